Source: an optimization exercise on an open RTL-to-GDS flow (aim: small area). Production flows keep margins and buffers that such runs may drop. Where RTL was checked, it was by simulation tests only, not by an equivalence proof against the original. The runs stand in the order in which they began. Some may have run side by side, so a run need not build on the results above it, and the first need not be the original design. Some runs may be left out. An edit can pass the tests and still lose a function that they never use. For runs 6 and 15, only the layout was checked, not whether the RTL still works. The clock port is modelled as an ideal driver; clocking choices that lean on that would not hold on a real chip.

[flow/design.v]
`timescale 1ns / 1ps
module hexto7segment (
    input [3:0] x,
    output reg [6:0] r
);
always @(*) begin
    case (x)
        4'b0000: r = 7'b1000000;  
        4'b0001: r = 7'b1111001;  
        4'b0010: r = 7'b0100100;  
        4'b0011: r = 7'b0110000;  
        4'b0100: r = 7'b0011001;  
        4'b0101: r = 7'b0010010;  
        4'b0110: r = 7'b0000010;  
        4'b0111: r = 7'b1111000;  
        4'b1000: r = 7'b0000000;  
        4'b1001: r = 7'b0010000;  
        default: r = 7'b1111111;  
    endcase
end
endmodule
`timescale 1ns / 1ps
module clk_div_disp(
    input clk,
    input reset,
    output clk_en
);
    reg [3:0] COUNT;
    assign clk_en = (COUNT == 4'd7);
    always @(posedge clk) begin
        if (reset)
            COUNT <= 0;
        else
            COUNT <= COUNT + 1;
    end
endmodule
`timescale 1ns / 1ps
module time_mux_state_machine(
    input clk,
    input clk_en,
    input reset,
    input [6:0] in0,
    input [6:0] in1,
    input [6:0] in2,
    input [6:0] in3,
    output reg [3:0] an,
    output reg [6:0] sseg
);
    reg [1:0] state;
    always @(posedge clk) begin
        if (reset)
            state <= 2'b00;
        else if (clk_en)
            state <= state + 1'b1;
    end
    always @(*) begin
        case (state)
            2'b00: begin
                sseg = in0;
                an   = 4'b1110;  
            end
            2'b01: begin
                sseg = in1;
                an   = 4'b1101;  
            end
            2'b10: begin
                sseg = in2;
                an   = 4'b1011;  
            end
            2'b11: begin
                sseg = in3;
                an   = 4'b0111;  
            end
            default: begin
                sseg = 7'b1111111;
                an   = 4'b1111;
            end
        endcase
    end
endmodule
`timescale 1ns / 1ps
module time_multiplexing_main(
    input clk,
    input reset,
    input [15:0] sw,
    output [3:0] an,
    output [6:0] sseg
);
    wire [6:0] in0, in1, in2, in3;
    wire slow_clk_en;
    hexto7segment c1 (.x(sw[3:0]),   .r(in0));
    hexto7segment c2 (.x(sw[7:4]),   .r(in1));
    hexto7segment c3 (.x(sw[11:8]),  .r(in2));
    hexto7segment c4 (.x(sw[15:12]), .r(in3));
    clk_div_disp c5 (.clk(clk), .reset(reset), .clk_en(slow_clk_en));
    time_mux_state_machine c6(
        .clk(clk),
        .clk_en(slow_clk_en),
        .reset(reset),
        .in0(in0),
        .in1(in1),
        .in2(in2),
        .in3(in3),
        .an(an),
        .sseg(sseg)
    );
endmodule
`timescale 1ns / 1ps
module button_debouncer (
    input clk,                  
    input reset,
    input buttonU, buttonL, buttonR, buttonD, 
    input switch0, switch1,     
    output reg [3:0] step_option, 
    output reg [2:0] hold_option  
);
    reg buttonU_state, buttonL_state, buttonR_state, buttonD_state;
    reg switch0_state, switch1_state;
    parameter DEBOUNCE_LIMIT = 200;
    reg [$clog2(DEBOUNCE_LIMIT+1)-1:0] counterU, counterL, counterR, counterD, counterS0, counterS1;
    always @(posedge clk) begin
        if (reset) begin
            counterU <= 0; counterL <= 0; counterR <= 0; counterD <= 0;
            counterS0 <= 0; counterS1 <= 0;
            buttonU_state <= 0; buttonL_state <= 0; buttonR_state <= 0; buttonD_state <= 0;
            switch0_state <= 0; switch1_state <= 0;
        end else begin
        if (buttonU == buttonU_state)
            counterU <= 0;
        else if (counterU < DEBOUNCE_LIMIT)
            counterU <= counterU + 1;
        else begin
            counterU <= 0;
            buttonU_state <= buttonU;
        end
        if (buttonL == buttonL_state)
            counterL <= 0;
        else if (counterL < DEBOUNCE_LIMIT)
            counterL <= counterL + 1;
        else begin
            counterL <= 0;
            buttonL_state <= buttonL;
        end
        if (buttonR == buttonR_state)
            counterR <= 0;
        else if (counterR < DEBOUNCE_LIMIT)
            counterR <= counterR + 1;
        else begin
            counterR <= 0;
            buttonR_state <= buttonR;
        end
        if (buttonD == buttonD_state)
            counterD <= 0;
        else if (counterD < DEBOUNCE_LIMIT)
            counterD <= counterD + 1;
        else begin
            counterD <= 0;
            buttonD_state <= buttonD;
        end
        if (switch0 == switch0_state)
            counterS0 <= 0;
        else if (counterS0 < DEBOUNCE_LIMIT)
            counterS0 <= counterS0 + 1;
        else begin
            counterS0 <= 0;
            switch0_state <= switch0;
        end
        if (switch1 == switch1_state)
            counterS1 <= 0;
        else if (counterS1 < DEBOUNCE_LIMIT)
            counterS1 <= counterS1 + 1;
        else begin
            counterS1 <= 0;
            switch1_state <= switch1;
        end
        end
    end
    always @(*) begin
        step_option = 4'b0000;
        if (buttonU_state) step_option = 4'b0001; 
        if (buttonL_state) step_option = 4'b0010; 
        if (buttonR_state) step_option = 4'b0100; 
        if (buttonD_state) step_option = 4'b1000; 
    end
    always @(*) begin
        hold_option = 3'b000;
        if (switch0_state) hold_option = 3'b001; 
        if (switch1_state) hold_option = 3'b010; 
    end
endmodule
`timescale 1ns / 1ps
module counter_bcd(
    input [3:0] step_option,
    input [2:0] hold_option,
    input clk,
    input reset,
    output reg [15:0] bcd_value,
    output reg flash_slow,
    output reg flash_fast
);
    parameter TICK_CYCLES = 12800;
    parameter FAST_CYCLES = 6400;
    reg [$clog2(TICK_CYCLES)-1:0] clock_divisor;
    reg clk_out_enable;
    parameter MAX_COUNT = 9999;
    reg [13:0] count;
    reg [$clog2(FAST_CYCLES)-1:0] flash_fast_divisor;
    reg [3:0] step_option_prev;
    reg [3:0] step_pulse;
    always @(posedge clk) begin
        if (reset) begin
            clock_divisor <= 0;
            clk_out_enable <= 0;
            count <= 0;
            step_option_prev <= 0;
            step_pulse <= 0;
        end else begin
            if (clock_divisor == TICK_CYCLES - 1) begin
                clock_divisor <= 0;
                clk_out_enable <= 1;
            end else begin
                clock_divisor <= clock_divisor + 1;
                clk_out_enable <= 0;
            end
            if (clk_out_enable) begin
                step_pulse <= step_option & ~step_option_prev;
                step_option_prev <= step_option;
                if (hold_option == 3'b001)
                    count <= 10;
                else if (hold_option == 3'b010)
                    count <= 205;
                else if (step_pulse != 4'b0000) begin
                    case (step_pulse)
                        4'b0001: count <= (count + 10  > MAX_COUNT) ? MAX_COUNT : count + 10;
                        4'b0010: count <= (count + 180 > MAX_COUNT) ? MAX_COUNT : count + 180;
                        4'b0100: count <= (count + 200 > MAX_COUNT) ? MAX_COUNT : count + 200;
                        4'b1000: count <= (count + 550 > MAX_COUNT) ? MAX_COUNT : count + 550;
                        default: count <= count;
                    endcase
                end 
                else if (count > 0)
                    count <= count - 1;
            end
        end
    end
    always @(posedge clk) begin
        if (reset)
            flash_slow <= 0;
        else if (clk_out_enable) begin
            if (count < 200 && count != 0)
                flash_slow <= ~flash_slow;
            else
                flash_slow <= 0;
        end
    end
    always @(posedge clk) begin
        if (reset) begin
            flash_fast_divisor <= 0;
            flash_fast <= 0;
        end else begin
            if (flash_fast_divisor == FAST_CYCLES - 1) begin
                flash_fast_divisor <= 0;
                if (count == 0)
                    flash_fast <= ~flash_fast;
                else
                    flash_fast <= 0;
            end else begin
                flash_fast_divisor <= flash_fast_divisor + 1;
            end
        end
    end
    reg [29:0] conv_data;
    reg [2:0] conv_state;
    reg conv_rdy;
    reg [3:0] conv_sh_counter;
    reg [1:0] conv_add_counter;
    reg conv_start;
    localparam IDLE   = 3'b000;
    localparam SETUP  = 3'b001;
    localparam ADD    = 3'b010;
    localparam SHIFT  = 3'b011;
    localparam DONE   = 3'b100;
    always @(posedge clk) begin
        if (reset)
            conv_start <= 0;
        else if (clk_out_enable)
            conv_start <= 1;
        else if (conv_state == IDLE && conv_rdy)
            conv_start <= 0;
    end
    always @(posedge clk) begin
        if (reset) begin
            conv_state <= IDLE;
            conv_rdy <= 0;
            conv_sh_counter <= 0;
            conv_add_counter <= 0;
            conv_data <= 0;
        end else begin
            if (conv_start && conv_state == IDLE) begin
                conv_data <= {16'b0, count};
                conv_state <= SETUP;
                conv_rdy <= 0;
                conv_sh_counter <= 0;
                conv_add_counter <= 0;
            end else begin
                case(conv_state)
                    IDLE: conv_rdy <= 0;
                    SETUP: conv_state <= ADD;
                    ADD: begin
                        case(conv_add_counter)
                            2'b00: begin
                                if(conv_data[17:14] > 4)
                                    conv_data[29:14] <= conv_data[29:14] + 3;
                                conv_add_counter <= conv_add_counter + 1;
                            end
                            2'b01: begin
                                if(conv_data[21:18] > 4)
                                    conv_data[29:18] <= conv_data[29:18] + 3;
                                conv_add_counter <= conv_add_counter + 1;
                            end
                            2'b10: begin
                                if(conv_data[25:22] > 4)
                                    conv_data[29:22] <= conv_data[29:22] + 3;
                                conv_add_counter <= conv_add_counter + 1;
                            end
                            2'b11: begin
                                if(conv_data[29:26] > 4)
                                    conv_data[29:26] <= conv_data[29:26] + 3;
                                conv_add_counter <= 0;
                                conv_state <= SHIFT;
                            end
                        endcase
                    end
                    SHIFT: begin
                        conv_sh_counter <= conv_sh_counter + 1;
                        conv_data <= conv_data << 1;
                        if(conv_sh_counter == 13) begin
                            conv_sh_counter <= 0;
                            conv_state <= DONE;
                        end else begin
                            conv_state <= ADD;
                        end
                    end
                    DONE: begin
                        conv_rdy <= 1;
                        conv_state <= IDLE;
                    end
                    default: conv_state <= IDLE;
                endcase
            end
        end
    end
    always @(posedge clk) begin
        if (reset)
            bcd_value <= 0;
        else if (conv_rdy)
            bcd_value <= conv_data[29:14];
    end
endmodule
`timescale 1ns / 1ps
module parking_meter_top(
    input clk,
    input reset,
    input buttonU, buttonL, buttonR, buttonD,
    input switch0, switch1,
    output [3:0] an,
    output [6:0] sseg
);
    wire [3:0] step_option;
    wire [2:0] hold_option;
    wire [15:0] bcd_value;
    wire flash_slow, flash_fast;
    button_debouncer db(
        .clk(clk),
        .reset(reset),
        .buttonU(buttonU),
        .buttonL(buttonL),
        .buttonR(buttonR),
        .buttonD(buttonD),
        .switch0(switch0),
        .switch1(switch1),
        .step_option(step_option),
        .hold_option(hold_option)
    );
    counter_bcd counter(
        .step_option(step_option),
        .hold_option(hold_option),
        .clk(clk),
        .reset(reset),
        .bcd_value(bcd_value),
        .flash_slow(flash_slow),
        .flash_fast(flash_fast)
    );
    time_multiplexing_main display(
        .clk(clk),
        .reset(reset),
        .sw(flash_fast ? 16'hFFFF : (flash_slow ? 16'hFFFF : bcd_value)),
        .an(an),
        .sseg(sseg)
    );
endmodule
[flow/run.sh]
#!/bin/bash
# synth_recipe.tcl (not shown) runs the flow's synth.tcl, then flattens the netlist and writes it again
# the make line also repeats each setting of config.mk as NAME=value (left out here)
make -C /OpenROAD-flow-scripts/flow DESIGN_CONFIG=/design/flow/config.mk WORK_HOME=/design/flow/orfs CLKGATE_MAP_FILE= SYNTH_SCRIPT=/design/flow/synth_recipe.tcl finish
[flow/config.mk]
export PLATFORM = sky130hd
export DESIGN_NAME = parking_meter_top
export DESIGN_NICKNAME = parking_meter_top
export VERILOG_FILES = /design/flow/design.v
export SDC_FILE = /design/flow/constraint.sdc
export NUM_CORES = 4
export LEC_CHECK = 0
export CAP_MARGIN = 20
export CORE_MARGIN = 2
export CORE_UTILIZATION = 40
export SLEW_MARGIN = 20
[flow/constraint.sdc]
create_clock -name core_clock -period 10.0 [get_ports {clk}]
set_input_delay 2.0000 -clock core_clock [delete_from_list [all_inputs] [get_ports {clk}]]
set_output_delay 2.0000 -clock core_clock [all_outputs]
set_load 0.01 [all_outputs]
==> results of run 1 <==
[layer usage]
| metal | up-vias | routed length, um |
|---|---|---|
| met3 | 50 | 1600 |
| met2 | 321 | 12900 |
| met1 | 4758 | 13700 |
| met5 | - | 0 |
| met4 | 0 | 577 |
| li1 | 5157 | - |
[synth_stat cells, types with 6 or more instances]
master and number:
nand2b_1 16, buf_2 9, or3_1 25, ha_1 73, a211oi_1 20, nand4_1 11, a21oi_1 89, a31oi_1 27
mux2i_1 35, o22ai_1 16, o21a_1 8, inv_1 61, nand2_1 125, buf_1 7, dfxtp_1 169, nand3_1 62
nand3b_1 10, a221o_1 6, xor2_1 36, o21ai_0 58, clkbuf_1 75, nor2_1 227, or2_2 7, o211ai_1 10
o221ai_1 7, nor2b_1 10, a21o_1 9, a311oi_1 16, o311a_1 8, and3_1 25, o31ai_1 7, o2111ai_1 8
nor4_1 13, and2_1 11, xnor2_1 70, a22oi_1 7, nor3_1 30
[cells by family (layout without fill, tap and decap cells)]
family	after synthesis	after routing
fa+ha+maj	73	73
compound gates	350	350
mux	35	35
flops	169	169
simple gates	590	590
buf+inv	158	124
xor+xnor	106	106
[cell type report]
| cell class | count | area, um2 | share of cell area, % |
|---|---|---|---|
| multi-input combinational | 1154 | 7330 | 59.6 |
| sequential | 169 | 3380 | 27.5 |
| tap | 378 | 473 | 3.84 |
| clock buffer | 18 | 439 | 3.57 |
| timing repair buffer | 29 | 258 | 2.09 |
| inverter | 64 | 240 | 1.95 |
| clock inverter | 13 | 181 | 1.47 |
[worst min-delay path by stage]
stage / end / slack, ns / cells past startpoint
after floorplan: db.counterD[0]$_SDFF_PP0_ / 0.41 / 1
after global placement: display.c5.COUNT[0]$_SDFF_PP0_ / 0.43 / 1
after detailed placement: db.counterS0[0]$_SDFF_PP0_ / 0.44 / 1
after CTS: db.counterD[0]$_SDFF_PP0_ / 0.45 / 1
after global routing: display.c5.COUNT[0]$_SDFF_PP0_ / 0.47 / 1
final: db.counterD[0]$_SDFF_PP0_ / 0.45 / 1
[flip-flops by register name (all words and copies together), names as in the netlist, 13 cells and up]
register and count:
counter.bcd_value 16, counter.flash_fast_divisor 13, counter.count 14, counter.clock_divisor 14, counter.conv_data 30
[placed cells by master (no fill, tap or decap), drive strengths merged, types with 7 or more instances in the layout]
cell type      netlist  final
a311oi              18     18
nor4                14     14
buf                 19     12
nand3b              10     10
o21a                 8      8
a31oi               28     28
ha                  73     73
nand3               62     62
nand2b              16     16
o21ai               63     63
nor2               227    227
clkbuf              75     18
xnor2               70     70
a211oi              21     21
o311a                8      8
o211ai              10     10
nand4               11     11
nand2              125    125
o221ai               8      8
a22oi                7      7
a21oi               89     89
and2                11     11
o22ai               16     16
nor3                30     30
inv                 62     68
or2                  8      8
xor2                36     36
a21o                 9      9
or3                 25     25
mux2i               35     35
dfxtp              169    169
nor2b               10     10
o31ai                7      7
and3                25     25
o2111ai              8      8
clkdlybuf4s50        0     17
[through the flow]
step                utilization, %  hold slack, ns
floorplan                        -           0.413
global placement              41.9           0.430
detailed placement            41.9           0.436
CTS                           44.2           0.449
global route                  44.2           0.467
finish                        44.2           0.447
==> results.py, run 1 <==
metrics = {
    "outcome": {
        "outcome": "finished clean",
    },
    "clock_tree": {
        "clock_path_buffers": 2,
        "cts_resized": 0,
        "cts.clk_slew.worst_paths_ns": 0.07,
        "clockRootBuffer": "clkbuf_16",
        "postCtsSetupRepairBufs": 0,
        "ctsHoldBuffers": 0,
        "numCtsBuffers": 17,
        "h-tree-depth": 4,
        "clock-sinks": 169,
        "cts_tree": "yes",
        "clock_latency_ns": 0.43,
    },
    "routing": {
        "drt_iter0_drc": 1058,
        "routed_wirelength_um": 28800,
        "dr_total_vias": 10286,
        "post_drt_wl_per_cell_um": 15.8,
        "dr.pass1.iters": 6,
        "via_per_inst": 5.64,
        "ant_nets": 0,
        "post-route-drc-count": 0,
    },
    "hold_path": {
        "hold_class": "reg2reg",
        "hold_start": "db.counterD[0]$_SDFF_PP0_",
    },
    "sta": {
        "hold_violations": 0,
        "fin_setup_tns_ns": 0,
        "timing.final.crit_share_pct": 51.3,
        "finalSetupViolations": 0,
        "tightest_slew_ns": 1.06,
        "slew_viol_final": 0,
        "slew_headroom_pct": 29.1,
        "skew_ns": 0.0107,
        "rsz0062_at_grt": "no",
        "post-route-min-period_ns": 5.13,
        "fin_ws_ns": 4.87,
        "fmax_ghz": 0.195,
    },
    "place": {
        "place.gp.congestion": 0.886,
        "dpl.hpwl_um": 20100,
        "io_buffers": 18,
        "pre_cts_ws_ns": 5.38,
        "placedCellCount": 1794,
        "placed_area_mm2": 0.0117,
    },
    "die": {
        "die_h_um": 172,
        "initial_core_util_pct": 40.7,
        "pin_count": 19,
        "die-area_mm2": 0.0297,
        "coreArea_mm2": 0.0279,
        "die_width_um": 172,
        "fp-row-count": 61,
    },
    "finish": {
        "fillCellCount": 2775,
        "final_nets": 1516,
        "fin_cells": 1825,
        "synthToLayoutAreaGrowth_pct": 8.60,
        "drive_above_1_share_pct": 4.35,
        "final_area_mm2": 0.0123,
        "antenna_cells": 0,
    },
    "global_routing": {
        "grt_pass1_vias": 9290,
        "grt_remaining_overflow": 0,
        "met1_usage_pct": 26.8,
        "grt_antenna_before_repair": 0,
        "use_met2_pct": 30.9,
        "top_usage_layer": "met2",
        "grt_start_max_net_pins": 70,
        "grt_use_total_pct": 19.6,
        "grt_util_met3_pct": 3.20,
        "grt_pass1_wl_um": 47100,
    },
    "yosys": {
        "syn_inst": 1481,
        "async_reset_ff_share_pct": 0,
        "yosysTopAreaCell": "dfxtp_1",
        "seq_area_frac_synth_pct": 29.9,
        "synth_area_mm2": 0.0113,
        "synth_xor_area_share_pct": 8.19,
        "syn_nets": 1562,
        "synth_edf_count": 0,
        "synth_top_area_share_pct": 29.9,
        "muxShareOfSynthArea_pct": 3.09,
        "synth_simple_gate_area_share_pct": 24.2,
        "ys_dominant_reg_cell": "dfxtp_1",
        "synth_top_family_by_area": "simple AND/OR/NAND/NOR gates",
        "avgSynthCellArea_um2": 7.65,
        "ys_types": 76,
        "yosys-top-cells-area": "dfxtp_1, ha_1, nor2_1, xnor2_1, nand2_1",
        "synth_fa_ha_area_share_pct": 8.06,
        "yosys_warnings": 5,
        "synth_compound_area_share_pct": 21.1,
        "ys_seq_elements": 169,
    },
    "worst_setup_path": {
        "path_max_fanout": 10,
        "crit_buf_inv": 2,
        "ff2ff_path_depth": 9,
        "rr_startpoint": "counter.count[3]$_SDFFE_PP0P_",
        "arrival_ns": 3.13,
        "crit_chain": "nor2_1 -> nand2_1 -> inv_1 -> ha_1 -> a21oi_1 -> o21ai_0 -> nand2_1 -> a221oi_1 -> a22oi_1 -> nor2_1 -> a21oi_1 -> clkdlybuf4s50_1",
        "crit_slowest_cell": "clkdlybuf4s50_1",
        "r2r_slack_ns": 5.96,
        "critPathCaptureType": "primary output",
        "critPathMaxStageDelay_ns": 0.49,
        "worstSetupStartpoint": "counter.flash_fast$_SDFFE_PP0P_",
        "crit_family": "compound AO/OA/AOI/OAI gates",
        "cp.depth": 12,
        "start_kind": "flop",
        "worstPathRequired_ns": 8.00,
        "crit_path_end": "sseg[4]",
        "r2r_end": "counter.count[9]$_SDFFE_PP0P_",
        "crit_type": "reg2out",
    },
    "flow_run": {
        "cap_violations": 0,
    },
}
Power of run 1 is not shown: the default activity estimate is doubtful for this run.
==> inputs of run 2 (changes only) <==
==> flow/design.v (replaced) <==
`timescale 1ns / 1ps
module button_debouncer (
    input  clk,
    input  reset,
    input  in,
    output reg state
);
    localparam [7:0] POL = 8'b1010_1010;
    reg  [7:0] r;                        
    wire [7:0] c = r ^ POL;              
    wire diff = in ^ state;
    wire term = (c & 8'hF5) == 8'h00;
    wire run  = ~reset & diff & ~term;
    wire [7:0] nc = run ? {c[6:0], c[2] ^ c[7]} : 8'h04;
    always @(posedge clk) begin
        r <= nc ^ POL;
        if (reset)
            state <= 1'b0;
        else if (diff && term)
            state <= in;
    end
endmodule
`timescale 1ns / 1ps
module parking_meter_top(
    input clk,
    input reset,
    input buttonU, buttonL, buttonR, buttonD,
    input switch0, switch1,
    output [3:0] an,
    output [6:0] sseg
);
    wire dU, dL, dR, dD, dS0, dS1;
    button_debouncer db0 (.clk(clk), .reset(reset), .in(buttonU), .state(dU));
    button_debouncer db1 (.clk(clk), .reset(reset), .in(buttonL), .state(dL));
    button_debouncer db2 (.clk(clk), .reset(reset), .in(buttonR), .state(dR));
    button_debouncer db3 (.clk(clk), .reset(reset), .in(buttonD), .state(dD));
    button_debouncer db4 (.clk(clk), .reset(reset), .in(switch0), .state(dS0));
    button_debouncer db5 (.clk(clk), .reset(reset), .in(switch1), .state(dS1));
    reg [13:0] E;
    wire wrap     = (E == 14'd12799);
    wire tick     = (E == 14'd8);       
    wire fast_ev  = (E == 14'd7) || (E == 14'd6407);
    wire apply    = (E == 14'd82);      
    always @(posedge clk) begin
        if (reset)
            E <= 14'd8;
        else if (wrap)
            E <= 14'd0;
        else
            E <= E + 1'b1;
    end
    wire       nz  = dU | dL | dR | dD;
    wire [1:0] idx = dD ? 2'd3 : dR ? 2'd2 : dL ? 2'd1 : 2'd0;
    reg  [1:0] prev_idx;
    reg        prev_nz;
    reg        pend;
    reg  [2:0] op;    
    always @(posedge clk) begin
        if (reset)
            pend <= 1'b0;
        else if (tick)
            pend <= nz & (~prev_nz | (idx != prev_idx));
        if (tick) begin
            prev_nz  <= nz;
            prev_idx <= idx;
            if (dS1)        op <= 3'b010;
            else if (dS0)   op <= 3'b001;
            else if (pend)  op <= {1'b1, prev_idx};
            else            op <= 3'b000;
        end
    end
    reg [3:0] d0, d1, d2, d3;
    wire zero = ~|{d3, d2, d1, d0};
    wire b1 = (d0 == 0);
    wire b2 = b1 & (d1 == 0);
    wire b3 = b2 & (d2 == 0);
    wire [3:0] m0 = b1 ? 4'd9 : d0 - 1'b1;
    wire [3:0] m1 = b1 ? ((d1 == 0) ? 4'd9 : d1 - 1'b1) : d1;
    wire [3:0] m2 = b2 ? ((d2 == 0) ? 4'd9 : d2 - 1'b1) : d2;
    wire [3:0] m3 = b3 ? d3 - 1'b1 : d3;
    reg [3:0] at, ah;
    always @(*) begin
        case (op[1:0])
            2'd0: begin at = 4'd1; ah = 4'd0; end    
            2'd1: begin at = 4'd8; ah = 4'd1; end    
            2'd2: begin at = 4'd0; ah = 4'd2; end    
            default: begin at = 4'd5; ah = 4'd5; end  
        endcase
    end
    wire [4:0] st  = d1 + at;
    wire       c1  = st > 9;
    wire [3:0] s1  = c1 ? st - 5'd10 : st[3:0];
    wire [4:0] sh  = d2 + ah + c1;
    wire       c2  = sh > 9;
    wire [3:0] s2  = c2 ? sh - 5'd10 : sh[3:0];
    wire [4:0] sk  = d3 + c2;
    wire       c3  = sk > 9;
    wire [3:0] s3  = sk[3:0];
    always @(posedge clk) begin
        if (reset) begin
            {d3, d2, d1, d0} <= 16'h0000;
        end else if (apply) begin
            case (op)
                3'b000: if (!zero) {d3, d2, d1, d0} <= {m3, m2, m1, m0};
                3'b001: {d3, d2, d1, d0} <= 16'h0010;
                3'b010: {d3, d2, d1, d0} <= 16'h0205;
                3'b100, 3'b101, 3'b110, 3'b111:
                    {d3, d2, d1, d0} <= c3 ? 16'h9999 : {s3, s2, s1, d0};
                default: ;
            endcase
        end
    end
    reg flash_slow, flash_fast;
    always @(posedge clk) begin
        if (reset)
            flash_slow <= 1'b0;
        else if (tick)
            flash_slow <= (d3 == 0 && d2 < 2 && !zero) ? ~flash_slow : 1'b0;
        if (reset)
            flash_fast <= 1'b0;
        else if (fast_ev)
            flash_fast <= zero ? ~flash_fast : 1'b0;
    end
    wire [1:0] sel = E[5:4];
    reg  [3:0] dig;
    always @(*) begin
        case (sel)
            2'd0: dig = d0;
            2'd1: dig = d1;
            2'd2: dig = d2;
            default: dig = d3;
        endcase
    end
    reg [6:0] seg;
    always @(*) begin
        case (dig)
            4'd0: seg = 7'b1000000;
            4'd1: seg = 7'b1111001;
            4'd2: seg = 7'b0100100;
            4'd3: seg = 7'b0110000;
            4'd4: seg = 7'b0011001;
            4'd5: seg = 7'b0010010;
            4'd6: seg = 7'b0000010;
            4'd7: seg = 7'b1111000;
            4'd8: seg = 7'b0000000;
            4'd9: seg = 7'b0010000;
            default: seg = 7'b1111111;
        endcase
    end
    assign sseg = (flash_fast | flash_slow) ? 7'b1111111 : seg;
    assign an   = ~(4'b0001 << sel);
endmodule
==> run 2 against run 1 <==
  * Setup slack got worse by 1.5 ns
  * Critical path depth rose by 16
  * Area after synthesis fell by 57%
  * Via count fell by 61%
  * Critical endpoint is now d0[1]$_SDFFE_PP0P_
==> results.py, run 2 <==
metrics = {
    "die": {
        "die_width_um": 115,
        "coreArea_mm2": 0.0120,
        "initial_core_util_pct": 41.0,
        "die-area_mm2": 0.0132,
        "pin_count": 19,
        "die_h_um": 115,
        "fp-row-count": 40,
    },
    "finish": {
        "antenna_cells": 0,
        "top_register": "E",
        "drive_above_1_share_pct": 7.03,
        "final_nets": 600,
        "synthToLayoutAreaGrowth_pct": 12.4,
        "mostFrequentLayoutCells": "dfxtp_1, nand2_1, nor2_1",
        "final_common_cell": "dfxtp_1",
        "largest_reg_flops": 14,
        "fillCellCount": 1137,
    },
    "routing": {
        "post_drt_wl_per_cell_um": 14.9,
        "drt_iter0_drc": 337,
        "ant_nets": 0,
        "routed_wirelength_um": 10700,
        "dr_total_vias": 3962,
        "post-route-drc-count": 0,
        "via_per_inst": 5.53,
        "dr.pass1.iters": 5,
    },
    "yosys": {
        "async_reset_ff_share_pct": 0,
        "synth_top_area_share_pct": 35.5,
        "syn_inst": 549,
        "synth_common_cells": "dfxtp_1, nand2_1, nor2_1",
        "ys_seq_elements": 93,
        "syn_nets": 585,
        "ys_dominant_reg_cell": "dfxtp_1",
        "yosysTopAreaCell": "dfxtp_1",
        "seq_area_frac_synth_pct": 39.2,
        "ys_types": 64,
        "yosys_warnings": 2,
        "synth.most_common_cell": "dfxtp_1",
        "synth_edf_count": 6,
        "synth_area_mm2": 0.00490,
        "yosys-top-cells-area": "dfxtp_1, ha_1, nand2_1, nor2_1, edfxtp_1",
        "avgSynthCellArea_um2": 8.93,
    },
    "flow_run": {
        "cap_violations": 0,
    },
    "clock_tree": {
        "clock_path_buffers": 2,
        "cts_tree": "yes",
        "cts_resized": 0,
        "ctsHoldBuffers": 0,
        "clock-sinks": 93,
        "clockRootBuffer": "clkbuf_16",
        "numCtsBuffers": 9,
        "cts.clk_slew.worst_paths_ns": 0.07,
        "h-tree-depth": 3,
        "clock_latency_ns": 0.34,
        "postCtsSetupRepairBufs": 0,
    },
    "worst_setup_path": {
        "crit_type": "reg2reg",
        "start_kind": "flop",
        "critPathCaptureType": "flop",
        "crit_slowest_cell": "o31ai_1",
        "crit_path_frequent_cell": "ha_1",
        "path_max_fanout": 6,
        "arrival_ns": 6.92,
        "worstPathRequired_ns": 10.27,
        "critPathMaxStageDelay_ns": 0.77,
    },
    "sta": {
        "skew_ns": 0.0117,
        "finalSetupViolations": 0,
        "rsz0062_at_grt": "no",
        "fin_setup_tns_ns": 0,
        "fmax_ghz": 0.150,
        "slew_viol_final": 0,
        "slew_headroom_pct": 35.3,
        "hold_violations": 0,
        "tightest_slew_ns": 0.960,
        "timing.final.crit_share_pct": 66.5,
        "post-route-min-period_ns": 6.65,
    },
    "global_routing": {
        "grt_pass1_wl_um": 18200,
        "grt_use_total_pct": 17.2,
        "grt_antenna_before_repair": 0,
        "grt_remaining_overflow": 0,
        "grt_pass1_vias": 3774,
        "grt_start_max_net_pins": 37,
    },
    "place": {
        "place.gp.congestion": 0.883,
        "io_buffers": 18,
        "dpl.hpwl_um": 7880,
    },
    "outcome": {
        "outcome": "finished clean",
    },
    "hold_path": {
        "hold_class": "reg2reg",
    },
}
==> run 2: cell count changes after synthesis, sizes merged, moves of 58 or more <==
| cell | delta |
|---|---|
| nand2 | -63 |
| a21oi | -71 |
| clkbuf | -63 |
| nor2 | -171 |
| dfxtp | -82 |
| xnor2 | -58 |
==> run 2: logic make-up (layout without fill, tap and decap cells) <==
| logic type | Yosys count | after routing | synth area share [%] |
|---|---|---|---|
| DFF | 93 | 93 | 39.2 |
| and+or+nand+nor | 237 | 237 | 25.1 |
| buffers and inverters | 39 | 59 | 3.01 |
| AOI/OAI and AO/OA | 103 | 103 | 14.8 |
| muxes | 16 | 16 | 4.31 |
| adders and majority gates | 28 | 28 | 7.45 |
| xor gates and xnor gates | 33 | 33 | 6.18 |
==> run 2: path summary, 6_finish.rpt <==
check,from,endpoint,slack [ns],depth (start not counted)
worst min register to register,db5.r[1]$_DFF_P_,db5.r[2]$_SDFF_PN1_,0.36,1
worst max-delay path,op[1]$_SDFFCE_PP1N_,d0[1]$_SDFFE_PP0P_,3.35,28
worst min-delay path,db5.r[1]$_DFF_P_,db5.r[2]$_SDFF_PN1_,0.36,1
worst max register to register,op[1]$_SDFFCE_PP1N_,d0[1]$_SDFFE_PP0P_,3.35,28
==> run 2: per-layer routing <==
layer  vias up  GRT usage, %  part of all wire (%)
met5         -             0                     0
li1       1973             -                     -
met4         0          6.10                   1.6
met1      1856          23.2                    48
met3        18          3.44                   5.1
met2       115          27.6                    45
==> run 2: final cells by class <==
cell class	count	area, um2	share of cell area (%)
Inverter	24	90.1	1.64
Multi-Input combinational cell	417	2840	51.5
Timing Repair Buffer	19	188	3.41
Clock buffer	11	243	4.41
Tap cell	147	184	3.34
Sequential cell	93	1920	34.9
Clock inverter	5	42.5	0.772
==> run 2: through the flow <==
step / setup slack, ns / util [%] / cells / hold slack, ns / instance area (um2)
after detailed placement: 3.45 / 43.7 / 700 / 0.350 / 5220
after floorplan: 4.28 / - / 549 / 0.343 / 4900
after CTS: 3.42 / 46.0 / 716 / 0.365 / 5510
after global routing: 2.80 / 46.0 / 716 / 0.382 / 5510
final: 3.35 / 46.0 / 716 / 0.363 / 5510
after global placement: 3.79 / 43.7 / 700 / 0.346 / 5220
==> run 2: worst max-delay path, delay by kind of cell, from the launching register on <==
kind                     cells  cell delay (ns)
adder cells (fa/ha/maj)      8             2.12
AO/OA/AOI/OAI                7             1.53
AND/OR/NAND/NOR              7             1.42
XOR/XNOR                     3             0.86
flip-flops                   1             0.43
buffers and inverters        3             0.22
Power of run 2 is not shown: the default activity estimate is doubtful for this run.
==> inputs of run 3 (changes only) <==
==> flow/design.v (replaced) <==
`timescale 1ns / 1ps
module button_debouncer (
    input  clk,
    input  reset,
    input  in,
    output reg state
);
    localparam [7:0] POL = 8'b1010_1010;
    reg  [7:0] r;                        
    wire [7:0] c = r ^ POL;              
    wire diff = in ^ state;
    wire term = (c & 8'hF5) == 8'h00;
    wire run  = ~reset & diff & ~term;
    wire [7:0] nc = run ? {c[6:0], c[2] ^ c[7]} : 8'h04;
    always @(posedge clk) begin
        r <= nc ^ POL;
        if (reset)
            state <= 1'b0;
        else if (diff && term)
            state <= in;
    end
endmodule
`timescale 1ns / 1ps
module parking_meter_top(
    input clk,
    input reset,
    input buttonU, buttonL, buttonR, buttonD,
    input switch0, switch1,
    output [3:0] an,
    output [6:0] sseg
);
    wire dU, dL, dR, dD, dS0, dS1;
    button_debouncer db0 (.clk(clk), .reset(reset), .in(buttonU), .state(dU));
    button_debouncer db1 (.clk(clk), .reset(reset), .in(buttonL), .state(dL));
    button_debouncer db2 (.clk(clk), .reset(reset), .in(buttonR), .state(dR));
    button_debouncer db3 (.clk(clk), .reset(reset), .in(buttonD), .state(dD));
    button_debouncer db4 (.clk(clk), .reset(reset), .in(switch0), .state(dS0));
    button_debouncer db5 (.clk(clk), .reset(reset), .in(switch1), .state(dS1));
    reg [13:0] E;
    wire wrap    = (E == 14'd12799);
    wire tick    = (E == 14'd8);
    wire fast_ev = (E == 14'd7) || (E == 14'd6407);
    wire go      = (E == 14'd82);
    wire stop    = (E == 14'd143);
    wire rot     = (E[3:0] == 4'd15);
    wire [1:0] sel = E[5:4];
    always @(posedge clk) begin
        if (reset)
            E <= 14'd8;
        else if (wrap)
            E <= 14'd0;
        else
            E <= E + 1'b1;
    end
    reg [15:0] R;
    wire [3:0] r0 = R[3:0], r1 = R[7:4], r2 = R[11:8], r3 = R[15:12];
    wire zero = ~|R;
    wire       nz  = dU | dL | dR | dD;
    wire [1:0] idx = dD ? 2'd3 : dR ? 2'd2 : dL ? 2'd1 : 2'd0;
    reg  [1:0] prev_idx;
    reg        prev_nz;
    reg        pend;
    localparam M_ZERO = 3'd0, M_9999 = 3'd1, M_0010 = 3'd2, M_0180 = 3'd3,
               M_0200 = 3'd4, M_0550 = 3'd5, M_0205 = 3'd6;
    reg  [3:0] op;
    reg        carry;
    reg        active;
    wire n9_3 = r3[3] & r3[0];
    wire n9_2 = r2[3] & r2[0];
    wire n9_1 = r1[3] & r1[0];
    reg  sat;
    always @(*) begin
        case (prev_idx)
            2'd0: sat = n9_3 & n9_2 & n9_1;                                    
            2'd1: sat = n9_3 & (n9_2 | (r2[3] & (r1[3] | r1[2] | r1[1])));     
            2'd2: sat = n9_3 & r2[3];                                          
            default: sat = n9_3 & (r2[3] | (r2[2] & (r2[1] | r2[0])) |
                                   (r2 == 4'd4 & (r1[3] | (r1[2] & (r1[1] | r1[0])))));  
        endcase
    end
    reg [3:0] op_next;
    always @(*) begin
        if (dS1)        op_next = {1'b1, M_0205};
        else if (dS0)   op_next = {1'b1, M_0010};
        else if (pend)  op_next = sat ? {1'b1, M_9999} : {1'b0, 3'd2 + {1'b0, prev_idx}};
        else if (zero)  op_next = {1'b0, M_ZERO};
        else            op_next = {1'b0, M_9999};
    end
    always @(posedge clk) begin
        if (reset)
            pend <= 1'b0;
        else if (tick)
            pend <= nz & (~prev_nz | (idx != prev_idx));
        if (tick) begin
            prev_nz  <= nz;
            prev_idx <= idx;
            op       <= op_next;
        end
    end
    reg [3:0] a;
    always @(*) begin
        case (op[2:0])
            M_9999: a = 4'd9;
            M_0010: a = (sel == 2'd1) ? 4'd1 : 4'd0;
            M_0180: a = (sel == 2'd1) ? 4'd8 : (sel == 2'd2) ? 4'd1 : 4'd0;
            M_0200: a = (sel == 2'd2) ? 4'd2 : 4'd0;
            M_0550: a = (sel == 2'd1 || sel == 2'd2) ? 4'd5 : 4'd0;
            M_0205: a = (sel == 2'd0) ? 4'd5 : (sel == 2'd2) ? 4'd2 : 4'd0;
            default: a = 4'd0;
        endcase
    end
    wire [3:0] x    = op[3] ? 4'd0 : r0;
    wire       cin  = carry & (sel != 2'd0);
    wire [4:0] sum  = x + a + cin;
    wire       cout = (sum > 5'd9);
    wire [3:0] sumd = cout ? sum[3:0] + 4'd6 : sum[3:0];
    wire [3:0] dig  = active ? sumd : r0;
    always @(posedge clk) begin
        if (reset) begin
            R <= 16'h0000;
        end else if (rot) begin
            R <= {dig, R[15:4]};
        end
        if (reset)
            active <= 1'b0;
        else if (go)
            active <= 1'b1;
        else if (stop)
            active <= 1'b0;
        if (tick)
            carry <= ~dS1 & ~dS0 & ~pend & (r0 != 4'd0);
        else if (rot & active)
            carry <= cout;
    end
    reg flash_slow, flash_fast;
    always @(posedge clk) begin
        if (reset)
            flash_slow <= 1'b0;
        else if (tick)
            flash_slow <= (r3 == 0 && r2 < 2 && !zero) ? ~flash_slow : 1'b0;
        if (reset)
            flash_fast <= 1'b0;
        else if (fast_ev)
            flash_fast <= zero ? ~flash_fast : 1'b0;
    end
    reg [6:0] seg;
    always @(*) begin
        case (dig)
            4'd0: seg = 7'b1000000;
            4'd1: seg = 7'b1111001;
            4'd2: seg = 7'b0100100;
            4'd3: seg = 7'b0110000;
            4'd4: seg = 7'b0011001;
            4'd5: seg = 7'b0010010;
            4'd6: seg = 7'b0000010;
            4'd7: seg = 7'b1111000;
            4'd8: seg = 7'b0000000;
            4'd9: seg = 7'b0010000;
            default: seg = 7'b1111111;
        endcase
    end
    assign sseg = (flash_fast | flash_slow) ? 7'b1111111 : seg;
    assign an   = ~(4'b0001 << sel);
endmodule
==> run 3 against run 2 <==
  * Still clean
  * Maximum frequency is 5.7% lower
  * Sequential cell count is 3 higher
  * Register-to-register slack better by 2.8 ns
  * Synthesized cell count is 13% lower
  * Routed wire length is 26% lower
  * First-iteration DRC count is 42% lower
  * Via count is 19% lower
  * Utilization is 0.33 points lower
  * Global-route usage is 2.5 points lower
  * Count of clock-buffer cells in the layout stayed put
==> results.py, run 3 <==
metrics = {
    "routing": {
        "post-route-drc-count": 0,
        "routed_wirelength_um": 7940,
        "via_per_inst": 5.00,
        "dr_total_vias": 3197,
        "post_drt_wl_per_cell_um": 12.4,
        "drt_iter0_drc": 195,
        "dr.pass1.iters": 4,
        "ant_nets": 0,
    },
    "place": {
        "io_buffers": 18,
        "place.gp.congestion": 0.823,
        "placed_area_mm2": 0.00466,
        "dpl.hpwl_um": 5860,
    },
    "yosys": {
        "async_reset_ff_share_pct": 0,
        "ys_types": 55,
        "seq_area_frac_synth_pct": 46.1,
        "yosys_warnings": 2,
        "synth_top_area_share_pct": 40.6,
        "yosys-top-cells-area": "dfxtp_1, nand2_1, edfxtp_1, ha_1, nor2_1",
        "avgSynthCellArea_um2": 9.10,
        "synth_common_cells": "dfxtp_1, nand2_1, nor2_1",
        "synth_edf_count": 8,
        "syn_nets": 506,
        "synth.most_common_cell": "dfxtp_1",
        "yosysTopAreaCell": "dfxtp_1",
        "syn_inst": 477,
        "synth_area_mm2": 0.00434,
        "ys_dominant_reg_cell": "dfxtp_1",
        "ys_seq_elements": 96,
    },
    "worst_setup_path": {
        "critPathCaptureType": "primary output",
        "path_max_fanout": 8,
        "worstPathRequired_ns": 8.00,
        "crit_type": "reg2out",
        "crit_chain": "inv_1 -> ha_1 -> nand3b_1 -> o21ai_0 -> and2_1 -> nor2_1 -> fa_1 -> inv_1 -> fa_1 -> inv_1 -> ha_1 -> a22o_1 -> or4_1 -> nand3_1 -> inv_2 -> ha_1 -> a2111oi_4 -> a21oi_1 -> clkdlybuf4s50_1",
        "arrival_ns": 5.05,
        "start_kind": "flop",
        "critPathMaxStageDelay_ns": 0.61,
        "crit_slowest_cell": "fa_1",
    },
    "global_routing": {
        "grt_pass1_vias": 3136,
        "grt_use_total_pct": 14.8,
        "grt_antenna_before_repair": 0,
        "grt_remaining_overflow": 0,
        "grt_start_max_net_pins": 40,
        "grt_pass1_wl_um": 14000,
    },
    "hold_path": {
        "hold_class": "reg2reg",
    },
    "finish": {
        "antenna_cells": 0,
        "largest_reg_flops": 16,
        "final_area_mm2": 0.00489,
        "final_common_cell": "dfxtp_1",
        "reg_top3": "R (16), E (14)",
        "top_register": "R",
        "fillCellCount": 1047,
        "drive_above_1_share_pct": 5.60,
        "mostFrequentLayoutCells": "dfxtp_1, nand2_1, nor2_1",
        "final_nets": 524,
        "synthToLayoutAreaGrowth_pct": 12.7,
    },
    "sta": {
        "hold_violations": 0,
        "skew_ns": 0.00509,
        "finalSetupViolations": 0,
        "post-route-min-period_ns": 7.05,
        "fmax_ghz": 0.142,
        "rsz0062_at_grt": "no",
        "fin_setup_tns_ns": 0,
        "slew_headroom_pct": 50.3,
        "slew_viol_final": 0,
        "timing.final.crit_share_pct": 70.5,
        "tightest_slew_ns": 0.746,
    },
    "die": {
        "initial_core_util_pct": 40.6,
        "pin_count": 19,
        "fp-row-count": 38,
        "coreArea_mm2": 0.0107,
        "die_width_um": 108,
        "die_h_um": 108,
        "die-area_mm2": 0.0117,
    },
    "clock_tree": {
        "clock_latency_ns": 0.36,
        "cts_resized": 0,
        "clock_path_buffers": 2,
        "clock-sinks": 96,
        "ctsHoldBuffers": 0,
        "cts.clk_slew.worst_paths_ns": 0.09,
        "numCtsBuffers": 9,
        "cts_tree": "yes",
        "clockRootBuffer": "clkbuf_8",
        "postCtsSetupRepairBufs": 0,
        "h-tree-depth": 3,
    },
    "flow_run": {
        "cap_violations": 0,
    },
    "outcome": {
        "outcome": "finished clean",
    },
}
[run 3: cell types whose count changed after synthesis, sizes merged, moves of 5 or more]
| cell | previous run | this run |
|---|---|---|
| nand2 | 62 | 76 |
| o21ai | 25 | 11 |
| nor2b | 21 | 16 |
| nor2 | 56 | 51 |
| ha | 26 | 19 |
| nor3b | 5 | 0 |
| and2 | 9 | 4 |
| o211ai | 6 | 0 |
| a21oi | 18 | 30 |
| or3 | 9 | 3 |
[run 3: cell families (layout without fill, tap and decap cells)]
family	Yosys count	after routing	share of synthesized area, %
AO/OA/AOI/OAI	73	73	11.9
flip-flops	96	96	46.1
multiplexers	9	9	2.45
AND/OR/NAND/NOR	212	212	23.8
adder cells (fa/ha/maj)	21	21	6.40
XOR/XNOR	30	30	6.22
buffers and inverters	36	59	3.11
[run 3: layout make-up]
cell class | instances | area [um2] | area share [%]
tap | 140 | 175 | 3.58
timing repair buffer | 19 | 188 | 3.84
clock buffer | 11 | 174 | 3.56
multi-input combinational | 345 | 2200 | 45.1
clock inverter | 5 | 57.6 | 1.18
inverter | 24 | 90.1 | 1.84
sequential | 96 | 2000 | 40.9
[run 3: worst max-delay path, delay by kind of cell, from the launching register on]
| kind | cells | cell delay (ns) |
|---|---|---|
| buffers and inverters | 5 | 0.86 |
| flip-flops | 1 | 0.45 |
| AO/OA/AOI/OAI | 4 | 0.77 |
| adder cells (fa/ha/maj) | 5 | 1.59 |
| AND/OR/NAND/NOR | 5 | 1.03 |
[run 3: stage by stage]
stage	utilization (%)	std cells	hold WS, ns	setup WS (ns)
finish	45.7	640	0.370	2.95
global route	45.7	640	0.395	2.62
CTS	45.7	640	0.375	2.93
detailed placement	43.6	624	0.353	3.37
global placement	43.6	624	0.347	3.49
floorplan	-	477	0.343	4.09
[run 3: worst paths after layout]
kind | from | end | slack [ns] | depth (start not counted)
max | E[5]$_SDFF_PP0_ | sseg[3] | 2.95 | 19
min | db1.r[1]$_DFF_P_ | db1.r[2]$_SDFF_PN1_ | 0.37 | 1
max reg2reg | E[5]$_SDFF_PP0_ | R[13]$_SDFFE_PP0P_ | 6.14 | 16
min reg2reg | db1.r[1]$_DFF_P_ | db1.r[2]$_SDFF_PN1_ | 0.37 | 1
[run 3: metal layers]
layer	track usage (%)	wire length [um]
met4	5.77	116
met5	0	0
met3	2.71	194
met1	19.0	3970
met2	24.6	3660
Power of run 3 is not shown: the default activity estimate is doubtful for this run.
==> inputs of run 4 (changes only) <==
--- a/flow/design.v
+++ b/flow/design.v
@@ -1,3 +1,29 @@
+`timescale 1ns / 1ps
+module hexto7segment (
+    input  [3:0] x,
+    output reg [6:0] r
+);
+    always @(*) begin
+        case (x)
+            4'd0:  r = 7'b1000000;
+            4'd1:  r = 7'b1111001;
+            4'd2:  r = 7'b0100100;
+            4'd3:  r = 7'b0110000;
+            4'd4:  r = 7'b0011001;
+            4'd5:  r = 7'b0010010;
+            4'd6:  r = 7'b0000010;
+            4'd7:  r = 7'b1111000;
+            4'd8:  r = 7'b0000000;
+            4'd9:  r = 7'b0010000;
+            4'd10: r = 7'b0100100;
+            4'd11: r = 7'b0110000;
+            4'd12: r = 7'b0011001;
+            4'd13: r = 7'b0010010;
+            4'd14: r = 7'b0000010;
+            default: r = 7'b1111000;
+        endcase
+    end
+endmodule
 `timescale 1ns / 1ps
 module button_debouncer (
     input  clk,
@@ -36,21 +62,24 @@
     button_debouncer db3 (.clk(clk), .reset(reset), .in(buttonD), .state(dD));
     button_debouncer db4 (.clk(clk), .reset(reset), .in(switch0), .state(dS0));
     button_debouncer db5 (.clk(clk), .reset(reset), .in(switch1), .state(dS1));
-    reg [13:0] E;
-    wire wrap    = (E == 14'd12799);
-    wire tick    = (E == 14'd8);
-    wire fast_ev = (E == 14'd7) || (E == 14'd6407);
-    wire go      = (E == 14'd82);
-    wire stop    = (E == 14'd143);
-    wire rot     = (E[3:0] == 4'd15);
-    wire [1:0] sel = E[5:4];
-    always @(posedge clk) begin
-        if (reset)
-            E <= 14'd8;
-        else if (wrap)
-            E <= 14'd0;
-        else
-            E <= E + 1'b1;
+    reg [8:0] A;
+    reg [4:0] B;
+    wire b24 = B[4] & B[3];                     
+    wire b23 = B[4] & B[2] & B[1] & B[0];       
+    wire tick    = (A == 9'd8) & b24;                        
+    wire fast_ev = (A[7:0] == 8'd7) & b23;                   
+    wire go      = (A == 9'd82) & b23;                       
+    wire stop    = (A[5:0] == 6'd15);
+    wire rot     = (A[3:0] == 4'd15);
+    wire [1:0] sel = A[5:4];
+    always @(posedge clk) begin
+        if (reset) begin
+            A <= 9'd8;
+            B <= 5'd24;
+        end else begin
+            A <= A + 1'b1;
+            B <= b24 ? 5'd0 : B + 1'b1;
+        end
     end
     reg [15:0] R;
     wire [3:0] r0 = R[3:0], r1 = R[7:4], r2 = R[11:8], r3 = R[15:12];
@@ -97,6 +126,53 @@
             op       <= op_next;
         end
     end
+    wire       cout;
+    wire [3:0] sumd;
+    digit_alu alu (.op(op), .sel(sel), .x_in(r0), .carry(carry), .cout(cout), .sumd(sumd));
+    wire [3:0] dig  = active ? sumd : r0;
+    always @(posedge clk) begin
+        if (reset) begin
+            R <= 16'h0000;
+        end else if (rot) begin
+            R <= {dig, R[15:4]};
+        end
+        if (reset)
+            active <= 1'b0;
+        else if (go)
+            active <= 1'b1;
+        else if (stop)
+            active <= 1'b0;
+        if (tick)
+            carry <= ~dS1 & ~dS0 & ~pend & (r0 != 4'd0);
+        else if (rot & active)
+            carry <= cout;
+    end
+    reg flash_slow, flash_fast;
+    always @(posedge clk) begin
+        if (reset)
+            flash_slow <= 1'b0;
+        else if (tick)
+            flash_slow <= (r3 == 0 && r2 < 2 && !zero) ? ~flash_slow : 1'b0;
+        if (reset)
+            flash_fast <= 1'b0;
+        else if (fast_ev)
+            flash_fast <= zero ? ~flash_fast : 1'b0;
+    end
+    wire [6:0] seg;
+    hexto7segment dec (.x(dig), .r(seg));
+    assign sseg = (flash_fast | flash_slow) ? 7'b1111111 : seg;
+    assign an   = ~(4'b0001 << sel);
+endmodule
+module digit_alu (
+    input  [3:0] op,
+    input  [1:0] sel,
+    input  [3:0] x_in,
+    input        carry,
+    output       cout,
+    output [3:0] sumd
+);
+    localparam M_ZERO = 3'd0, M_9999 = 3'd1, M_0010 = 3'd2, M_0180 = 3'd3,
+               M_0200 = 3'd4, M_0550 = 3'd5, M_0205 = 3'd6;
     reg [3:0] a;
     always @(*) begin
         case (op[2:0])
@@ -109,56 +185,16 @@
             default: a = 4'd0;
         endcase
     end
-    wire [3:0] x    = op[3] ? 4'd0 : r0;
+    wire [3:0] x    = op[3] ? 4'd0 : x_in;
     wire       cin  = carry & (sel != 2'd0);
-    wire [4:0] sum  = x + a + cin;
-    wire       cout = (sum > 5'd9);
-    wire [3:0] sumd = cout ? sum[3:0] + 4'd6 : sum[3:0];
-    wire [3:0] dig  = active ? sumd : r0;
-    always @(posedge clk) begin
-        if (reset) begin
-            R <= 16'h0000;
-        end else if (rot) begin
-            R <= {dig, R[15:4]};
-        end
-        if (reset)
-            active <= 1'b0;
-        else if (go)
-            active <= 1'b1;
-        else if (stop)
-            active <= 1'b0;
-        if (tick)
-            carry <= ~dS1 & ~dS0 & ~pend & (r0 != 4'd0);
-        else if (rot & active)
-            carry <= cout;
-    end
-    reg flash_slow, flash_fast;
-    always @(posedge clk) begin
-        if (reset)
-            flash_slow <= 1'b0;
-        else if (tick)
-            flash_slow <= (r3 == 0 && r2 < 2 && !zero) ? ~flash_slow : 1'b0;
-        if (reset)
-            flash_fast <= 1'b0;
-        else if (fast_ev)
-            flash_fast <= zero ? ~flash_fast : 1'b0;
-    end
-    reg [6:0] seg;
-    always @(*) begin
-        case (dig)
-            4'd0: seg = 7'b1000000;
-            4'd1: seg = 7'b1111001;
-            4'd2: seg = 7'b0100100;
-            4'd3: seg = 7'b0110000;
-            4'd4: seg = 7'b0011001;
-            4'd5: seg = 7'b0010010;
-            4'd6: seg = 7'b0000010;
-            4'd7: seg = 7'b1111000;
-            4'd8: seg = 7'b0000000;
-            4'd9: seg = 7'b0010000;
-            default: seg = 7'b1111111;
-        endcase
-    end
-    assign sseg = (flash_fast | flash_slow) ? 7'b1111111 : seg;
-    assign an   = ~(4'b0001 << sel);
-endmodule
+    wire c1 = (x[0] & a[0]) | (cin & (x[0] ^ a[0]));
+    wire s0 = x[0] ^ a[0] ^ cin;
+    wire c2 = (x[1] & a[1]) | (c1 & (x[1] ^ a[1]));
+    wire s1 = x[1] ^ a[1] ^ c1;
+    wire c3 = (x[2] & a[2]) | (c2 & (x[2] ^ a[2]));
+    wire s2 = x[2] ^ a[2] ^ c2;
+    wire s4 = (x[3] & a[3]) | (c3 & (x[3] ^ a[3]));
+    wire s3 = x[3] ^ a[3] ^ c3;
+    assign cout = s4 | (s3 & (s2 | s1));
+    assign sumd = cout ? {s3 ^ (s2 | s1), ~(s2 ^ s1), ~s1, s0} : {s3, s2, s1, s0};
+endmodule
==> flow/flow/run.sh (new file) <==
#!/bin/bash
# Layout: the standard flow (standard synthesis unchanged), with two changes:
#  - port buffers are the smallest buffer, sky130_fd_sc_hd__buf_1;
#  - clock tree synthesis uses clkbuf_8 and inserts no dummy loads.
# The output of each run goes to a log file here; ORFS keeps per-step logs in orfs/logs/.
set -euo pipefail
export BUFFER_PORTS_ARGS="-buffer_cell sky130_fd_sc_hd__buf_1"
export CTS_ARGS="-sink_clustering_enable -repair_clock_nets -dont_use_dummy_load -sink_clustering_size 30 -buf_list sky130_fd_sc_hd__clkbuf_8"
bash standard.sh synth > synth.log 2>&1
bash standard.sh > layout.log 2>&1
==> flow/standard.sh (new file) <==
#!/bin/bash
# synth_recipe.tcl (not shown) runs the flow's synth.tcl, then flattens the netlist and writes it again
# the make line also repeats each setting of config.mk as NAME=value (left out here)
make -C /OpenROAD-flow-scripts/flow DESIGN_CONFIG=/design/flow/config.mk WORK_HOME=/design/flow/orfs CLKGATE_MAP_FILE= SYNTH_SCRIPT=/design/flow/synth_recipe.tcl "${@:-finish}"
--- a/flow/config.mk
+++ b/flow/config.mk
@@ -7,5 +7,5 @@
 export LEC_CHECK = 0
 export CAP_MARGIN = 20
 export CORE_MARGIN = 2
-export CORE_UTILIZATION = 40
+export CORE_UTILIZATION = 60
 export SLEW_MARGIN = 20
removed: flow/run.sh
==> run 4 against run 3 <==
  * Final cell count shrank 17%
  * Die area shrank 37%
  * Critical endpoint is now sseg[5]
  * Area after synthesis shrank 6.8%
  * First-iteration DRC count shrank 13%
  * Utilization grew 21 points
  * Register-to-register slack lost 0.24 ns
  * Still clean
  * Via count shrank 9.8%
  * Synthesized cell count shrank 8.0%
  * Setup slack gained 0.18 ns
==> results.py, run 4 <==
metrics = {
    "clock_tree": {
        "h-tree-depth": 3,
        "cts_resized": 0,
        "postCtsSetupRepairBufs": 0,
        "clock_path_buffers": 2,
        "cts_tree": "yes",
        "cts.clk_slew.worst_paths_ns": 0.09,
        "clock-sinks": 96,
        "numCtsBuffers": 9,
        "ctsHoldBuffers": 0,
        "clock_latency_ns": 0.35,
        "clockRootBuffer": "clkbuf_8",
    },
    "yosys": {
        "synth_top_family_by_area": "simple AND/OR/NAND/NOR gates",
        "synth_common_cells": "dfxtp_1, nand2_1, nor2_1",
        "synth_area_mm2": 0.00405,
        "ys_seq_elements": 96,
        "synth_simple_gate_area_share_pct": 24.6,
        "synth_xor_area_share_pct": 4.98,
        "synth_compound_area_share_pct": 8.32,
        "synth_fa_ha_area_share_pct": 8.17,
        "avgSynthCellArea_um2": 9.21,
        "yosysTopAreaCell": "dfxtp_1",
        "syn_inst": 439,
        "ys_types": 45,
        "seq_area_frac_synth_pct": 49.5,
        "synth_top_area_share_pct": 43.6,
        "yosys-top-cells-area": "dfxtp_1, nand2_1, ha_1, edfxtp_1, nor2_1",
        "yosys_warnings": 4,
        "synth_edf_count": 8,
        "muxShareOfSynthArea_pct": 1.48,
        "ys_dominant_reg_cell": "dfxtp_1",
        "synth.most_common_cell": "dfxtp_1",
        "async_reset_ff_share_pct": 0,
        "syn_nets": 471,
    },
    "worst_setup_path": {
        "crit_type": "reg2out",
        "worstPathRequired_ns": 8.00,
        "r2r_end": "R[13]$_SDFFE_PP0P_",
        "arrival_ns": 4.86,
        "path_max_fanout": 6,
        "worstSetupStartpoint": "A[5]$_SDFF_PP0_",
        "ff2ff_path_depth": 20,
        "crit_path_end": "sseg[5]",
        "rr_startpoint": "A[5]$_SDFF_PP0_",
        "critPathCaptureType": "primary output",
        "start_kind": "flop",
        "r2r_slack_ns": 5.90,
    },
    "sta": {
        "skew_ns": 0.0228,
        "tightest_slew_ns": 0.895,
        "rsz0062_at_grt": "no",
        "post-route-min-period_ns": 6.86,
        "fmax_ghz": 0.146,
        "holdWs_ns": 0.342,
        "slew_viol_final": 0,
        "timing.final.crit_share_pct": 68.6,
        "fin_setup_tns_ns": 0,
        "finalSetupViolations": 0,
        "slew_headroom_pct": 40.3,
        "hold_violations": 0,
    },
    "finish": {
        "antenna_cells": 0,
        "final_area_mm2": 0.00430,
        "mostFrequentLayoutCells": "dfxtp_1, nand2_1, nor2_1",
        "final-seq-area_mm2": 0.00200,
        "final_common_cell": "dfxtp_1",
        "synthToLayoutAreaGrowth_pct": 6.28,
        "largest_reg_flops": 16,
        "drive_above_1_share_pct": 2.84,
        "top_register": "R",
        "reg_top3": "R (16), A (9)",
        "fillCellCount": 539,
        "final_nets": 491,
        "multi_input_area_mm2": 0.00192,
        "fin_util_pct": 66.9,
    },
    "place": {
        "dpl.hpwl_um": 5000,
        "io_buffers": 18,
        "placed_area_mm2": 0.00418,
        "place.gp.congestion": 0.791,
    },
    "die": {
        "fp-row-count": 29,
        "die_width_um": 86.1,
        "initial_core_util_pct": 63.0,
        "pin_count": 19,
        "coreArea_mm2": 0.00642,
        "die_h_um": 86.1,
        "die-area_mm2": 0.00741,
    },
    "global_routing": {
        "grt_remaining_overflow": 0,
        "grt_antenna_before_repair": 0,
        "grt_pass1_vias": 2829,
        "grt_use_total_pct": 21.1,
        "grt_pass1_wl_um": 12500,
        "grt_start_max_net_pins": 47,
    },
    "routing": {
        "dr_total_vias": 2884,
        "post_drt_wl_per_cell_um": 13.0,
        "post-route-drc-count": 0,
        "routed_wirelength_um": 6930,
        "ant_nets": 0,
        "drt_iter0_drc": 170,
        "via_per_inst": 5.40,
        "dr.pass1.iters": 4,
    },
    "hold_path": {
        "hold_start": "db4.r[1]$_DFF_P_",
        "hold_class": "reg2reg",
    },
    "flow_run": {
        "cap_violations": 0,
    },
    "outcome": {
        "outcome": "finished clean",
    },
}
run 4: cell type report:
type                    count  area share (%)
clock buffers               9            2.88
inverters                  23            2.01
multi-input cells         311            44.7
flip-flops and latches     96            46.6
well taps                  77            2.24
repair buffers             18            1.60
run 4: kinds of logic (layout without fill, tap and decap cells):
| family | Yosys count | in the layout |
|---|---|---|
| and+or+nand+nor | 204 | 204 |
| muxes | 6 | 6 |
| DFF | 96 | 96 |
| xor gates and xnor gates | 23 | 23 |
| adders and majority gates | 24 | 24 |
| AOI/OAI and AO/OA | 54 | 54 |
| buffers and inverters | 32 | 50 |
run 4: worst max-delay path: stages, from the launching register on:
cell	delay [ns]
dfxtp_1	0.45
inv_1	0.10
ha_1	0.28
nand3b_1	0.06
o21ai_0	0.06
and2_1	0.18
nor2_1	0.07
fa_1	0.42
fa_1	0.39
inv_1	0.08
fa_1	0.16
inv_1	0.05
fa_1	0.52
inv_1	0.06
ha_1	0.22
nor2b_1	0.23
xnor2_1	0.15
a21o_1	0.23
inv_2	0.09
ha_1	0.21
nor4_1	0.29
a31oi_1	0.08
buf_1	0.14
run 4: worst min-delay path by stage:
stage,slack (ns),to,depth (start not counted)
after CTS,0.35,db4.r[2]$_SDFF_PN1_,1
after global placement,0.35,db3.r[2]$_SDFF_PN1_,1
final,0.34,db4.r[2]$_SDFF_PN1_,1
after floorplan,0.34,db0.r[2]$_SDFF_PN1_,1
after detailed placement,0.35,db4.r[2]$_SDFF_PN1_,1
after global routing,0.37,db4.r[2]$_SDFF_PN1_,1
run 4: metal layers:
layer | GRT usage [%] | wire (um)
met1 | 27.6 | 3490
met2 | 34.3 | 3140
met4 | 6.93 | 89
met3 | 5.10 | 202
met5 | 0 | 0
run 4: through the flow:
stage,worst slack (ns),instances
2_1_floorplan,3.99,439
3_3_place_gp,3.77,525
3_5_place_dp,3.52,525
4_1_cts,3.13,534
5_1_grt,2.81,534
6_report,3.14,534
Power of run 4 is not shown: the default activity estimate is doubtful for this run.
==> inputs of run 5 (changes only) <==
==> flow/run.sh (new file) <==
#!/bin/bash
# synth_recipe.tcl (not shown) runs the flow's synth.tcl, then flattens the netlist and writes it again
# the make line also repeats each setting of config.mk as NAME=value (left out here)
make -C /OpenROAD-flow-scripts/flow DESIGN_CONFIG=/design/flow/config.mk WORK_HOME=/design/flow/orfs CLKGATE_MAP_FILE= SYNTH_SCRIPT=/design/flow/synth_recipe.tcl finish
--- a/flow/config.mk
+++ b/flow/config.mk
@@ -8,4 +8,6 @@
 export CAP_MARGIN = 20
 export CORE_MARGIN = 2
 export CORE_UTILIZATION = 60
+export CTS_BUF_LIST = sky130_fd_sc_hd__clkbuf_8
+export CTS_CLUSTER_SIZE = 30
 export SLEW_MARGIN = 20
removed: flow/flow/run.sh
removed: flow/standard.sh
==> run 5 against run 4 <==
  * Still clean on timing, DRC and antenna
  * Setup slack got worse by 0.28 ns
  * Register-to-register slack improved by 0.06 ns
  * Design area increased by 4.9%
  * Area after synthesis unchanged
  * Synthesized cell count unchanged
  * Count of clock-buffer cells in the layout unchanged
  * Largest cell class unchanged
==> results.py, run 5 <==
metrics = {
    "outcome": {
        "outcome": "finished clean",
    },
    "global_routing": {
        "grt_pass1_wl_um": 12500,
        "grt_start_max_net_pins": 47,
        "grt_pass1_vias": 2779,
        "grt_remaining_overflow": 0,
        "grt_use_total_pct": 20.9,
        "grt_antenna_before_repair": 0,
    },
    "worst_setup_path": {
        "path_max_fanout": 5,
        "start_kind": "flop",
        "crit_chain": "inv_1 -> ha_1 -> nand3b_1 -> o21ai_0 -> and2_1 -> nor2_1 -> fa_1 -> fa_1 -> inv_1 -> fa_1 -> inv_1 -> fa_1 -> inv_1 -> ha_1 -> nor2b_1 -> xnor2_1 -> a21o_1 -> inv_2 -> ha_1 -> o211ai_1 -> clkdlybuf4s50_1",
        "crit_family": "adder cells",
        "crit_buf_inv": 6,
        "crit_slowest_cell": "clkdlybuf4s50_1",
        "worstPathRequired_ns": 8.00,
        "crit_type": "reg2out",
        "arrival_ns": 5.14,
        "critPathMaxStageDelay_ns": 0.56,
        "critPathCaptureType": "primary output",
    },
    "place": {
        "dpl.hpwl_um": 5060,
        "io_buffers": 18,
        "pre_cts_ws_ns": 3.26,
        "place.gp.congestion": 0.812,
    },
    "clock_tree": {
        "numCtsBuffers": 9,
        "ctsHoldBuffers": 0,
        "clockRootBuffer": "clkbuf_8",
        "clock-sinks": 96,
        "cts_resized": 0,
        "cts_tree": "yes",
        "cts.clk_slew.worst_paths_ns": 0.09,
        "clock_path_buffers": 2,
        "postCtsSetupRepairBufs": 0,
        "clock_latency_ns": 0.35,
        "h-tree-depth": 3,
    },
    "yosys": {
        "synth_edf_count": 8,
        "seq_area_frac_synth_pct": 49.5,
        "synth_xor_area_share_pct": 4.98,
        "synth_compound_area_share_pct": 8.32,
        "synth_common_cells": "dfxtp_1, nand2_1, nor2_1",
        "synth_area_mm2": 0.00405,
        "synth_simple_gate_area_share_pct": 24.6,
        "async_reset_ff_share_pct": 0,
        "yosysTopAreaCell": "dfxtp_1",
        "synth.most_common_cell": "dfxtp_1",
        "ys_types": 45,
        "ys_dominant_reg_cell": "dfxtp_1",
        "synth_top_area_share_pct": 43.6,
        "syn_nets": 471,
        "yosys-top-cells-area": "dfxtp_1, nand2_1, ha_1, edfxtp_1, nor2_1",
        "synth_top_family_by_area": "simple AND/OR/NAND/NOR gates",
        "yosys_warnings": 4,
        "muxShareOfSynthArea_pct": 1.48,
        "synth_fa_ha_area_share_pct": 8.17,
        "avgSynthCellArea_um2": 9.21,
        "ys_seq_elements": 96,
        "syn_inst": 439,
    },
    "finish": {
        "mostFrequentLayoutCells": "dfxtp_1, nand2_1, nor2_1",
        "antenna_cells": 0,
        "fillCellCount": 499,
        "final_common_cell": "dfxtp_1",
        "fin_util_pct": 70.2,
        "synthToLayoutAreaGrowth_pct": 11.5,
        "reg_top3": "R (16), A (9)",
        "final-seq-area_mm2": 0.00200,
        "top_register": "R",
        "drive_above_1_share_pct": 4.09,
        "multi_input_area_mm2": 0.00192,
        "largest_reg_flops": 16,
        "final_nets": 492,
    },
    "die": {
        "die-area_mm2": 0.00741,
        "die_h_um": 86.1,
        "coreArea_mm2": 0.00642,
        "pin_count": 19,
        "initial_core_util_pct": 63.0,
        "fp-row-count": 29,
        "die_width_um": 86.1,
    },
    "sta": {
        "fmax_ghz": 0.140,
        "finalSetupViolations": 0,
        "skew_ns": 0.0126,
        "post-route-min-period_ns": 7.14,
        "timing.final.crit_share_pct": 71.4,
        "rsz0062_at_grt": "no",
        "fin_setup_tns_ns": 0,
        "holdWs_ns": 0.369,
        "slew_viol_final": 0,
        "hold_violations": 0,
        "slew_headroom_pct": 51.7,
        "tightest_slew_ns": 0.725,
        "fin_ws_ns": 2.86,
    },
    "routing": {
        "drt_iter0_drc": 163,
        "post_drt_wl_per_cell_um": 12.9,
        "via_per_inst": 5.35,
        "post-route-drc-count": 0,
        "dr_total_vias": 2897,
        "ant_nets": 0,
        "dr.pass1.iters": 4,
        "routed_wirelength_um": 7000,
    },
    "hold_path": {
        "hold_class": "reg2reg",
    },
    "flow_run": {
        "cap_violations": 0,
    },
}
-- run 5: cell type report --
cell class | count | area share (%)
Clock buffer | 9 | 2.75
Timing Repair Buffer | 19 | 4.16
Clock inverter | 7 | 2.05
Tap cell | 77 | 2.14
Inverter | 23 | 1.91
Sequential cell | 96 | 44.4
Multi-Input combinational cell | 311 | 42.6
-- run 5: logic make-up (layout without fill, tap and decap cells) --
family | after synthesis | in the layout
AOI/OAI and AO/OA | 54 | 54
xor gates and xnor gates | 23 | 23
adders and majority gates | 24 | 24
and+or+nand+nor | 204 | 204
muxes | 6 | 6
DFF | 96 | 96
buffers and inverters | 32 | 58
-- run 5: stage by stage --
step	cell area, um2	std cells
final	4510	542
after global routing	4510	542
after CTS	4510	542
after detailed placement	4290	526
after global placement	4290	526
after floorplan	4050	439
-- run 5: final timing paths --
kind / start / end / slack, ns / depth (start not counted)
max: A[4]$_SDFF_PP0_ / sseg[3] / 2.86 / 21
min reg2reg: db3.r[1]$_DFF_P_ / db3.r[2]$_SDFF_PN1_ / 0.37 / 1
min: db3.r[1]$_DFF_P_ / db3.r[2]$_SDFF_PN1_ / 0.37 / 1
max reg2reg: A[4]$_SDFF_PP0_ / R[13]$_SDFFE_PP0P_ / 5.96 / 20
-- run 5: layer usage --
metal / global-route usage (%) / up-vias / wire [um]
met5: 0 / - / 0
met4: 7.94 / 0 / 118
met3: 3.18 / 12 / 148
met2: 33.8 / 28 / 3200
met1: 28.4 / 1334 / 3530
li1: - / 1523 / -
Power of run 5 is not shown: the default activity estimate is doubtful for this run.
==> inputs of run 6 (changes only) <==
--- a/flow/design.v
+++ b/flow/design.v
@@ -128,8 +128,9 @@
     end
     wire       cout;
     wire [3:0] sumd;
-    digit_alu alu (.op(op), .sel(sel), .x_in(r0), .carry(carry), .cout(cout), .sumd(sumd));
-    wire [3:0] dig  = active ? sumd : r0;
+    wire [3:0] dig;
+    digit_alu alu (.op(op & {4{active}}), .sel(sel), .x_in(r0), .carry(carry & active),
+                   .cout(cout), .sumd(dig));
     always @(posedge clk) begin
         if (reset) begin
             R <= 16'h0000;
==> flow/flow/run.sh (new file) <==
#!/bin/bash
# Layout: the standard flow (standard synthesis unchanged), with two changes:
#  - port buffers are the smallest buffer, sky130_fd_sc_hd__buf_1;
#  - clock tree synthesis uses clkbuf_8 and inserts no dummy loads.
# The output of each run goes to a log file here; ORFS keeps per-step logs in orfs/logs/.
set -euo pipefail
export BUFFER_PORTS_ARGS="-buffer_cell sky130_fd_sc_hd__buf_1"
export CTS_ARGS="-sink_clustering_enable -repair_clock_nets -dont_use_dummy_load -sink_clustering_size 60 -sink_clustering_max_diameter 300 -buf_list sky130_fd_sc_hd__clkbuf_16"
bash standard.sh synth > synth.log 2>&1
bash standard.sh > layout.log 2>&1
==> flow/standard.sh (new file) <==
#!/bin/bash
# synth_recipe.tcl (not shown) runs the flow's synth.tcl, then flattens the netlist and writes it again
# the make line also repeats each setting of config.mk as NAME=value (left out here)
make -C /OpenROAD-flow-scripts/flow DESIGN_CONFIG=/design/flow/config.mk WORK_HOME=/design/flow/orfs CLKGATE_MAP_FILE= SYNTH_SCRIPT=/design/flow/synth_recipe.tcl "${@:-finish}"
--- a/flow/config.mk
+++ b/flow/config.mk
@@ -8,6 +8,4 @@
 export CAP_MARGIN = 20
 export CORE_MARGIN = 2
 export CORE_UTILIZATION = 60
-export CTS_BUF_LIST = sky130_fd_sc_hd__clkbuf_8
-export CTS_CLUSTER_SIZE = 30
 export SLEW_MARGIN = 20
removed: flow/run.sh
==> run 6 against run 5 <==
  * Sequential share of layout area rose by 1.5 points
  * Worst hold slack got worse by 0.0028 ns
  * Critical path type unchanged
  * Register-to-register slack lost 0.13 ns
  * Final cell count fell by 3.3%
  * Setup slack improved by 0.19 ns
  * Critical path depth is 1 lower
  * Design area is 3.3% lower
==> results.py, run 6 <==
metrics = {
    "sta": {
        "slew_headroom_pct": 45.0,
        "holdWs_ns": 0.366,
        "hold_violations": 0,
        "finalSetupViolations": 0,
        "rsz0062_at_grt": "no",
        "skew_ns": 0.0112,
        "post-route-min-period_ns": 6.95,
        "slew_viol_final": 0,
        "tightest_slew_ns": 0.825,
        "timing.final.crit_share_pct": 69.5,
        "fmax_ghz": 0.144,
        "fin_setup_tns_ns": 0,
    },
    "clock_tree": {
        "postCtsSetupRepairBufs": 0,
        "numCtsBuffers": 9,
        "clock-sinks": 96,
        "cts_resized": 0,
        "clock_path_buffers": 2,
        "clockRootBuffer": "clkbuf_16",
        "cts_tree": "yes",
        "clock_latency_ns": 0.33,
        "h-tree-depth": 3,
        "ctsHoldBuffers": 0,
        "cts.clk_slew.worst_paths_ns": 0.06,
    },
    "die": {
        "coreArea_mm2": 0.00642,
        "die_width_um": 85.8,
        "die-area_mm2": 0.00737,
        "fp-row-count": 29,
        "pin_count": 19,
        "initial_core_util_pct": 62.6,
        "die_h_um": 85.8,
    },
    "yosys": {
        "synth_edf_count": 8,
        "synth_xor_area_share_pct": 4.14,
        "ys_seq_elements": 96,
        "ys_types": 50,
        "synth_simple_gate_area_share_pct": 23.9,
        "synth_common_cells": "nand2_1, dfxtp_1, nor2_1",
        "async_reset_ff_share_pct": 0,
        "synth_top_area_share_pct": 43.8,
        "ys_dominant_reg_cell": "dfxtp_1",
        "yosys-top-cells-area": "dfxtp_1, nand2_1, ha_1, edfxtp_1, nor2_1",
        "synth_top_family_by_area": "simple AND/OR/NAND/NOR gates",
        "seq_area_frac_synth_pct": 49.8,
        "yosysTopAreaCell": "dfxtp_1",
        "synth_fa_ha_area_share_pct": 8.22,
        "muxShareOfSynthArea_pct": 3.21,
        "yosys_warnings": 4,
        "synth_area_mm2": 0.00402,
        "synth.most_common_cell": "nand2_1",
        "syn_inst": 431,
        "avgSynthCellArea_um2": 9.32,
        "synth_compound_area_share_pct": 7.32,
        "syn_nets": 463,
    },
    "worst_setup_path": {
        "worstPathRequired_ns": 8.00,
        "critPathCaptureType": "primary output",
        "crit_path_frequent_cell": "inv_1",
        "rr_startpoint": "A[4]$_SDFF_PP0_",
        "path_max_fanout": 6,
        "arrival_ns": 4.95,
        "worstSetupStartpoint": "A[4]$_SDFF_PP0_",
        "crit_family": "adder cells",
        "critPathMaxStageDelay_ns": 0.47,
        "crit_chain": "inv_1 -> ha_1 -> nand3b_1 -> a21oi_1 -> a21oi_1 -> fa_1 -> fa_1 -> inv_1 -> fa_1 -> inv_1 -> fa_1 -> inv_1 -> ha_1 -> nor2b_1 -> xnor2_1 -> inv_1 -> ha_1 -> a21boi_0 -> o31ai_1 -> buf_1",
        "crit_type": "reg2out",
        "crit_buf_inv": 6,
        "start_kind": "flop",
        "crit_slowest_cell": "fa_1",
    },
    "routing": {
        "via_per_inst": 5.38,
        "drt_iter0_drc": 134,
        "routed_wirelength_um": 6950,
        "dr_total_vias": 2819,
        "post-route-drc-count": 0,
        "post_drt_wl_per_cell_um": 13.3,
        "dr.pass1.iters": 19,
        "ant_nets": 0,
    },
    "hold_path": {
        "hold_start": "db3.r[1]$_DFF_P_",
        "hold_class": "reg2reg",
    },
    "finish": {
        "final-seq-area_mm2": 0.00200,
        "drive_above_1_share_pct": 4.92,
        "synthToLayoutAreaGrowth_pct": 8.60,
        "antenna_cells": 0,
        "fin_cells": 524,
        "top_register": "R",
        "fin_util_pct": 67.9,
        "multi_input_area_mm2": 0.00188,
        "largest_reg_flops": 16,
        "mostFrequentLayoutCells": "nand2_1, dfxtp_1, nor2_1",
        "fillCellCount": 527,
        "final_nets": 481,
        "final_common_cell": "nand2_1",
        "reg_top3": "R (16), A (9)",
    },
    "flow_run": {
        "cap_violations": 0,
    },
    "global_routing": {
        "grt_pass1_wl_um": 12000,
        "grt_remaining_overflow": 0,
        "grt_use_total_pct": 20.8,
        "grt_antenna_before_repair": 0,
        "grt_start_max_net_pins": 39,
        "grt_pass1_vias": 2657,
    },
    "place": {
        "io_buffers": 18,
        "place.gp.congestion": 0.824,
        "dpl.hpwl_um": 4970,
        "placedCellCount": 515,
    },
    "outcome": {
        "outcome": "finished clean",
    },
}
run 6: cell count changes after synthesis, sizes merged, moves of 4 or more:
cell    before  now
nand2b      11    1
nand2       83   89
and3         6    2
mux2         0    4
xnor2       10    6
run 6: cell families after synthesis:
| kind of cell | after synthesis |
|---|---|
| AO/OA/AOI/OAI | 49 |
| XOR/XNOR | 19 |
| adder cells (fa/ha/maj) | 24 |
| buffers and inverters | 34 |
| flip-flops | 96 |
| multiplexers | 12 |
| AND/OR/NAND/NOR | 197 |
run 6: routing by layer:
metal	global-route usage [%]	part of all wire, %	up-vias
met3	4.72	2.9	7
li1	-	-	1468
met5	0	0	-
met1	27.4	50	1310
met2	33.3	46	34
met4	8.23	1.3	0
run 6: area by class of cell:
type	count	area share [%]
inverter	22	1.89
multi-input combinational	301	43.1
clock buffer	9	5.16
tap	77	2.21
sequential	96	45.9
timing repair buffer	19	1.72
run 6: path summary, 6_finish.rpt:
kind | end | slack (ns) | cells after the start
setup reg to reg | R[14]$_SDFFE_PP0P_ | 5.83 | 16
hold / removal | db3.r[2]$_SDFF_PN1_ | 0.37 | 1
hold reg to reg | db3.r[2]$_SDFF_PN1_ | 0.37 | 1
setup / recovery | sseg[6] | 3.05 | 20
run 6: metrics by stage:
step / setup WS (ns) / cell area, um2
finish: 3.05 / 4360
global route: 2.64 / 4360
CTS: 3.04 / 4360
detailed placement: 3.41 / 4140
global placement: 3.60 / 4140
floorplan: 3.93 / 4020
Power of run 6 is not shown: the default activity estimate is doubtful for this run.
==> inputs of run 7 (changes only) <==
--- a/flow/design.v
+++ b/flow/design.v
@@ -64,21 +64,22 @@
     button_debouncer db5 (.clk(clk), .reset(reset), .in(switch1), .state(dS1));
     reg [8:0] A;
     reg [4:0] B;
-    wire b24 = B[4] & B[3];                     
-    wire b23 = B[4] & B[2] & B[1] & B[0];       
-    wire tick    = (A == 9'd8) & b24;                        
-    wire fast_ev = (A[7:0] == 8'd7) & b23;                   
-    wire go      = (A == 9'd82) & b23;                       
+    wire bz  = ~B[0] &  B[1] & ~B[2] & ~B[3];    
+    wire bm1 =  B[0] & ~B[1] & ~B[3] & ~B[4];    
+    wire bfb = B[4] ? ~B[2] : (B[2] | (B[0] & B[3]));
+    wire tick    = (A == 9'd8) & bz;                         
+    wire fast_ev = (A[7:0] == 8'd7) & bm1;                   
+    wire go      = (A == 9'd82) & bm1;                       
     wire stop    = (A[5:0] == 6'd15);
     wire rot     = (A[3:0] == 4'd15);
     wire [1:0] sel = A[5:4];
     always @(posedge clk) begin
         if (reset) begin
             A <= 9'd8;
-            B <= 5'd24;
+            B <= 5'b00010;
         end else begin
             A <= A + 1'b1;
-            B <= b24 ? 5'd0 : B + 1'b1;
+            B <= {B[3:0], bfb};
         end
     end
     reg [15:0] R;
==> flow/flow/run.sh (replaced) <==
#!/bin/bash
# Layout: the standard flow (standard synthesis unchanged), with two changes:
#  - port buffers are the smallest buffer, sky130_fd_sc_hd__buf_1;
#  - clock tree synthesis uses clkbuf_8 and inserts no dummy loads.
# The output of each run goes to a log file here; ORFS keeps per-step logs in orfs/logs/.
set -euo pipefail
export BUFFER_PORTS_ARGS="-buffer_cell sky130_fd_sc_hd__buf_1"
export CTS_ARGS="-sink_clustering_enable -repair_clock_nets -dont_use_dummy_load -sink_clustering_size 30 -buf_list sky130_fd_sc_hd__clkbuf_8"
bash standard.sh synth > synth.log 2>&1
bash standard.sh > layout.log 2>&1
==> run 7 against run 6 <==
  * Sequential share of layout area rose by 1.3 points
  * Sequential cell count unchanged
  * Die area shrank 0.72%
  * Final cell count decreased by 1.7%
  * Global-route usage increased by 0.15 points
  * Critical path type unchanged
  * Utilization shrank 1.5 points
  * Highest routed layer unchanged
  * Area after synthesis is 0.75% lower
  * Worst hold slack gained 0.0026 ns
  * Largest cell class unchanged
  * Setup slack about the same
  * Routed wire length decreased by 0.60%
  * Register-to-register slack improved by 0.05 ns
==> results.py, run 7 <==
metrics = {
    "sta": {
        "post-route-min-period_ns": 6.95,
        "fin_setup_tns_ns": 0,
        "tightest_slew_ns": 0.784,
        "slew_viol_final": 0,
        "holdWs_ns": 0.368,
        "slew_headroom_pct": 47.7,
        "timing.final.crit_share_pct": 69.5,
        "finalSetupViolations": 0,
        "skew_ns": 0.0172,
        "rsz0062_at_grt": "no",
        "hold_violations": 0,
        "fmax_ghz": 0.144,
    },
    "flow_run": {
        "cap_violations": 0,
    },
    "clock_tree": {
        "h-tree-depth": 3,
        "postCtsSetupRepairBufs": 0,
        "cts.clk_slew.worst_paths_ns": 0.08,
        "clockRootBuffer": "clkbuf_8",
        "clock_latency_ns": 0.35,
        "cts_tree": "yes",
        "clock_path_buffers": 2,
        "clock-sinks": 96,
        "ctsHoldBuffers": 0,
        "numCtsBuffers": 9,
        "cts_resized": 0,
    },
    "die": {
        "pin_count": 19,
        "die_h_um": 85.5,
        "fp-row-count": 29,
        "die_width_um": 85.5,
        "coreArea_mm2": 0.00639,
        "die-area_mm2": 0.00731,
        "initial_core_util_pct": 62.4,
    },
    "routing": {
        "dr_total_vias": 2823,
        "drt_iter0_drc": 186,
        "ant_nets": 0,
        "routed_wirelength_um": 6910,
        "dr_wl_met3_um": 186,
        "dr.pass1.iters": 4,
        "post_drt_wl_per_cell_um": 13.4,
        "via_per_inst": 5.48,
        "maxUsedRoutingLayer": "met4",
        "met1Wirelength_um": 3470,
        "post-route-drc-count": 0,
        "wl_met2_um": 3160,
    },
    "finish": {
        "final_common_cell": "dfxtp_1",
        "largest_reg_flops": 16,
        "final_nets": 471,
        "synthToLayoutAreaGrowth_pct": 6.46,
        "drive_above_1_share_pct": 5.02,
        "antenna_cells": 0,
        "top_register": "R",
        "reg_top3": "R (16), A (9)",
        "mostFrequentLayoutCells": "dfxtp_1, nand2_1, nor2_1",
        "fin_util_pct": 66.5,
    },
    "yosys": {
        "avgSynthCellArea_um2": 9.49,
        "synth_top_area_share_pct": 44.2,
        "ys_dominant_reg_cell": "dfxtp_1",
        "yosys_warnings": 4,
        "syn_inst": 420,
        "async_reset_ff_share_pct": 0,
        "synth_common_cells": "dfxtp_1, nand2_1, nor2_1",
        "yosysTopAreaCell": "dfxtp_1",
        "ys_seq_elements": 96,
        "seq_area_frac_synth_pct": 50.2,
        "synth.most_common_cell": "dfxtp_1",
        "synth_edf_count": 8,
        "yosys-top-cells-area": "dfxtp_1, nand2_1, edfxtp_1, ha_1, nor2b_1",
        "synth_area_mm2": 0.00399,
        "ys_types": 48,
        "syn_nets": 451,
    },
    "hold_path": {
        "worstHoldPathCells": 1,
        "hold_class": "reg2reg",
    },
    "worst_setup_path": {
        "worstPathRequired_ns": 8.00,
        "crit_buf_inv": 6,
        "crit_slowest_cell": "dfxtp_1",
        "cp.depth": 20,
        "critPathMaxStageDelay_ns": 0.43,
        "rr_startpoint": "A[5]$_SDFF_PP0_",
        "crit_chain": "inv_1 -> ha_1 -> nand3b_1 -> a21o_1 -> a21boi_0 -> fa_1 -> inv_1 -> fa_1 -> inv_1 -> fa_1 -> inv_1 -> fa_1 -> ha_1 -> nor2_1 -> xnor2_1 -> inv_1 -> ha_1 -> nor4_1 -> a31oi_1 -> buf_1",
        "start_kind": "flop",
        "crit_path_end": "sseg[5]",
        "path_max_fanout": 7,
        "ff2ff_path_depth": 18,
        "crit_type": "reg2out",
        "r2r_end": "R[13]$_SDFFE_PP0P_",
        "crit_path_frequent_cell": "inv_1",
        "crit_family": "adder cells",
        "arrival_ns": 4.95,
        "r2r_slack_ns": 5.88,
        "critPathCaptureType": "primary output",
        "worstSetupStartpoint": "A[5]$_SDFF_PP0_",
    },
    "outcome": {
        "outcome": "finished clean",
    },
    "global_routing": {
        "grt_antenna_before_repair": 0,
        "grt_pass1_vias": 2786,
        "grt_pass1_wl_um": 12400,
        "grt_remaining_overflow": 0,
        "grt_use_total_pct": 20.9,
        "grt_start_max_net_pins": 44,
    },
    "place": {
        "dpl.hpwl_um": 4920,
        "place.gp.congestion": 0.851,
        "io_buffers": 18,
    },
}
run 7: cell types whose count changed after synthesis, sizes merged, moves of 3 or more:
cell   before  now
nor3        4    7
nor2b      15   18
and2        2    5
nor2       38   28
nor4        6    3
or4         0    5
nor4b       5    8
o31ai       4    1
inv        22   19
nand2      89   85
run 7: metrics by stage:
step                      worst slack (ns)  area (um2)  std cells
after CTS                             3.00        4250        515
after detailed placement              3.42        4120        506
after floorplan                       3.90        3990        420
after global routing                  2.67        4250        515
after global placement                3.70        4120        506
final                                 3.05        4250        515
run 7: worst min path at each step:
| stage | end | from |
|---|---|---|
| after floorplan | db0.r[2]$_SDFF_PN1_ | db0.r[1]$_DFF_P_ |
| after global placement | db0.r[2]$_SDFF_PN1_ | db0.r[1]$_DFF_P_ |
| after detailed placement | db0.r[2]$_SDFF_PN1_ | db0.r[1]$_DFF_P_ |
| after CTS | db5.r[2]$_SDFF_PN1_ | db5.r[1]$_DFF_P_ |
| after global routing | db3.r[2]$_SDFF_PN1_ | db3.r[1]$_DFF_P_ |
| final | db5.r[2]$_SDFF_PN1_ | db5.r[1]$_DFF_P_ |
run 7: final cells by class:
class	instances	area, um2
inverters	20	75.1
clock buffers	9	124
well taps	77	96.3
fillers	530	2140
flip-flops and latches	96	2000
repair buffers	19	76.3
multi-input cells	294	1870
run 7: logic make-up (layout without fill, tap and decap cells):
group / Yosys count / in the layout / share of synthesized area, %
buffers and inverters: 30 / 48 / 2.86
XOR/XNOR: 18 / 18 / 3.95
adder cells (fa/ha/maj): 23 / 23 / 7.97
AND/OR/NAND/NOR: 193 / 193 / 24.3
multiplexers: 13 / 13 / 3.36
AO/OA/AOI/OAI: 47 / 47 / 7.34
flip-flops: 96 / 96 / 50.2
run 7: routing by layer:
layer,vias up,GRT usage [%]
met1,1327,28.1
met2,33,33.6
met4,0,8.51
met3,9,3.85
li1,1454,-
met5,-,0
Power of run 7 is not shown: the default activity estimate is doubtful for this run.
==> inputs of run 8 (changes only) <==
--- a/flow/design.v
+++ b/flow/design.v
@@ -1,28 +1,15 @@
 `timescale 1ns / 1ps
 module hexto7segment (
     input  [3:0] x,
-    output reg [6:0] r
+    output [6:0] r
 );
-    always @(*) begin
-        case (x)
-            4'd0:  r = 7'b1000000;
-            4'd1:  r = 7'b1111001;
-            4'd2:  r = 7'b0100100;
-            4'd3:  r = 7'b0110000;
-            4'd4:  r = 7'b0011001;
-            4'd5:  r = 7'b0010010;
-            4'd6:  r = 7'b0000010;
-            4'd7:  r = 7'b1111000;
-            4'd8:  r = 7'b0000000;
-            4'd9:  r = 7'b0010000;
-            4'd10: r = 7'b0100100;
-            4'd11: r = 7'b0110000;
-            4'd12: r = 7'b0011001;
-            4'd13: r = 7'b0010010;
-            4'd14: r = 7'b0000010;
-            default: r = 7'b1111000;
-        endcase
-    end
+    assign r[0] = (~x[0] & ~x[1] & x[2]) | (x[0] & ~x[1] & ~x[2] & ~x[3]);
+    assign r[1] = (~x[0] & x[1] & x[2]) | (x[0] & ~x[1] & x[2]);
+    assign r[2] = ~x[0] & x[1] & ~x[2];
+    assign r[3] = (~x[0] & ~x[1] & x[2]) | (x[0] & ~x[1] & ~x[2] & ~x[3]) | (x[0] & x[1] & x[2]);
+    assign r[4] = x[0] | (~x[1] & x[2]);
+    assign r[5] = (x[0] & x[1]) | (x[0] & ~x[2] & ~x[3]) | (x[1] & ~x[2]);
+    assign r[6] = (x[0] & x[1] & x[2]) | (~x[1] & ~x[2] & ~x[3]);
 endmodule
 `timescale 1ns / 1ps
 module button_debouncer (
==> run 8 against run 7 <==
  * Final cell count is 0.78% lower
  * Clock skew is 0.0096 ns higher
  * First-iteration DRC count decreased by 44%
  * Synthesized cell count unchanged
  * Sequential share of layout area grew 0.95 points
  * Maximum frequency is 1.1% higher
  * Via count shrank 0.39%
  * Count of clock-buffer cells in the layout stayed put
  * Routed wire length down 1.8%
  * Worst hold slack got worse by 0.00095 ns
  * Design area down 2.0%
  * Still clean
  * Die area decreased by 1.2%
==> results.py, run 8 <==
metrics = {
    "finish": {
        "final_nets": 461,
        "antenna_cells": 0,
        "mostFrequentLayoutCells": "dfxtp_1, nand2_1, nor2_1",
        "fillCellCount": 537,
        "largest_reg_flops": 16,
        "top_register": "R",
        "reg_top3": "R (16), A (9)",
        "drive_above_1_share_pct": 4.38,
        "fin_cells": 511,
        "synthToLayoutAreaGrowth_pct": 5.69,
        "final_common_cell": "dfxtp_1",
    },
    "die": {
        "pin_count": 19,
        "die-area_mm2": 0.00723,
        "coreArea_mm2": 0.00635,
        "die_h_um": 85.0,
        "die_width_um": 85.0,
        "initial_core_util_pct": 62.0,
        "fp-row-count": 29,
    },
    "global_routing": {
        "grt_pass1_vias": 2568,
        "grt_antenna_before_repair": 0,
        "grt_start_max_net_pins": 46,
        "grt_remaining_overflow": 0,
        "grt_use_total_pct": 19.9,
        "grt_pass1_wl_um": 11600,
    },
    "clock_tree": {
        "cts.clk_slew.worst_paths_ns": 0.09,
        "ctsHoldBuffers": 0,
        "cts_tree": "yes",
        "h-tree-depth": 3,
        "postCtsSetupRepairBufs": 0,
        "cts_resized": 0,
        "clock_latency_ns": 0.35,
        "clockRootBuffer": "clkbuf_8",
        "clock_path_buffers": 2,
        "clock-sinks": 96,
        "numCtsBuffers": 9,
    },
    "routing": {
        "via_per_inst": 5.50,
        "dr.pass1.iters": 4,
        "post-route-drc-count": 0,
        "drt_iter0_drc": 104,
        "dr_total_vias": 2812,
        "post_drt_wl_per_cell_um": 13.3,
        "ant_nets": 0,
        "routed_wirelength_um": 6790,
    },
    "worst_setup_path": {
        "path_max_fanout": 8,
        "critPathMaxStageDelay_ns": 0.52,
        "crit_chain": "inv_1 -> ha_1 -> nand3b_1 -> a21oi_1 -> nor2_1 -> fa_1 -> fa_1 -> inv_1 -> fa_1 -> inv_1 -> fa_1 -> inv_1 -> ha_1 -> nor2b_1 -> mux2_2 -> o21a_1 -> o21ai_0 -> buf_1",
        "crit_slowest_cell": "fa_1",
        "crit_family": "adder cells",
        "arrival_ns": 4.87,
        "crit_buf_inv": 5,
        "worstPathRequired_ns": 8.00,
        "critPathCaptureType": "primary output",
        "crit_type": "reg2out",
        "start_kind": "flop",
    },
    "yosys": {
        "seq_area_frac_synth_pct": 50.8,
        "ys_dominant_reg_cell": "dfxtp_1",
        "yosys_warnings": 3,
        "synth_common_cells": "dfxtp_1, nand2_1, nor2_1",
        "synth_edf_count": 8,
        "synth_area_mm2": 0.00394,
        "avgSynthCellArea_um2": 9.38,
        "ys_seq_elements": 96,
        "async_reset_ff_share_pct": 0,
        "syn_nets": 445,
        "yosys-top-cells-area": "dfxtp_1, nand2_1, edfxtp_1, ha_1, nor2b_1",
        "syn_inst": 420,
        "yosysTopAreaCell": "dfxtp_1",
        "synth_top_area_share_pct": 44.7,
        "ys_types": 44,
        "synth.most_common_cell": "dfxtp_1",
    },
    "sta": {
        "slew_viol_final": 0,
        "fin_setup_tns_ns": 0,
        "rsz0062_at_grt": "no",
        "hold_violations": 0,
        "skew_ns": 0.0268,
        "finalSetupViolations": 0,
        "tightest_slew_ns": 0.898,
        "fmax_ghz": 0.145,
        "post-route-min-period_ns": 6.87,
        "slew_headroom_pct": 40.1,
        "timing.final.crit_share_pct": 68.7,
    },
    "place": {
        "dpl.hpwl_um": 4880,
        "io_buffers": 18,
        "place.gp.congestion": 0.778,
        "placedCellCount": 502,
    },
    "flow_run": {
        "cap_violations": 0,
    },
    "hold_path": {
        "hold_class": "reg2reg",
    },
    "outcome": {
        "outcome": "finished clean",
    },
}
[run 8: cell types whose count changed after synthesis, moves of 4 or more]
cell     change
o21ai_0      +5
ha_1         -6
nor4_1       +4
nand2_1      -5
[run 8: cells by family after synthesis]
kind of cell / count (synthesis) / share of synthesized area, %
and+or+nand+nor: 193 / 24.6
buffers and inverters: 31 / 3.37
AOI/OAI and AO/OA: 54 / 8.29
DFF: 96 / 50.8
muxes: 8 / 2.07
xor gates and xnor gates: 21 / 4.67
adders and majority gates: 17 / 6.16
[run 8: layout make-up]
cell class,count,area [um2],share of cell area [%]
Clock buffer,9,124,2.98
Inverter,18,67.6,1.62
Multi-Input combinational cell,293,1800,43.3
Sequential cell,96,2000,48.1
Tap cell,77,96.3,2.32
Timing Repair Buffer,18,68.8,1.65
[run 8: metrics by stage]
stage	hold slack, ns	cell area, um2	setup slack, ns	utilization (%)
after floorplan	0.343	3940	3.93	-
after global placement	0.345	4040	3.70	63.6
after detailed placement	0.348	4040	3.51	63.6
after CTS	0.370	4160	3.12	65.5
after global routing	0.374	4160	2.68	65.5
final	0.368	4160	3.13	65.5
[run 8: metal layers]
layer | vias up | share of wire [%] | global-route usage, %
li1 | 1436 | - | -
met1 | 1313 | 50 | 27.4
met2 | 55 | 45 | 31.0
met3 | 8 | 3.6 | 4.38
met4 | 0 | 1.2 | 6.93
met5 | - | 0 | 0
[run 8: final timing paths]
check	start	end	slack, ns	cells past startpoint
setup / recovery	A[4]$_SDFF_PP0_	sseg[6]	3.13	18
hold / removal	db3.r[1]$_DFF_P_	db3.r[2]$_SDFF_PN1_	0.37	1
hold reg to reg	db3.r[1]$_DFF_P_	db3.r[2]$_SDFF_PN1_	0.37	1
setup reg to reg	A[4]$_SDFF_PP0_	R[14]$_SDFFE_PP0P_	5.61	16
Power of run 8 is not shown: the default activity estimate is doubtful for this run.
==> inputs of run 9 (changes only) <==
--- a/flow/design.v
+++ b/flow/design.v
@@ -57,8 +57,7 @@
     wire tick    = (A == 9'd8) & bz;                         
     wire fast_ev = (A[7:0] == 8'd7) & bm1;                   
     wire go      = (A == 9'd82) & bm1;                       
-    wire stop    = (A[5:0] == 6'd15);
-    wire rot     = (A[3:0] == 4'd15);
+    wire stop    = (A[2:0] == 3'd5);                         
     wire [1:0] sel = A[5:4];
     always @(posedge clk) begin
         if (reset) begin
@@ -70,7 +69,8 @@
         end
     end
     reg [15:0] R;
-    wire [3:0] r0 = R[3:0], r1 = R[7:4], r2 = R[11:8], r3 = R[15:12];
+    wire [1:0] p = A[1:0] - 2'd1;
+    wire [3:0] r0 = R[7:4], r1 = R[11:8], r2 = R[15:12], r3 = R[3:0];    
     wire zero = ~|R;
     wire       nz  = dU | dL | dR | dD;
     wire [1:0] idx = dD ? 2'd3 : dR ? 2'd2 : dL ? 2'd1 : 2'd0;
@@ -115,15 +115,15 @@
         end
     end
     wire       cout;
-    wire [3:0] sumd;
-    wire [3:0] dig;
-    digit_alu alu (.op(op & {4{active}}), .sel(sel), .x_in(r0), .carry(carry & active),
-                   .cout(cout), .sumd(dig));
+    wire [3:0] alu_out;
+    wire       upd = go | active;
+    digit_alu alu (.op(op & {4{upd}}), .sel(p), .x_in(R[3:0]), .carry(carry & upd),
+                   .cout(cout), .sumd(alu_out));
     always @(posedge clk) begin
         if (reset) begin
             R <= 16'h0000;
-        end else if (rot) begin
-            R <= {dig, R[15:4]};
+        end else begin
+            R <= {alu_out, R[15:4]};
         end
         if (reset)
             active <= 1'b0;
@@ -133,7 +133,7 @@
             active <= 1'b0;
         if (tick)
             carry <= ~dS1 & ~dS0 & ~pend & (r0 != 4'd0);
-        else if (rot & active)
+        else if (upd)
             carry <= cout;
     end
     reg flash_slow, flash_fast;
@@ -148,6 +148,16 @@
             flash_fast <= zero ? ~flash_fast : 1'b0;
     end
     wire [6:0] seg;
+    wire [1:0] j = sel - p;
+    reg  [3:0] dig;
+    always @(*) begin
+        case (j)
+            2'd0: dig = R[3:0];
+            2'd1: dig = R[7:4];
+            2'd2: dig = R[11:8];
+            default: dig = R[15:12];
+        endcase
+    end
     hexto7segment dec (.x(dig), .r(seg));
     assign sseg = (flash_fast | flash_slow) ? 7'b1111111 : seg;
     assign an   = ~(4'b0001 << sel);
==> run 9 against run 8 <==
  * Design area up 0.36%
  * Critical path depth is 10 lower
  * Area after synthesis shrank 0.60%
  * Worst hold slack worse by 0.00098 ns
  * Setup slack better by 1.9 ns
  * Via count is 6.2% lower
  * Non-clock buffer count is 1 higher
  * Clock skew down 0.0035 ns
  * Maximum frequency rose by 39%
  * Utilization increased by 0.61 points
  * Synthesized cell count decreased by 7.4%
  * Highest routed layer unchanged
==> results.py, run 9 <==
metrics = {
    "clock_tree": {
        "clock_path_buffers": 2,
        "cts_resized": 0,
        "cts_tree": "yes",
        "ctsHoldBuffers": 0,
        "clockRootBuffer": "clkbuf_8",
        "numCtsBuffers": 9,
        "h-tree-depth": 3,
        "clock_latency_ns": 0.36,
        "postCtsSetupRepairBufs": 0,
        "cts.clk_slew.worst_paths_ns": 0.08,
        "clock-sinks": 96,
    },
    "worst_setup_path": {
        "worstPathRequired_ns": 8.00,
        "path_max_fanout": 8,
        "arrival_ns": 2.96,
        "critPathCaptureType": "primary output",
        "rr_startpoint": "B[1]$_SDFF_PP1_",
        "crit_slowest_cell": "dfxtp_1",
        "start_kind": "flop",
        "crit_type": "reg2out",
        "worstSetupStartpoint": "A[0]$_SDFF_PP0_",
        "critPathMaxStageDelay_ns": 0.45,
        "crit_chain": "inv_1 -> ha_1 -> xnor3_2 -> mux4_2 -> or3_1 -> and3_1 -> o21ai_2 -> buf_1",
    },
    "place": {
        "place.gp.congestion": 0.846,
        "dpl.hpwl_um": 4770,
        "io_buffers": 18,
        "pre_cts_ws_ns": 5.39,
    },
    "die": {
        "die-area_mm2": 0.00719,
        "die_width_um": 84.8,
        "initial_core_util_pct": 62.0,
        "coreArea_mm2": 0.00631,
        "fp-row-count": 29,
        "pin_count": 19,
        "die_h_um": 84.8,
    },
    "finish": {
        "mostFrequentLayoutCells": "dfxtp_1, nand2_1, nor2_1",
        "synthToLayoutAreaGrowth_pct": 6.71,
        "largest_reg_flops": 16,
        "final_common_cell": "dfxtp_1",
        "antenna_cells": 0,
        "reg_top3": "R (16), A (9)",
        "top_register": "R",
        "drive_above_1_share_pct": 6.34,
        "final_nets": 437,
    },
    "sta": {
        "fin_setup_tns_ns": 0,
        "post-route-min-period_ns": 4.96,
        "fin_ws_ns": 5.04,
        "hold_violations": 0,
        "finalSetupViolations": 0,
        "rsz0062_at_grt": "no",
        "slew_viol_final": 0,
        "skew_ns": 0.0233,
        "fmax_ghz": 0.202,
        "timing.final.crit_share_pct": 49.6,
        "slew_headroom_pct": 40.4,
        "tightest_slew_ns": 0.894,
    },
    "yosys": {
        "avgSynthCellArea_um2": 10.1,
        "syn_nets": 414,
        "ys_dominant_reg_cell": "dfxtp_1",
        "yosysTopAreaCell": "dfxtp_1",
        "synth_edf_count": 8,
        "synth.most_common_cell": "dfxtp_1",
        "synth_common_cells": "dfxtp_1, nand2_1, nor2_1",
        "ys_seq_elements": 96,
        "yosys_warnings": 3,
        "synth_area_mm2": 0.00391,
        "synth_top_area_share_pct": 45.0,
        "seq_area_frac_synth_pct": 51.2,
        "syn_inst": 389,
        "ys_types": 48,
        "async_reset_ff_share_pct": 0,
        "yosys-top-cells-area": "dfxtp_1, edfxtp_1, nor2b_1, nand2_1, ha_1",
    },
    "routing": {
        "dr.pass1.iters": 4,
        "drt_iter0_drc": 175,
        "post-route-drc-count": 0,
        "ant_nets": 0,
        "routed_wirelength_um": 6550,
        "dr_total_vias": 2639,
        "post_drt_wl_per_cell_um": 13.5,
        "via_per_inst": 5.42,
    },
    "global_routing": {
        "grt_remaining_overflow": 0,
        "grt_use_total_pct": 20.6,
        "grt_pass1_wl_um": 11800,
        "grt_pass1_vias": 2601,
        "grt_start_max_net_pins": 48,
        "grt_antenna_before_repair": 0,
    },
    "flow_run": {
        "cap_violations": 0,
    },
    "outcome": {
        "outcome": "finished clean",
    },
    "hold_path": {
        "hold_class": "reg2reg",
        "hold_start": "db5.r[1]$_DFF_P_",
    },
}
[run 9: worst max-delay path, delay by kind of cell, from the launching register on]
kind / cells / cell delay (ns)
muxes: 1 / 0.39
adders and majority gates: 1 / 0.34
and+or+nand+nor: 2 / 0.59
xor gates and xnor gates: 1 / 0.45
buffers and inverters: 2 / 0.30
DFF: 1 / 0.45
AOI/OAI and AO/OA: 1 / 0.10
[run 9: final cells by class]
class | instances | area [um2]
Inverter | 15 | 56.3
Clock buffer | 9 | 124
Timing Repair Buffer | 19 | 76.3
Tap cell | 77 | 96.3
Multi-Input combinational cell | 271 | 1820
Fill cell | 515 | 2140
Sequential cell | 96 | 2000
[run 9: worst paths after layout]
path | to | slack [ns] | cells past startpoint
worst min-delay path | db5.r[2]$_SDFF_PN1_ | 0.37 | 1
worst max-delay path | sseg[3] | 5.04 | 8
worst max register to register | R[14]$_SDFF_PP0_ | 5.79 | 14
worst min register to register | db5.r[2]$_SDFF_PN1_ | 0.37 | 1
[run 9: routing by layer]
layer	track usage, %	wire (um)	part of all wire (%)	vias to the layer above
met5	0	0	0	-
met4	9.09	135	2.1	0
met3	4.03	174	2.7	12
met2	33.4	3090	47	36
met1	26.8	3150	48	1234
li1	-	-	-	1357
[run 9: metrics by stage]
| step | std cells | hold slack, ns | utilization, % | area (um2) |
|---|---|---|---|---|
| 3_5_place_dp | 478 | 0.352 | 64.2 | 4050 |
| 3_3_place_gp | 478 | 0.344 | 64.2 | 4050 |
| 5_1_grt | 487 | 0.376 | 66.2 | 4180 |
| 6_report | 487 | 0.367 | 66.2 | 4180 |
| 2_1_floorplan | 389 | 0.343 | - | 3910 |
| 4_1_cts | 487 | 0.370 | 66.2 | 4180 |
[run 9: cells by family after synthesis]
logic type	share of synthesized area [%]
compound gates	5.95
xor+xnor	5.08
fa+ha+maj	6.20
buf+inv	2.30
flops	51.2
mux	4.83
simple gates	24.5
Power of run 9 is not shown: the default activity estimate is doubtful for this run.
==> inputs of run 10 (changes only) <==
==> flow/flow/run.sh (replaced) <==
#!/bin/bash
# Layout: the standard flow (standard synthesis unchanged), with these changes:
#  - port buffers are the smallest buffer, sky130_fd_sc_hd__buf_1;
#  - the clock tree is built by flow/clock_tree.tcl just before the CTS step
#    (which then adds nothing): 6 leaf clock buffers (clkbuf_8), one per group
#    of nearby clock sinks, driven by one root clock buffer (clkbuf_2).
# Each run's full output goes to a log file here; ORFS keeps per-step logs in orfs/logs/.
set -euo pipefail
here=$(pwd)
export BUFFER_PORTS_ARGS="-buffer_cell sky130_fd_sc_hd__buf_1"
export PRE_CTS_TCL="$here/flow/clock_tree.tcl"
export CLOCK_NX=3
export CLOCK_NY=2
export CLOCK_LEAF_BUFFER=sky130_fd_sc_hd__clkbuf_8
export CLOCK_ROOT_BUFFER=sky130_fd_sc_hd__clkbuf_2
export CTS_ARGS="-sink_clustering_enable -dont_use_dummy_load"
bash standard.sh synth > synth.log 2>&1
bash standard.sh > layout.log 2>&1
==> flow/flow/clock_tree.tcl (new file) <==
set block [ord::get_db_block]
set dbu [$block getDbUnitsPerMicron]
set nx $::env(CLOCK_NX)
set ny $::env(CLOCK_NY)
set sinks {}
foreach pin [get_pins -of_objects [get_nets clk]] {
  if {[get_property $pin direction] ne "input"} { continue }
  set loc [[sta::sta_to_db_inst [$pin instance]] getLocation]
  lappend sinks [list [lindex $loc 0] [lindex $loc 1] $pin]
}
set sinks [lsort -integer -index 0 $sinks]
set n [llength $sinks]
set groups {}
for {set c 0} {$c < $nx} {incr c} {
  set col [lsort -integer -index 1 [lrange $sinks [expr {$c * $n / $nx}] [expr {($c + 1) * $n / $nx - 1}]]]
  set m [llength $col]
  for {set r 0} {$r < $ny} {incr r} {
    lappend groups [lrange $col [expr {$r * $m / $ny}] [expr {($r + 1) * $m / $ny - 1}]]
  }
}
set nets [list clk]
set leaves {}
set i 0
set lx 0.0
set ly 0.0
foreach g $groups {
  if {[llength $g] == 0} { continue }
  set sx 0.0
  set sy 0.0
  set pins {}
  foreach s $g {
    set sx [expr {$sx + [lindex $s 0]}]
    set sy [expr {$sy + [lindex $s 1]}]
    lappend pins [lindex $s 2]
  }
  set cx [expr {$sx / [llength $g] / $dbu}]
  set cy [expr {$sy / [llength $g] / $dbu}]
  set lx [expr {$lx + $cx}]
  set ly [expr {$ly + $cy}]
  insert_buffer -buffer_cell $::env(CLOCK_LEAF_BUFFER) -net clk -load_pins $pins \
    -location [list $cx $cy] -buffer_name clkleaf$i -net_name clkleaf${i}_net
  puts "clock group $i: [llength $g] sinks, buffer at ($cx, $cy)"
  incr i
}
set_propagated_clock [all_clocks]
foreach pin [get_pins -of_objects [get_nets clk]] {
  if {[get_property $pin direction] eq "output"} { continue }
  lappend leaves $pin
  lappend nets [get_full_name [get_nets -of_objects [get_pins [get_full_name [$pin instance]]/X]]]
}
if {[info exists ::env(CLOCK_ROOT_BUFFER)] && $::env(CLOCK_ROOT_BUFFER) ne ""} {
  insert_buffer -buffer_cell $::env(CLOCK_ROOT_BUFFER) -net clk -load_pins $leaves \
    -location [list [expr {$lx / $i}] [expr {$ly / $i}]] -buffer_name clkroot -net_name clkroot_net
  foreach pin [get_pins -of_objects [get_nets clk]] {
    if {[get_property $pin direction] eq "output"} { continue }
    lappend nets [get_full_name [get_nets -of_objects [get_pins [get_full_name [$pin instance]]/X]]]
  }
}
puts "clock nets: $nets"
set_cts_config -skip_nets $nets
==> run 10 against run 9 <==
  * Utilization decreased by 0.57 points
  * Critical path depth unchanged
  * Critical path type unchanged
  * Sequential cell count is the same
  * Worst hold slack got worse by 0.0012 ns
  * Clock skew is 0.011 ns lower
  * Largest cell class unchanged
  * Final cell count down 0.41%
  * Critical endpoint unchanged
  * First-iteration DRC count shrank 34%
  * Setup slack got worse by 0.16 ns
  * Highest routed layer unchanged
  * Die area unchanged
  * Via count fell by 0.99%
  * Design area shrank 0.87%
==> results.py, run 10 <==
metrics = {
    "place": {
        "place.gp.congestion": 0.846,
        "placed_area_mm2": 0.00405,
        "dpl.hpwl_um": 4770,
        "pre_cts_ws_ns": 5.39,
        "io_buffers": 18,
    },
    "global_routing": {
        "grt_antenna_before_repair": 0,
        "grt_start_max_net_pins": 48,
        "grt_use_total_pct": 19.1,
        "grt_pass1_wl_um": 11700,
        "grt_pass1_vias": 2573,
        "grt_remaining_overflow": 0,
    },
    "worst_setup_path": {
        "critPathMaxStageDelay_ns": 0.46,
        "worstPathRequired_ns": 8.00,
        "crit_slowest_cell": "dfxtp_1",
        "arrival_ns": 3.12,
        "start_kind": "flop",
        "critPathCaptureType": "primary output",
        "crit_type": "reg2out",
        "crit_chain": "inv_1 -> ha_1 -> xnor3_2 -> mux4_2 -> or3_1 -> and3_1 -> o21ai_2 -> buf_1",
        "path_max_fanout": 8,
    },
    "die": {
        "coreArea_mm2": 0.00631,
        "fp-row-count": 29,
        "die_width_um": 84.8,
        "die-area_mm2": 0.00719,
        "die_h_um": 84.8,
        "initial_core_util_pct": 62.0,
        "pin_count": 19,
    },
    "yosys": {
        "yosys_warnings": 3,
        "ys_types": 48,
        "synth_area_mm2": 0.00391,
        "seq_area_frac_synth_pct": 51.2,
        "synth_common_cells": "dfxtp_1, nand2_1, nor2_1",
        "synth_edf_count": 8,
        "ys_seq_elements": 96,
        "syn_inst": 389,
        "async_reset_ff_share_pct": 0,
        "avgSynthCellArea_um2": 10.1,
        "synth_top_area_share_pct": 45.0,
        "yosysTopAreaCell": "dfxtp_1",
        "synth.most_common_cell": "dfxtp_1",
        "ys_dominant_reg_cell": "dfxtp_1",
        "syn_nets": 414,
        "yosys-top-cells-area": "dfxtp_1, edfxtp_1, nor2b_1, nand2_1, ha_1",
    },
    "sta": {
        "fin_ws_ns": 4.88,
        "skew_ns": 0.0124,
        "slew_viol_final": 0,
        "fmax_ghz": 0.195,
        "timing.final.crit_share_pct": 51.2,
        "finalSetupViolations": 0,
        "hold_violations": 0,
        "rsz0062_at_grt": "no",
        "slew_headroom_pct": 39.5,
        "fin_setup_tns_ns": 0,
        "tightest_slew_ns": 0.907,
        "post-route-min-period_ns": 5.12,
    },
    "routing": {
        "post-route-drc-count": 0,
        "ant_nets": 0,
        "post_drt_wl_per_cell_um": 13.4,
        "dr.pass1.iters": 4,
        "drt_iter0_drc": 115,
        "via_per_inst": 5.39,
        "dr_total_vias": 2613,
        "routed_wirelength_um": 6480,
    },
    "finish": {
        "top_register": "R",
        "mostFrequentLayoutCells": "dfxtp_1, nand2_1, nor2_1",
        "fillCellCount": 520,
        "final_common_cell": "dfxtp_1",
        "reg_top3": "R (16), A (9)",
        "synthToLayoutAreaGrowth_pct": 5.79,
        "antenna_cells": 0,
        "largest_reg_flops": 16,
        "drive_above_1_share_pct": 5.88,
        "final_area_mm2": 0.00414,
        "final_nets": 435,
    },
    "clock_tree": {
        "postCtsSetupRepairBufs": 0,
        "cts.clk_slew.worst_paths_ns": 0.10,
        "ctsHoldBuffers": 0,
        "clock_latency_ns": 0.50,
        "cts_resized": 0,
    },
    "outcome": {
        "outcome": "finished clean",
    },
    "flow_run": {
        "cap_violations": 0,
    },
    "hold_path": {
        "hold_class": "reg2reg",
    },
}
[run 10: cell counts after synthesis]
Identical to the previous run, type by type.
[run 10: logic make-up after synthesis]
logic type / after synthesis / synth area share [%]
AND/OR/NAND/NOR: 180 / 24.5
XOR/XNOR: 21 / 5.08
adder cells (fa/ha/maj): 17 / 6.20
buffers and inverters: 22 / 2.30
flip-flops: 96 / 51.2
multiplexers: 15 / 4.83
AO/OA/AOI/OAI: 38 / 5.95
[run 10: path summary, 6_finish.rpt]
check | startpoint | endpoint | slack [ns] | depth (start not counted)
max | A[0]$_SDFF_PP0_ | sseg[3] | 4.88 | 8
min | db5.r[1]$_DFF_P_ | db5.r[2]$_SDFF_PN1_ | 0.37 | 1
max reg2reg | B[1]$_SDFF_PP1_ | R[14]$_SDFF_PP0_ | 5.83 | 14
min reg2reg | db5.r[1]$_DFF_P_ | db5.r[2]$_SDFF_PN1_ | 0.37 | 1
[run 10: stage by stage]
step | utilization [%] | instances | hold slack, ns
6_report | 65.6 | 485 | 0.365
5_1_grt | 65.6 | 485 | 0.383
4_1_cts | 65.6 | 485 | 0.370
3_5_place_dp | 64.2 | 478 | 0.352
3_3_place_gp | 64.2 | 478 | 0.344
2_1_floorplan | - | 389 | 0.343
[run 10: cell type report, without the clock buffers]
type	count	area, um2	area share, %
timing repair buffer	19	76.3	1.84
multi-input combinational	271	1820	44.0
inverter	15	56.3	1.36
tap	77	96.3	2.33
sequential	96	2000	48.4
[run 10: worst max-delay path: cells and delay by family (launching register included)]
| family | cells | cell delay, ns |
|---|---|---|
| simple gates | 2 | 0.59 |
| flops | 1 | 0.46 |
| xor+xnor | 1 | 0.45 |
| mux | 1 | 0.39 |
| fa+ha+maj | 1 | 0.35 |
| buf+inv | 2 | 0.30 |
| compound gates | 1 | 0.10 |
[run 10: layer usage]
metal	vias up	share of wire (%)	track usage [%]
met5	-	0	0
met4	0	1.0	1.88
met2	37	47	33.9
li1	1352	-	-
met3	5	3.5	1.87
met1	1219	48	26.3
Power of run 10 is not shown: the default activity estimate is doubtful for this run.
==> inputs of run 11 (changes only) <==
--- a/flow/design.v
+++ b/flow/design.v
@@ -57,7 +57,8 @@
     wire tick    = (A == 9'd8) & bz;                         
     wire fast_ev = (A[7:0] == 8'd7) & bm1;                   
     wire go      = (A == 9'd82) & bm1;                       
-    wire stop    = (A[2:0] == 3'd5);                         
+    wire stop    = (A[5:0] == 6'd15);
+    wire rot     = (A[3:0] == 4'd15);
     wire [1:0] sel = A[5:4];
     always @(posedge clk) begin
         if (reset) begin
@@ -69,8 +70,7 @@
         end
     end
     reg [15:0] R;
-    wire [1:0] p = A[1:0] - 2'd1;
-    wire [3:0] r0 = R[7:4], r1 = R[11:8], r2 = R[15:12], r3 = R[3:0];    
+    wire [3:0] r0 = R[3:0], r1 = R[7:4], r2 = R[11:8], r3 = R[15:12];
     wire zero = ~|R;
     wire       nz  = dU | dL | dR | dD;
     wire [1:0] idx = dD ? 2'd3 : dR ? 2'd2 : dL ? 2'd1 : 2'd0;
@@ -115,15 +115,15 @@
         end
     end
     wire       cout;
-    wire [3:0] alu_out;
-    wire       upd = go | active;
-    digit_alu alu (.op(op & {4{upd}}), .sel(p), .x_in(R[3:0]), .carry(carry & upd),
-                   .cout(cout), .sumd(alu_out));
+    wire [3:0] sumd;
+    wire [3:0] dig;
+    digit_alu alu (.op(op & {4{active}}), .sel(sel), .x_in(r0), .carry(carry & active),
+                   .cout(cout), .sumd(dig));
     always @(posedge clk) begin
         if (reset) begin
             R <= 16'h0000;
-        end else begin
-            R <= {alu_out, R[15:4]};
+        end else if (rot) begin
+            R <= {dig, R[15:4]};
         end
         if (reset)
             active <= 1'b0;
@@ -133,7 +133,7 @@
             active <= 1'b0;
         if (tick)
             carry <= ~dS1 & ~dS0 & ~pend & (r0 != 4'd0);
-        else if (upd)
+        else if (rot & active)
             carry <= cout;
     end
     reg flash_slow, flash_fast;
@@ -148,16 +148,6 @@
             flash_fast <= zero ? ~flash_fast : 1'b0;
     end
     wire [6:0] seg;
-    wire [1:0] j = sel - p;
-    reg  [3:0] dig;
-    always @(*) begin
-        case (j)
-            2'd0: dig = R[3:0];
-            2'd1: dig = R[7:4];
-            2'd2: dig = R[11:8];
-            default: dig = R[15:12];
-        endcase
-    end
     hexto7segment dec (.x(dig), .r(seg));
     assign sseg = (flash_fast | flash_slow) ? 7'b1111111 : seg;
     assign an   = ~(4'b0001 << sel);
==> run 11 against run 10 <==
  * Still clean on timing, DRC and antenna
  * Routed wire length is 3.1% higher
  * Final cell count is 4.9% higher
  * Sequential share of layout area is 0.18 points higher
  * First-iteration DRC count is 30% lower
  * Global-route usage is 0.59 points lower
  * Clock skew is 0.0030 ns lower
  * Worst hold slack better by 0.0025 ns
  * Via count is 6.8% higher
  * Register-to-register slack worse by 0.21 ns
  * Area after synthesis is 0.61% higher
  * Highest routed layer unchanged
==> results.py, run 11 <==
metrics = {
    "die": {
        "die_width_um": 85.0,
        "die-area_mm2": 0.00723,
        "die_h_um": 85.0,
        "coreArea_mm2": 0.00635,
        "initial_core_util_pct": 62.0,
        "fp-row-count": 29,
        "pin_count": 19,
    },
    "worst_setup_path": {
        "ff2ff_path_depth": 16,
        "r2r_slack_ns": 5.62,
        "rr_startpoint": "A[4]$_SDFF_PP0_",
        "critPathCaptureType": "primary output",
        "r2r_end": "R[14]$_SDFFE_PP0P_",
        "crit_type": "reg2out",
        "worstPathRequired_ns": 8.00,
        "path_max_fanout": 8,
        "arrival_ns": 5.03,
        "start_kind": "flop",
    },
    "sta": {
        "post-route-min-period_ns": 7.03,
        "hold_violations": 0,
        "finalSetupViolations": 0,
        "fin_setup_tns_ns": 0,
        "fmax_ghz": 0.142,
        "rsz0062_at_grt": "no",
        "holdWs_ns": 0.368,
        "skew_ns": 0.00942,
        "slew_viol_final": 0,
        "fin_ws_ns": 2.97,
        "tightest_slew_ns": 0.902,
        "timing.final.crit_share_pct": 70.3,
        "slew_headroom_pct": 39.9,
    },
    "hold_path": {
        "min_to": "db3.r[2]$_SDFF_PN1_",
        "worstHoldPathCells": 1,
        "hold_start": "db3.r[1]$_DFF_P_",
        "hold_class": "reg2reg",
    },
    "yosys": {
        "yosys_warnings": 3,
        "ys_seq_elements": 96,
        "seq_area_frac_synth_pct": 50.8,
        "yosysTopAreaCell": "dfxtp_1",
        "yosys-top-cells-area": "dfxtp_1, nand2_1, edfxtp_1, ha_1, nor2b_1",
        "avgSynthCellArea_um2": 9.38,
        "synth_edf_count": 8,
        "syn_inst": 420,
        "syn_nets": 445,
        "synth_common_cells": "dfxtp_1, nand2_1, nor2_1",
        "synth.most_common_cell": "dfxtp_1",
        "ys_types": 44,
        "synth_top_area_share_pct": 44.7,
        "synth_area_mm2": 0.00394,
        "ys_dominant_reg_cell": "dfxtp_1",
        "async_reset_ff_share_pct": 0,
    },
    "clock_tree": {
        "cts.clk_slew.worst_paths_ns": 0.10,
        "ctsHoldBuffers": 0,
        "clock_latency_ns": 0.49,
        "postCtsSetupRepairBufs": 0,
        "cts_resized": 0,
    },
    "global_routing": {
        "grt_antenna_before_repair": 0,
        "grt_start_max_net_pins": 46,
        "grt_use_total_pct": 18.5,
        "grt_pass1_wl_um": 11500,
        "grt_remaining_overflow": 0,
        "grt_pass1_vias": 2573,
    },
    "routing": {
        "via_per_inst": 5.48,
        "post-route-drc-count": 0,
        "dr_total_vias": 2790,
        "dr.pass1.iters": 4,
        "drt_iter0_drc": 81,
        "ant_nets": 0,
        "routed_wirelength_um": 6680,
        "post_drt_wl_per_cell_um": 13.1,
    },
    "finish": {
        "drive_above_1_share_pct": 3.94,
        "synthToLayoutAreaGrowth_pct": 4.77,
        "reg_top3": "R (16), A (9)",
        "final_nets": 459,
        "antenna_cells": 0,
        "mostFrequentLayoutCells": "dfxtp_1, nand2_1, nor2_1",
        "final_common_cell": "dfxtp_1",
        "largest_reg_flops": 16,
        "top_register": "R",
    },
    "place": {
        "pre_cts_ws_ns": 3.51,
        "dpl.hpwl_um": 4880,
        "place.gp.congestion": 0.778,
        "io_buffers": 18,
    },
    "flow_run": {
        "cap_violations": 0,
    },
    "outcome": {
        "outcome": "finished clean",
    },
}
## run 11: cell types whose count changed after synthesis, moves of 5 or more
cell      before  now
nor2b_1       31   20
nand2_1       50   80
nand2b_1       8    3
nor2_1        35   30
a21oi_1       11   22
## run 11: critical path, stage by stage (launching register included)
cell and delay [ns]:
dfxtp_1 0.41, inv_1 0.12, ha_1 0.29, nand3b_1 0.07, a21oi_1 0.28, nor2_1 0.11, fa_1 0.41, fa_1 0.37
inv_1 0.08, fa_1 0.16, inv_1 0.05, fa_1 0.52, inv_1 0.05, ha_1 0.19, nor2b_1 0.45, mux2_2 0.47
o21a_1 0.18, o21ai_0 0.15, buf_1 0.17
## run 11: logic make-up (layout without fill, tap and decap cells)
kind of cell / count (synthesis) / in the layout / share of synthesized area [%]
AO/OA/AOI/OAI: 54 / 54 / 8.29
XOR/XNOR: 21 / 21 / 4.67
multiplexers: 8 / 8 / 2.07
AND/OR/NAND/NOR: 193 / 193 / 24.6
flip-flops: 96 / 96 / 50.8
adder cells (fa/ha/maj): 17 / 17 / 6.16
buffers and inverters: 31 / 43 / 3.37
## run 11: per-stage QoR
stage | cell area (um2) | instances | utilization [%]
after floorplan | 3940 | 420 | -
after global placement | 4040 | 502 | 63.6
after detailed placement | 4040 | 502 | 63.6
after CTS | 4130 | 509 | 65.0
after global routing | 4130 | 509 | 65.0
final | 4130 | 509 | 65.0
## run 11: how the worst max path moves through the flow
stage                               start       to  slack [ns]  depth (start not counted)
after global placement    A[4]$_SDFF_PP0_  sseg[0]        3.70                         18
after floorplan           A[4]$_SDFF_PP0_  sseg[0]        3.93                         18
final                     A[4]$_SDFF_PP0_  sseg[6]        2.97                         18
after global routing      A[5]$_SDFF_PP0_  sseg[5]        2.50                         18
after detailed placement  A[5]$_SDFF_PP0_  sseg[6]        3.51                         18
after CTS                 A[4]$_SDFF_PP0_  sseg[5]        2.94                         18
## run 11: metal layers
metal,vias up,GRT usage (%),part of all wire [%]
li1,1433,-,-
met5,-,0,0
met4,0,1.59,0.76
met3,4,1.75,4.0
met1,1305,26.5,49
met2,48,31.8,46
## run 11: layout make-up, without the clock buffers
type,instances,area [um2]
fill,545,2220
inverter,18,67.6
multi-input combinational,293,1800
timing repair buffer,18,68.8
sequential,96,2000
tap,77,96.3
Power of run 11 is not shown: the default activity estimate is doubtful for this run.
==> inputs of run 12 (changes only) <==
--- a/flow/config.mk
+++ b/flow/config.mk
@@ -7,5 +7,5 @@
 export LEC_CHECK = 0
 export CAP_MARGIN = 20
 export CORE_MARGIN = 2
-export CORE_UTILIZATION = 60
+export CORE_UTILIZATION = 75
 export SLEW_MARGIN = 20
==> run 12 against run 11 <==
  * Global-route usage rose by 5.9 points
  * Die area is 19% lower
  * Maximum frequency up 1.1%
  * Still clean on timing, DRC and antenna
==> results.py, run 12 <==
metrics = {
    "global_routing": {
        "grt_pass1_wl_um": 12200,
        "grt_antenna_before_repair": 0,
        "grt_start_max_net_pins": 46,
        "use_met2_pct": 42.9,
        "top_usage_layer": "met2",
        "met1_usage_pct": 33.7,
        "grt_util_met3_pct": 1.54,
        "grt_pass1_vias": 2723,
        "grt_use_total_pct": 24.4,
        "grt_remaining_overflow": 0,
    },
    "hold_path": {
        "worstHoldPathCells": 1,
        "hold_class": "reg2reg",
    },
    "yosys": {
        "synth_edf_count": 8,
        "yosys_warnings": 3,
        "ys_seq_elements": 96,
        "synth.most_common_cell": "dfxtp_1",
        "async_reset_ff_share_pct": 0,
        "synth_top_area_share_pct": 44.7,
        "avgSynthCellArea_um2": 9.38,
        "ys_types": 44,
        "ys_dominant_reg_cell": "dfxtp_1",
        "syn_nets": 445,
        "yosys-top-cells-area": "dfxtp_1, nand2_1, edfxtp_1, ha_1, nor2b_1",
        "synth_common_cells": "dfxtp_1, nand2_1, nor2_1",
        "synth_area_mm2": 0.00394,
        "seq_area_frac_synth_pct": 50.8,
        "yosysTopAreaCell": "dfxtp_1",
        "syn_inst": 420,
    },
    "finish": {
        "final_nets": 459,
        "synthToLayoutAreaGrowth_pct": 4.54,
        "final_common_cell": "dfxtp_1",
        "fillCellCount": 335,
        "fin_cells": 502,
        "drive_above_1_share_pct": 3.94,
        "multi_input_area_mm2": 0.00180,
        "top_register": "R",
        "mostFrequentLayoutCells": "dfxtp_1, nand2_1, nor2_1",
        "antenna_cells": 0,
        "reg_top3": "R (16), A (9)",
        "largest_reg_flops": 16,
        "final-seq-area_mm2": 0.00200,
    },
    "die": {
        "die_h_um": 76.5,
        "initial_core_util_pct": 77.6,
        "coreArea_mm2": 0.00507,
        "fp-row-count": 26,
        "pin_count": 19,
        "die_width_um": 76.5,
        "die-area_mm2": 0.00585,
    },
    "clock_tree": {
        "ctsHoldBuffers": 0,
        "cts.clk_slew.worst_paths_ns": 0.10,
        "clock_latency_ns": 0.48,
        "postCtsSetupRepairBufs": 0,
        "cts_resized": 0,
    },
    "sta": {
        "fin_setup_tns_ns": 0,
        "slew_viol_final": 0,
        "fin_ws_ns": 3.04,
        "skew_ns": 0.00597,
        "fmax_ghz": 0.144,
        "finalSetupViolations": 0,
        "timing.final.crit_share_pct": 69.6,
        "rsz0062_at_grt": "no",
        "post-route-min-period_ns": 6.96,
        "hold_violations": 0,
        "tightest_slew_ns": 0.904,
        "slew_headroom_pct": 39.7,
    },
    "routing": {
        "routed_wirelength_um": 7040,
        "ant_nets": 0,
        "post-route-drc-count": 0,
        "drt_iter0_drc": 182,
        "via_per_inst": 5.70,
        "dr.pass1.iters": 5,
        "post_drt_wl_per_cell_um": 14.0,
        "dr_total_vias": 2863,
    },
    "worst_setup_path": {
        "path_max_fanout": 8,
        "arrival_ns": 4.96,
        "crit_type": "reg2out",
        "start_kind": "flop",
        "critPathCaptureType": "primary output",
        "crit_chain": "inv_1 -> ha_1 -> nand3b_1 -> a21oi_1 -> nor2_1 -> fa_1 -> fa_1 -> inv_1 -> fa_1 -> inv_1 -> fa_1 -> inv_1 -> ha_1 -> nor2b_1 -> mux2_2 -> o21a_1 -> o21ai_0 -> buf_1",
        "crit_slowest_cell": "fa_1",
        "r2r_slack_ns": 5.71,
        "critPathMaxStageDelay_ns": 0.52,
        "ff2ff_path_depth": 16,
        "worstPathRequired_ns": 8.00,
    },
    "place": {
        "place.gp.congestion": 0.798,
        "pre_cts_ws_ns": 3.58,
        "io_buffers": 18,
        "dpl.hpwl_um": 4980,
        "placedCellCount": 495,
    },
    "flow_run": {
        "cap_violations": 0,
    },
    "outcome": {
        "outcome": "finished clean",
    },
}
## run 12: layout make-up, without the clock buffers
type	count	share of cell area (%)
Multi-Input combinational cell	293	43.8
Tap cell	70	2.13
Timing Repair Buffer	18	1.67
Sequential cell	96	48.6
Inverter	18	1.64
## run 12: cell families after synthesis
kind of cell             count (synthesis)  synth area share (%)
AND/OR/NAND/NOR                        193                  24.6
flip-flops                              96                  50.8
AO/OA/AOI/OAI                           54                  8.29
buffers and inverters                   31                  3.37
XOR/XNOR                                21                  4.67
adder cells (fa/ha/maj)                 17                  6.16
multiplexers                             8                  2.07
## run 12: stage by stage
stage                     area, um2  utilization, %  hold WS (ns)
after global placement         4030            79.4         0.345
after floorplan                3940               -         0.343
after global routing           4120            81.1         0.376
after detailed placement       4030            79.4         0.349
after CTS                      4120            81.1         0.375
final                          4120            81.1         0.373
## run 12: path summary, 6_finish.rpt
check                                 startpoint             endpoint
worst min register to register  db3.r[1]$_DFF_P_  db3.r[2]$_SDFF_PN1_
worst max register to register   A[5]$_SDFF_PP0_   R[14]$_SDFFE_PP0P_
worst min-delay path            db3.r[1]$_DFF_P_  db3.r[2]$_SDFF_PN1_
worst max-delay path             A[5]$_SDFF_PP0_              sseg[6]
## run 12: critical path: cells and delay by family (launching register included)
family | cells | cell delay [ns]
AND/OR/NAND/NOR | 3 | 0.59
buffers and inverters | 5 | 0.46
multiplexers | 1 | 0.46
adder cells (fa/ha/maj) | 6 | 1.95
AO/OA/AOI/OAI | 3 | 0.58
flip-flops | 1 | 0.44
## run 12: layer usage
layer  share of wire [%]  vias to the layer above
met3                 3.6                       11
li1                    -                     1435
met1                  46                     1350
met2                  48                       67
met5                   0                        -
met4                 1.7                        0
Power of run 12 is not shown: the default activity estimate is doubtful for this run.
==> inputs of run 13 (changes only) <==
--- a/flow/flow/run.sh
+++ b/flow/flow/run.sh
@@ -9,10 +9,10 @@
 here=$(pwd)
 export BUFFER_PORTS_ARGS="-buffer_cell sky130_fd_sc_hd__buf_1"
 export PRE_CTS_TCL="$here/flow/clock_tree.tcl"
-export CLOCK_NX=3
+export CLOCK_NX=4
 export CLOCK_NY=2
-export CLOCK_LEAF_BUFFER=sky130_fd_sc_hd__clkbuf_8
-export CLOCK_ROOT_BUFFER=sky130_fd_sc_hd__clkbuf_2
+export CLOCK_LEAF_BUFFER=sky130_fd_sc_hd__clkbuf_4
+export CLOCK_ROOT_BUFFER=sky130_fd_sc_hd__clkbuf_4
 export CTS_ARGS="-sink_clustering_enable -dont_use_dummy_load"
 bash standard.sh synth > synth.log 2>&1
 bash standard.sh > layout.log 2>&1
==> run 13 against run 12 <==
  * Setup slack gained 0.021 ns
  * Global-route usage is 0.43 points lower
  * Maximum frequency is 0.30% higher
  * First-iteration DRC count is 24% lower
  * Sequential cell count did not move
  * Final cell count is 0.40% higher
==> results.py, run 13 <==
metrics = {
    "finish": {
        "largest_reg_flops": 16,
        "synthToLayoutAreaGrowth_pct": 4.04,
        "final_nets": 461,
        "fillCellCount": 337,
        "antenna_cells": 0,
        "reg_top3": "R (16), A (9)",
        "drive_above_1_share_pct": 4.38,
        "top_register": "R",
        "mostFrequentLayoutCells": "dfxtp_1, nand2_1, nor2_1",
        "final_common_cell": "dfxtp_1",
    },
    "yosys": {
        "synth_xor_area_share_pct": 4.67,
        "seq_area_frac_synth_pct": 50.8,
        "ys_seq_elements": 96,
        "avgSynthCellArea_um2": 9.38,
        "async_reset_ff_share_pct": 0,
        "muxShareOfSynthArea_pct": 2.07,
        "yosys_warnings": 3,
        "synth_compound_area_share_pct": 8.29,
        "synth_simple_gate_area_share_pct": 24.6,
        "synth.most_common_cell": "dfxtp_1",
        "synth_fa_ha_area_share_pct": 6.16,
        "ys_types": 44,
        "syn_nets": 445,
        "synth_area_mm2": 0.00394,
        "synth_edf_count": 8,
        "synth_top_area_share_pct": 44.7,
        "syn_inst": 420,
        "yosysTopAreaCell": "dfxtp_1",
        "synth_top_family_by_area": "simple AND/OR/NAND/NOR gates",
        "ys_dominant_reg_cell": "dfxtp_1",
        "yosys-top-cells-area": "dfxtp_1, nand2_1, edfxtp_1, ha_1, nor2b_1",
        "synth_common_cells": "dfxtp_1, nand2_1, nor2_1",
    },
    "worst_setup_path": {
        "crit_chain": "inv_1 -> ha_1 -> nand3b_1 -> a21oi_1 -> nor2_1 -> fa_1 -> fa_1 -> inv_1 -> fa_1 -> inv_1 -> fa_1 -> inv_1 -> ha_1 -> nor2b_1 -> mux2_2 -> o21a_1 -> o21ai_0 -> buf_1",
        "worstSetupStartpoint": "A[5]$_SDFF_PP0_",
        "rr_startpoint": "A[5]$_SDFF_PP0_",
        "critPathCaptureType": "primary output",
        "start_kind": "flop",
        "crit_buf_inv": 5,
        "arrival_ns": 4.93,
        "path_max_fanout": 8,
        "critPathMaxStageDelay_ns": 0.51,
        "crit_family": "adder cells",
        "crit_type": "reg2out",
        "crit_slowest_cell": "fa_1",
        "worstPathRequired_ns": 8.00,
    },
    "die": {
        "die-area_mm2": 0.00585,
        "initial_core_util_pct": 77.6,
        "die_width_um": 76.5,
        "coreArea_mm2": 0.00507,
        "pin_count": 19,
        "die_h_um": 76.5,
        "fp-row-count": 26,
    },
    "sta": {
        "slew_viol_final": 0,
        "post-route-min-period_ns": 6.93,
        "rsz0062_at_grt": "no",
        "tightest_slew_ns": 0.891,
        "hold_violations": 0,
        "fmax_ghz": 0.144,
        "fin_setup_tns_ns": 0,
        "finalSetupViolations": 0,
        "timing.final.crit_share_pct": 69.3,
        "slew_headroom_pct": 40.6,
        "holdWs_ns": 0.367,
        "skew_ns": 0.0129,
    },
    "routing": {
        "post-route-drc-count": 0,
        "drt_iter0_drc": 138,
        "dr.pass1.iters": 4,
        "via_per_inst": 5.63,
        "post_drt_wl_per_cell_um": 13.6,
        "routed_wirelength_um": 6870,
        "ant_nets": 0,
        "dr_total_vias": 2838,
    },
    "global_routing": {
        "grt_use_total_pct": 23.9,
        "grt_start_max_net_pins": 46,
        "grt_remaining_overflow": 0,
        "grt_pass1_vias": 2735,
        "grt_pass1_wl_um": 12000,
        "grt_antenna_before_repair": 0,
    },
    "clock_tree": {
        "ctsHoldBuffers": 0,
        "clock_latency_ns": 0.42,
        "cts.clk_slew.worst_paths_ns": 0.12,
        "cts_resized": 0,
        "postCtsSetupRepairBufs": 0,
    },
    "place": {
        "io_buffers": 18,
        "dpl.hpwl_um": 4980,
        "place.gp.congestion": 0.798,
    },
    "hold_path": {
        "hold_start": "db5.r[1]$_DFF_P_",
        "hold_class": "reg2reg",
    },
    "outcome": {
        "outcome": "finished clean",
    },
    "flow_run": {
        "cap_violations": 0,
    },
}
run 13: cell types whose count changed in the layout (fill, tap and decap cells not counted), sizes merged:
cell | previous run | this run
clkbuf | 8 | 10
run 13: routing by layer:
metal	vias to the layer above	global-route usage (%)	wire length [um]
met3	15	2.25	274
met2	61	41.7	3260
li1	1443	-	-
met4	0	5.82	167
met5	-	0	0
met1	1319	32.4	3160
run 13: cell type report, without the clock buffers:
| cell class | count | area (um2) | area share [%] |
|---|---|---|---|
| Multi-Input combinational cell | 293 | 1800 | 44.0 |
| Sequential cell | 96 | 2000 | 48.9 |
| Tap cell | 70 | 87.6 | 2.14 |
| Inverter | 18 | 67.6 | 1.65 |
| Timing Repair Buffer | 18 | 68.8 | 1.68 |
run 13: stage by stage:
stage,setup slack [ns],util (%),instances,cell area (um2)
after detailed placement,3.58,79.4,495,4030
after global routing,2.65,80.7,504,4100
after floorplan,3.93,-,420,3940
after CTS,3.09,80.7,504,4100
after global placement,3.75,79.4,495,4030
final,3.07,80.7,504,4100
run 13: cell families (layout without fill, tap and decap cells):
family	after synthesis	after routing
buffers and inverters	31	45
AOI/OAI and AO/OA	54	54
DFF	96	96
and+or+nand+nor	193	193
xor gates and xnor gates	21	21
adders and majority gates	17	17
muxes	8	8
run 13: worst paths after layout:
path / cells past startpoint / endpoint / slack (ns)
worst max-delay path: 18 / sseg[6] / 3.07
worst min-delay path: 1 / db5.r[2]$_SDFF_PN1_ / 0.37
worst max register to register: 16 / R[14]$_SDFFE_PP0P_ / 5.68
worst min register to register: 1 / db5.r[2]$_SDFF_PN1_ / 0.37
run 13: worst reg2reg max path: stages (launching register included):
cell      delay [ns]
dfxtp_1         0.45
inv_1           0.11
ha_1            0.28
nand3b_1        0.07
a21oi_1         0.26
nor2_1          0.11
fa_1            0.41
fa_1            0.37
inv_1           0.08
fa_1            0.17
inv_1           0.05
fa_1            0.51
inv_1           0.05
ha_1            0.20
nor2b_1         0.42
mux2_2          0.47
a211oi_1        0.22
Power of run 13 is not shown: the default activity estimate is doubtful for this run.
==> inputs of run 14 (changes only) <==
--- a/flow/flow/run.sh
+++ b/flow/flow/run.sh
@@ -9,7 +9,7 @@
 here=$(pwd)
 export BUFFER_PORTS_ARGS="-buffer_cell sky130_fd_sc_hd__buf_1"
 export PRE_CTS_TCL="$here/flow/clock_tree.tcl"
-export CLOCK_NX=4
+export CLOCK_NX=5
 export CLOCK_NY=2
 export CLOCK_LEAF_BUFFER=sky130_fd_sc_hd__clkbuf_4
 export CLOCK_ROOT_BUFFER=sky130_fd_sc_hd__clkbuf_4
--- a/flow/config.mk
+++ b/flow/config.mk
@@ -7,5 +7,5 @@
 export LEC_CHECK = 0
 export CAP_MARGIN = 20
 export CORE_MARGIN = 2
-export CORE_UTILIZATION = 75
+export CORE_UTILIZATION = 60
 export SLEW_MARGIN = 20
==> run 14 against run 13 <==
  * Still clean on timing, DRC and antenna
  * Design area rose by 0.58%
  * Die area rose by 24%
  * Register-to-register slack got worse by 0.07 ns
  * Sequential cell count did not move
  * Worst hold slack improved by 0.0037 ns
  * Setup slack got worse by 0.061 ns
  * Synthesized cell count did not move
  * Maximum frequency fell by 0.87%
  * Global-route usage fell by 5.2 points
  * Sequential share of layout area fell by 0.28 points
  * Largest cell class unchanged
==> results.py, run 14 <==
metrics = {
    "yosys": {
        "synth_top_area_share_pct": 44.7,
        "yosysTopAreaCell": "dfxtp_1",
        "avgSynthCellArea_um2": 9.38,
        "yosys-top-cells-area": "dfxtp_1, nand2_1, edfxtp_1, ha_1, nor2b_1",
        "synth.most_common_cell": "dfxtp_1",
        "ys_seq_elements": 96,
        "synth_edf_count": 8,
        "yosys_warnings": 3,
        "syn_inst": 420,
        "syn_nets": 445,
        "ys_types": 44,
        "synth_area_mm2": 0.00394,
        "ys_dominant_reg_cell": "dfxtp_1",
        "seq_area_frac_synth_pct": 50.8,
        "async_reset_ff_share_pct": 0,
        "synth_common_cells": "dfxtp_1, nand2_1, nor2_1",
    },
    "die": {
        "fp-row-count": 29,
        "pin_count": 19,
        "die_width_um": 85.0,
        "initial_core_util_pct": 62.0,
        "die-area_mm2": 0.00723,
        "die_h_um": 85.0,
        "coreArea_mm2": 0.00635,
    },
    "routing": {
        "post_drt_wl_per_cell_um": 13.1,
        "drt_iter0_drc": 96,
        "ant_nets": 0,
        "dr.pass1.iters": 4,
        "post-route-drc-count": 0,
        "routed_wirelength_um": 6730,
        "dr_total_vias": 2836,
        "via_per_inst": 5.53,
    },
    "finish": {
        "top_register": "R",
        "final_nets": 463,
        "synthToLayoutAreaGrowth_pct": 4.64,
        "final_common_cell": "dfxtp_1",
        "largest_reg_flops": 16,
        "drive_above_1_share_pct": 4.82,
        "antenna_cells": 0,
        "reg_top3": "R (16), A (9)",
        "mostFrequentLayoutCells": "dfxtp_1, nand2_1, nor2_1",
    },
    "worst_setup_path": {
        "worstPathRequired_ns": 8.00,
        "critPathMaxStageDelay_ns": 0.52,
        "crit_buf_inv": 5,
        "critPathCaptureType": "primary output",
        "crit_chain": "inv_1 -> ha_1 -> nand3b_1 -> a21oi_1 -> nor2_1 -> fa_1 -> fa_1 -> inv_1 -> fa_1 -> inv_1 -> fa_1 -> inv_1 -> ha_1 -> nor2b_1 -> mux2_2 -> o21a_1 -> o21ai_0 -> buf_1",
        "arrival_ns": 5.00,
        "crit_family": "adder cells",
        "crit_slowest_cell": "fa_1",
        "crit_type": "reg2out",
        "path_max_fanout": 8,
        "start_kind": "flop",
    },
    "sta": {
        "fmax_ghz": 0.143,
        "tightest_slew_ns": 0.888,
        "post-route-min-period_ns": 7.00,
        "slew_viol_final": 0,
        "fin_setup_tns_ns": 0,
        "finalSetupViolations": 0,
        "slew_headroom_pct": 40.8,
        "hold_violations": 0,
        "timing.final.crit_share_pct": 70.0,
        "rsz0062_at_grt": "no",
        "skew_ns": 0.0172,
    },
    "global_routing": {
        "grt_remaining_overflow": 0,
        "grt_pass1_vias": 2604,
        "grt_pass1_wl_um": 11600,
        "grt_use_total_pct": 18.7,
        "grt_start_max_net_pins": 46,
        "grt_antenna_before_repair": 0,
    },
    "clock_tree": {
        "cts.clk_slew.worst_paths_ns": 0.11,
        "cts_resized": 0,
        "postCtsSetupRepairBufs": 0,
        "clock_latency_ns": 0.44,
        "ctsHoldBuffers": 0,
    },
    "outcome": {
        "outcome": "finished clean",
    },
    "place": {
        "dpl.hpwl_um": 4880,
        "io_buffers": 18,
        "place.gp.congestion": 0.778,
    },
    "hold_path": {
        "hold_class": "reg2reg",
    },
    "flow_run": {
        "cap_violations": 0,
    },
}
run 14: cell counts after synthesis:
Identical to the previous run, type by type.
run 14: worst register-to-register path: stages (launching register included):
cell and delay [ns]:
dfxtp_1 0.42, inv_1 0.12, ha_1 0.30, nand3b_1 0.07, a21oi_1 0.29, nor2_1 0.11, fa_1 0.41, fa_1 0.37
inv_1 0.08, fa_1 0.16, inv_1 0.05, fa_1 0.52, inv_1 0.05, ha_1 0.19, nor2b_1 0.45, mux2_2 0.47
a211oi_1 0.23
run 14: area by class of cell, without the clock buffers:
type                    count  area, um2
fillers                   541       2230
inverters                  18       67.6
multi-input cells         293       1800
flip-flops and latches     96       2000
well taps                  77       96.3
repair buffers             18       68.8
run 14: metal layers:
layer	global-route usage (%)	routed length, um
met2	32.4	3150
met5	0	0
met1	26.3	3250
met4	2.02	77
met3	2.24	256
run 14: cells by family (layout without fill, tap and decap cells):
| kind of cell | after synthesis | after routing | share of synthesized area, % |
|---|---|---|---|
| AOI/OAI and AO/OA | 54 | 54 | 8.29 |
| xor gates and xnor gates | 21 | 21 | 4.67 |
| adders and majority gates | 17 | 17 | 6.16 |
| buffers and inverters | 31 | 47 | 3.37 |
| DFF | 96 | 96 | 50.8 |
| muxes | 8 | 8 | 2.07 |
| and+or+nand+nor | 193 | 193 | 24.6 |
run 14: final timing paths:
kind	depth (start not counted)	start	endpoint	slack, ns
max	18	A[4]$_SDFF_PP0_	sseg[6]	3.00
min	1	db3.r[1]$_DFF_P_	db3.r[2]$_SDFF_PN1_	0.37
max reg2reg	16	A[4]$_SDFF_PP0_	R[14]$_SDFFE_PP0P_	5.61
min reg2reg	1	db3.r[1]$_DFF_P_	db3.r[2]$_SDFF_PN1_	0.37
run 14: stage by stage:
| step | setup slack (ns) | instances | cell area (um2) | hold WS, ns | util, % |
|---|---|---|---|---|---|
| after floorplan | 3.93 | 420 | 3940 | 0.343 | - |
| after CTS | 2.99 | 513 | 4120 | 0.373 | 64.9 |
| after global routing | 2.55 | 513 | 4120 | 0.377 | 64.9 |
| final | 3.00 | 513 | 4120 | 0.371 | 64.9 |
| after global placement | 3.70 | 502 | 4040 | 0.345 | 63.6 |
| after detailed placement | 3.51 | 502 | 4040 | 0.348 | 63.6 |
Power of run 14 is not shown: the default activity estimate is doubtful for this run.
==> inputs of run 15 (changes only) <==
--- a/flow/design.v
+++ b/flow/design.v
@@ -77,9 +77,9 @@
     reg  [1:0] prev_idx;
     reg        prev_nz;
     reg        pend;
-    localparam M_ZERO = 3'd0, M_9999 = 3'd1, M_0010 = 3'd2, M_0180 = 3'd3,
-               M_0200 = 3'd4, M_0550 = 3'd5, M_0205 = 3'd6;
-    reg  [3:0] op;
+    localparam OP_DEC = 3'b000, OP_ADD10 = 3'b001, OP_ADD200 = 3'b010, OP_ADD180 = 3'b011,
+               OP_SAT = 3'b100, OP_SET10 = 3'b101, OP_SET205 = 3'b110, OP_ADD550 = 3'b111;
+    reg  [2:0] op;
     reg        carry;
     reg        active;
     wire n9_3 = r3[3] & r3[0];
@@ -95,13 +95,19 @@
                                    (r2 == 4'd4 & (r1[3] | (r1[2] & (r1[1] | r1[0])))));  
         endcase
     end
-    reg [3:0] op_next;
+    reg [2:0] op_next;
     always @(*) begin
-        if (dS1)        op_next = {1'b1, M_0205};
-        else if (dS0)   op_next = {1'b1, M_0010};
-        else if (pend)  op_next = sat ? {1'b1, M_9999} : {1'b0, 3'd2 + {1'b0, prev_idx}};
-        else if (zero)  op_next = {1'b0, M_ZERO};
-        else            op_next = {1'b0, M_9999};
+        if (dS1)        op_next = OP_SET205;
+        else if (dS0)   op_next = OP_SET10;
+        else if (pend) begin
+            if (sat)    op_next = OP_SAT;
+            else case (prev_idx)
+                2'd0:    op_next = OP_ADD10;
+                2'd1:    op_next = OP_ADD180;
+                2'd2:    op_next = OP_ADD200;
+                default: op_next = OP_ADD550;
+            endcase
+        end else        op_next = OP_DEC;
     end
     always @(posedge clk) begin
         if (reset)
@@ -117,7 +123,7 @@
     wire       cout;
     wire [3:0] sumd;
     wire [3:0] dig;
-    digit_alu alu (.op(op & {4{active}}), .sel(sel), .x_in(r0), .carry(carry & active),
+    digit_alu alu (.op(op), .en(active), .sel(sel), .x_in(r0), .carry(carry & active),
                    .cout(cout), .sumd(dig));
     always @(posedge clk) begin
         if (reset) begin
@@ -128,7 +134,7 @@
         if (reset)
             active <= 1'b0;
         else if (go)
-            active <= 1'b1;
+            active <= ~(op == OP_DEC && zero);
         else if (stop)
             active <= 1'b0;
         if (tick)
@@ -153,28 +159,28 @@
     assign an   = ~(4'b0001 << sel);
 endmodule
 module digit_alu (
-    input  [3:0] op,
+    input  [2:0] op,
+    input        en,
     input  [1:0] sel,
     input  [3:0] x_in,
     input        carry,
     output       cout,
     output [3:0] sumd
 );
-    localparam M_ZERO = 3'd0, M_9999 = 3'd1, M_0010 = 3'd2, M_0180 = 3'd3,
-               M_0200 = 3'd4, M_0550 = 3'd5, M_0205 = 3'd6;
     reg [3:0] a;
     always @(*) begin
-        case (op[2:0])
-            M_9999: a = 4'd9;
-            M_0010: a = (sel == 2'd1) ? 4'd1 : 4'd0;
-            M_0180: a = (sel == 2'd1) ? 4'd8 : (sel == 2'd2) ? 4'd1 : 4'd0;
-            M_0200: a = (sel == 2'd2) ? 4'd2 : 4'd0;
-            M_0550: a = (sel == 2'd1 || sel == 2'd2) ? 4'd5 : 4'd0;
-            M_0205: a = (sel == 2'd0) ? 4'd5 : (sel == 2'd2) ? 4'd2 : 4'd0;
-            default: a = 4'd0;
+        case (op[1:0])
+            2'b00: a = 4'd9;
+            2'b01: a = (sel == 2'd1) ? 4'd1 : 4'd0;
+            2'b10: a = (sel == 2'd2) ? 4'd2 : (sel == 2'd0 && op[2]) ? 4'd5 : 4'd0;
+            default: a = op[2] ? ((sel == 2'd1 || sel == 2'd2) ? 4'd5 : 4'd0)
+                               : ((sel == 2'd1) ? 4'd8 : (sel == 2'd2) ? 4'd1 : 4'd0);
         endcase
+        if (!en)
+            a = 4'd0;
     end
-    wire [3:0] x    = op[3] ? 4'd0 : x_in;
+    wire       clr  = en & op[2] & ~(op[1] & op[0]);
+    wire [3:0] x    = clr ? 4'd0 : x_in;
     wire       cin  = carry & (sel != 2'd0);
     wire c1 = (x[0] & a[0]) | (cin & (x[0] ^ a[0]));
     wire s0 = x[0] ^ a[0] ^ cin;
--- a/flow/flow/run.sh
+++ b/flow/flow/run.sh
@@ -9,10 +9,10 @@
 here=$(pwd)
 export BUFFER_PORTS_ARGS="-buffer_cell sky130_fd_sc_hd__buf_1"
 export PRE_CTS_TCL="$here/flow/clock_tree.tcl"
-export CLOCK_NX=5
+export CLOCK_NX=3
 export CLOCK_NY=2
-export CLOCK_LEAF_BUFFER=sky130_fd_sc_hd__clkbuf_4
-export CLOCK_ROOT_BUFFER=sky130_fd_sc_hd__clkbuf_4
+export CLOCK_LEAF_BUFFER=sky130_fd_sc_hd__clkbuf_8
+export CLOCK_ROOT_BUFFER=sky130_fd_sc_hd__clkbuf_2
 export CTS_ARGS="-sink_clustering_enable -dont_use_dummy_load"
 bash standard.sh synth > synth.log 2>&1
 bash standard.sh > layout.log 2>&1
==> run 15 against run 14 <==
  * Setup slack improved by 0.27 ns
  * Utilization increased by 0.40 points
  * Routed wire length increased by 4.3%
  * Register-to-register slack gained 0.49 ns
  * Largest cell class unchanged
  * Highest routed layer unchanged
==> results.py, run 15 <==
metrics = {
    "routing": {
        "maxUsedRoutingLayer": "met4",
        "routed_wirelength_um": 7020,
        "post-route-drc-count": 0,
        "wl_met2_um": 3070,
        "via_per_inst": 5.44,
        "dr_wl_met3_um": 289,
        "met1Wirelength_um": 3600,
        "post_drt_wl_per_cell_um": 13.6,
        "ant_nets": 0,
        "drt_iter0_drc": 143,
        "dr.pass1.iters": 4,
        "dr_total_vias": 2803,
    },
    "die": {
        "die-area_mm2": 0.00728,
        "coreArea_mm2": 0.00639,
        "die_h_um": 85.3,
        "fp-row-count": 29,
        "pin_count": 19,
        "die_width_um": 85.3,
        "initial_core_util_pct": 62.1,
    },
    "yosys": {
        "synth_common_cells": "dfxtp_1, nand2_1, nor2_1",
        "synth.most_common_cell": "dfxtp_1",
        "syn_nets": 451,
        "yosysTopAreaCell": "dfxtp_1",
        "yosys-top-cells-area": "dfxtp_1, nand2_1, edfxtp_1, ha_1, nor2_1",
        "ys_seq_elements": 95,
        "synth_edf_count": 7,
        "avgSynthCellArea_um2": 9.33,
        "synth_top_area_share_pct": 44.4,
        "async_reset_ff_share_pct": 0,
        "seq_area_frac_synth_pct": 49.7,
        "synth_area_mm2": 0.00397,
        "ys_dominant_reg_cell": "dfxtp_1",
        "ys_types": 57,
        "yosys_warnings": 3,
        "syn_inst": 425,
    },
    "finish": {
        "antenna_cells": 0,
        "mostFrequentLayoutCells": "dfxtp_1, nand2_1, nor2_1",
        "final_common_cell": "dfxtp_1",
        "final_nets": 466,
        "drive_above_1_share_pct": 5.02,
        "reg_top3": "R (16), A (9)",
        "final_area_mm2": 0.00417,
        "largest_reg_flops": 16,
        "fin_util_pct": 65.3,
        "fillCellCount": 572,
        "top_register": "R",
        "synthToLayoutAreaGrowth_pct": 5.11,
    },
    "sta": {
        "fin_setup_tns_ns": 0,
        "tightest_slew_ns": 0.799,
        "slew_viol_final": 0,
        "finalSetupViolations": 0,
        "slew_headroom_pct": 46.7,
        "timing.final.crit_share_pct": 67.2,
        "post-route-min-period_ns": 6.72,
        "skew_ns": 0.0171,
        "hold_violations": 0,
        "fmax_ghz": 0.149,
        "rsz0062_at_grt": "no",
        "holdWs_ns": 0.371,
    },
    "worst_setup_path": {
        "crit_buf_inv": 5,
        "critPathCaptureType": "primary output",
        "start_kind": "flop",
        "path_max_fanout": 7,
        "crit_family": "adder cells",
        "crit_type": "reg2out",
        "cp.depth": 18,
        "r2r_slack_ns": 6.10,
        "worstPathRequired_ns": 8.00,
        "crit_slowest_cell": "mux2i_1",
        "ff2ff_path_depth": 17,
        "critPathMaxStageDelay_ns": 0.48,
        "crit_chain": "inv_1 -> ha_1 -> nand3_1 -> a21oi_1 -> o21ai_0 -> fa_1 -> inv_1 -> fa_1 -> fa_1 -> inv_1 -> fa_1 -> inv_1 -> ha_1 -> nand2b_4 -> mux2i_1 -> nor4_1 -> a2111o_1 -> buf_1",
        "arrival_ns": 4.72,
    },
    "global_routing": {
        "grt_antenna_before_repair": 0,
        "grt_start_max_net_pins": 47,
        "grt_use_total_pct": 20.2,
        "grt_pass1_vias": 2688,
        "grt_pass1_wl_um": 12400,
        "grt_remaining_overflow": 0,
    },
    "clock_tree": {
        "cts.clk_slew.worst_paths_ns": 0.10,
        "ctsHoldBuffers": 0,
        "clock_latency_ns": 0.50,
        "postCtsSetupRepairBufs": 0,
        "cts_resized": 0,
    },
    "place": {
        "dpl.hpwl_um": 5110,
        "io_buffers": 18,
        "place.gp.congestion": 0.882,
        "placed_area_mm2": 0.00408,
    },
    "flow_run": {
        "cap_violations": 0,
    },
    "hold_path": {
        "worstHoldPathCells": 1,
        "hold_class": "reg2reg",
    },
    "outcome": {
        "outcome": "finished clean",
    },
}
run 15: changes by cell type in the layout (fill, tap and decap cells not counted), moves of 2 or more:
| cell | before | now |
|---|---|---|
| a211oi_1 | 5 | 3 |
| nand2_1 | 80 | 83 |
| clkbuf_4 | 11 | 0 |
| nand2b_1 | 3 | 0 |
| clkbuf_8 | 0 | 6 |
| a31o_2 | 2 | 0 |
| nand3b_1 | 9 | 6 |
| xnor2_1 | 9 | 7 |
| nor4b_1 | 7 | 5 |
| nor2b_1 | 20 | 16 |
| nand4bb_1 | 2 | 0 |
| nor3_1 | 7 | 13 |
| nor3b_1 | 0 | 2 |
run 15: area by class of cell, without the clock buffers:
cell class              instances  area [um2]  area share [%]
multi-input cells             298        1870            44.7
well taps                      77        96.3            2.31
inverters                      19        71.3            1.71
flip-flops and latches         95        1970            47.3
repair buffers                 19        76.3            1.83
run 15: layer usage:
layer	track usage (%)	vias up
met2	32.5	37
met4	2.16	0
met1	30.9	1296
met3	1.85	6
met5	0	-
li1	-	1464
run 15: logic make-up after synthesis:
family                     synth area share (%)
adders and majority gates                  6.44
DFF                                        49.7
xor gates and xnor gates                   4.61
buffers and inverters                      3.25
AOI/OAI and AO/OA                          8.39
and+or+nand+nor                            25.6
muxes                                      2.05
run 15: worst paths after layout:
| path | startpoint | endpoint |
|---|---|---|
| worst max-delay path | A[4]$_SDFF_PP0_ | sseg[3] |
| worst min-delay path | db4.r[1]$_DFF_P_ | db4.r[2]$_SDFF_PN1_ |
| worst max register to register | A[4]$_SDFF_PP0_ | R[14]$_SDFFE_PP0P_ |
| worst min register to register | db4.r[1]$_DFF_P_ | db4.r[2]$_SDFF_PN1_ |
run 15: through the flow:
| step | cells | setup WS, ns |
|---|---|---|
| after detailed placement | 508 | 3.83 |
| after global placement | 508 | 3.99 |
| after global routing | 515 | 2.82 |
| final | 515 | 3.28 |
| after floorplan | 425 | 4.18 |
| after CTS | 515 | 3.23 |
Power of run 15 is not shown: the default activity estimate is doubtful for this run.
==> inputs of run 16 (changes only) <==
==> flow/design.v: back to that of run 8 <==
==> flow/flow/run.sh (replaced) <==
#!/bin/bash
# Layout: the standard flow (standard synthesis unchanged), with these changes:
#  - port buffers are the smallest buffer, sky130_fd_sc_hd__buf_1;
#  - the clock tree is built by flow/clock_tree.tcl just before the CTS step
#    (which then adds nothing): 10 leaf clock buffers (clkbuf_4), one per group
#    of nearby clock sinks, driven by one root clock buffer (clkbuf_4).
# Each run's full output goes to a log file here; ORFS keeps per-step logs in orfs/logs/.
set -euo pipefail
here=$(pwd)
export BUFFER_PORTS_ARGS="-buffer_cell sky130_fd_sc_hd__buf_1"
export PRE_CTS_TCL="$here/flow/clock_tree.tcl"
export CLOCK_NX=5
export CLOCK_NY=2
export CLOCK_LEAF_BUFFER=sky130_fd_sc_hd__clkbuf_4
export CLOCK_ROOT_BUFFER=sky130_fd_sc_hd__clkbuf_4
export CTS_ARGS="-sink_clustering_enable -dont_use_dummy_load"
bash standard.sh synth > synth.log 2>&1
bash standard.sh > layout.log 2>&1
==> run 16 against run 15 <==
  * Worst hold slack about the same
  * Still clean on timing, DRC and antenna
  * Critical path depth did not move
  * Via count rose by 1.2%
  * Sequential share of layout area up 1.3 points
  * Final cell count is 0.39% lower
  * Register-to-register slack got worse by 0.49 ns
  * Die area shrank 0.69%
  * Routed wire length down 4.1%
  * Clock skew about the same
  * Global-route usage decreased by 1.5 points
  * Largest cell class unchanged
==> results.py, run 16 <==
metrics = {
    "outcome": {
        "outcome": "finished clean",
    },
    "yosys": {
        "ys_dominant_reg_cell": "dfxtp_1",
        "synth.most_common_cell": "dfxtp_1",
        "ys_seq_elements": 96,
        "synth_area_mm2": 0.00394,
        "synth_common_cells": "dfxtp_1, nand2_1, nor2_1",
        "synth_top_area_share_pct": 44.7,
        "yosys_warnings": 3,
        "seq_area_frac_synth_pct": 50.8,
        "ys_types": 44,
        "syn_inst": 420,
        "syn_nets": 445,
        "avgSynthCellArea_um2": 9.38,
        "synth_edf_count": 8,
        "yosys-top-cells-area": "dfxtp_1, nand2_1, edfxtp_1, ha_1, nor2b_1",
        "async_reset_ff_share_pct": 0,
        "yosysTopAreaCell": "dfxtp_1",
    },
    "sta": {
        "skew_ns": 0.0172,
        "slew_headroom_pct": 40.8,
        "finalSetupViolations": 0,
        "post-route-min-period_ns": 7.00,
        "timing.final.crit_share_pct": 70.0,
        "fin_setup_tns_ns": 0,
        "rsz0062_at_grt": "no",
        "fmax_ghz": 0.143,
        "tightest_slew_ns": 0.888,
        "hold_violations": 0,
        "slew_viol_final": 0,
    },
    "finish": {
        "fillCellCount": 541,
        "synthToLayoutAreaGrowth_pct": 4.64,
        "final_area_mm2": 0.00412,
        "multi_input_area_mm2": 0.00180,
        "final_nets": 463,
        "top_register": "R",
        "antenna_cells": 0,
        "mostFrequentLayoutCells": "dfxtp_1, nand2_1, nor2_1",
        "reg_top3": "R (16), A (9)",
        "final-seq-area_mm2": 0.00200,
        "largest_reg_flops": 16,
        "drive_above_1_share_pct": 4.82,
        "final_common_cell": "dfxtp_1",
    },
    "worst_setup_path": {
        "start_kind": "flop",
        "worstPathRequired_ns": 8.00,
        "crit_slowest_cell": "fa_1",
        "path_max_fanout": 8,
        "crit_chain": "inv_1 -> ha_1 -> nand3b_1 -> a21oi_1 -> nor2_1 -> fa_1 -> fa_1 -> inv_1 -> fa_1 -> inv_1 -> fa_1 -> inv_1 -> ha_1 -> nor2b_1 -> mux2_2 -> o21a_1 -> o21ai_0 -> buf_1",
        "crit_type": "reg2out",
        "arrival_ns": 5.00,
        "critPathCaptureType": "primary output",
        "crit_buf_inv": 5,
        "crit_family": "adder cells",
        "critPathMaxStageDelay_ns": 0.52,
    },
    "die": {
        "coreArea_mm2": 0.00635,
        "fp-row-count": 29,
        "pin_count": 19,
        "die_h_um": 85.0,
        "die-area_mm2": 0.00723,
        "initial_core_util_pct": 62.0,
        "die_width_um": 85.0,
    },
    "place": {
        "dpl.hpwl_um": 4880,
        "place.gp.congestion": 0.778,
        "io_buffers": 18,
        "placed_area_mm2": 0.00404,
    },
    "global_routing": {
        "grt_antenna_before_repair": 0,
        "grt_start_max_net_pins": 46,
        "grt_pass1_vias": 2604,
        "grt_remaining_overflow": 0,
        "grt_use_total_pct": 18.7,
        "grt_pass1_wl_um": 11600,
    },
    "hold_path": {
        "hold_class": "reg2reg",
    },
    "clock_tree": {
        "cts.clk_slew.worst_paths_ns": 0.11,
        "ctsHoldBuffers": 0,
        "postCtsSetupRepairBufs": 0,
        "clock_latency_ns": 0.44,
        "cts_resized": 0,
    },
    "routing": {
        "via_per_inst": 5.53,
        "routed_wirelength_um": 6730,
        "dr.pass1.iters": 4,
        "dr_total_vias": 2836,
        "post-route-drc-count": 0,
        "drt_iter0_drc": 96,
        "post_drt_wl_per_cell_um": 13.1,
        "ant_nets": 0,
    },
    "flow_run": {
        "cap_violations": 0,
    },
}
==> run 16: changes by cell type after synthesis, sizes merged, moves of 2 or more <==
| cell | before | now |
|---|---|---|
| nand2b | 1 | 3 |
| nor2b | 16 | 20 |
| nor3b | 4 | 0 |
| nor3 | 13 | 7 |
| nand2 | 83 | 80 |
| nand3 | 8 | 6 |
| nand4bb | 0 | 2 |
| a31o | 0 | 2 |
| a211oi | 3 | 5 |
| nand3b | 6 | 9 |
==> run 16: cells by family (layout without fill, tap and decap cells) <==
group                    count (synthesis)  in the layout  share of synthesized area, %
AND/OR/NAND/NOR                        193            193                          24.6
multiplexers                             8              8                          2.07
flip-flops                              96             96                          50.8
buffers and inverters                   31             47                          3.37
AO/OA/AOI/OAI                           54             54                          8.29
adder cells (fa/ha/maj)                 17             17                          6.16
XOR/XNOR                                21             21                          4.67
==> run 16: layer usage <==
metal  global-route usage (%)  up-vias  wire length (um)
met4                     2.02        0                77
met5                        0        -                 0
met1                     26.3     1335              3250
met3                     2.24       10               256
li1                         -     1449                 -
met2                     32.4       42              3150
==> run 16: area by class of cell, without the clock buffers <==
class / instances / share of cell area, %
inverter: 18 / 1.64
multi-input combinational: 293 / 43.8
sequential: 96 / 48.6
tap: 77 / 2.34
timing repair buffer: 18 / 1.67
==> run 16: stage by stage <==
stage	hold WS, ns	worst slack [ns]	instances	util [%]
finish	0.371	3.00	513	64.9
global route	0.377	2.55	513	64.9
CTS	0.373	2.99	513	64.9
detailed placement	0.348	3.51	502	63.6
global placement	0.345	3.70	502	63.6
floorplan	0.343	3.93	420	-
==> run 16: final timing paths <==
kind | start | to | slack, ns | cells after the start
min reg2reg | db3.r[1]$_DFF_P_ | db3.r[2]$_SDFF_PN1_ | 0.37 | 1
max reg2reg | A[4]$_SDFF_PP0_ | R[14]$_SDFFE_PP0P_ | 5.61 | 16
min | db3.r[1]$_DFF_P_ | db3.r[2]$_SDFF_PN1_ | 0.37 | 1
max | A[4]$_SDFF_PP0_ | sseg[6] | 3.00 | 18
Power of run 16 is not shown: the default activity estimate is doubtful for this run.

re-timing with driven ports:
The results above use ideal ports. As a check the final layouts listed here were re-extracted and re-timed, cells and wires unchanged. Step 1 sets driving cells, clkbuf_16 on the clock port and buf_2 on the other inputs (assumed; they add their load-dependent delay and slew). Step 2 also shifts input and output timing later by t, the mid clock arrival at the registers, as if the neighbouring blocks saw the same clock. a / b / c = ideal ports / drivers / drivers and shift; a / b = the first two.
run | shift t [ns] | setup WS [ns] | latest minus earliest clock arrival (ns) | pins driven straight from the clock port
run 1 | 0.475 | 4.869 / 4.820 / 5.295 | 0.011 / 0.012 | 1
run 2 | 0.375 | 3.353 / 3.353 / 3.353 | 0.011 / 0.012 | 1
run 3 | 0.389 | 2.950 / 2.916 / 3.304 | 0.007 / 0.007 | 1
run 4 | 0.370 | 3.135 / 3.105 / 3.476 | 0.023 / 0.023 | 1
run 5 | 0.374 | 2.857 / 2.828 / 3.202 | 0.013 / 0.013 | 1
run 6 | 0.364 | 3.049 / 3.011 / 3.375 | 0.012 / 0.012 | 1
run 7 | 0.371 | 3.049 / 3.020 / 3.391 | 0.025 / 0.025 | 1
run 8 | 0.365 | 3.126 / 3.096 / 3.461 | 0.027 / 0.027 | 1
run 9 | 0.377 | 5.041 / 5.012 / 5.388 | 0.023 / 0.023 | 1
run 10 | 0.521 | 4.877 / 4.851 / 5.372 | 0.014 / 0.014 | 1
run 11 | 0.508 | 2.970 / 2.945 / 3.452 | 0.010 / 0.011 | 1
run 12 | 0.498 | 3.044 / 3.022 / 3.520 | 0.006 / 0.006 | 1
run 13 | 0.435 | 3.065 / 3.041 / 3.476 | 0.015 / 0.014 | 1
run 14 | 0.454 | 3.004 / 2.977 / 3.431 | 0.020 / 0.020 | 1
run 15 | 0.522 | 3.275 / 3.250 / 3.771 | 0.017 / 0.017 | 1
run 16 | 0.454 | 3.004 / 2.977 / 3.431 | 0.020 / 0.020 | 1
After both steps every run listed still meets setup and hold.
